Source: an optimization exercise on an open RTL-to-GDS flow (aim: small area, a short achievable clock period and few clock cycles). Production flows keep margins and buffers that such runs may drop.
Where RTL was checked, it was by simulation tests only, not by an equivalence proof against the original.
Order is by start time. A run may have started before the one above it ended, and the first run may already hold edits.
Not every run is shown, and edits may drop behaviour that the tests do not exercise.
No functional check of the RTL was part of run 2.
Power figures rest on the tool's default switching activity, not on a simulated workload.

==> design/flow/design.v <==
module multi_64_33_9_10_16_3(clk, reset, s_data_in_x, s_valid_x, s_ready_x, m_data_out_y, m_valid_y, m_ready_y);
    parameter                      T = 16;
    input                          clk, reset, s_valid_x, m_ready_y;
    input signed [T-1:0]           s_data_in_x;
    output logic                   s_ready_x, m_valid_y;
    output logic signed [T-1:0]    m_data_out_y;
    logic                          m_ready_y1, m_ready_y2;
    logic                          m_valid_y1, m_valid_y2;
    logic signed [T-1:0]           m_data_out_y1, m_data_out_y2;
    layer1_64_33_16_1 l1(.clk(clk), .reset(reset), .s_data_in_x(s_data_in_x), .s_valid_x(s_valid_x), .s_ready_x(s_ready_x),
                       .m_data_out_y(m_data_out_y1), .m_valid_y(m_valid_y1), .m_ready_y(m_ready_y1));
    layer2_32_9_16_1 l2(.clk(clk), .reset(reset), .s_data_in_x(m_data_out_y1), .s_valid_x(m_valid_y1), .s_ready_x(m_ready_y1),
                       .m_data_out_y(m_data_out_y2), .m_valid_y(m_valid_y2), .m_ready_y(m_ready_y2));
    layer3_24_10_16_1 l3(.clk(clk), .reset(reset), .s_data_in_x(m_data_out_y2), .s_valid_x(m_valid_y2), .s_ready_x(m_ready_y2),
                      .m_data_out_y(m_data_out_y), .m_valid_y(m_valid_y), .m_ready_y(m_ready_y));
endmodule
module layer1_64_33_16_1(clk, reset, s_data_in_x, s_valid_x, s_ready_x, m_data_out_y, m_valid_y, m_ready_y);
    parameter                      T = 16, X_COUNT = 64, F_COUNT = 33, ADDR_X = $clog2(X_COUNT), ADDR_F = $clog2(F_COUNT);
    input                          clk, reset, s_valid_x, m_ready_y;
    input signed [T-1:0]           s_data_in_x;
    output logic                   s_ready_x, m_valid_y;
    output logic signed [T-1:0]    m_data_out_y;
    logic [ADDR_X-1:0]             addr_x1;
    logic [ADDR_F-1:0]             addr_f;
    logic                          wr_en_x, clear_acc, en_acc, op_done;
    datapath1 d(.clk(clk), .reset(reset), .s_data_in_x(s_data_in_x), .wr_en_x(wr_en_x), .clear_acc(clear_acc), .en_acc(en_acc),
               .m_data_out_y(m_data_out_y), .m_valid_y(m_valid_y), .m_ready_y(m_ready_y), .op_done(op_done), .addr_f(addr_f),
               .addr_x1(addr_x1));
    ctrlpath1 c(.clk(clk), .reset(reset), .s_valid_x(s_valid_x), .m_ready_y(m_ready_y), .wr_en_x(wr_en_x), .clear_acc(clear_acc),
               .en_acc(en_acc), .s_ready_x(s_ready_x), .m_valid_y(m_valid_y), .op_done(op_done), .addr_f(addr_f),
               .addr_x1(addr_x1));
endmodule
module datapath1 (clk, reset, s_data_in_x, wr_en_x, clear_acc, en_acc, m_data_out_y, m_valid_y, m_ready_y, op_done, addr_f,
                 addr_x1);
    parameter                      T = 16, P = 1, X_COUNT = 64, F_COUNT = 33, ADDR_X = $clog2(X_COUNT), ADDR_F = $clog2(F_COUNT);
    input                          clk, reset, wr_en_x, clear_acc, en_acc;
    input signed [T-1:0]           s_data_in_x;
    input [ADDR_X-1:0]             addr_x1;
    input [ADDR_F-1:0]             addr_f;
    logic signed [T-1:0]           m_data_out_y1;
    logic signed [T-1:0]           s_data_out_f, s_data_out_x1;
    output logic signed [T-1:0]    m_data_out_y;
    input logic                    m_valid_y, m_ready_y;
    logic [P:0]                    counter2;
    output logic                   op_done;
    layer1_64_33_16_1_f_rom rom(.clk(clk), .addr(addr_f), .z(s_data_out_f));
    memory1 #(T, X_COUNT, ADDR_X) x_mem1(.clk(clk), .data_in(s_data_in_x), .data_out(s_data_out_x1), .addr(addr_x1), .wr_en(wr_en_x));
    mac1 m1 (.clk(clk), .en_acc(en_acc), .reset(reset), .clear_acc(clear_acc), .inx(s_data_out_x1), .inf(s_data_out_f), .out(m_data_out_y1),
        	.m_valid_y(m_valid_y));
    always_comb begin
        if((m_valid_y == 1) & (m_ready_y == 1)) begin
            if(counter2 == 0) begin
                m_data_out_y = m_data_out_y1;
            end
            else begin
                m_data_out_y = 0;
            end
        end
        else begin
            m_data_out_y = 0;
        end
    end
    assign op_done = (m_valid_y == 1) & (m_ready_y == 1) & (counter2 == P-1); 
    always_ff @(posedge clk) begin
        if (reset == 1) begin
            counter2 <= 0;
        end
        else if((m_valid_y == 1) & (m_ready_y == 1)) begin
            counter2 <= counter2 + 1;
        end
        else if((m_valid_y == 0) & (m_ready_y == 1)) begin
            counter2 <= 0;
        end
        else if((m_valid_y == 0) & (m_ready_y == 0)) begin
            counter2 <= 0;
        end
    end
endmodule
module ctrlpath1 (clk, reset, s_valid_x, m_ready_y, wr_en_x, clear_acc, en_acc, s_ready_x, m_valid_y, op_done, addr_f,
                 addr_x1);
    parameter                      T = 16, P = 1, X_COUNT = 64, F_COUNT = 33, ADDR_X = $clog2(X_COUNT), ADDR_F = $clog2(F_COUNT),
	                               OP_COUNT = X_COUNT-F_COUNT+1, COUNTER_V = $clog2(OP_COUNT);
    input logic                    clk, reset, s_valid_x, m_ready_y;
    output logic                   s_ready_x, m_valid_y;
    output logic [ADDR_X-1:0]             addr_x1;
    output logic [ADDR_F-1:0]      addr_f;
    output logic                   wr_en_x, clear_acc, en_acc;
    logic                          wr_done_x, loaded_x; 
    logic [COUNTER_V + 1:0]        counter;
    logic [ADDR_F:0]               counter1;
    input logic                    op_done;
    always_ff @(posedge clk) begin
        if (reset == 1) begin
            s_ready_x <= 1;
            addr_x1<= 0;
            addr_f <= 0;
            counter1 <= 0;
            en_acc <= 0;
            counter <= P;
            wr_done_x <= 0;
            m_valid_y <= 0;
        end
        else begin
        if (wr_en_x == 1) begin
            addr_x1 <= addr_x1 + 1;
        end
        if (loaded_x == 1) begin
            addr_x1 <= 0;
            addr_f <= 0;
            counter1 <= 0;
            s_ready_x <= 0;
        end
        if ((s_ready_x == 0) & (m_valid_y == 0)) begin
            if (counter < OP_COUNT+1) begin
                if (counter1 == 1) begin
                    en_acc <= 1;
                end
                else if (counter1 == F_COUNT+1) begin
                    en_acc <= 0;
                end
                if (counter1 < F_COUNT+1) begin
                    addr_x1 <= addr_x1 + 1;
                    addr_f <=  addr_f + 1;
                    counter1 <= counter1 + 1;
                end
                else begin
                    m_valid_y <= 1;
                    counter <= counter + P;
                    addr_x1 <= counter + 0;
                    addr_f <= 0;
                    counter1 <= 0;
                end
            end
            else begin
                addr_x1<= 0;
                addr_f <= 0;
                counter1 <= 0;
                s_ready_x <= 1;
                counter <= P;
            end
        end
        if (clear_acc == 1) begin
            m_valid_y <= 0;
        end
        end
    end
    assign wr_en_x = (s_ready_x == 1) & (s_valid_x == 1);
    assign loaded_x = (addr_x1 == X_COUNT-1) & (wr_en_x == 1);
    assign clear_acc = (m_valid_y == 1) & (m_ready_y == 1) & (op_done == 1);
endmodule
module mac1(clk, en_acc, reset, clear_acc, inx, inf, out, m_valid_y);
    parameter                    T = 16, MAX_VAL = ((1<<(T-1))-1), MIN_VAL = (-1*(1<<(T-1)));
    input                        clk, clear_acc, reset;
    input signed [T-1:0]         inx, inf;
    output logic signed[T-1:0]   out;
    logic signed[T:0]            out_temp;
    logic signed[T-1:0]          mul;
    logic signed[2*T-1:0]        mul_temp;
    input                        en_acc;
    input logic                  m_valid_y;
    always_ff @(posedge clk)
    begin
        mul_temp <= inx * inf;
    end
    always_ff @(posedge clk) begin
        if (reset == 1) begin
           out_temp <= 0;
        end
        else if (clear_acc == 1) begin
           out_temp <= 0;
        end
         else if(en_acc == 1) begin
           out_temp <= mul + out;
        end
    end
    always_comb begin
        if(mul_temp>MAX_VAL) begin
            mul = MAX_VAL;
        end
        else if(mul_temp<MIN_VAL) begin
            mul = MIN_VAL;
        end
        else begin
            mul = mul_temp;
        end
        if(m_valid_y == 1) begin
            if(out_temp < 0) begin
                out = 0;
            end
            else if(out_temp>MAX_VAL) begin
                out = MAX_VAL;
            end
            else begin
                out = out_temp;
            end
        end
        else if(out_temp>MAX_VAL) begin
            out = MAX_VAL;
        end
        else if(out_temp<MIN_VAL)begin 
            out = MIN_VAL;
        end
        else begin
            out = out_temp;
        end
    end
endmodule
module memory1(clk, data_in, data_out, addr, wr_en);
    parameter                   WIDTH=16, SIZE=64, LOGSIZE=6;
    input [WIDTH-1:0]           data_in;
    output logic [WIDTH-1:0]    data_out;
    input [LOGSIZE-1:0]         addr;
    input                       clk, wr_en;
    logic [SIZE-1:0][WIDTH-1:0] mem;
    always_ff @(posedge clk) begin
        data_out <= mem[addr];
        if (wr_en)
            mem[addr] <= data_in;
    end
endmodule
module layer1_64_33_16_1_f_rom(clk, addr, z);
   input clk;
   input [5:0] addr;
   output logic signed [15:0] z;
   always_ff @(posedge clk) begin
      case(addr)
        0: z <= 16'd26;
        1: z <= 16'd236;
        2: z <= -16'd36;
        3: z <= -16'd27;
        4: z <= -16'd93;
        5: z <= 16'd111;
        6: z <= 16'd195;
        7: z <= 16'd114;
        8: z <= 16'd1;
        9: z <= 16'd234;
        10: z <= -16'd202;
        11: z <= -16'd14;
        12: z <= 16'd123;
        13: z <= 16'd236;
        14: z <= 16'd42;
        15: z <= -16'd3;
        16: z <= 16'd175;
        17: z <= -16'd152;
        18: z <= 16'd78;
        19: z <= -16'd210;
        20: z <= -16'd251;
        21: z <= -16'd206;
        22: z <= 16'd90;
        23: z <= 16'd54;
        24: z <= 16'd198;
        25: z <= -16'd30;
        26: z <= 16'd220;
        27: z <= -16'd48;
        28: z <= -16'd8;
        29: z <= 16'd169;
        30: z <= 16'd106;
        31: z <= -16'd238;
        32: z <= 16'd149;
      endcase
   end
endmodule
module layer2_32_9_16_1(clk, reset, s_data_in_x, s_valid_x, s_ready_x, m_data_out_y, m_valid_y, m_ready_y);
    parameter                      T = 16, X_COUNT = 32, F_COUNT = 9, ADDR_X = $clog2(X_COUNT), ADDR_F = $clog2(F_COUNT);
    input                          clk, reset, s_valid_x, m_ready_y;
    input signed [T-1:0]           s_data_in_x;
    output logic                   s_ready_x, m_valid_y;
    output logic signed [T-1:0]    m_data_out_y;
    logic [ADDR_X-1:0]             addr_x1;
    logic [ADDR_F-1:0]             addr_f;
    logic                          wr_en_x, clear_acc, en_acc, op_done;
    datapath2 d(.clk(clk), .reset(reset), .s_data_in_x(s_data_in_x), .wr_en_x(wr_en_x), .clear_acc(clear_acc), .en_acc(en_acc),
               .m_data_out_y(m_data_out_y), .m_valid_y(m_valid_y), .m_ready_y(m_ready_y), .op_done(op_done), .addr_f(addr_f),
               .addr_x1(addr_x1));
    ctrlpath2 c(.clk(clk), .reset(reset), .s_valid_x(s_valid_x), .m_ready_y(m_ready_y), .wr_en_x(wr_en_x), .clear_acc(clear_acc),
               .en_acc(en_acc), .s_ready_x(s_ready_x), .m_valid_y(m_valid_y), .op_done(op_done), .addr_f(addr_f),
               .addr_x1(addr_x1));
endmodule
module datapath2 (clk, reset, s_data_in_x, wr_en_x, clear_acc, en_acc, m_data_out_y, m_valid_y, m_ready_y, op_done, addr_f,
                 addr_x1);
    parameter                      T = 16, P = 1, X_COUNT = 32, F_COUNT = 9, ADDR_X = $clog2(X_COUNT), ADDR_F = $clog2(F_COUNT);
    input                          clk, reset, wr_en_x, clear_acc, en_acc;
    input signed [T-1:0]           s_data_in_x;
    input [ADDR_X-1:0]             addr_x1;
    input [ADDR_F-1:0]             addr_f;
    logic signed [T-1:0]           m_data_out_y1;
    logic signed [T-1:0]           s_data_out_f, s_data_out_x1;
    output logic signed [T-1:0]    m_data_out_y;
    input logic                    m_valid_y, m_ready_y;
    logic [P:0]                    counter2;
    output logic                   op_done;
    layer2_32_9_16_1_f_rom rom(.clk(clk), .addr(addr_f), .z(s_data_out_f));
    memory2 #(T, X_COUNT, ADDR_X) x_mem1(.clk(clk), .data_in(s_data_in_x), .data_out(s_data_out_x1), .addr(addr_x1), .wr_en(wr_en_x));
    mac2 m1 (.clk(clk), .en_acc(en_acc), .reset(reset), .clear_acc(clear_acc), .inx(s_data_out_x1), .inf(s_data_out_f), .out(m_data_out_y1),
        	.m_valid_y(m_valid_y));
    always_comb begin
        if((m_valid_y == 1) & (m_ready_y == 1)) begin
            if(counter2 == 0) begin
                m_data_out_y = m_data_out_y1;
            end
            else begin
                m_data_out_y = 0;
            end
        end
        else begin
            m_data_out_y = 0;
        end
    end
    assign op_done = (m_valid_y == 1) & (m_ready_y == 1) & (counter2 == P-1); 
    always_ff @(posedge clk) begin
        if (reset == 1) begin
            counter2 <= 0;
        end
        else if((m_valid_y == 1) & (m_ready_y == 1)) begin
            counter2 <= counter2 + 1;
        end
        else if((m_valid_y == 0) & (m_ready_y == 1)) begin
            counter2 <= 0;
        end
        else if((m_valid_y == 0) & (m_ready_y == 0)) begin
            counter2 <= 0;
        end
    end
endmodule
module ctrlpath2 (clk, reset, s_valid_x, m_ready_y, wr_en_x, clear_acc, en_acc, s_ready_x, m_valid_y, op_done, addr_f,
                 addr_x1);
    parameter                      T = 16, P = 1, X_COUNT = 32, F_COUNT = 9, ADDR_X = $clog2(X_COUNT), ADDR_F = $clog2(F_COUNT),
	                               OP_COUNT = X_COUNT-F_COUNT+1, COUNTER_V = $clog2(OP_COUNT);
    input logic                    clk, reset, s_valid_x, m_ready_y;
    output logic                   s_ready_x, m_valid_y;
    output logic [ADDR_X-1:0]             addr_x1;
    output logic [ADDR_F-1:0]      addr_f;
    output logic                   wr_en_x, clear_acc, en_acc;
    logic                          wr_done_x, loaded_x; 
    logic [COUNTER_V + 1:0]        counter;
    logic [ADDR_F:0]               counter1;
    input logic                    op_done;
    always_ff @(posedge clk) begin
        if (reset == 1) begin
            s_ready_x <= 1;
            addr_x1<= 0;
            addr_f <= 0;
            counter1 <= 0;
            en_acc <= 0;
            counter <= P;
            wr_done_x <= 0;
            m_valid_y <= 0;
        end
        else begin
        if (wr_en_x == 1) begin
            addr_x1 <= addr_x1 + 1;
        end
        if (loaded_x == 1) begin
            addr_x1 <= 0;
            addr_f <= 0;
            counter1 <= 0;
            s_ready_x <= 0;
        end
        if ((s_ready_x == 0) & (m_valid_y == 0)) begin
            if (counter < OP_COUNT+1) begin
                if (counter1 == 1) begin
                    en_acc <= 1;
                end
                else if (counter1 == F_COUNT+1) begin
                    en_acc <= 0;
                end
                if (counter1 < F_COUNT+1) begin
                    addr_x1 <= addr_x1 + 1;
                    addr_f <=  addr_f + 1;
                    counter1 <= counter1 + 1;
                end
                else begin
                    m_valid_y <= 1;
                    counter <= counter + P;
                    addr_x1 <= counter + 0;
                    addr_f <= 0;
                    counter1 <= 0;
                end
            end
            else begin
                addr_x1<= 0;
                addr_f <= 0;
                counter1 <= 0;
                s_ready_x <= 1;
                counter <= P;
            end
        end
        if (clear_acc == 1) begin
            m_valid_y <= 0;
        end
        end
    end
    assign wr_en_x = (s_ready_x == 1) & (s_valid_x == 1);
    assign loaded_x = (addr_x1 == X_COUNT-1) & (wr_en_x == 1);
    assign clear_acc = (m_valid_y == 1) & (m_ready_y == 1) & (op_done == 1);
endmodule
module mac2(clk, en_acc, reset, clear_acc, inx, inf, out, m_valid_y);
    parameter                    T = 16, MAX_VAL = ((1<<(T-1))-1), MIN_VAL = (-1*(1<<(T-1)));
    input                        clk, clear_acc, reset;
    input signed [T-1:0]         inx, inf;
    output logic signed[T-1:0]   out;
    logic signed[T:0]            out_temp;
    logic signed[T-1:0]          mul;
    logic signed[2*T-1:0]        mul_temp;
    input                        en_acc;
    input logic                  m_valid_y;
    always_ff @(posedge clk)
    begin
        mul_temp <= inx * inf;
    end
    always_ff @(posedge clk) begin
        if (reset == 1) begin
           out_temp <= 0;
        end
        else if (clear_acc == 1) begin
           out_temp <= 0;
        end
         else if(en_acc == 1) begin
           out_temp <= mul + out;
        end
    end
    always_comb begin
        if(mul_temp>MAX_VAL) begin
            mul = MAX_VAL;
        end
        else if(mul_temp<MIN_VAL) begin
            mul = MIN_VAL;
        end
        else begin
            mul = mul_temp;
        end
        if(m_valid_y == 1) begin
            if(out_temp < 0) begin
                out = 0;
            end
            else if(out_temp>MAX_VAL) begin
                out = MAX_VAL;
            end
            else begin
                out = out_temp;
            end
        end
        else if(out_temp>MAX_VAL) begin
            out = MAX_VAL;
        end
        else if(out_temp<MIN_VAL)begin 
            out = MIN_VAL;
        end
        else begin
            out = out_temp;
        end
    end
endmodule
module memory2(clk, data_in, data_out, addr, wr_en);
    parameter                   WIDTH=16, SIZE=64, LOGSIZE=6;
    input [WIDTH-1:0]           data_in;
    output logic [WIDTH-1:0]    data_out;
    input [LOGSIZE-1:0]         addr;
    input                       clk, wr_en;
    logic [SIZE-1:0][WIDTH-1:0] mem;
    always_ff @(posedge clk) begin
        data_out <= mem[addr];
        if (wr_en)
            mem[addr] <= data_in;
    end
endmodule
module layer2_32_9_16_1_f_rom(clk, addr, z);
   input clk;
   input [3:0] addr;
   output logic signed [15:0] z;
   always_ff @(posedge clk) begin
      case(addr)
        0: z <= -16'd186;
        1: z <= -16'd9;
        2: z <= -16'd200;
        3: z <= 16'd181;
        4: z <= -16'd70;
        5: z <= 16'd170;
        6: z <= -16'd74;
        7: z <= -16'd92;
        8: z <= 16'd224;
      endcase
   end
endmodule
module layer3_24_10_16_1(clk, reset, s_data_in_x, s_valid_x, s_ready_x, m_data_out_y, m_valid_y, m_ready_y);
    parameter                      T = 16, X_COUNT = 24, F_COUNT = 10, ADDR_X = $clog2(X_COUNT), ADDR_F = $clog2(F_COUNT);
    input                          clk, reset, s_valid_x, m_ready_y;
    input signed [T-1:0]           s_data_in_x;
    output logic                   s_ready_x, m_valid_y;
    output logic signed [T-1:0]    m_data_out_y;
    logic [ADDR_X-1:0]             addr_x1;
    logic [ADDR_F-1:0]             addr_f;
    logic                          wr_en_x, clear_acc, en_acc, op_done;
    datapath3 d(.clk(clk), .reset(reset), .s_data_in_x(s_data_in_x), .wr_en_x(wr_en_x), .clear_acc(clear_acc), .en_acc(en_acc),
               .m_data_out_y(m_data_out_y), .m_valid_y(m_valid_y), .m_ready_y(m_ready_y), .op_done(op_done), .addr_f(addr_f),
               .addr_x1(addr_x1));
    ctrlpath3 c(.clk(clk), .reset(reset), .s_valid_x(s_valid_x), .m_ready_y(m_ready_y), .wr_en_x(wr_en_x), .clear_acc(clear_acc),
               .en_acc(en_acc), .s_ready_x(s_ready_x), .m_valid_y(m_valid_y), .op_done(op_done), .addr_f(addr_f),
               .addr_x1(addr_x1));
endmodule
module datapath3 (clk, reset, s_data_in_x, wr_en_x, clear_acc, en_acc, m_data_out_y, m_valid_y, m_ready_y, op_done, addr_f,
                 addr_x1);
    parameter                      T = 16, P = 1, X_COUNT = 24, F_COUNT = 10, ADDR_X = $clog2(X_COUNT), ADDR_F = $clog2(F_COUNT);
    input                          clk, reset, wr_en_x, clear_acc, en_acc;
    input signed [T-1:0]           s_data_in_x;
    input [ADDR_X-1:0]             addr_x1;
    input [ADDR_F-1:0]             addr_f;
    logic signed [T-1:0]           m_data_out_y1;
    logic signed [T-1:0]           s_data_out_f, s_data_out_x1;
    output logic signed [T-1:0]    m_data_out_y;
    input logic                    m_valid_y, m_ready_y;
    logic [P:0]                    counter2;
    output logic                   op_done;
    layer3_24_10_16_1_f_rom rom(.clk(clk), .addr(addr_f), .z(s_data_out_f));
    memory3 #(T, X_COUNT, ADDR_X) x_mem1(.clk(clk), .data_in(s_data_in_x), .data_out(s_data_out_x1), .addr(addr_x1), .wr_en(wr_en_x));
    mac3 m1 (.clk(clk), .en_acc(en_acc), .reset(reset), .clear_acc(clear_acc), .inx(s_data_out_x1), .inf(s_data_out_f), .out(m_data_out_y1),
        	.m_valid_y(m_valid_y));
    always_comb begin
        if((m_valid_y == 1) & (m_ready_y == 1)) begin
            if(counter2 == 0) begin
                m_data_out_y = m_data_out_y1;
            end
            else begin
                m_data_out_y = 0;
            end
        end
        else begin
            m_data_out_y = 0;
        end
    end
    assign op_done = (m_valid_y == 1) & (m_ready_y == 1) & (counter2 == P-1); 
    always_ff @(posedge clk) begin
        if (reset == 1) begin
            counter2 <= 0;
        end
        else if((m_valid_y == 1) & (m_ready_y == 1)) begin
            counter2 <= counter2 + 1;
        end
        else if((m_valid_y == 0) & (m_ready_y == 1)) begin
            counter2 <= 0;
        end
        else if((m_valid_y == 0) & (m_ready_y == 0)) begin
            counter2 <= 0;
        end
    end
endmodule
module ctrlpath3 (clk, reset, s_valid_x, m_ready_y, wr_en_x, clear_acc, en_acc, s_ready_x, m_valid_y, op_done, addr_f,
                 addr_x1);
    parameter                      T = 16, P = 1, X_COUNT = 24, F_COUNT = 10, ADDR_X = $clog2(X_COUNT), ADDR_F = $clog2(F_COUNT),
	                               OP_COUNT = X_COUNT-F_COUNT+1, COUNTER_V = $clog2(OP_COUNT);
    input logic                    clk, reset, s_valid_x, m_ready_y;
    output logic                   s_ready_x, m_valid_y;
    output logic [ADDR_X-1:0]             addr_x1;
    output logic [ADDR_F-1:0]      addr_f;
    output logic                   wr_en_x, clear_acc, en_acc;
    logic                          wr_done_x, loaded_x; 
    logic [COUNTER_V + 1:0]        counter;
    logic [ADDR_F:0]               counter1;
    input logic                    op_done;
    always_ff @(posedge clk) begin
        if (reset == 1) begin
            s_ready_x <= 1;
            addr_x1<= 0;
            addr_f <= 0;
            counter1 <= 0;
            en_acc <= 0;
            counter <= P;
            wr_done_x <= 0;
            m_valid_y <= 0;
        end
        else begin
        if (wr_en_x == 1) begin
            addr_x1 <= addr_x1 + 1;
        end
        if (loaded_x == 1) begin
            addr_x1 <= 0;
            addr_f <= 0;
            counter1 <= 0;
            s_ready_x <= 0;
        end
        if ((s_ready_x == 0) & (m_valid_y == 0)) begin
            if (counter < OP_COUNT+1) begin
                if (counter1 == 1) begin
                    en_acc <= 1;
                end
                else if (counter1 == F_COUNT+1) begin
                    en_acc <= 0;
                end
                if (counter1 < F_COUNT+1) begin
                    addr_x1 <= addr_x1 + 1;
                    addr_f <=  addr_f + 1;
                    counter1 <= counter1 + 1;
                end
                else begin
                    m_valid_y <= 1;
                    counter <= counter + P;
                    addr_x1 <= counter + 0;
                    addr_f <= 0;
                    counter1 <= 0;
                end
            end
            else begin
                addr_x1<= 0;
                addr_f <= 0;
                counter1 <= 0;
                s_ready_x <= 1;
                counter <= P;
            end
        end
        if (clear_acc == 1) begin
            m_valid_y <= 0;
        end
        end
    end
    assign wr_en_x = (s_ready_x == 1) & (s_valid_x == 1);
    assign loaded_x = (addr_x1 == X_COUNT-1) & (wr_en_x == 1);
    assign clear_acc = (m_valid_y == 1) & (m_ready_y == 1) & (op_done == 1);
endmodule
module mac3(clk, en_acc, reset, clear_acc, inx, inf, out, m_valid_y);
    parameter                    T = 16, MAX_VAL = ((1<<(T-1))-1), MIN_VAL = (-1*(1<<(T-1)));
    input                        clk, clear_acc, reset;
    input signed [T-1:0]         inx, inf;
    output logic signed[T-1:0]   out;
    logic signed[T:0]            out_temp;
    logic signed[T-1:0]          mul;
    logic signed[2*T-1:0]        mul_temp;
    input                        en_acc;
    input logic                  m_valid_y;
    always_ff @(posedge clk)
    begin
        mul_temp <= inx * inf;
    end
    always_ff @(posedge clk) begin
        if (reset == 1) begin
           out_temp <= 0;
        end
        else if (clear_acc == 1) begin
           out_temp <= 0;
        end
         else if(en_acc == 1) begin
           out_temp <= mul + out;
        end
    end
    always_comb begin
        if(mul_temp>MAX_VAL) begin
            mul = MAX_VAL;
        end
        else if(mul_temp<MIN_VAL) begin
            mul = MIN_VAL;
        end
        else begin
            mul = mul_temp;
        end
        if(m_valid_y == 1) begin
            if(out_temp < 0) begin
                out = 0;
            end
            else if(out_temp>MAX_VAL) begin
                out = MAX_VAL;
            end
            else begin
                out = out_temp;
            end
        end
        else if(out_temp>MAX_VAL) begin
            out = MAX_VAL;
        end
        else if(out_temp<MIN_VAL)begin 
            out = MIN_VAL;
        end
        else begin
            out = out_temp;
        end
    end
endmodule
module memory3(clk, data_in, data_out, addr, wr_en);
    parameter                   WIDTH=16, SIZE=64, LOGSIZE=6;
    input [WIDTH-1:0]           data_in;
    output logic [WIDTH-1:0]    data_out;
    input [LOGSIZE-1:0]         addr;
    input                       clk, wr_en;
    logic [SIZE-1:0][WIDTH-1:0] mem;
    always_ff @(posedge clk) begin
        data_out <= mem[addr];
        if (wr_en)
            mem[addr] <= data_in;
    end
endmodule
module layer3_24_10_16_1_f_rom(clk, addr, z);
   input clk;
   input [3:0] addr;
   output logic signed [15:0] z;
   always_ff @(posedge clk) begin
      case(addr)
        0: z <= 16'd168;
        1: z <= -16'd224;
        2: z <= 16'd204;
        3: z <= -16'd46;
        4: z <= 16'd29;
        5: z <= 16'd123;
        6: z <= 16'd58;
        7: z <= -16'd149;
        8: z <= 16'd169;
        9: z <= 16'd64;
      endcase
   end
endmodule
==> design/flow/run.sh <==
#!/bin/bash
# synth_recipe.tcl (not shown) runs the flow's synth.tcl, then flattens the netlist and writes it again
# the make line also repeats each setting of config.mk as NAME=value (left out here)
make -C /OpenROAD-flow-scripts/flow DESIGN_CONFIG=/design/flow/config.mk WORK_HOME=/design/flow/orfs CLKGATE_MAP_FILE= SYNTH_SCRIPT=/design/flow/synth_recipe.tcl finish
==> design/flow/config.mk <==
export PLATFORM = sky130hd
export DESIGN_NAME = multi_64_33_9_10_16_3
export DESIGN_NICKNAME = multi_64_33_9_10_16_3
export VERILOG_FILES = /design/flow/design.v
export SDC_FILE = /design/flow/constraint.sdc
export NUM_CORES = 4
export LEC_CHECK = 0
export CAP_MARGIN = 20
export CORE_MARGIN = 2
export CORE_UTILIZATION = 40
export PLACE_DENSITY = 0.6
export SLEW_MARGIN = 20
==> design/flow/constraint.sdc <==
create_clock -name core_clock -period 8.0 [get_ports {clk}]
set_input_delay 1.6000 -clock core_clock [delete_from_list [all_inputs] [get_ports {clk}]]
set_output_delay 1.6000 -clock core_clock [all_outputs]
set_load 0.01 [all_outputs]
==> results.json, run 1 <==
{
  "status": "timing/DRC/antenna clean",
  "grt_max_degree": 184,
  "start_kind": "flip-flop",
  "fillerInstances": 30800,
  "power.internal_mw": 21.3,
  "core_um2": 336000,
  "cpLargestDelayFamily": "adder cells",
  "grt.total_usage": 0.215,
  "start_util": 0.401,
  "clock_latency_ps": 940,
  "drt_iter0_markers": 9492,
  "grt_pass1_vias": 92200,
  "synth.distinct_cells": 89,
  "dieArea_um2": 342000,
  "place_ws_ps": 1150,
  "worstPathRequired_ps": 8810,
  "gr-usage-met1": 0.283,
  "pin_count": 38,
  "drc": 0,
  "reg2reg_slack_ps": 1010,
  "setup-violations-final": 0,
  "crit_start": "l1.d.rom.z[14]",
  "dp.final_hpwl_um": 245000,
  "period_share": 0.874,
  "cp.arrival_ps": 7800,
  "rsz0062_at_grt": "false",
  "slew_violations": 0,
  "grt_most_used_layer": "met2",
  "cts_buffers": 244,
  "yosysTopAreaCell": "edfxtp_1",
  "fin_tns_setup_ps": 0,
  "yosys-top-cells-area": "edfxtp_1, fa_1, mux4_2",
  "wl_per_cell_um": 23.3,
  "setup_ws_ps": 1010,
  "fin_crit_ps": 6990,
  "crit_slowest_cell": "a211oi_1",
  "cp_cell_sequence": "and2_1, inv_1, fa_1, inv_1, fa_1, fa_1, fa_1, fa_1, inv_1, fa_1, inv_1, ha_1, a21o_1, a21o_1, a211oi_1, o21ai_0, a211oi_1, o31ai_1, o41ai_1, xnor2_1",
  "crit_cells": 20,
  "row_count": 213,
  "cp-end-kind": "flip-flop",
  "cts_max_level": 4,
  "post_cts_buffers": 0,
  "cts-root-buf": "clkbuf_16",
  "area_growth_pct": 9.12,
  "synth-edff-count": 1947,
  "synth.avg_cell_area_um2": 11.7,
  "grt_pass1_wl_um": 570000,
  "ant_nets": 0,
  "cts_tree": "done",
  "p_leak_nw": 55.8,
  "vdd_drop_max_v": 0.000211,
  "relSlewSlack": 0.248,
  "ys_warn_count": 15,
  "die_w_um": 585,
  "clkPwrFrac": 0.384,
  "fin_util": 0.438,
  "path_clk_slew_ps": 60,
  "gp_congestion": 0.875,
  "max_cap_viol_count": 0,
  "io_buffers": 36,
  "powerDensity_nw_per_um2": 198,
  "antenna_found_initial": 18,
  "p_sw_mw": 7.90,
  "met3_usage": 0.0343,
  "ys_seq_elements": 2224,
  "hold_path_class": "flip-flop to flip-flop",
  "async_reset_ff_frac": 0,
  "combPwrFrac": 0.162,
  "fin_nets": 12300,
  "cts_sinks": 2224,
  "cts_resized": 0,
  "final_cell_mix": "nand2_1, edfxtp_1, o21ai_0, inv_1, fa_1",
  "path_common_cell": "fa_1",
  "r2r_cells": 20,
  "cts_hold_buf": 0,
  "viasPerCell": 5.67,
  "synth_area_um2": 135000,
  "fmax_mhz": 143,
  "netlist.area_leader.share": 0.433,
  "seqPwrFrac": 0.454,
  "critPathMaxStageDelay_ps": 630,
  "synth_ff_type": "edfxtp_1",
  "syn_inst": 11500,
  "worstReg2RegEnd": "l1.d.m1.mul_temp[29]",
  "grtUsageMet2": 0.361,
  "cts.path.max_buffers": 4,
  "skew_ps": 83.9,
  "final_common_cell": "nand2_1",
  "yosysSeqAreaShare": 0.475,
  "drt-total-wl_um": 371000,
  "drt-pass1-iter-count": 6,
  "r2r_start": "l1.d.rom.z[14]",
  "overflow": 0,
  "die_h_um": 585,
  "critPathKind": "flip-flop to flip-flop",
  "layout-drive-gt1-share": 0.116,
  "crit_buf_inv": 4,
  "p_sw_frac": 0.270,
  "crit_path_end": "l1.d.m1.mul_temp[29]",
  "num_vias": 90400,
  "tightest_slew_ps": 1130,
  "critPathMaxFanout": 14,
  "hold_viol": 0
}
[through the flow]
| step | total power [mW] | std cells | hold WS, ps | area [um2] |
|---|---|---|---|---|
| after floorplan | 16.9 | 11500 | 445 | 135000 |
| after global placement | 18.1 | 15500 | 468 | 139000 |
| after detailed placement | 18.2 | 15500 | 467 | 139000 |
| after CTS | 29.4 | 15900 | 475 | 147000 |
| after global routing | 30.4 | 15900 | 498 | 147000 |
| final | 29.2 | 15900 | 477 | 147000 |
[worst reg2reg max path, cell delays in order, from the launching register on]
cell and delay (ps):
edfxtp_1 600, and2_1 390, inv_1 180, fa_1 520
inv_1 50, fa_1 440, fa_1 530, fa_1 430
fa_1 500, inv_1 50, fa_1 480, inv_1 40
ha_1 350, a21o_1 200, a21o_1 210, a211oi_1 300
o21ai_0 170, a211oi_1 630, o31ai_1 250, o41ai_1 380
xnor2_1 170
[metal layers]
layer / wire [um] / up-vias / share of wire
li1: - / 40200 / -
met1: 149000 / 45800 / 0.40
met2: 179000 / 3656 / 0.48
met3: 28400 / 650 / 0.077
met4: 13800 / 6 / 0.037
met5: 34 / - / 0.000092
[flip-flops by register name, indices dropped and copies added (netlist names), 6 cells and up]
register / flops
l2.c.counter: 7
l3.d.m1.out_temp: 17
l1.c.counter: 7
l1.d.x_mem1.mem: 1024
l3.d.x_mem1.data_out: 16
l3.d.rom.z: 9
l1.c.addr_x1: 6
l1.c.addr_f: 6
l1.d.rom.z: 9
l2.d.m1.out_temp: 17
l1.c.counter1: 7
l1.d.m1.out_temp: 17
l2.d.rom.z: 9
l1.d.m1.mul_temp: 32
l2.d.x_mem1.data_out: 16
l1.d.x_mem1.data_out: 16
l2.d.m1.mul_temp: 32
l3.d.m1.mul_temp: 32
l3.c.counter: 6
l2.d.x_mem1.mem: 512
l3.d.x_mem1.mem: 384
[Yosys cell counts, types with 11 or more instances]
library cell and count:
a211oi_1 27, mux4_2 599, nand2b_1 56, nor3b_1 15
buf_1 23, dfxtp_1 277, buf_2 145, inv_1 966
nand3_1 64, and3_1 23, xnor2_1 110, nand2_1 2019
a21oi_1 184, nand3b_1 24, a22o_1 345, fa_1 760
nor2_1 340, buf_4 25, clkbuf_1 612, or2_2 18
a22oi_1 13, o21bai_1 14, and2_1 318, a21o_1 45
nor2b_1 60, or3_1 12, nor3_1 78, xor2_1 39
o21ai_0 1549, o31ai_1 11, mux2i_1 96, o21a_1 66
a31oi_1 31, o211ai_1 14, mux2_2 99, nor4_1 18
edfxtp_1 1947, nand4_1 31, ha_1 327
[how the worst min path moves through the flow]
stage	from	to	slack, ps	depth (start not counted)
after floorplan	l3.c.counter[4]	l3.c.counter[4]	440	2
after global placement	l2.c.counter[5]	l2.c.counter[5]	470	1
after detailed placement	l2.c.counter[5]	l2.c.counter[5]	470	1
after CTS	l2.c.counter[5]	l2.c.counter[5]	470	1
after global routing	l2.c.counter[6]	l2.c.counter[6]	500	1
final	l2.c.counter[6]	l2.c.counter[6]	480	1
[cells by family after synthesis]
kind of cell             share of synthesized area
AO/OA/AOI/OAI                                0.105
XOR/XNOR                                   0.00980
adder cells (fa/ha/maj)                      0.143
flip-flops                                   0.475
AND/OR/NAND/NOR                              0.100
multiplexers                                 0.116
other                                    0.0000278
buffers and inverters                       0.0518
[final cells by class]
| type | count | area [um2] | area share |
|---|---|---|---|
| Clock inverter | 132 | 1100 | 0.00747 |
| Timing Repair Buffer | 216 | 1860 | 0.0127 |
| Antenna cell | 8 | 20.0 | 0.000136 |
| Multi-Input combinational cell | 7543 | 64100 | 0.435 |
| Inverter | 970 | 3660 | 0.0249 |
| Sequential cell | 2224 | 64000 | 0.435 |
| Tap cell | 4515 | 5650 | 0.0384 |
| Clock buffer | 324 | 6780 | 0.0461 |
[power by group through the flow]
stage	registers, mW	logic [mW]	clock network (mW)
4_1_cts	13.2	4.76	11.4
3_5_place_dp	13.5	4.74	0
5_1_grt	13.3	5.27	11.9
3_3_place_gp	13.5	4.63	0
2_1_floorplan	13.5	3.45	0
6_report	13.2	4.73	11.2
Testbench counts, summed over its fixed seeds: cycles 272,296.
==> run 2: changes to the inputs <==
==> design/flow/design.v (replaced) <==
module multi_64_33_9_10_16_3(clk, reset, s_data_in_x, s_valid_x, s_ready_x, m_data_out_y, m_valid_y, m_ready_y);
    parameter                      T = 16;
    input                          clk, reset, s_valid_x, m_ready_y;
    input signed [T-1:0]           s_data_in_x;
    output logic                   s_ready_x, m_valid_y;
    output logic signed [T-1:0]    m_data_out_y;
    logic [5:0] idx, idx_n;
    logic [3:0] credit, credit_n;
    logic accept, reserve, pop;
    assign accept   = s_valid_x & s_ready_x;
    assign reserve  = accept & (idx >= 6'd49);
    assign pop      = m_valid_y & m_ready_y;
    assign idx_n    = idx + {5'd0, accept};
    assign credit_n = credit - {3'd0, reserve} + {3'd0, pop};
    always_ff @(posedge clk) begin
        if (reset) begin
            idx       <= 6'd0;
            credit    <= 4'd15;
            s_ready_x <= 1'b1;
        end else begin
            idx       <= idx_n;
            credit    <= credit_n;
            s_ready_x <= (idx_n < 6'd49) | (credit_n != 0);
        end
    end
    logic signed [15:0] x0;
    logic v0;
    logic [2:0] t0;
    always_ff @(posedge clk) begin
        x0 <= s_data_in_x;
        t0 <= {idx >= 6'd49, idx >= 6'd40, idx >= 6'd32};
        if (reset) v0 <= 1'b0; else v0 <= accept;
    end
    logic [16:0] l1_m1;
    assign l1_m1 = {{1{x0[15]}}, x0};
    logic [16:0] l1_m3;
    assign l1_m3 = (l1_m1 << 1) + l1_m1;   
    logic [16:0] l1_m7;
    assign l1_m7 = (l1_m1 << 3) - l1_m1;   
    logic [16:0] l1_m9;
    assign l1_m9 = (l1_m1 << 3) + l1_m1;   
    logic [16:0] l1_m15;
    assign l1_m15 = (l1_m1 << 4) - l1_m1;   
    logic [16:0] l1_m13;
    assign l1_m13 = (l1_m3 << 2) + l1_m1;   
    logic [16:0] l1_m19;
    assign l1_m19 = (l1_m1 << 4) + l1_m3;   
    logic [16:0] l1_m21;
    assign l1_m21 = (l1_m3 << 3) - l1_m3;   
    logic [16:0] l1_m27;
    assign l1_m27 = (l1_m7 << 2) - l1_m1;   
    logic [16:0] l1_m39;
    assign l1_m39 = (l1_m1 << 5) + l1_m7;   
    logic [16:0] l1_m45;
    assign l1_m45 = (l1_m3 << 4) - l1_m3;   
    logic [16:0] l1_m53;
    assign l1_m53 = (l1_m7 << 3) - l1_m3;   
    logic [16:0] l1_m55;
    assign l1_m55 = (l1_m1 << 6) - l1_m9;   
    logic [16:0] l1_m57;
    assign l1_m57 = (l1_m7 << 3) + l1_m1;   
    logic [16:0] l1_m59;
    assign l1_m59 = (l1_m15 << 2) - l1_m1;   
    logic [16:0] l1_m93;
    assign l1_m93 = (l1_m3 << 5) - l1_m3;   
    logic [16:0] l1_m99;
    assign l1_m99 = (l1_m3 << 5) + l1_m3;   
    logic [16:0] l1_m103;
    assign l1_m103 = (l1_m3 << 5) + l1_m7;   
    logic [16:0] l1_m105;
    assign l1_m105 = (l1_m3 << 5) + l1_m9;   
    logic [16:0] l1_m111;
    assign l1_m111 = (l1_m7 << 4) - l1_m1;   
    logic [16:0] l1_m117;
    assign l1_m117 = (l1_m15 << 3) - l1_m3;   
    logic [16:0] l1_m119;
    assign l1_m119 = (l1_m1 << 7) - l1_m9;   
    logic [16:0] l1_m123;
    assign l1_m123 = (l1_m15 << 3) + l1_m3;   
    logic [16:0] l1_m195;
    assign l1_m195 = (l1_m3 << 6) + l1_m3;   
    logic [16:0] l1_m101;
    assign l1_m101 = (l1_m1 << 7) - l1_m27;   
    logic [16:0] l1_m149;
    assign l1_m149 = (l1_m1 << 7) + l1_m21;   
    logic [16:0] l1_m169;
    assign l1_m169 = (l1_m21 << 3) + l1_m1;   
    logic [16:0] l1_m175;
    assign l1_m175 = (l1_m1 << 6) + l1_m111;   
    logic [16:0] l1_m251;
    assign l1_m251 = (l1_m1 << 7) + l1_m123;   
    logic [32:0] l1_ovf;
    assign l1_ovf[0] = ($signed(x0) > 16'sd1260) | ($signed(x0) < -16'sd1260);
    assign l1_ovf[1] = ($signed(x0) > 16'sd138) | ($signed(x0) < -16'sd138);
    assign l1_ovf[2] = ($signed(x0) < -16'sd910) | ($signed(x0) > 16'sd910);
    assign l1_ovf[3] = ($signed(x0) < -16'sd1213) | ($signed(x0) > 16'sd1213);
    assign l1_ovf[4] = ($signed(x0) < -16'sd352) | ($signed(x0) > 16'sd352);
    assign l1_ovf[5] = ($signed(x0) > 16'sd295) | ($signed(x0) < -16'sd295);
    assign l1_ovf[6] = ($signed(x0) > 16'sd168) | ($signed(x0) < -16'sd168);
    assign l1_ovf[7] = ($signed(x0) > 16'sd287) | ($signed(x0) < -16'sd287);
    assign l1_ovf[8] = ($signed(x0) > 16'sd32767) | ($signed(x0) < -16'sd32768);
    assign l1_ovf[9] = ($signed(x0) > 16'sd140) | ($signed(x0) < -16'sd140);
    assign l1_ovf[10] = ($signed(x0) < -16'sd162) | ($signed(x0) > 16'sd162);
    assign l1_ovf[11] = ($signed(x0) < -16'sd2340) | ($signed(x0) > 16'sd2340);
    assign l1_ovf[12] = ($signed(x0) > 16'sd266) | ($signed(x0) < -16'sd266);
    assign l1_ovf[13] = ($signed(x0) > 16'sd138) | ($signed(x0) < -16'sd138);
    assign l1_ovf[14] = ($signed(x0) > 16'sd780) | ($signed(x0) < -16'sd780);
    assign l1_ovf[15] = ($signed(x0) < -16'sd10922) | ($signed(x0) > 16'sd10922);
    assign l1_ovf[16] = ($signed(x0) > 16'sd187) | ($signed(x0) < -16'sd187);
    assign l1_ovf[17] = ($signed(x0) < -16'sd215) | ($signed(x0) > 16'sd215);
    assign l1_ovf[18] = ($signed(x0) > 16'sd420) | ($signed(x0) < -16'sd420);
    assign l1_ovf[19] = ($signed(x0) < -16'sd156) | ($signed(x0) > 16'sd156);
    assign l1_ovf[20] = ($signed(x0) < -16'sd130) | ($signed(x0) > 16'sd130);
    assign l1_ovf[21] = ($signed(x0) < -16'sd159) | ($signed(x0) > 16'sd159);
    assign l1_ovf[22] = ($signed(x0) > 16'sd364) | ($signed(x0) < -16'sd364);
    assign l1_ovf[23] = ($signed(x0) > 16'sd606) | ($signed(x0) < -16'sd606);
    assign l1_ovf[24] = ($signed(x0) > 16'sd165) | ($signed(x0) < -16'sd165);
    assign l1_ovf[25] = ($signed(x0) < -16'sd1092) | ($signed(x0) > 16'sd1092);
    assign l1_ovf[26] = ($signed(x0) > 16'sd148) | ($signed(x0) < -16'sd148);
    assign l1_ovf[27] = ($signed(x0) < -16'sd682) | ($signed(x0) > 16'sd682);
    assign l1_ovf[28] = ($signed(x0) < -16'sd4095) | ($signed(x0) > 16'sd4096);
    assign l1_ovf[29] = ($signed(x0) > 16'sd193) | ($signed(x0) < -16'sd193);
    assign l1_ovf[30] = ($signed(x0) > 16'sd309) | ($signed(x0) < -16'sd309);
    assign l1_ovf[31] = ($signed(x0) < -16'sd137) | ($signed(x0) > 16'sd137);
    assign l1_ovf[32] = ($signed(x0) > 16'sd219) | ($signed(x0) < -16'sd219);
    logic [16:0] l1_q1, l1_q3, l1_q7, l1_q9, l1_q13, l1_q15, l1_q19, l1_q21, l1_q27, l1_q39, l1_q45, l1_q53, l1_q55, l1_q57, l1_q59, l1_q93, l1_q99, l1_q101, l1_q103, l1_q105, l1_q111, l1_q117, l1_q119, l1_q123, l1_q149, l1_q169, l1_q175, l1_q195, l1_q251;
    logic [32:0] l1_ovf_q;
    logic l1_neg_q, l1_v_q;
    logic [2:0] l1_t_q;
    always_ff @(posedge clk) begin
        l1_q1 <= l1_m1;
        l1_q3 <= l1_m3;
        l1_q7 <= l1_m7;
        l1_q9 <= l1_m9;
        l1_q13 <= l1_m13;
        l1_q15 <= l1_m15;
        l1_q19 <= l1_m19;
        l1_q21 <= l1_m21;
        l1_q27 <= l1_m27;
        l1_q39 <= l1_m39;
        l1_q45 <= l1_m45;
        l1_q53 <= l1_m53;
        l1_q55 <= l1_m55;
        l1_q57 <= l1_m57;
        l1_q59 <= l1_m59;
        l1_q93 <= l1_m93;
        l1_q99 <= l1_m99;
        l1_q101 <= l1_m101;
        l1_q103 <= l1_m103;
        l1_q105 <= l1_m105;
        l1_q111 <= l1_m111;
        l1_q117 <= l1_m117;
        l1_q119 <= l1_m119;
        l1_q123 <= l1_m123;
        l1_q149 <= l1_m149;
        l1_q169 <= l1_m169;
        l1_q175 <= l1_m175;
        l1_q195 <= l1_m195;
        l1_q251 <= l1_m251;
        l1_ovf_q <= l1_ovf;
        l1_neg_q <= x0[15];
        l1_t_q <= t0;
        if (reset) l1_v_q <= 1'b0; else l1_v_q <= v0;
    end
    logic signed [15:0] l1_s [0:31];
    logic [14:0] l1_y;
    wire [16:0] l1_sum0 = 17'd0 + (l1_ovf_q[0] ? (l1_neg_q ? 17'h18000 : 17'h07fff) : (l1_q13 << 1));
    wire [16:0] l1_sum1 = {l1_s[0][15], l1_s[0]} + (l1_ovf_q[1] ? (l1_neg_q ? 17'h18000 : 17'h07fff) : (l1_q59 << 2));
    wire [16:0] l1_sum2 = {l1_s[1][15], l1_s[1]} - (l1_ovf_q[2] ? (l1_neg_q ? 17'h18001 : 17'h08000) : (l1_q9 << 2));
    wire [16:0] l1_sum3 = {l1_s[2][15], l1_s[2]} - (l1_ovf_q[3] ? (l1_neg_q ? 17'h18001 : 17'h08000) : l1_q27);
    wire [16:0] l1_sum4 = {l1_s[3][15], l1_s[3]} - (l1_ovf_q[4] ? (l1_neg_q ? 17'h18001 : 17'h08000) : l1_q93);
    wire [16:0] l1_sum5 = {l1_s[4][15], l1_s[4]} + (l1_ovf_q[5] ? (l1_neg_q ? 17'h18000 : 17'h07fff) : l1_q111);
    wire [16:0] l1_sum6 = {l1_s[5][15], l1_s[5]} + (l1_ovf_q[6] ? (l1_neg_q ? 17'h18000 : 17'h07fff) : l1_q195);
    wire [16:0] l1_sum7 = {l1_s[6][15], l1_s[6]} + (l1_ovf_q[7] ? (l1_neg_q ? 17'h18000 : 17'h07fff) : (l1_q57 << 1));
    wire [16:0] l1_sum8 = {l1_s[7][15], l1_s[7]} + (l1_ovf_q[8] ? (l1_neg_q ? 17'h18000 : 17'h07fff) : l1_q1);
    wire [16:0] l1_sum9 = {l1_s[8][15], l1_s[8]} + (l1_ovf_q[9] ? (l1_neg_q ? 17'h18000 : 17'h07fff) : (l1_q117 << 1));
    wire [16:0] l1_sum10 = {l1_s[9][15], l1_s[9]} - (l1_ovf_q[10] ? (l1_neg_q ? 17'h18001 : 17'h08000) : (l1_q101 << 1));
    wire [16:0] l1_sum11 = {l1_s[10][15], l1_s[10]} - (l1_ovf_q[11] ? (l1_neg_q ? 17'h18001 : 17'h08000) : (l1_q7 << 1));
    wire [16:0] l1_sum12 = {l1_s[11][15], l1_s[11]} + (l1_ovf_q[12] ? (l1_neg_q ? 17'h18000 : 17'h07fff) : l1_q123);
    wire [16:0] l1_sum13 = {l1_s[12][15], l1_s[12]} + (l1_ovf_q[13] ? (l1_neg_q ? 17'h18000 : 17'h07fff) : (l1_q59 << 2));
    wire [16:0] l1_sum14 = {l1_s[13][15], l1_s[13]} + (l1_ovf_q[14] ? (l1_neg_q ? 17'h18000 : 17'h07fff) : (l1_q21 << 1));
    wire [16:0] l1_sum15 = {l1_s[14][15], l1_s[14]} - (l1_ovf_q[15] ? (l1_neg_q ? 17'h18001 : 17'h08000) : l1_q3);
    wire [16:0] l1_sum16 = {l1_s[15][15], l1_s[15]} + (l1_ovf_q[16] ? (l1_neg_q ? 17'h18000 : 17'h07fff) : l1_q175);
    wire [16:0] l1_sum17 = {l1_s[16][15], l1_s[16]} - (l1_ovf_q[17] ? (l1_neg_q ? 17'h18001 : 17'h08000) : (l1_q19 << 3));
    wire [16:0] l1_sum18 = {l1_s[17][15], l1_s[17]} + (l1_ovf_q[18] ? (l1_neg_q ? 17'h18000 : 17'h07fff) : (l1_q39 << 1));
    wire [16:0] l1_sum19 = {l1_s[18][15], l1_s[18]} - (l1_ovf_q[19] ? (l1_neg_q ? 17'h18001 : 17'h08000) : (l1_q105 << 1));
    wire [16:0] l1_sum20 = {l1_s[19][15], l1_s[19]} - (l1_ovf_q[20] ? (l1_neg_q ? 17'h18001 : 17'h08000) : l1_q251);
    wire [16:0] l1_sum21 = {l1_s[20][15], l1_s[20]} - (l1_ovf_q[21] ? (l1_neg_q ? 17'h18001 : 17'h08000) : (l1_q103 << 1));
    wire [16:0] l1_sum22 = {l1_s[21][15], l1_s[21]} + (l1_ovf_q[22] ? (l1_neg_q ? 17'h18000 : 17'h07fff) : (l1_q45 << 1));
    wire [16:0] l1_sum23 = {l1_s[22][15], l1_s[22]} + (l1_ovf_q[23] ? (l1_neg_q ? 17'h18000 : 17'h07fff) : (l1_q27 << 1));
    wire [16:0] l1_sum24 = {l1_s[23][15], l1_s[23]} + (l1_ovf_q[24] ? (l1_neg_q ? 17'h18000 : 17'h07fff) : (l1_q99 << 1));
    wire [16:0] l1_sum25 = {l1_s[24][15], l1_s[24]} - (l1_ovf_q[25] ? (l1_neg_q ? 17'h18001 : 17'h08000) : (l1_q15 << 1));
    wire [16:0] l1_sum26 = {l1_s[25][15], l1_s[25]} + (l1_ovf_q[26] ? (l1_neg_q ? 17'h18000 : 17'h07fff) : (l1_q55 << 2));
    wire [16:0] l1_sum27 = {l1_s[26][15], l1_s[26]} - (l1_ovf_q[27] ? (l1_neg_q ? 17'h18001 : 17'h08000) : (l1_q3 << 4));
    wire [16:0] l1_sum28 = {l1_s[27][15], l1_s[27]} - (l1_ovf_q[28] ? (l1_neg_q ? 17'h18001 : 17'h08000) : (l1_q1 << 3));
    wire [16:0] l1_sum29 = {l1_s[28][15], l1_s[28]} + (l1_ovf_q[29] ? (l1_neg_q ? 17'h18000 : 17'h07fff) : l1_q169);
    wire [16:0] l1_sum30 = {l1_s[29][15], l1_s[29]} + (l1_ovf_q[30] ? (l1_neg_q ? 17'h18000 : 17'h07fff) : (l1_q53 << 1));
    wire [16:0] l1_sum31 = {l1_s[30][15], l1_s[30]} - (l1_ovf_q[31] ? (l1_neg_q ? 17'h18001 : 17'h08000) : (l1_q119 << 1));
    wire [16:0] l1_sum32 = {l1_s[31][15], l1_s[31]} + (l1_ovf_q[32] ? (l1_neg_q ? 17'h18000 : 17'h07fff) : l1_q149);
    always_ff @(posedge clk) begin
        if (l1_v_q) begin
            l1_s[0] <= (l1_sum0[16] != l1_sum0[15]) ? {l1_sum0[16], {15{~l1_sum0[16]}}} : l1_sum0[15:0];
            l1_s[1] <= (l1_sum1[16] != l1_sum1[15]) ? {l1_sum1[16], {15{~l1_sum1[16]}}} : l1_sum1[15:0];
            l1_s[2] <= (l1_sum2[16] != l1_sum2[15]) ? {l1_sum2[16], {15{~l1_sum2[16]}}} : l1_sum2[15:0];
            l1_s[3] <= (l1_sum3[16] != l1_sum3[15]) ? {l1_sum3[16], {15{~l1_sum3[16]}}} : l1_sum3[15:0];
            l1_s[4] <= (l1_sum4[16] != l1_sum4[15]) ? {l1_sum4[16], {15{~l1_sum4[16]}}} : l1_sum4[15:0];
            l1_s[5] <= (l1_sum5[16] != l1_sum5[15]) ? {l1_sum5[16], {15{~l1_sum5[16]}}} : l1_sum5[15:0];
            l1_s[6] <= (l1_sum6[16] != l1_sum6[15]) ? {l1_sum6[16], {15{~l1_sum6[16]}}} : l1_sum6[15:0];
            l1_s[7] <= (l1_sum7[16] != l1_sum7[15]) ? {l1_sum7[16], {15{~l1_sum7[16]}}} : l1_sum7[15:0];
            l1_s[8] <= (l1_sum8[16] != l1_sum8[15]) ? {l1_sum8[16], {15{~l1_sum8[16]}}} : l1_sum8[15:0];
            l1_s[9] <= (l1_sum9[16] != l1_sum9[15]) ? {l1_sum9[16], {15{~l1_sum9[16]}}} : l1_sum9[15:0];
            l1_s[10] <= (l1_sum10[16] != l1_sum10[15]) ? {l1_sum10[16], {15{~l1_sum10[16]}}} : l1_sum10[15:0];
            l1_s[11] <= (l1_sum11[16] != l1_sum11[15]) ? {l1_sum11[16], {15{~l1_sum11[16]}}} : l1_sum11[15:0];
            l1_s[12] <= (l1_sum12[16] != l1_sum12[15]) ? {l1_sum12[16], {15{~l1_sum12[16]}}} : l1_sum12[15:0];
            l1_s[13] <= (l1_sum13[16] != l1_sum13[15]) ? {l1_sum13[16], {15{~l1_sum13[16]}}} : l1_sum13[15:0];
            l1_s[14] <= (l1_sum14[16] != l1_sum14[15]) ? {l1_sum14[16], {15{~l1_sum14[16]}}} : l1_sum14[15:0];
            l1_s[15] <= (l1_sum15[16] != l1_sum15[15]) ? {l1_sum15[16], {15{~l1_sum15[16]}}} : l1_sum15[15:0];
            l1_s[16] <= (l1_sum16[16] != l1_sum16[15]) ? {l1_sum16[16], {15{~l1_sum16[16]}}} : l1_sum16[15:0];
            l1_s[17] <= (l1_sum17[16] != l1_sum17[15]) ? {l1_sum17[16], {15{~l1_sum17[16]}}} : l1_sum17[15:0];
            l1_s[18] <= (l1_sum18[16] != l1_sum18[15]) ? {l1_sum18[16], {15{~l1_sum18[16]}}} : l1_sum18[15:0];
            l1_s[19] <= (l1_sum19[16] != l1_sum19[15]) ? {l1_sum19[16], {15{~l1_sum19[16]}}} : l1_sum19[15:0];
            l1_s[20] <= (l1_sum20[16] != l1_sum20[15]) ? {l1_sum20[16], {15{~l1_sum20[16]}}} : l1_sum20[15:0];
            l1_s[21] <= (l1_sum21[16] != l1_sum21[15]) ? {l1_sum21[16], {15{~l1_sum21[16]}}} : l1_sum21[15:0];
            l1_s[22] <= (l1_sum22[16] != l1_sum22[15]) ? {l1_sum22[16], {15{~l1_sum22[16]}}} : l1_sum22[15:0];
            l1_s[23] <= (l1_sum23[16] != l1_sum23[15]) ? {l1_sum23[16], {15{~l1_sum23[16]}}} : l1_sum23[15:0];
            l1_s[24] <= (l1_sum24[16] != l1_sum24[15]) ? {l1_sum24[16], {15{~l1_sum24[16]}}} : l1_sum24[15:0];
            l1_s[25] <= (l1_sum25[16] != l1_sum25[15]) ? {l1_sum25[16], {15{~l1_sum25[16]}}} : l1_sum25[15:0];
            l1_s[26] <= (l1_sum26[16] != l1_sum26[15]) ? {l1_sum26[16], {15{~l1_sum26[16]}}} : l1_sum26[15:0];
            l1_s[27] <= (l1_sum27[16] != l1_sum27[15]) ? {l1_sum27[16], {15{~l1_sum27[16]}}} : l1_sum27[15:0];
            l1_s[28] <= (l1_sum28[16] != l1_sum28[15]) ? {l1_sum28[16], {15{~l1_sum28[16]}}} : l1_sum28[15:0];
            l1_s[29] <= (l1_sum29[16] != l1_sum29[15]) ? {l1_sum29[16], {15{~l1_sum29[16]}}} : l1_sum29[15:0];
            l1_s[30] <= (l1_sum30[16] != l1_sum30[15]) ? {l1_sum30[16], {15{~l1_sum30[16]}}} : l1_sum30[15:0];
            l1_s[31] <= (l1_sum31[16] != l1_sum31[15]) ? {l1_sum31[16], {15{~l1_sum31[16]}}} : l1_sum31[15:0];
            l1_y <= (l1_sum32[16] ? 15'd0 : (l1_sum32[15] ? 15'h7fff : l1_sum32[14:0]));
        end
    end
    logic l1_vo;
    logic [2:0] l1_to;
    always_ff @(posedge clk) begin
        l1_to <= l1_t_q;
        if (reset) l1_vo <= 1'b0; else l1_vo <= l1_v_q & l1_t_q[0];
    end
    logic [16:0] l2_m1;
    assign l2_m1 = {2'd0, l1_y};
    logic [16:0] l2_m7;
    assign l2_m7 = (l2_m1 << 3) - l2_m1;   
    logic [16:0] l2_m9;
    assign l2_m9 = (l2_m1 << 3) + l2_m1;   
    logic [16:0] l2_m23;
    assign l2_m23 = (l2_m1 << 5) - l2_m9;   
    logic [16:0] l2_m25;
    assign l2_m25 = (l2_m1 << 4) + l2_m9;   
    logic [16:0] l2_m35;
    assign l2_m35 = (l2_m9 << 2) - l2_m1;   
    logic [16:0] l2_m37;
    assign l2_m37 = (l2_m9 << 2) + l2_m1;   
    logic [16:0] l2_m85;
    assign l2_m85 = (l2_m23 << 2) - l2_m7;   
    logic [16:0] l2_m93;
    assign l2_m93 = (l2_m1 << 7) - l2_m35;   
    logic [16:0] l2_m181;
    assign l2_m181 = (l2_m9 << 4) + l2_m37;   
    logic [8:0] l2_ovf;
    assign l2_ovf[0] = (l1_y > 15'd176);
    assign l2_ovf[1] = (l1_y > 15'd3640);
    assign l2_ovf[2] = (l1_y > 15'd163);
    assign l2_ovf[3] = (l1_y > 15'd181);
    assign l2_ovf[4] = (l1_y > 15'd468);
    assign l2_ovf[5] = (l1_y > 15'd192);
    assign l2_ovf[6] = (l1_y > 15'd442);
    assign l2_ovf[7] = (l1_y > 15'd356);
    assign l2_ovf[8] = (l1_y > 15'd146);
    logic [16:0] l2_q7, l2_q9, l2_q23, l2_q25, l2_q35, l2_q37, l2_q85, l2_q93, l2_q181;
    logic [8:0] l2_ovf_q;
    logic l2_neg_q, l2_v_q;
    logic [2:0] l2_t_q;
    always_ff @(posedge clk) begin
        l2_q7 <= l2_m7;
        l2_q9 <= l2_m9;
        l2_q23 <= l2_m23;
        l2_q25 <= l2_m25;
        l2_q35 <= l2_m35;
        l2_q37 <= l2_m37;
        l2_q85 <= l2_m85;
        l2_q93 <= l2_m93;
        l2_q181 <= l2_m181;
        l2_ovf_q <= l2_ovf;
        l2_neg_q <= 1'b0;
        l2_t_q <= l1_to;
        if (reset) l2_v_q <= 1'b0; else l2_v_q <= l1_vo;
    end
    logic signed [15:0] l2_s [0:7];
    logic [14:0] l2_y;
    wire [16:0] l2_sum0 = 17'd0 - (l2_ovf_q[0] ? (l2_neg_q ? 17'h18001 : 17'h08000) : (l2_q93 << 1));
    wire [16:0] l2_sum1 = {l2_s[0][15], l2_s[0]} - (l2_ovf_q[1] ? (l2_neg_q ? 17'h18001 : 17'h08000) : l2_q9);
    wire [16:0] l2_sum2 = {l2_s[1][15], l2_s[1]} - (l2_ovf_q[2] ? (l2_neg_q ? 17'h18001 : 17'h08000) : (l2_q25 << 3));
    wire [16:0] l2_sum3 = {l2_s[2][15], l2_s[2]} + (l2_ovf_q[3] ? (l2_neg_q ? 17'h18000 : 17'h07fff) : l2_q181);
    wire [16:0] l2_sum4 = {l2_s[3][15], l2_s[3]} - (l2_ovf_q[4] ? (l2_neg_q ? 17'h18001 : 17'h08000) : (l2_q35 << 1));
    wire [16:0] l2_sum5 = {l2_s[4][15], l2_s[4]} + (l2_ovf_q[5] ? (l2_neg_q ? 17'h18000 : 17'h07fff) : (l2_q85 << 1));
    wire [16:0] l2_sum6 = {l2_s[5][15], l2_s[5]} - (l2_ovf_q[6] ? (l2_neg_q ? 17'h18001 : 17'h08000) : (l2_q37 << 1));
    wire [16:0] l2_sum7 = {l2_s[6][15], l2_s[6]} - (l2_ovf_q[7] ? (l2_neg_q ? 17'h18001 : 17'h08000) : (l2_q23 << 2));
    wire [16:0] l2_sum8 = {l2_s[7][15], l2_s[7]} + (l2_ovf_q[8] ? (l2_neg_q ? 17'h18000 : 17'h07fff) : (l2_q7 << 5));
    always_ff @(posedge clk) begin
        if (l2_v_q) begin
            l2_s[0] <= (l2_sum0[16] != l2_sum0[15]) ? {l2_sum0[16], {15{~l2_sum0[16]}}} : l2_sum0[15:0];
            l2_s[1] <= (l2_sum1[16] != l2_sum1[15]) ? {l2_sum1[16], {15{~l2_sum1[16]}}} : l2_sum1[15:0];
            l2_s[2] <= (l2_sum2[16] != l2_sum2[15]) ? {l2_sum2[16], {15{~l2_sum2[16]}}} : l2_sum2[15:0];
            l2_s[3] <= (l2_sum3[16] != l2_sum3[15]) ? {l2_sum3[16], {15{~l2_sum3[16]}}} : l2_sum3[15:0];
            l2_s[4] <= (l2_sum4[16] != l2_sum4[15]) ? {l2_sum4[16], {15{~l2_sum4[16]}}} : l2_sum4[15:0];
            l2_s[5] <= (l2_sum5[16] != l2_sum5[15]) ? {l2_sum5[16], {15{~l2_sum5[16]}}} : l2_sum5[15:0];
            l2_s[6] <= (l2_sum6[16] != l2_sum6[15]) ? {l2_sum6[16], {15{~l2_sum6[16]}}} : l2_sum6[15:0];
            l2_s[7] <= (l2_sum7[16] != l2_sum7[15]) ? {l2_sum7[16], {15{~l2_sum7[16]}}} : l2_sum7[15:0];
            l2_y <= (l2_sum8[16] ? 15'd0 : (l2_sum8[15] ? 15'h7fff : l2_sum8[14:0]));
        end
    end
    logic l2_vo;
    logic [2:0] l2_to;
    always_ff @(posedge clk) begin
        l2_to <= l2_t_q;
        if (reset) l2_vo <= 1'b0; else l2_vo <= l2_v_q & l2_t_q[1];
    end
    logic [16:0] l3_m1;
    assign l3_m1 = {2'd0, l2_y};
    logic [16:0] l3_m7;
    assign l3_m7 = (l3_m1 << 3) - l3_m1;   
    logic [16:0] l3_m21;
    assign l3_m21 = (l3_m7 << 1) + l3_m7;   
    logic [16:0] l3_m23;
    assign l3_m23 = (l3_m1 << 4) + l3_m7;   
    logic [16:0] l3_m29;
    assign l3_m29 = (l3_m7 << 2) + l3_m1;   
    logic [16:0] l3_m51;
    assign l3_m51 = (l3_m29 << 1) - l3_m7;   
    logic [16:0] l3_m123;
    assign l3_m123 = (l3_m29 << 2) + l3_m7;   
    logic [16:0] l3_m149;
    assign l3_m149 = (l3_m1 << 7) + l3_m21;   
    logic [16:0] l3_m169;
    assign l3_m169 = (l3_m21 << 3) + l3_m1;   
    logic [9:0] l3_ovf;
    assign l3_ovf[0] = (l2_y > 15'd195);
    assign l3_ovf[1] = (l2_y > 15'd146);
    assign l3_ovf[2] = (l2_y > 15'd160);
    assign l3_ovf[3] = (l2_y > 15'd712);
    assign l3_ovf[4] = (l2_y > 15'd1129);
    assign l3_ovf[5] = (l2_y > 15'd266);
    assign l3_ovf[6] = (l2_y > 15'd564);
    assign l3_ovf[7] = (l2_y > 15'd219);
    assign l3_ovf[8] = (l2_y > 15'd193);
    assign l3_ovf[9] = (l2_y > 15'd511);
    logic [16:0] l3_q1, l3_q7, l3_q21, l3_q23, l3_q29, l3_q51, l3_q123, l3_q149, l3_q169;
    logic [9:0] l3_ovf_q;
    logic l3_neg_q, l3_v_q;
    logic [2:0] l3_t_q;
    always_ff @(posedge clk) begin
        l3_q1 <= l3_m1;
        l3_q7 <= l3_m7;
        l3_q21 <= l3_m21;
        l3_q23 <= l3_m23;
        l3_q29 <= l3_m29;
        l3_q51 <= l3_m51;
        l3_q123 <= l3_m123;
        l3_q149 <= l3_m149;
        l3_q169 <= l3_m169;
        l3_ovf_q <= l3_ovf;
        l3_neg_q <= 1'b0;
        l3_t_q <= l2_to;
        if (reset) l3_v_q <= 1'b0; else l3_v_q <= l2_vo;
    end
    logic signed [15:0] l3_s [0:8];
    logic [14:0] l3_y;
    wire [16:0] l3_sum0 = 17'd0 + (l3_ovf_q[0] ? (l3_neg_q ? 17'h18000 : 17'h07fff) : (l3_q21 << 3));
    wire [16:0] l3_sum1 = {l3_s[0][15], l3_s[0]} - (l3_ovf_q[1] ? (l3_neg_q ? 17'h18001 : 17'h08000) : (l3_q7 << 5));
    wire [16:0] l3_sum2 = {l3_s[1][15], l3_s[1]} + (l3_ovf_q[2] ? (l3_neg_q ? 17'h18000 : 17'h07fff) : (l3_q51 << 2));
    wire [16:0] l3_sum3 = {l3_s[2][15], l3_s[2]} - (l3_ovf_q[3] ? (l3_neg_q ? 17'h18001 : 17'h08000) : (l3_q23 << 1));
    wire [16:0] l3_sum4 = {l3_s[3][15], l3_s[3]} + (l3_ovf_q[4] ? (l3_neg_q ? 17'h18000 : 17'h07fff) : l3_q29);
    wire [16:0] l3_sum5 = {l3_s[4][15], l3_s[4]} + (l3_ovf_q[5] ? (l3_neg_q ? 17'h18000 : 17'h07fff) : l3_q123);
    wire [16:0] l3_sum6 = {l3_s[5][15], l3_s[5]} + (l3_ovf_q[6] ? (l3_neg_q ? 17'h18000 : 17'h07fff) : (l3_q29 << 1));
    wire [16:0] l3_sum7 = {l3_s[6][15], l3_s[6]} - (l3_ovf_q[7] ? (l3_neg_q ? 17'h18001 : 17'h08000) : l3_q149);
    wire [16:0] l3_sum8 = {l3_s[7][15], l3_s[7]} + (l3_ovf_q[8] ? (l3_neg_q ? 17'h18000 : 17'h07fff) : l3_q169);
    wire [16:0] l3_sum9 = {l3_s[8][15], l3_s[8]} + (l3_ovf_q[9] ? (l3_neg_q ? 17'h18000 : 17'h07fff) : (l3_q1 << 6));
    always_ff @(posedge clk) begin
        if (l3_v_q) begin
            l3_s[0] <= (l3_sum0[16] != l3_sum0[15]) ? {l3_sum0[16], {15{~l3_sum0[16]}}} : l3_sum0[15:0];
            l3_s[1] <= (l3_sum1[16] != l3_sum1[15]) ? {l3_sum1[16], {15{~l3_sum1[16]}}} : l3_sum1[15:0];
            l3_s[2] <= (l3_sum2[16] != l3_sum2[15]) ? {l3_sum2[16], {15{~l3_sum2[16]}}} : l3_sum2[15:0];
            l3_s[3] <= (l3_sum3[16] != l3_sum3[15]) ? {l3_sum3[16], {15{~l3_sum3[16]}}} : l3_sum3[15:0];
            l3_s[4] <= (l3_sum4[16] != l3_sum4[15]) ? {l3_sum4[16], {15{~l3_sum4[16]}}} : l3_sum4[15:0];
            l3_s[5] <= (l3_sum5[16] != l3_sum5[15]) ? {l3_sum5[16], {15{~l3_sum5[16]}}} : l3_sum5[15:0];
            l3_s[6] <= (l3_sum6[16] != l3_sum6[15]) ? {l3_sum6[16], {15{~l3_sum6[16]}}} : l3_sum6[15:0];
            l3_s[7] <= (l3_sum7[16] != l3_sum7[15]) ? {l3_sum7[16], {15{~l3_sum7[16]}}} : l3_sum7[15:0];
            l3_s[8] <= (l3_sum8[16] != l3_sum8[15]) ? {l3_sum8[16], {15{~l3_sum8[16]}}} : l3_sum8[15:0];
        end
    end
    wire [14:0] res = (l3_sum9[16] ? 15'd0 : (l3_sum9[15] ? 15'h7fff : l3_sum9[14:0]));
    wire res_wr = l3_v_q & l3_t_q[2];
    logic [14:0] q [0:14];
    logic [14:0] qv;
    logic [14:0] qv_s;
    assign qv_s = pop ? {1'b0, qv[14:1]} : qv;
    always_ff @(posedge clk) begin
        if (res_wr & ~qv_s[0]) q[0] <= res;
        else if (pop) q[0] <= q[1];
        if (res_wr & qv_s[0] & ~qv_s[1]) q[1] <= res;
        else if (pop) q[1] <= q[2];
        if (res_wr & qv_s[1] & ~qv_s[2]) q[2] <= res;
        else if (pop) q[2] <= q[3];
        if (res_wr & qv_s[2] & ~qv_s[3]) q[3] <= res;
        else if (pop) q[3] <= q[4];
        if (res_wr & qv_s[3] & ~qv_s[4]) q[4] <= res;
        else if (pop) q[4] <= q[5];
        if (res_wr & qv_s[4] & ~qv_s[5]) q[5] <= res;
        else if (pop) q[5] <= q[6];
        if (res_wr & qv_s[5] & ~qv_s[6]) q[6] <= res;
        else if (pop) q[6] <= q[7];
        if (res_wr & qv_s[6] & ~qv_s[7]) q[7] <= res;
        else if (pop) q[7] <= q[8];
        if (res_wr & qv_s[7] & ~qv_s[8]) q[8] <= res;
        else if (pop) q[8] <= q[9];
        if (res_wr & qv_s[8] & ~qv_s[9]) q[9] <= res;
        else if (pop) q[9] <= q[10];
        if (res_wr & qv_s[9] & ~qv_s[10]) q[10] <= res;
        else if (pop) q[10] <= q[11];
        if (res_wr & qv_s[10] & ~qv_s[11]) q[11] <= res;
        else if (pop) q[11] <= q[12];
        if (res_wr & qv_s[11] & ~qv_s[12]) q[12] <= res;
        else if (pop) q[12] <= q[13];
        if (res_wr & qv_s[12] & ~qv_s[13]) q[13] <= res;
        else if (pop) q[13] <= q[14];
        if (res_wr & qv_s[13] & ~qv_s[14]) q[14] <= res;
        else if (pop) q[14] <= q[14];
        if (reset) qv <= '0;
        else qv <= res_wr ? {qv_s[13:0], 1'b1} : qv_s;
    end
    logic [3:0] rel;
    always_ff @(posedge clk) begin
        if (reset) rel <= '0;
        else rel <= rel + ((accept && idx == 6'd63) ? 4'd15 : 4'd0) - {3'd0, pop};
    end
    assign m_valid_y = qv[0] & (rel != '0);
    assign m_data_out_y = {1'b0, q[0]};
endmodule
==> results.json, run 2 <==
{
  "area_growth_pct": 10.0,
  "grt_max_degree": 168,
  "largestRegisters": "l1_s x512, q x225, l3_s x140",
  "dp.cells": 15800,
  "post_layout_nonfiller_instances": 16200,
  "num_vias": 88000,
  "yosysTopAreaCell": "edfxtp_1",
  "crit_path_end": "l1_q251[16]",
  "reg2reg_slack_ps": 1570,
  "power.internal_mw": 20.7,
  "core_um2": 288000,
  "path_clk_slew_ps": 70,
  "critPathKind": "flip-flop to flip-flop",
  "drc": 0,
  "vdd_drop_max_v": 0.000188,
  "slew_violations": 0,
  "period_share": 0.804,
  "cts_hold_buf": 0,
  "skew_ps": 76.7,
  "cts.path.max_buffers": 4,
  "antenna_found_initial": 30,
  "fin_area_um2": 127000,
  "async_reset_ff_frac": 0,
  "powerDensity_nw_per_um2": 256,
  "cts_tree": "done",
  "r2r_cells": 26,
  "fin_tns_setup_ps": 0,
  "ant_nets": 0,
  "synth-edff-count": 1035,
  "syn_inst": 12200,
  "fin_util": 0.442,
  "synth.avg_cell_area_um2": 9.46,
  "synth_ff_type": "edfxtp_1",
  "p_leak_nw": 51.8,
  "crit_start": "x0[1]",
  "row_count": 197,
  "start_util": 0.402,
  "grt_pass1_vias": 83700,
  "max_cap_viol_count": 0,
  "pin_count": 38,
  "worstReg2RegEnd": "l1_q251[16]",
  "drt-total-wl_um": 360000,
  "tightest_slew_ps": 1260,
  "whs_ps": 325,
  "final_common_cell": "ha_1",
  "synth.distinct_cells": 113,
  "ys_warn_count": 5,
  "gp_congestion": 0.989,
  "viasPerCell": 5.43,
  "worstPathRequired_ps": 8820,
  "post_cts_buffers": 0,
  "largest_register": "l1_s",
  "dp.final_hpwl_um": 280000,
  "io_buffers": 36,
  "cts_max_level": 4,
  "cts_sinks": 1735,
  "place_ws_ps": 1720,
  "synth_area_um2": 116000,
  "cp.arrival_ps": 7250,
  "cts_buffers": 202,
  "die_h_um": 542,
  "cts-root-buf": "clkbuf_16",
  "status": "timing/DRC/antenna clean",
  "hold_viol": 0,
  "place_area_um2": 121000,
  "die_w_um": 542,
  "critPathMaxFanout": 16,
  "relSlewSlack": 0.154,
  "drt_iter0_markers": 6805,
  "grt_pass1_wl_um": 529000,
  "p_sw_frac": 0.364,
  "yosysSeqAreaShare": 0.389,
  "fmax_mhz": 155,
  "synth.top_cells.by_count": "ha_1, o21ai_0, a21oi_1, edfxtp_1, inv_1",
  "netlist.area_leader.share": 0.268,
  "layout-drive-gt1-share": 0.0600,
  "setup_ws_ps": 1570,
  "yosys-top-cells-area": "edfxtp_1, ha_1, dfxtp_1",
  "drt-pass1-iter-count": 9,
  "fin_crit_ps": 6430,
  "overflow": 0,
  "hold_path_class": "flip-flop to flip-flop",
  "rsz0062_at_grt": "false",
  "largest_reg_flops": 512,
  "wl_per_cell_um": 22.2,
  "ys_seq_elements": 1735,
  "p_sw_mw": 11.8,
  "cts_resized": 0,
  "r2r_start": "x0[1]",
  "power_mw": 32.6,
  "final_cell_mix": "ha_1, o21ai_0, a21oi_1, edfxtp_1, inv_1",
  "clkPwrFrac": 0.291,
  "fin_nets": 13600,
  "dieArea_um2": 294000,
  "cp-end-kind": "flip-flop",
  "seqPwrFrac": 0.371,
  "synth_most_common_cell": "ha_1",
  "combPwrFrac": 0.338,
  "grt.total_usage": 0.238,
  "setup-violations-final": 0,
  "start_kind": "flip-flop",
  "clock_latency_ps": 910
}
run 2: cell count changes after synthesis, sizes merged, moves of 311 or more:
cell	delta
nand2	-1164
a21oi	+968
ha	+965
edfxtp	-912
xnor2	+756
fa	-689
mux4	-599
dfxtp	+423
xor2	+378
o21ai	-358
a22o	-342
clkbuf	-333
nor2	+311
run 2: kinds of logic after synthesis:
logic type	synth area share
AO/OA/AOI/OAI	0.191
AND/OR/NAND/NOR	0.118
flip-flops	0.389
adder cells (fa/ha/maj)	0.158
XOR/XNOR	0.0987
buffers and inverters	0.0412
multiplexers	0.00399
other	0.0000324
run 2: power by group through the flow:
stage | logic (mW) | registers [mW] | clock network (mW)
global route | 11.9 | 12.1 | 9.99
CTS | 10.9 | 12.1 | 9.67
detailed placement | 10.8 | 12.2 | 0
finish | 11.0 | 12.1 | 9.49
global placement | 10.8 | 12.3 | 0
floorplan | 7.51 | 11.6 | 0
run 2: final cells by class:
cell class | count | area (um2)
antenna | 25 | 62.6
clock buffer | 273 | 5770
clock inverter | 98 | 982
fill | 27800 | 161000
inverter | 883 | 3310
multi-input combinational | 9265 | 66000
sequential | 1735 | 45100
tap | 3781 | 4730
timing repair buffer | 160 | 1330
run 2: worst min path at each step:
stage	from	endpoint	depth (start not counted)
2_1_floorplan	t0[0]	l1_t_q[0]	0
3_3_place_gp	t0[0]	l1_t_q[0]	0
3_5_place_dp	t0[1]	l1_t_q[1]	0
4_1_cts	t0[1]	l1_t_q[1]	0
5_1_grt	t0[1]	l1_t_q[1]	0
6_report	t0[1]	l1_t_q[1]	0
run 2: critical path, stage by stage, from the launching register on:
cell and delay, ps:
dfxtp_2 560, ha_1 490, inv_1 130, fa_1 440, nand2b_1 220, a2111oi_1 510
a211oi_2 90, buf_4 260, inv_1 410, ha_1 410, nand2_1 100, nor2_1 50
a21oi_1 270, nor2b_1 200, xnor2_1 260, ha_1 320, a21o_1 160, a21oi_1 240
o21bai_1 90, a21oi_1 250, nor2b_1 80, o21a_1 190, o21ai_0 140, nand2b_1 70
a21oi_1 170, xnor2_1 150, xnor2_1 140
run 2: routing by layer:
metal,share of wire,global-route usage
met1,0.43,0.298
met2,0.46,0.390
met3,0.055,0.0383
met4,0.063,0.135
met5,0.00034,0
==> run 3: changes to the inputs <==
==> design/flow/design.v (replaced) <==
module multi_64_33_9_10_16_3(clk, reset, s_data_in_x, s_valid_x, s_ready_x, m_data_out_y, m_valid_y, m_ready_y);
    parameter                      T = 16;
    input                          clk, reset, s_valid_x, m_ready_y;
    input signed [T-1:0]           s_data_in_x;
    output logic                   s_ready_x, m_valid_y;
    output logic signed [T-1:0]    m_data_out_y;
    logic [5:0] idx, idx_n;
    logic [3:0] credit, credit_n;
    logic accept, reserve, pop;
    assign accept   = s_valid_x & s_ready_x;
    assign reserve  = accept & (idx >= 6'd49);
    assign pop      = m_valid_y & m_ready_y;
    assign idx_n    = idx + {5'd0, accept};
    assign credit_n = credit - {3'd0, reserve} + {3'd0, pop};
    always_ff @(posedge clk) begin
        if (reset) begin
            idx       <= 6'd0;
            credit    <= 4'd15;
            s_ready_x <= 1'b1;
        end else begin
            idx       <= idx_n;
            credit    <= credit_n;
            s_ready_x <= (idx_n < 6'd49) | (credit_n != 0);
        end
    end
    logic signed [15:0] x0;
    logic v0;
    logic [2:0] t0;
    always_ff @(posedge clk) begin
        x0 <= s_data_in_x;
        t0 <= {idx >= 6'd49, idx >= 6'd40, idx >= 6'd32};
        if (reset) v0 <= 1'b0; else v0 <= accept;
    end
    logic [16:0] l1_x1;
    assign l1_x1 = {{1{x0[15]}}, x0};
    logic [16:0] l1_x3;
    assign l1_x3 = (l1_x1 << 1) + l1_x1;
    logic [16:0] l1_x5;
    assign l1_x5 = (l1_x1 << 2) + l1_x1;
    logic [16:0] l1_x7;
    assign l1_x7 = (l1_x1 << 3) - l1_x1;
    logic [16:0] l1_x9;
    assign l1_x9 = (l1_x1 << 3) + l1_x1;
    logic [16:0] l1_x15;
    assign l1_x15 = (l1_x1 << 4) - l1_x1;
    logic [32:0] l1_ovf;
    assign l1_ovf[0] = (x0 > 16'sd1260) | (x0 < -16'sd1260);
    assign l1_ovf[1] = (x0 > 16'sd138) | (x0 < -16'sd138);
    assign l1_ovf[2] = (x0 < -16'sd910) | (x0 > 16'sd910);
    assign l1_ovf[3] = (x0 < -16'sd1213) | (x0 > 16'sd1213);
    assign l1_ovf[4] = (x0 < -16'sd352) | (x0 > 16'sd352);
    assign l1_ovf[5] = (x0 > 16'sd295) | (x0 < -16'sd295);
    assign l1_ovf[6] = (x0 > 16'sd168) | (x0 < -16'sd168);
    assign l1_ovf[7] = (x0 > 16'sd287) | (x0 < -16'sd287);
    assign l1_ovf[8] = 1'b0;
    assign l1_ovf[9] = (x0 > 16'sd140) | (x0 < -16'sd140);
    assign l1_ovf[10] = (x0 < -16'sd162) | (x0 > 16'sd162);
    assign l1_ovf[11] = (x0 < -16'sd2340) | (x0 > 16'sd2340);
    assign l1_ovf[12] = (x0 > 16'sd266) | (x0 < -16'sd266);
    assign l1_ovf[13] = (x0 > 16'sd138) | (x0 < -16'sd138);
    assign l1_ovf[14] = (x0 > 16'sd780) | (x0 < -16'sd780);
    assign l1_ovf[15] = (x0 < -16'sd10922) | (x0 > 16'sd10922);
    assign l1_ovf[16] = (x0 > 16'sd187) | (x0 < -16'sd187);
    assign l1_ovf[17] = (x0 < -16'sd215) | (x0 > 16'sd215);
    assign l1_ovf[18] = (x0 > 16'sd420) | (x0 < -16'sd420);
    assign l1_ovf[19] = (x0 < -16'sd156) | (x0 > 16'sd156);
    assign l1_ovf[20] = (x0 < -16'sd130) | (x0 > 16'sd130);
    assign l1_ovf[21] = (x0 < -16'sd159) | (x0 > 16'sd159);
    assign l1_ovf[22] = (x0 > 16'sd364) | (x0 < -16'sd364);
    assign l1_ovf[23] = (x0 > 16'sd606) | (x0 < -16'sd606);
    assign l1_ovf[24] = (x0 > 16'sd165) | (x0 < -16'sd165);
    assign l1_ovf[25] = (x0 < -16'sd1092) | (x0 > 16'sd1092);
    assign l1_ovf[26] = (x0 > 16'sd148) | (x0 < -16'sd148);
    assign l1_ovf[27] = (x0 < -16'sd682) | (x0 > 16'sd682);
    assign l1_ovf[28] = (x0 < -16'sd4095) | (x0 > 16'sd4096);
    assign l1_ovf[29] = (x0 > 16'sd193) | (x0 < -16'sd193);
    assign l1_ovf[30] = (x0 > 16'sd309) | (x0 < -16'sd309);
    assign l1_ovf[31] = (x0 < -16'sd137) | (x0 > 16'sd137);
    assign l1_ovf[32] = (x0 > 16'sd219) | (x0 < -16'sd219);
    logic l1_neg;
    assign l1_neg = x0[15];
    logic [16:0] l1_b1, l1_b3, l1_b5, l1_b7, l1_b9, l1_b15;
    logic [32:0] l1_ovf_b;
    logic l1_neg_b, l1_v_b;
    logic [2:0] l1_t_b;
    always_ff @(posedge clk) begin
        l1_b1 <= l1_x1;
        l1_b3 <= l1_x3;
        l1_b5 <= l1_x5;
        l1_b7 <= l1_x7;
        l1_b9 <= l1_x9;
        l1_b15 <= l1_x15;
        l1_ovf_b <= l1_ovf;
        l1_neg_b <= l1_neg;
        l1_t_b <= t0;
        if (reset) l1_v_b <= 1'b0; else l1_v_b <= v0;
    end
    wire [16:0] l1_m1 = l1_b1;
    wire [16:0] l1_m3 = l1_b3;
    wire [16:0] l1_m7 = l1_b7;
    wire [16:0] l1_m9 = l1_b9;
    wire [16:0] l1_m13 = l1_b3 + (l1_b5 << 1);   
    wire [16:0] l1_m15 = l1_b15;
    wire [16:0] l1_m19 = l1_b1 + (l1_b9 << 1);   
    wire [16:0] l1_m21 = l1_b3 + (l1_b9 << 1);   
    wire [16:0] l1_m27 = l1_b9 + (l1_b9 << 1);   
    wire [16:0] l1_m39 = l1_b9 + (l1_b15 << 1);   
    wire [16:0] l1_m45 = l1_b15 + (l1_b15 << 1);   
    wire [16:0] l1_m53 = (l1_b15 << 2) - l1_b7;   
    wire [16:0] l1_m55 = (l1_b15 << 2) - l1_b5;   
    wire [16:0] l1_m57 = (l1_b15 << 2) - l1_b3;   
    wire [16:0] l1_m59 = (l1_b15 << 2) - l1_b1;   
    wire [16:0] l1_m93 = (l1_b3 << 5) - l1_b3;   
    wire [16:0] l1_m99 = l1_b3 + (l1_b3 << 5);   
    wire [16:0] l1_m101 = (l1_b3 << 5) + l1_b5;   
    wire [16:0] l1_m103 = (l1_b7 << 4) - l1_b9;   
    wire [16:0] l1_m105 = (l1_b15 << 3) - l1_b15;   
    wire [16:0] l1_m111 = (l1_b15 << 3) - l1_b9;   
    wire [16:0] l1_m117 = (l1_b15 << 3) - l1_b3;   
    wire [16:0] l1_m119 = (l1_b15 << 3) - l1_b1;   
    wire [16:0] l1_m123 = l1_b3 + (l1_b15 << 3);   
    wire [16:0] l1_m149 = l1_b5 + (l1_b9 << 4);   
    wire [16:0] l1_m169 = (l1_b5 << 5) + l1_b9;   
    wire [16:0] l1_m175 = (l1_b5 << 5) + l1_b15;   
    wire [16:0] l1_m195 = l1_b3 + (l1_b3 << 6);   
    wire [16:0] l1_m251 = (l1_b1 << 8) - l1_b5;   
    logic [15:0] l1_op0;
    logic [15:0] l1_op1;
    logic [16:0] l1_op2;
    logic [16:0] l1_op3;
    logic [16:0] l1_op4;
    logic [15:0] l1_op5;
    logic [15:0] l1_op6;
    logic [15:0] l1_op7;
    logic [15:0] l1_op8;
    logic [15:0] l1_op9;
    logic [16:0] l1_op10;
    logic [16:0] l1_op11;
    logic [15:0] l1_op12;
    logic [15:0] l1_op13;
    logic [15:0] l1_op14;
    logic [16:0] l1_op15;
    logic [15:0] l1_op16;
    logic [16:0] l1_op17;
    logic [15:0] l1_op18;
    logic [16:0] l1_op19;
    logic [16:0] l1_op20;
    logic [16:0] l1_op21;
    logic [15:0] l1_op22;
    logic [15:0] l1_op23;
    logic [15:0] l1_op24;
    logic [16:0] l1_op25;
    logic [15:0] l1_op26;
    logic [16:0] l1_op27;
    logic [16:0] l1_op28;
    logic [15:0] l1_op29;
    logic [15:0] l1_op30;
    logic [16:0] l1_op31;
    logic [15:0] l1_op32;
    logic l1_v_o;
    logic [2:0] l1_t_o;
    always_ff @(posedge clk) begin
        l1_op0 <= l1_ovf_b[0] ? (l1_neg_b ? 16'h8000 : 16'h7fff) : {l1_m13[14:0], 1'd0};
        l1_op1 <= l1_ovf_b[1] ? (l1_neg_b ? 16'h8000 : 16'h7fff) : {l1_m59[13:0], 2'd0};
        l1_op2 <= l1_ovf_b[2] ? (l1_neg_b ? 17'h18001 : 17'h08000) : {l1_m9[14:0], 2'd0};
        l1_op3 <= l1_ovf_b[3] ? (l1_neg_b ? 17'h18001 : 17'h08000) : l1_m27;
        l1_op4 <= l1_ovf_b[4] ? (l1_neg_b ? 17'h18001 : 17'h08000) : l1_m93;
        l1_op5 <= l1_ovf_b[5] ? (l1_neg_b ? 16'h8000 : 16'h7fff) : l1_m111[15:0];
        l1_op6 <= l1_ovf_b[6] ? (l1_neg_b ? 16'h8000 : 16'h7fff) : l1_m195[15:0];
        l1_op7 <= l1_ovf_b[7] ? (l1_neg_b ? 16'h8000 : 16'h7fff) : {l1_m57[14:0], 1'd0};
        l1_op8 <= l1_ovf_b[8] ? (l1_neg_b ? 16'h8000 : 16'h7fff) : l1_m1[15:0];
        l1_op9 <= l1_ovf_b[9] ? (l1_neg_b ? 16'h8000 : 16'h7fff) : {l1_m117[14:0], 1'd0};
        l1_op10 <= l1_ovf_b[10] ? (l1_neg_b ? 17'h18001 : 17'h08000) : {l1_m101[15:0], 1'd0};
        l1_op11 <= l1_ovf_b[11] ? (l1_neg_b ? 17'h18001 : 17'h08000) : {l1_m7[15:0], 1'd0};
        l1_op12 <= l1_ovf_b[12] ? (l1_neg_b ? 16'h8000 : 16'h7fff) : l1_m123[15:0];
        l1_op13 <= l1_ovf_b[13] ? (l1_neg_b ? 16'h8000 : 16'h7fff) : {l1_m59[13:0], 2'd0};
        l1_op14 <= l1_ovf_b[14] ? (l1_neg_b ? 16'h8000 : 16'h7fff) : {l1_m21[14:0], 1'd0};
        l1_op15 <= l1_ovf_b[15] ? (l1_neg_b ? 17'h18001 : 17'h08000) : l1_m3;
        l1_op16 <= l1_ovf_b[16] ? (l1_neg_b ? 16'h8000 : 16'h7fff) : l1_m175[15:0];
        l1_op17 <= l1_ovf_b[17] ? (l1_neg_b ? 17'h18001 : 17'h08000) : {l1_m19[13:0], 3'd0};
        l1_op18 <= l1_ovf_b[18] ? (l1_neg_b ? 16'h8000 : 16'h7fff) : {l1_m39[14:0], 1'd0};
        l1_op19 <= l1_ovf_b[19] ? (l1_neg_b ? 17'h18001 : 17'h08000) : {l1_m105[15:0], 1'd0};
        l1_op20 <= l1_ovf_b[20] ? (l1_neg_b ? 17'h18001 : 17'h08000) : l1_m251;
        l1_op21 <= l1_ovf_b[21] ? (l1_neg_b ? 17'h18001 : 17'h08000) : {l1_m103[15:0], 1'd0};
        l1_op22 <= l1_ovf_b[22] ? (l1_neg_b ? 16'h8000 : 16'h7fff) : {l1_m45[14:0], 1'd0};
        l1_op23 <= l1_ovf_b[23] ? (l1_neg_b ? 16'h8000 : 16'h7fff) : {l1_m27[14:0], 1'd0};
        l1_op24 <= l1_ovf_b[24] ? (l1_neg_b ? 16'h8000 : 16'h7fff) : {l1_m99[14:0], 1'd0};
        l1_op25 <= l1_ovf_b[25] ? (l1_neg_b ? 17'h18001 : 17'h08000) : {l1_m15[15:0], 1'd0};
        l1_op26 <= l1_ovf_b[26] ? (l1_neg_b ? 16'h8000 : 16'h7fff) : {l1_m55[13:0], 2'd0};
        l1_op27 <= l1_ovf_b[27] ? (l1_neg_b ? 17'h18001 : 17'h08000) : {l1_m3[12:0], 4'd0};
        l1_op28 <= l1_ovf_b[28] ? (l1_neg_b ? 17'h18001 : 17'h08000) : {l1_m1[13:0], 3'd0};
        l1_op29 <= l1_ovf_b[29] ? (l1_neg_b ? 16'h8000 : 16'h7fff) : l1_m169[15:0];
        l1_op30 <= l1_ovf_b[30] ? (l1_neg_b ? 16'h8000 : 16'h7fff) : {l1_m53[14:0], 1'd0};
        l1_op31 <= l1_ovf_b[31] ? (l1_neg_b ? 17'h18001 : 17'h08000) : {l1_m119[15:0], 1'd0};
        l1_op32 <= l1_ovf_b[32] ? (l1_neg_b ? 16'h8000 : 16'h7fff) : l1_m149[15:0];
        l1_t_o <= l1_t_b;
        if (reset) l1_v_o <= 1'b0; else l1_v_o <= l1_v_b;
    end
    logic signed [15:0] l1_s [0:31];
    logic [14:0] l1_y;
    wire [16:0] l1_sum0 = {l1_op0[15], l1_op0};
    wire [16:0] l1_sum1 = {l1_s[0][15], l1_s[0]} + {l1_op1[15], l1_op1};
    wire [16:0] l1_sum2 = {l1_s[1][15], l1_s[1]} - l1_op2;
    wire [16:0] l1_sum3 = {l1_s[2][15], l1_s[2]} - l1_op3;
    wire [16:0] l1_sum4 = {l1_s[3][15], l1_s[3]} - l1_op4;
    wire [16:0] l1_sum5 = {l1_s[4][15], l1_s[4]} + {l1_op5[15], l1_op5};
    wire [16:0] l1_sum6 = {l1_s[5][15], l1_s[5]} + {l1_op6[15], l1_op6};
    wire [16:0] l1_sum7 = {l1_s[6][15], l1_s[6]} + {l1_op7[15], l1_op7};
    wire [16:0] l1_sum8 = {l1_s[7][15], l1_s[7]} + {l1_op8[15], l1_op8};
    wire [16:0] l1_sum9 = {l1_s[8][15], l1_s[8]} + {l1_op9[15], l1_op9};
    wire [16:0] l1_sum10 = {l1_s[9][15], l1_s[9]} - l1_op10;
    wire [16:0] l1_sum11 = {l1_s[10][15], l1_s[10]} - l1_op11;
    wire [16:0] l1_sum12 = {l1_s[11][15], l1_s[11]} + {l1_op12[15], l1_op12};
    wire [16:0] l1_sum13 = {l1_s[12][15], l1_s[12]} + {l1_op13[15], l1_op13};
    wire [16:0] l1_sum14 = {l1_s[13][15], l1_s[13]} + {l1_op14[15], l1_op14};
    wire [16:0] l1_sum15 = {l1_s[14][15], l1_s[14]} - l1_op15;
    wire [16:0] l1_sum16 = {l1_s[15][15], l1_s[15]} + {l1_op16[15], l1_op16};
    wire [16:0] l1_sum17 = {l1_s[16][15], l1_s[16]} - l1_op17;
    wire [16:0] l1_sum18 = {l1_s[17][15], l1_s[17]} + {l1_op18[15], l1_op18};
    wire [16:0] l1_sum19 = {l1_s[18][15], l1_s[18]} - l1_op19;
    wire [16:0] l1_sum20 = {l1_s[19][15], l1_s[19]} - l1_op20;
    wire [16:0] l1_sum21 = {l1_s[20][15], l1_s[20]} - l1_op21;
    wire [16:0] l1_sum22 = {l1_s[21][15], l1_s[21]} + {l1_op22[15], l1_op22};
    wire [16:0] l1_sum23 = {l1_s[22][15], l1_s[22]} + {l1_op23[15], l1_op23};
    wire [16:0] l1_sum24 = {l1_s[23][15], l1_s[23]} + {l1_op24[15], l1_op24};
    wire [16:0] l1_sum25 = {l1_s[24][15], l1_s[24]} - l1_op25;
    wire [16:0] l1_sum26 = {l1_s[25][15], l1_s[25]} + {l1_op26[15], l1_op26};
    wire [16:0] l1_sum27 = {l1_s[26][15], l1_s[26]} - l1_op27;
    wire [16:0] l1_sum28 = {l1_s[27][15], l1_s[27]} - l1_op28;
    wire [16:0] l1_sum29 = {l1_s[28][15], l1_s[28]} + {l1_op29[15], l1_op29};
    wire [16:0] l1_sum30 = {l1_s[29][15], l1_s[29]} + {l1_op30[15], l1_op30};
    wire [16:0] l1_sum31 = {l1_s[30][15], l1_s[30]} - l1_op31;
    wire [16:0] l1_sum32 = {l1_s[31][15], l1_s[31]} + {l1_op32[15], l1_op32};
    always_ff @(posedge clk) begin
        if (l1_v_o) begin
            l1_s[0] <= (l1_sum0[16] != l1_sum0[15]) ? {l1_sum0[16], {15{~l1_sum0[16]}}} : l1_sum0[15:0];
            l1_s[1] <= (l1_sum1[16] != l1_sum1[15]) ? {l1_sum1[16], {15{~l1_sum1[16]}}} : l1_sum1[15:0];
            l1_s[2] <= (l1_sum2[16] != l1_sum2[15]) ? {l1_sum2[16], {15{~l1_sum2[16]}}} : l1_sum2[15:0];
            l1_s[3] <= (l1_sum3[16] != l1_sum3[15]) ? {l1_sum3[16], {15{~l1_sum3[16]}}} : l1_sum3[15:0];
            l1_s[4] <= (l1_sum4[16] != l1_sum4[15]) ? {l1_sum4[16], {15{~l1_sum4[16]}}} : l1_sum4[15:0];
            l1_s[5] <= (l1_sum5[16] != l1_sum5[15]) ? {l1_sum5[16], {15{~l1_sum5[16]}}} : l1_sum5[15:0];
            l1_s[6] <= (l1_sum6[16] != l1_sum6[15]) ? {l1_sum6[16], {15{~l1_sum6[16]}}} : l1_sum6[15:0];
            l1_s[7] <= (l1_sum7[16] != l1_sum7[15]) ? {l1_sum7[16], {15{~l1_sum7[16]}}} : l1_sum7[15:0];
            l1_s[8] <= (l1_sum8[16] != l1_sum8[15]) ? {l1_sum8[16], {15{~l1_sum8[16]}}} : l1_sum8[15:0];
            l1_s[9] <= (l1_sum9[16] != l1_sum9[15]) ? {l1_sum9[16], {15{~l1_sum9[16]}}} : l1_sum9[15:0];
            l1_s[10] <= (l1_sum10[16] != l1_sum10[15]) ? {l1_sum10[16], {15{~l1_sum10[16]}}} : l1_sum10[15:0];
            l1_s[11] <= (l1_sum11[16] != l1_sum11[15]) ? {l1_sum11[16], {15{~l1_sum11[16]}}} : l1_sum11[15:0];
            l1_s[12] <= (l1_sum12[16] != l1_sum12[15]) ? {l1_sum12[16], {15{~l1_sum12[16]}}} : l1_sum12[15:0];
            l1_s[13] <= (l1_sum13[16] != l1_sum13[15]) ? {l1_sum13[16], {15{~l1_sum13[16]}}} : l1_sum13[15:0];
            l1_s[14] <= (l1_sum14[16] != l1_sum14[15]) ? {l1_sum14[16], {15{~l1_sum14[16]}}} : l1_sum14[15:0];
            l1_s[15] <= (l1_sum15[16] != l1_sum15[15]) ? {l1_sum15[16], {15{~l1_sum15[16]}}} : l1_sum15[15:0];
            l1_s[16] <= (l1_sum16[16] != l1_sum16[15]) ? {l1_sum16[16], {15{~l1_sum16[16]}}} : l1_sum16[15:0];
            l1_s[17] <= (l1_sum17[16] != l1_sum17[15]) ? {l1_sum17[16], {15{~l1_sum17[16]}}} : l1_sum17[15:0];
            l1_s[18] <= (l1_sum18[16] != l1_sum18[15]) ? {l1_sum18[16], {15{~l1_sum18[16]}}} : l1_sum18[15:0];
            l1_s[19] <= (l1_sum19[16] != l1_sum19[15]) ? {l1_sum19[16], {15{~l1_sum19[16]}}} : l1_sum19[15:0];
            l1_s[20] <= (l1_sum20[16] != l1_sum20[15]) ? {l1_sum20[16], {15{~l1_sum20[16]}}} : l1_sum20[15:0];
            l1_s[21] <= (l1_sum21[16] != l1_sum21[15]) ? {l1_sum21[16], {15{~l1_sum21[16]}}} : l1_sum21[15:0];
            l1_s[22] <= (l1_sum22[16] != l1_sum22[15]) ? {l1_sum22[16], {15{~l1_sum22[16]}}} : l1_sum22[15:0];
            l1_s[23] <= (l1_sum23[16] != l1_sum23[15]) ? {l1_sum23[16], {15{~l1_sum23[16]}}} : l1_sum23[15:0];
            l1_s[24] <= (l1_sum24[16] != l1_sum24[15]) ? {l1_sum24[16], {15{~l1_sum24[16]}}} : l1_sum24[15:0];
            l1_s[25] <= (l1_sum25[16] != l1_sum25[15]) ? {l1_sum25[16], {15{~l1_sum25[16]}}} : l1_sum25[15:0];
            l1_s[26] <= (l1_sum26[16] != l1_sum26[15]) ? {l1_sum26[16], {15{~l1_sum26[16]}}} : l1_sum26[15:0];
            l1_s[27] <= (l1_sum27[16] != l1_sum27[15]) ? {l1_sum27[16], {15{~l1_sum27[16]}}} : l1_sum27[15:0];
            l1_s[28] <= (l1_sum28[16] != l1_sum28[15]) ? {l1_sum28[16], {15{~l1_sum28[16]}}} : l1_sum28[15:0];
            l1_s[29] <= (l1_sum29[16] != l1_sum29[15]) ? {l1_sum29[16], {15{~l1_sum29[16]}}} : l1_sum29[15:0];
            l1_s[30] <= (l1_sum30[16] != l1_sum30[15]) ? {l1_sum30[16], {15{~l1_sum30[16]}}} : l1_sum30[15:0];
            l1_s[31] <= (l1_sum31[16] != l1_sum31[15]) ? {l1_sum31[16], {15{~l1_sum31[16]}}} : l1_sum31[15:0];
            l1_y <= (l1_sum32[16] ? 15'd0 : (l1_sum32[15] ? 15'h7fff : l1_sum32[14:0]));
        end
    end
    logic l1_vo;
    logic [2:0] l1_to;
    always_ff @(posedge clk) begin
        l1_to <= l1_t_o;
        if (reset) l1_vo <= 1'b0; else l1_vo <= l1_v_o & l1_t_o[0];
    end
    logic [16:0] l2_x1;
    assign l2_x1 = {2'd0, l1_y};
    logic [16:0] l2_x3;
    assign l2_x3 = (l2_x1 << 1) + l2_x1;
    logic [16:0] l2_x5;
    assign l2_x5 = (l2_x1 << 2) + l2_x1;
    logic [8:0] l2_ovf;
    assign l2_ovf[0] = (l1_y > 15'd176);
    assign l2_ovf[1] = (l1_y > 15'd3640);
    assign l2_ovf[2] = (l1_y > 15'd163);
    assign l2_ovf[3] = (l1_y > 15'd181);
    assign l2_ovf[4] = (l1_y > 15'd468);
    assign l2_ovf[5] = (l1_y > 15'd192);
    assign l2_ovf[6] = (l1_y > 15'd442);
    assign l2_ovf[7] = (l1_y > 15'd356);
    assign l2_ovf[8] = (l1_y > 15'd146);
    logic l2_neg;
    assign l2_neg = 1'b0;
    logic [16:0] l2_b1, l2_b3, l2_b5;
    logic [8:0] l2_ovf_b;
    logic l2_neg_b, l2_v_b;
    logic [2:0] l2_t_b;
    always_ff @(posedge clk) begin
        l2_b1 <= l2_x1;
        l2_b3 <= l2_x3;
        l2_b5 <= l2_x5;
        l2_ovf_b <= l2_ovf;
        l2_neg_b <= l2_neg;
        l2_t_b <= l1_to;
        if (reset) l2_v_b <= 1'b0; else l2_v_b <= l1_vo;
    end
    wire [16:0] l2_m7 = l2_b1 + (l2_b3 << 1);   
    wire [16:0] l2_m9 = l2_b3 + (l2_b3 << 1);   
    wire [16:0] l2_m23 = l2_b3 + (l2_b5 << 2);   
    wire [16:0] l2_m25 = l2_b5 + (l2_b5 << 2);   
    wire [16:0] l2_m35 = (l2_b5 << 3) - l2_b5;   
    wire [16:0] l2_m37 = (l2_b5 << 3) - l2_b3;   
    wire [16:0] l2_m85 = l2_b5 + (l2_b5 << 4);   
    wire [16:0] l2_m93 = (l2_b3 << 5) - l2_b3;   
    wire [16:0] l2_m181 = l2_b1 - (l2_b3 << 2) + (l2_b3 << 6);   
    logic [16:0] l2_op0;
    logic [16:0] l2_op1;
    logic [16:0] l2_op2;
    logic [15:0] l2_op3;
    logic [16:0] l2_op4;
    logic [15:0] l2_op5;
    logic [16:0] l2_op6;
    logic [16:0] l2_op7;
    logic [15:0] l2_op8;
    logic l2_v_o;
    logic [2:0] l2_t_o;
    always_ff @(posedge clk) begin
        l2_op0 <= l2_ovf_b[0] ? (l2_neg_b ? 17'h18001 : 17'h08000) : {l2_m93[15:0], 1'd0};
        l2_op1 <= l2_ovf_b[1] ? (l2_neg_b ? 17'h18001 : 17'h08000) : l2_m9;
        l2_op2 <= l2_ovf_b[2] ? (l2_neg_b ? 17'h18001 : 17'h08000) : {l2_m25[13:0], 3'd0};
        l2_op3 <= l2_ovf_b[3] ? (l2_neg_b ? 16'h8000 : 16'h7fff) : l2_m181[15:0];
        l2_op4 <= l2_ovf_b[4] ? (l2_neg_b ? 17'h18001 : 17'h08000) : {l2_m35[15:0], 1'd0};
        l2_op5 <= l2_ovf_b[5] ? (l2_neg_b ? 16'h8000 : 16'h7fff) : {l2_m85[14:0], 1'd0};
        l2_op6 <= l2_ovf_b[6] ? (l2_neg_b ? 17'h18001 : 17'h08000) : {l2_m37[15:0], 1'd0};
        l2_op7 <= l2_ovf_b[7] ? (l2_neg_b ? 17'h18001 : 17'h08000) : {l2_m23[14:0], 2'd0};
        l2_op8 <= l2_ovf_b[8] ? (l2_neg_b ? 16'h8000 : 16'h7fff) : {l2_m7[10:0], 5'd0};
        l2_t_o <= l2_t_b;
        if (reset) l2_v_o <= 1'b0; else l2_v_o <= l2_v_b;
    end
    logic signed [15:0] l2_s [0:7];
    logic [14:0] l2_y;
    wire [16:0] l2_sum0 = 17'd0 - l2_op0;
    wire [16:0] l2_sum1 = {l2_s[0][15], l2_s[0]} - l2_op1;
    wire [16:0] l2_sum2 = {l2_s[1][15], l2_s[1]} - l2_op2;
    wire [16:0] l2_sum3 = {l2_s[2][15], l2_s[2]} + {l2_op3[15], l2_op3};
    wire [16:0] l2_sum4 = {l2_s[3][15], l2_s[3]} - l2_op4;
    wire [16:0] l2_sum5 = {l2_s[4][15], l2_s[4]} + {l2_op5[15], l2_op5};
    wire [16:0] l2_sum6 = {l2_s[5][15], l2_s[5]} - l2_op6;
    wire [16:0] l2_sum7 = {l2_s[6][15], l2_s[6]} - l2_op7;
    wire [16:0] l2_sum8 = {l2_s[7][15], l2_s[7]} + {l2_op8[15], l2_op8};
    always_ff @(posedge clk) begin
        if (l2_v_o) begin
            l2_s[0] <= (l2_sum0[16] != l2_sum0[15]) ? {l2_sum0[16], {15{~l2_sum0[16]}}} : l2_sum0[15:0];
            l2_s[1] <= (l2_sum1[16] != l2_sum1[15]) ? {l2_sum1[16], {15{~l2_sum1[16]}}} : l2_sum1[15:0];
            l2_s[2] <= (l2_sum2[16] != l2_sum2[15]) ? {l2_sum2[16], {15{~l2_sum2[16]}}} : l2_sum2[15:0];
            l2_s[3] <= (l2_sum3[16] != l2_sum3[15]) ? {l2_sum3[16], {15{~l2_sum3[16]}}} : l2_sum3[15:0];
            l2_s[4] <= (l2_sum4[16] != l2_sum4[15]) ? {l2_sum4[16], {15{~l2_sum4[16]}}} : l2_sum4[15:0];
            l2_s[5] <= (l2_sum5[16] != l2_sum5[15]) ? {l2_sum5[16], {15{~l2_sum5[16]}}} : l2_sum5[15:0];
            l2_s[6] <= (l2_sum6[16] != l2_sum6[15]) ? {l2_sum6[16], {15{~l2_sum6[16]}}} : l2_sum6[15:0];
            l2_s[7] <= (l2_sum7[16] != l2_sum7[15]) ? {l2_sum7[16], {15{~l2_sum7[16]}}} : l2_sum7[15:0];
            l2_y <= (l2_sum8[16] ? 15'd0 : (l2_sum8[15] ? 15'h7fff : l2_sum8[14:0]));
        end
    end
    logic l2_vo;
    logic [2:0] l2_to;
    always_ff @(posedge clk) begin
        l2_to <= l2_t_o;
        if (reset) l2_vo <= 1'b0; else l2_vo <= l2_v_o & l2_t_o[1];
    end
    logic [16:0] l3_x1;
    assign l3_x1 = {2'd0, l2_y};
    logic [16:0] l3_x5;
    assign l3_x5 = (l3_x1 << 2) + l3_x1;
    logic [16:0] l3_x7;
    assign l3_x7 = (l3_x1 << 3) - l3_x1;
    logic [16:0] l3_x9;
    assign l3_x9 = (l3_x1 << 3) + l3_x1;
    logic [9:0] l3_ovf;
    assign l3_ovf[0] = (l2_y > 15'd195);
    assign l3_ovf[1] = (l2_y > 15'd146);
    assign l3_ovf[2] = (l2_y > 15'd160);
    assign l3_ovf[3] = (l2_y > 15'd712);
    assign l3_ovf[4] = (l2_y > 15'd1129);
    assign l3_ovf[5] = (l2_y > 15'd266);
    assign l3_ovf[6] = (l2_y > 15'd564);
    assign l3_ovf[7] = (l2_y > 15'd219);
    assign l3_ovf[8] = (l2_y > 15'd193);
    assign l3_ovf[9] = (l2_y > 15'd511);
    logic l3_neg;
    assign l3_neg = 1'b0;
    logic [16:0] l3_b1, l3_b5, l3_b7, l3_b9;
    logic [9:0] l3_ovf_b;
    logic l3_neg_b, l3_v_b;
    logic [2:0] l3_t_b;
    always_ff @(posedge clk) begin
        l3_b1 <= l3_x1;
        l3_b5 <= l3_x5;
        l3_b7 <= l3_x7;
        l3_b9 <= l3_x9;
        l3_ovf_b <= l3_ovf;
        l3_neg_b <= l3_neg;
        l3_t_b <= l2_to;
        if (reset) l3_v_b <= 1'b0; else l3_v_b <= l2_vo;
    end
    wire [16:0] l3_m1 = l3_b1;
    wire [16:0] l3_m7 = l3_b7;
    wire [16:0] l3_m21 = l3_b7 + (l3_b7 << 1);   
    wire [16:0] l3_m23 = l3_b5 + (l3_b9 << 1);   
    wire [16:0] l3_m29 = l3_b1 + (l3_b7 << 2);   
    wire [16:0] l3_m51 = (l3_b7 << 3) - l3_b5;   
    wire [16:0] l3_m123 = (l3_b1 << 7) - l3_b5;   
    wire [16:0] l3_m149 = l3_b5 + (l3_b9 << 4);   
    wire [16:0] l3_m169 = (l3_b5 << 5) + l3_b9;   
    logic [15:0] l3_op0;
    logic [16:0] l3_op1;
    logic [15:0] l3_op2;
    logic [16:0] l3_op3;
    logic [15:0] l3_op4;
    logic [15:0] l3_op5;
    logic [15:0] l3_op6;
    logic [16:0] l3_op7;
    logic [15:0] l3_op8;
    logic [15:0] l3_op9;
    logic l3_v_o;
    logic [2:0] l3_t_o;
    always_ff @(posedge clk) begin
        l3_op0 <= l3_ovf_b[0] ? (l3_neg_b ? 16'h8000 : 16'h7fff) : {l3_m21[12:0], 3'd0};
        l3_op1 <= l3_ovf_b[1] ? (l3_neg_b ? 17'h18001 : 17'h08000) : {l3_m7[11:0], 5'd0};
        l3_op2 <= l3_ovf_b[2] ? (l3_neg_b ? 16'h8000 : 16'h7fff) : {l3_m51[13:0], 2'd0};
        l3_op3 <= l3_ovf_b[3] ? (l3_neg_b ? 17'h18001 : 17'h08000) : {l3_m23[15:0], 1'd0};
        l3_op4 <= l3_ovf_b[4] ? (l3_neg_b ? 16'h8000 : 16'h7fff) : l3_m29[15:0];
        l3_op5 <= l3_ovf_b[5] ? (l3_neg_b ? 16'h8000 : 16'h7fff) : l3_m123[15:0];
        l3_op6 <= l3_ovf_b[6] ? (l3_neg_b ? 16'h8000 : 16'h7fff) : {l3_m29[14:0], 1'd0};
        l3_op7 <= l3_ovf_b[7] ? (l3_neg_b ? 17'h18001 : 17'h08000) : l3_m149;
        l3_op8 <= l3_ovf_b[8] ? (l3_neg_b ? 16'h8000 : 16'h7fff) : l3_m169[15:0];
        l3_op9 <= l3_ovf_b[9] ? (l3_neg_b ? 16'h8000 : 16'h7fff) : {l3_m1[9:0], 6'd0};
        l3_t_o <= l3_t_b;
        if (reset) l3_v_o <= 1'b0; else l3_v_o <= l3_v_b;
    end
    logic signed [15:0] l3_s [0:8];
    logic [14:0] l3_y;
    wire [16:0] l3_sum0 = {l3_op0[15], l3_op0};
    wire [16:0] l3_sum1 = {l3_s[0][15], l3_s[0]} - l3_op1;
    wire [16:0] l3_sum2 = {l3_s[1][15], l3_s[1]} + {l3_op2[15], l3_op2};
    wire [16:0] l3_sum3 = {l3_s[2][15], l3_s[2]} - l3_op3;
    wire [16:0] l3_sum4 = {l3_s[3][15], l3_s[3]} + {l3_op4[15], l3_op4};
    wire [16:0] l3_sum5 = {l3_s[4][15], l3_s[4]} + {l3_op5[15], l3_op5};
    wire [16:0] l3_sum6 = {l3_s[5][15], l3_s[5]} + {l3_op6[15], l3_op6};
    wire [16:0] l3_sum7 = {l3_s[6][15], l3_s[6]} - l3_op7;
    wire [16:0] l3_sum8 = {l3_s[7][15], l3_s[7]} + {l3_op8[15], l3_op8};
    wire [16:0] l3_sum9 = {l3_s[8][15], l3_s[8]} + {l3_op9[15], l3_op9};
    always_ff @(posedge clk) begin
        if (l3_v_o) begin
            l3_s[0] <= (l3_sum0[16] != l3_sum0[15]) ? {l3_sum0[16], {15{~l3_sum0[16]}}} : l3_sum0[15:0];
            l3_s[1] <= (l3_sum1[16] != l3_sum1[15]) ? {l3_sum1[16], {15{~l3_sum1[16]}}} : l3_sum1[15:0];
            l3_s[2] <= (l3_sum2[16] != l3_sum2[15]) ? {l3_sum2[16], {15{~l3_sum2[16]}}} : l3_sum2[15:0];
            l3_s[3] <= (l3_sum3[16] != l3_sum3[15]) ? {l3_sum3[16], {15{~l3_sum3[16]}}} : l3_sum3[15:0];
            l3_s[4] <= (l3_sum4[16] != l3_sum4[15]) ? {l3_sum4[16], {15{~l3_sum4[16]}}} : l3_sum4[15:0];
            l3_s[5] <= (l3_sum5[16] != l3_sum5[15]) ? {l3_sum5[16], {15{~l3_sum5[16]}}} : l3_sum5[15:0];
            l3_s[6] <= (l3_sum6[16] != l3_sum6[15]) ? {l3_sum6[16], {15{~l3_sum6[16]}}} : l3_sum6[15:0];
            l3_s[7] <= (l3_sum7[16] != l3_sum7[15]) ? {l3_sum7[16], {15{~l3_sum7[16]}}} : l3_sum7[15:0];
            l3_s[8] <= (l3_sum8[16] != l3_sum8[15]) ? {l3_sum8[16], {15{~l3_sum8[16]}}} : l3_sum8[15:0];
        end
    end
    wire [14:0] res = (l3_sum9[16] ? 15'd0 : (l3_sum9[15] ? 15'h7fff : l3_sum9[14:0]));
    wire res_wr = l3_v_o & l3_t_o[2];
    logic [14:0] mem [0:13];
    logic [3:0] wp, rp;
    logic [3:0] cnt;
    logic [3:0] rel, rel_n;
    logic hv, take, direct;
    assign take = ~hv | pop;
    assign direct = (cnt == '0);
    assign rel_n = rel + ((accept && idx == 6'd63) ? 4'd15 : 4'd0) - {3'd0, pop};
    always_ff @(posedge clk) begin
        if (res_wr & ~(direct & take)) mem[wp] <= res;
        if (take) m_data_out_y <= {1'b0, direct ? res : mem[rp]};
        if (reset) begin
            wp <= '0;
            rp <= '0;
            cnt <= '0;
            hv <= 1'b0;
            rel <= '0;
            m_valid_y <= 1'b0;
        end else begin
            if (res_wr & ~(direct & take)) wp <= (wp == 4'd13) ? '0 : wp + 1'b1;
            if (take & ~direct) rp <= (rp == 4'd13) ? '0 : rp + 1'b1;
            cnt <= cnt + {3'd0, res_wr & ~(direct & take)} - {3'd0, take & ~direct};
            hv <= take ? (~direct | res_wr) : hv;
            rel <= rel_n;
            m_valid_y <= (take ? (~direct | res_wr) : hv) & (rel_n != '0);
        end
    end
endmodule
==> results.json, run 3 <==
{
  "grt_max_degree": 166,
  "critPathKind": "flip-flop to flip-flop",
  "synth-xor-area-share": 0.0756,
  "rsz0062_at_grt": "false",
  "die_w_um": 578,
  "reg2reg_slack_ps": 3850,
  "drt-pass1-iter-count": 6,
  "hold_path_class": "flip-flop to flip-flop",
  "r2r_cells": 12,
  "drt_iter0_markers": 8639,
  "power.internal_mw": 23.3,
  "synth.distinct_cells": 110,
  "r2r_start": "l1_s[5][0]",
  "core_um2": 328000,
  "period_share": 0.519,
  "final_common_cell": "ha_1",
  "area_growth_pct": 10.6,
  "worstPathRequired_ps": 8620,
  "viasPerCell": 5.47,
  "critPathMaxFanout": 16,
  "io_buffers": 36,
  "relSlewSlack": 0.190,
  "synth_ff_type": "dfxtp_1",
  "p_leak_nw": 58.5,
  "synthAdderAreaFrac": 0.160,
  "largest_reg_flops": 512,
  "ys_seq_elements": 2153,
  "synth_area_um2": 132000,
  "cts_tree": "done",
  "drt-total-wl_um": 387000,
  "synth_top_family_by_area": "compound AO/OA/AOI/OAI gates",
  "cpLargestDelayFamily": "compound AO/OA/AOI/OAI gates",
  "yosysTopAreaCell": "edfxtp_1",
  "dp.final_hpwl_um": 288000,
  "die_h_um": 578,
  "fin_nets": 15300,
  "gp_congestion": 0.981,
  "yosysSeqAreaShare": 0.405,
  "fin_util": 0.445,
  "cts_resized": 0,
  "num_vias": 100000,
  "fillerInstances": 31400,
  "wl_per_cell_um": 21.1,
  "combPwrFrac": 0.292,
  "dieArea_um2": 334000,
  "overflow": 0,
  "ant_nets": 0,
  "start_util": 0.403,
  "crit_start": "l1_s[5][0]",
  "fin_crit_ps": 4150,
  "netlist.area_leader.share": 0.236,
  "p_sw_mw": 11.5,
  "final_cell_mix": "ha_1, a21oi_1, inv_1, dfxtp_1, o21ai_0",
  "pin_count": 38,
  "vdd_drop_max_v": 0.000211,
  "cp.arrival_ps": 4770,
  "cts_hold_buf": 0,
  "worstReg2RegEnd": "l1_s[6][8]",
  "fmax_mhz": 241,
  "path_clk_slew_ps": 60,
  "row_count": 210,
  "cp-end-kind": "flip-flop",
  "crit_path_end": "l1_s[6][8]",
  "cp_cell_sequence": "ha_1, inv_1, fa_1, nor2b_1, o21ai_0, a21boi_0, o211ai_1, o211ai_1, a21boi_1, inv_1, o21ai_0, o32ai_1",
  "skew_ps": 103,
  "powerDensity_nw_per_um2": 239,
  "grt.total_usage": 0.226,
  "cts_max_level": 4,
  "seqPwrFrac": 0.373,
  "synth_most_common_cell": "ha_1",
  "antenna_found_initial": 31,
  "clock_latency_ps": 970,
  "crit_slowest_cell": "a21boi_1",
  "slew_violations": 0,
  "syn_inst": 13700,
  "ys_warn_count": 4,
  "grt_pass1_vias": 95300,
  "async_reset_ff_frac": 0,
  "largest_register": "l1_s",
  "largestRegisters": "l1_s x512, mem x210, l3_s x140",
  "hold_viol": 0,
  "fin_tns_setup_ps": 0,
  "max_cap_viol_count": 0,
  "synth-edff-count": 1035,
  "synth.avg_cell_area_um2": 9.66,
  "layout-drive-gt1-share": 0.0599,
  "setup-violations-final": 0,
  "yosys-top-cells-area": "edfxtp_1, dfxtp_1, ha_1",
  "clkPwrFrac": 0.335,
  "cts_sinks": 2153,
  "synth.top_cells.by_count": "ha_1, a21oi_1, inv_1, dfxtp_1, o21ai_0",
  "drc": 0,
  "synth-simple-area-share": 0.116,
  "cts-root-buf": "clkbuf_16",
  "critPathMaxStageDelay_ps": 870,
  "start_kind": "flip-flop",
  "tightest_slew_ps": 1210,
  "crit_buf_inv": 2,
  "synthMuxAreaShare": 0.0151,
  "post_cts_buffers": 0,
  "p_sw_frac": 0.329,
  "crit_cells": 12,
  "cts.path.max_buffers": 4,
  "grt_pass1_wl_um": 580000,
  "cts_buffers": 243,
  "synth-compound-area-share": 0.185,
  "status": "timing/DRC/antenna clean"
}
[run 3: changes by cell type after synthesis, moves of 84 or more]
cell,previous run,this run
dfxtp_1,700,1118
nor2_1,656,1053
inv_1,874,1138
nand2_1,865,603
ha_1,1292,1463
xnor2_1,858,695
o21ai_0,1176,1061
o21a_1,156,258
a31oi_1,91,175
[run 3: metrics by stage]
step | cell area (um2) | setup slack, ps | hold WS [ps] | cells | power, mW
floorplan | 132000 | 916 | 310 | 13700 | 20.2
global placement | 137000 | 3180 | 312 | 17800 | 23.1
detailed placement | 138000 | 3130 | 312 | 17800 | 23.2
CTS | 146000 | 3810 | 327 | 18300 | 34.9
global route | 146000 | 3510 | 332 | 18300 | 36.5
finish | 146000 | 3850 | 326 | 18300 | 34.8
[run 3: kinds of logic after synthesis]
logic type | Yosys count
xor gates and xnor gates | 1136
muxes | 120
and+or+nand+nor | 3151
buffers and inverters | 1464
DFF | 2153
other | 1
adders and majority gates | 1664
AOI/OAI and AO/OA | 3962
[run 3: power by group through the flow]
stage	clock network, mW	logic (mW)	registers, mW
final	11.7	10.2	13.0
after global routing	12.3	11.2	13.0
after CTS	11.9	10.0	13.0
after detailed placement	0	9.96	13.2
after global placement	0	9.94	13.2
after floorplan	0	7.24	13.0
[run 3: how the worst min path moves through the flow]
| stage | startpoint | endpoint | slack (ps) | cells after the start |
|---|---|---|---|---|
| 5_1_grt | t0[2] | l1_t_b[2] | 330 | 0 |
| 3_5_place_dp | t0[0] | l1_t_b[0] | 310 | 0 |
| 4_1_cts | t0[2] | l1_t_b[2] | 330 | 0 |
| 2_1_floorplan | t0[0] | l1_t_b[0] | 310 | 0 |
| 3_3_place_gp | l1_t_o[1] | l1_to[1] | 310 | 0 |
| 6_report | t0[2] | l1_t_b[2] | 330 | 0 |
[run 3: cell type report]
class,instances,area (um2),share of cell area
antenna,16,40.0,0.000274
clock inverter,129,1480,0.0101
tap,4346,5440,0.0373
inverter,1141,4280,0.0294
sequential,2153,53500,0.367
multi-input combinational,10000,73000,0.500
timing repair buffer,163,1370,0.00937
clock buffer,329,6830,0.0468
[run 3: metal layers]
metal	up-vias	GRT usage	routed length, um
met1	47300	0.300	169000
met2	2932	0.365	174000
met3	731	0.0351	25600
met5	-	0	69
met4	8	0.0966	18100
li1	49100	-	-
Testbench counts for the RTL of run 3, summed over its fixed seeds: cycles 12,408.
==> run 4: changes to the inputs <==
--- a/design/flow/config.mk
+++ b/design/flow/config.mk
@@ -9,4 +9,5 @@
 export CORE_MARGIN = 2
 export CORE_UTILIZATION = 40
 export PLACE_DENSITY = 0.6
+export SETUP_SLACK_MARGIN = 4
 export SLEW_MARGIN = 20
==> results.json, run 4 <==
{
  "status": "timing/DRC/antenna clean",
  "die_w_um": 578,
  "power.internal_mw": 23.2,
  "synthMuxAreaShare": 0.0151,
  "row_count": 210,
  "dieArea_um2": 334000,
  "grt_pass1_vias": 94900,
  "drc": 0,
  "synth_ff_type": "dfxtp_1",
  "cp_cell_sequence": "ha_1, inv_1, fa_1, nor2b_1, o31a_1, o211ai_1, a21boi_1, or2_2, a31oi_1, nand2b_1, o21ai_0, o22ai_1",
  "start_util": 0.403,
  "critPathMaxStageDelay_ps": 730,
  "synth_top_family_by_area": "compound AO/OA/AOI/OAI gates",
  "yosysTopAreaCell": "edfxtp_1",
  "rsz0062_at_grt": "false",
  "fin_crit_ps": 3840,
  "relSlewSlack": 0.176,
  "fin_tns_setup_ps": 0,
  "drt-total-wl_um": 385000,
  "drt-pass1-iter-count": 6,
  "clkPwrFrac": 0.333,
  "syn_inst": 13700,
  "largest_reg_flops": 512,
  "synth-simple-area-share": 0.116,
  "cpLargestDelayFamily": "compound AO/OA/AOI/OAI gates",
  "path_clk_slew_ps": 60,
  "power_mw": 34.8,
  "hold_path_class": "flip-flop to flip-flop",
  "start_kind": "flip-flop",
  "drt_iter0_markers": 8051,
  "ant_nets": 0,
  "viasPerCell": 5.48,
  "clock_latency_ps": 990,
  "max_cap_viol_count": 0,
  "area_growth_pct": 10.7,
  "grt.total_usage": 0.224,
  "worstPathRequired_ps": 8600,
  "overflow": 0,
  "final_cell_mix": "ha_1, a21oi_1, inv_1, dfxtp_1, o21ai_0",
  "yosysSeqAreaShare": 0.405,
  "crit_slowest_cell": "a31oi_1",
  "cp-end-kind": "flip-flop",
  "cts_tree": "done",
  "synth-edff-count": 1035,
  "synthAdderAreaFrac": 0.160,
  "synth.top_cells.by_count": "ha_1, a21oi_1, inv_1, dfxtp_1, o21ai_0",
  "period_share": 0.479,
  "p_sw_mw": 11.5,
  "wl_per_cell_um": 21.1,
  "cts.path.max_buffers": 4,
  "hold_viol": 0,
  "synth.distinct_cells": 110,
  "cts_sinks": 2153,
  "final_common_cell": "ha_1",
  "die_h_um": 578,
  "powerDensity_nw_per_um2": 238,
  "synth_area_um2": 132000,
  "skew_ps": 127,
  "p_leak_nw": 58.5,
  "layout-drive-gt1-share": 0.0625,
  "tightest_slew_ps": 1220,
  "fin_util": 0.446,
  "cts_hold_buf": 0,
  "critPathMaxFanout": 11,
  "cts_buffers": 241,
  "grt_max_degree": 159,
  "ys_warn_count": 4,
  "p_sw_frac": 0.331,
  "io_buffers": 36,
  "synth-xor-area-share": 0.0756,
  "gp_congestion": 0.957,
  "netlist.area_leader.share": 0.236,
  "critPathKind": "flip-flop to flip-flop",
  "fin_nets": 15300,
  "ys_seq_elements": 2153,
  "yosys-top-cells-area": "edfxtp_1, dfxtp_1, ha_1",
  "num_vias": 100000,
  "synth_most_common_cell": "ha_1",
  "largestRegisters": "l1_s x512, mem x210, l3_s x140",
  "cts-root-buf": "clkbuf_16",
  "largest_register": "l1_s",
  "setup-violations-final": 0,
  "synth-compound-area-share": 0.185,
  "seqPwrFrac": 0.374,
  "antenna_found_initial": 29,
  "synth.avg_cell_area_um2": 9.66,
  "fmax_mhz": 261,
  "grt_pass1_wl_um": 576000,
  "vdd_drop_max_v": 0.000237,
  "pin_count": 38,
  "slew_violations": 0,
  "cts_max_level": 4,
  "core_um2": 328000,
  "combPwrFrac": 0.292,
  "cp.arrival_ps": 4440,
  "async_reset_ff_frac": 0,
  "dp.final_hpwl_um": 287000,
  "crit_buf_inv": 1
}
==> run 4: cell types whose count changed in the layout (fill, tap and decap cells not counted), moves of 6 or more <==
cell | previous run | this run
clkinv_1 | 29 | 14
nor2_1 | 1048 | 1034
bufinv_16 | 28 | 17
clkbuf_16 | 252 | 263
nor2_2 | 5 | 13
diode_2 | 16 | 9
clkbuf_1 | 53 | 47
nor2_4 | 1 | 7
==> run 4: layer usage <==
layer	wire [um]	vias to the layer above	track usage
met2	172000	2979	0.362
met4	17900	14	0.0923
li1	-	49100	-
met3	25100	770	0.0324
met5	86	-	0
met1	170000	47400	0.300
==> run 4: timing repair <==
item | CTS | global route
endpoints found under the setup margin | 164 | 237
gates resized for setup | 12 | 28
setup buffers | 0 | 6
==> run 4: logic make-up after synthesis <==
| family | after synthesis |
|---|---|
| muxes | 120 |
| xor gates and xnor gates | 1136 |
| and+or+nand+nor | 3151 |
| AOI/OAI and AO/OA | 3962 |
| adders and majority gates | 1664 |
| other | 1 |
| DFF | 2153 |
| buffers and inverters | 1464 |
==> run 4: worst reg2reg max path, delay by kind of cell (launching register included) <==
kind,cells,cell delay (ps)
adder cells (fa/ha/maj),2,420
AND/OR/NAND/NOR,3,740
AO/OA/AOI/OAI,6,1920
buffers and inverters,1,70
flip-flops,1,390
==> run 4: area by class of cell <==
class                           instances  area (um2)
Inverter                             1141        4290
Sequential cell                      2153       53500
Timing Repair Buffer                  159        1340
Clock buffer                          337        7120
Antenna cell                            9        22.5
Multi-Input combinational cell      10000       73100
Tap cell                             4346        5440
Fill cell                           31200      182000
Clock inverter                        115        1190
==> run 4: final timing paths <==
kind | startpoint | end | slack (ps) | depth (start not counted)
max | l1_s[13][0] | l1_s[14][0] | 4160 | 12
min | l3_op0[12] | l3_s[0][12] | 300 | 0
max reg2reg | l1_s[13][0] | l1_s[14][0] | 4160 | 12
min reg2reg | l3_op0[12] | l3_s[0][12] | 300 | 0
==> run 4: power by group through the flow <==
stage / logic (mW) / clock network (mW) / registers (mW)
floorplan: 7.24 / 0 / 13.0
finish: 10.2 / 11.6 / 13.0
global placement: 9.92 / 0 / 13.2
CTS: 10.0 / 11.8 / 13.0
global route: 11.2 / 12.2 / 13.0
detailed placement: 9.95 / 0 / 13.2
==> run 4: metrics by stage <==
stage / setup WS (ps) / cell area, um2 / std cells / hold WS, ps
finish: 4160 / 146000 / 18300 / 304
global route: 4000 / 146000 / 18300 / 307
CTS: 3860 / 146000 / 18300 / 291
detailed placement: 3120 / 137000 / 17800 / 312
global placement: 3170 / 137000 / 17800 / 310
floorplan: 3690 / 132000 / 13700 / 310
==> run 5: changes to the inputs <==
--- a/design/flow/config.mk
+++ b/design/flow/config.mk
@@ -9,5 +9,5 @@
 export CORE_MARGIN = 2
 export CORE_UTILIZATION = 40
 export PLACE_DENSITY = 0.6
-export SETUP_SLACK_MARGIN = 4
+export SETUP_SLACK_MARGIN = 5
 export SLEW_MARGIN = 20
==> results.json, run 5 <==
{
  "async_reset_ff_frac": 0,
  "pin_count": 38,
  "largestRegisters": "l1_s x512, mem x210, l3_s x140",
  "yosys-top-cells-area": "edfxtp_1, dfxtp_1, ha_1",
  "viasPerCell": 5.51,
  "drt-met1-wl_um": 170000,
  "relSlewSlack": 0.145,
  "start_util": 0.403,
  "cts.path.max_buffers": 4,
  "drc": 0,
  "gp_congestion": 0.961,
  "ys_warn_count": 4,
  "area_growth_pct": 19.7,
  "cts_max_level": 4,
  "skew_ps": 115,
  "setup-violations-final": 0,
  "ys_seq_elements": 2153,
  "critPathKind": "flip-flop to flip-flop",
  "grt_max_degree": 152,
  "path_clk_slew_ps": 70,
  "period_share": 0.405,
  "power_mw": 36.4,
  "cp.arrival_ps": 3900,
  "drt-total-wl_um": 404000,
  "start_kind": "flip-flop",
  "fin_nets": 15900,
  "synth_most_common_cell": "ha_1",
  "yosysTopAreaCell": "edfxtp_1",
  "yosysSeqAreaShare": 0.405,
  "largest_reg_flops": 512,
  "hold_path_class": "flip-flop to flip-flop",
  "core_um2": 328000,
  "dr_wl_met2_um": 185000,
  "die_w_um": 578,
  "synth_area_um2": 132000,
  "row_count": 210,
  "fin_util": 0.482,
  "overflow": 0,
  "clock_latency_ps": 960,
  "p_leak_nw": 62.8,
  "wl_met3_um": 26900,
  "synth.top_cells.by_count": "ha_1, a21oi_1, inv_1, dfxtp_1, o21ai_0",
  "grt_pass1_vias": 98400,
  "synth_ff_type": "dfxtp_1",
  "status": "timing/DRC/antenna clean",
  "fin_crit_ps": 3240,
  "final_common_cell": "ha_1",
  "antenna_found_initial": 29,
  "num_vias": 104000,
  "vdd_drop_max_v": 0.000222,
  "powerDensity_nw_per_um2": 231,
  "dp.final_hpwl_um": 286000,
  "slew_violations": 0,
  "synth-edff-count": 1035,
  "synth.avg_cell_area_um2": 9.66,
  "drt-pass1-iter-count": 6,
  "hold_viol": 0,
  "io_buffers": 36,
  "final_cell_mix": "ha_1, inv_1, dfxtp_1, edfxtp_1, a21oi_1",
  "fmax_mhz": 309,
  "critPathMaxFanout": 5,
  "worstPathRequired_ps": 8660,
  "routed.top_layer": "met5",
  "synth.distinct_cells": 110,
  "whs_ps": 298,
  "dieArea_um2": 334000,
  "cp-end-kind": "flip-flop",
  "tightest_slew_ps": 1280,
  "layout-drive-gt1-share": 0.175,
  "largest_register": "l1_s",
  "cts_hold_buf": 0,
  "max_cap_viol_count": 0,
  "grt.total_usage": 0.230,
  "drt_iter0_markers": 8218,
  "ant_nets": 0,
  "cts_buffers": 238,
  "fin_tns_setup_ps": 0,
  "grt_pass1_wl_um": 593000,
  "cts_tree": "done",
  "die_h_um": 578,
  "rsz0062_at_grt": "true",
  "cts-root-buf": "clkbuf_16",
  "wl_per_cell_um": 21.4,
  "cts_sinks": 2153,
  "netlist.area_leader.share": 0.236,
  "syn_inst": 13700
}
## run 5: cell counts after synthesis
No cell type changed its count.
## run 5: power by group
part,internal (mW),leakage (nW),switching [mW]
logic,4.97,40.2,6.80
registers,12.4,18.6,0.626
clock network,6.77,4.06,4.84
total,24.1,62.8,12.3
## run 5: final cells by class
type	instances	area, um2
clock buffer	321	6840
antenna	12	30.0
timing repair inverter	1	16.3
tap	4346	5440
multi-input combinational	10100	79400
timing repair buffer	716	6640
clock inverter	130	1470
fill	30200	170000
sequential	2153	53600
inverter	1141	4400
## run 5: worst paths after layout
check | start | endpoint | slack (ps) | cells past startpoint
max reg2reg | l1_s[1][5] | l1_s[2][3] | 4760 | 12
min reg2reg | t0[1] | l1_t_b[1] | 300 | 0
min | t0[1] | l1_t_b[1] | 300 | 0
max | l1_s[1][5] | l1_s[2][3] | 4760 | 12
## run 5: critical path, stage by stage (launching register included)
cell and delay, ps:
edfxtp_1 420, ha_4 240, or4_4 530, o21ai_4 80, a211oi_2 70, o31a_1 270, or4_4 440, a31oi_4 240
xnor2_4 140, nor2_4 220, buf_6 140, buf_12 120, a21oi_2 40
## run 5: cell families after synthesis
logic type | after synthesis | share of synthesized area
adders and majority gates | 1664 | 0.160
AOI/OAI and AO/OA | 3962 | 0.185
xor gates and xnor gates | 1136 | 0.0756
other | 1 | 0.0000284
buffers and inverters | 1464 | 0.0422
muxes | 120 | 0.0151
and+or+nand+nor | 3151 | 0.116
DFF | 2153 | 0.405
## run 5: layer usage
layer	track usage	vias up
met5	0	-
met4	0.112	10
li1	-	50400
met2	0.376	3205
met3	0.0390	896
met1	0.293	49700
## run 5: timing repair
action                                   CTS  global route
cloned                                    39            18
endpoints found under the setup margin  1322          1162
buffers inserted                         308           253
pin swaps                                241           479
resized for setup                        852          1015
## run 5: through the flow
| step | instances | cell area (um2) | worst slack, ps |
|---|---|---|---|
| 5_1_grt | 18900 | 158000 | 4640 |
| 3_3_place_gp | 17800 | 138000 | 3660 |
| 3_5_place_dp | 17800 | 138000 | 3640 |
| 4_1_cts | 18600 | 152000 | 4740 |
| 2_1_floorplan | 13700 | 132000 | 3690 |
| 6_report | 18900 | 158000 | 4760 |
==> run 6: changes to the inputs <==
--- a/design/flow/config.mk
+++ b/design/flow/config.mk
@@ -7,7 +7,10 @@
 export LEC_CHECK = 0
 export CAP_MARGIN = 20
 export CORE_MARGIN = 2
-export CORE_UTILIZATION = 40
-export PLACE_DENSITY = 0.6
+export CORE_UTILIZATION = 55
+export CTS_BUF_LIST = sky130_fd_sc_hd__clkbuf_16
+export CTS_CLUSTER_DIAMETER = 80
+export CTS_CLUSTER_SIZE = 30
+export PLACE_DENSITY = 0.7
 export SETUP_SLACK_MARGIN = 5
 export SLEW_MARGIN = 20
==> results.json, run 6 <==
{
  "status": "timing/DRC/antenna clean",
  "netlist.area_leader.share": 0.236,
  "cts_max_level": 4,
  "hold_viol": 0,
  "skew_ps": 40.8,
  "ys_seq_elements": 2153,
  "yosysSeqAreaShare": 0.405,
  "viasPerCell": 6.10,
  "grt_pass1_vias": 102000,
  "r2r_start": "l3_op9[4]",
  "largestRegisters": "l1_s x512, mem x210, l3_s x140",
  "drt-total-wl_um": 412000,
  "hold_path.startpoint": "l1_t_b[0]",
  "final_common_cell": "ha_1",
  "p_leak_nw": 61.1,
  "syn_inst": 13700,
  "ant_nets": 0,
  "setup-violations-final": 0,
  "synth-edff-count": 1035,
  "cp-end-kind": "flip-flop",
  "cp.arrival_ps": 3940,
  "area_growth_pct": 16.1,
  "crit_slowest_cell": "or4_4",
  "critPathMaxFanout": 7,
  "combPwrFrac": 0.364,
  "min_path_cells": 0,
  "r2r_cells": 13,
  "ys_warn_count": 4,
  "synth_ff_type": "dfxtp_1",
  "final_cell_mix": "ha_1, inv_1, dfxtp_1, edfxtp_1, a21oi_1",
  "num_vias": 107000,
  "reg2reg_slack_ps": 4730,
  "start_util": 0.554,
  "p_sw_frac": 0.366,
  "path_clk_slew_ps": 110,
  "grt.total_usage": 0.321,
  "dp.final_hpwl_um": 294000,
  "slew_violations": 0,
  "largest_reg_flops": 512,
  "powerDensity_nw_per_um2": 217,
  "dieArea_um2": 244000,
  "cts_tree": "done",
  "start_kind": "flip-flop",
  "overflow": 0,
  "rsz0062_at_grt": "true",
  "path_common_cell": "buf_12",
  "worstReg2RegEnd": "mem[4][3]",
  "fin_tns_setup_ps": 0,
  "die_w_um": 494,
  "relSlewSlack": 0.0836,
  "pin_count": 38,
  "yosysTopAreaCell": "edfxtp_1",
  "clock_latency_ps": 850,
  "fin_area_um2": 153000,
  "vdd_drop_max_v": 0.000172,
  "worstPathRequired_ps": 8670,
  "place_area_um2": 136000,
  "synth_area_um2": 132000,
  "max_cap_viol_count": 0,
  "hold_path_class": "flip-flop to flip-flop",
  "min_to": "l1_t_o[0]",
  "drt-pass1-iter-count": 6,
  "drt_iter0_markers": 9937,
  "power.internal_mw": 21.1,
  "largest_register": "l1_s",
  "layout-drive-gt1-share": 0.167,
  "cts_sinks": 2153,
  "cts_buffers": 132,
  "critPathKind": "flip-flop to flip-flop",
  "cts.path.max_buffers": 3,
  "fin_nets": 15800,
  "synth.distinct_cells": 110,
  "clkPwrFrac": 0.244,
  "fin_crit_ps": 3270,
  "io_buffers": 36,
  "yosys-top-cells-area": "edfxtp_1, dfxtp_1, ha_1",
  "antenna_found_initial": 13,
  "cts-root-buf": "clkbuf_16",
  "fmax_mhz": 306,
  "gp_congestion": 0.990,
  "wl_per_cell_um": 23.6,
  "period_share": 0.409,
  "async_reset_ff_frac": 0,
  "cts_hold_buf": 0,
  "seqPwrFrac": 0.392,
  "row_count": 179,
  "synth_most_common_cell": "ha_1",
  "grt_pass1_wl_um": 605000,
  "die_h_um": 494,
  "synth.avg_cell_area_um2": 9.66,
  "drc": 0,
  "critPathMaxStageDelay_ps": 580,
  "tightest_slew_ps": 1370,
  "cp_cell_sequence": "buf_12, ha_4, a211oi_2, o21bai_1, a211oi_2, o21ai_2, o311a_1, or4_4, buf_12, nand3_4, buf_12, nor2_4, nor2_4",
  "grt_max_degree": 150,
  "synth.top_cells.by_count": "ha_1, a21oi_1, inv_1, dfxtp_1, o21ai_0",
  "core_um2": 238000,
  "p_sw_mw": 12.2
}
## run 6: cell counts after synthesis
No cell type changed its count.
## run 6: cell families after synthesis
kind of cell | after synthesis | share of synthesized area
other cells | 1 | 0.0000284
xor+xnor | 1136 | 0.0756
simple gates | 3151 | 0.116
fa+ha+maj | 1664 | 0.160
flops | 2153 | 0.405
mux | 120 | 0.0151
compound gates | 3962 | 0.185
buf+inv | 1464 | 0.0422
## run 6: worst max-delay path by stage
stage / startpoint / endpoint / slack, ps
6_report: l3_op9[4] / mem[4][3] / 4730
5_1_grt: l2_s[5][2] / l2_s[6][1] / 4650
4_1_cts: l2_s[5][2] / l2_s[6][1] / 4720
3_5_place_dp: s_valid_x / s_ready_x / 3540
3_3_place_gp: s_valid_x / s_ready_x / 3470
2_1_floorplan: l1_v_o / l1_s[0][0] / 3690
## run 6: per-layer routing
layer,global-route usage,vias up,wire length [um]
met1,0.401,51600,165000
met4,0.197,10,29200
met2,0.523,3911,191000
met5,0,-,64
met3,0.0494,1141,27500
li1,-,50000,-
## run 6: power by group through the flow
stage / logic (mW) / registers (mW) / clock network [mW]
finish: 12.1 / 13.1 / 8.11
global route: 13.1 / 13.1 / 8.59
CTS: 10.9 / 13.0 / 8.22
detailed placement: 10.1 / 13.3 / 0
global placement: 9.85 / 13.3 / 0
floorplan: 7.28 / 13.0 / 0
## run 6: layout make-up
cell class	instances	area, um2
flip-flops and latches	2153	53600
well taps	3167	3960
repair buffers	692	6540
multi-input cells	10100	79600
inverters	1141	4410
clock inverters	101	1340
fillers	18900	85200
repair inverters	1	11.3
diodes	12	30.0
clock buffers	145	3630
## run 6: worst max-delay path, delay by kind of cell (launching register included)
family	cells	cell delay, ps
AO/OA/AOI/OAI	5	1050
adder cells (fa/ha/maj)	1	210
buffers and inverters	3	430
flip-flops	1	390
AND/OR/NAND/NOR	4	1020
## run 6: stage by stage
step                      power [mW]  hold slack [ps]  cells  utilization  setup slack (ps)
after detailed placement        23.3              315  16600        0.571              3540
after floorplan                 20.2              310  13700            -              3690
final                           33.3              310  17500        0.643              4730
after global routing            34.7              319  17500        0.642              4650
after CTS                       32.2              312  17200        0.617              4720
after global placement          23.1              312  16600        0.570              3470
## run 6: repair_timing
action	CTS	global route
pin swaps	250	500
setup buffers	288	270
gates cloned	32	27
gates resized for setup	926	950
endpoints found under the setup margin	1317	1115
==> run 7: changes to the inputs <==
--- a/design/flow/config.mk
+++ b/design/flow/config.mk
@@ -8,9 +8,9 @@
 export CAP_MARGIN = 20
 export CORE_MARGIN = 2
 export CORE_UTILIZATION = 55
-export CTS_BUF_LIST = sky130_fd_sc_hd__clkbuf_16
-export CTS_CLUSTER_DIAMETER = 80
-export CTS_CLUSTER_SIZE = 30
+export CTS_BUF_LIST = sky130_fd_sc_hd__clkbuf_8
+export CTS_CLUSTER_DIAMETER = 40
+export CTS_CLUSTER_SIZE = 16
 export PLACE_DENSITY = 0.7
 export SETUP_SLACK_MARGIN = 5
 export SLEW_MARGIN = 20
==> results.json, run 7 <==
{
  "synthAdderAreaFrac": 0.160,
  "drt-total-wl_um": 419000,
  "fin_crit_ps": 3390,
  "crit_start": "m_data_out_y[14]",
  "power.internal_mw": 23.4,
  "place_area_um2": 136000,
  "start_kind": "flip-flop",
  "grt_pass1_wl_um": 611000,
  "largest_register": "l1_s",
  "p_sw_mw": 13.3,
  "min_to": "l1_t_o[0]",
  "hold_path_class": "flip-flop to flip-flop",
  "pin_count": 38,
  "period_share": 0.423,
  "die_w_um": 494,
  "cp-end-kind": "output port",
  "synth-compound-area-share": 0.185,
  "yosysSeqAreaShare": 0.405,
  "fin_area_um2": 157000,
  "cts.path.max_buffers": 4,
  "cts_buffers": 364,
  "fmax_mhz": 295,
  "antenna_found_initial": 15,
  "p_leak_nw": 63.0,
  "row_count": 179,
  "ant_nets": 0,
  "viasPerCell": 6.04,
  "critPathKind": "flip-flop to output port",
  "seqPwrFrac": 0.357,
  "fin_util": 0.659,
  "crit_slowest_cell": "edfxtp_1",
  "drt-pass1-iter-count": 8,
  "rsz0062_at_grt": "true",
  "seqCellArea_um2": 53600,
  "dp.final_hpwl_um": 294000,
  "ys_warn_count": 4,
  "dp.cells": 16600,
  "yosysTopAreaCell": "edfxtp_1",
  "fin_nets": 16000,
  "cts_sinks": 2153,
  "fin_tns_setup_ps": 0,
  "setup-violations-final": 0,
  "num_vias": 108000,
  "synth.distinct_cells": 110,
  "largestRegisters": "l1_s x512, mem x210, l3_s x140",
  "synth_area_um2": 132000,
  "power_mw": 36.6,
  "yosys-top-cells-area": "edfxtp_1, dfxtp_1, ha_1",
  "clkPwrFrac": 0.309,
  "grt.total_usage": 0.324,
  "final_common_cell": "ha_1",
  "synth-xor-area-share": 0.0756,
  "whs_ps": 309,
  "crit_buf_inv": 1,
  "slew_violations": 0,
  "grt_max_degree": 150,
  "critPathMaxStageDelay_ps": 490,
  "core_um2": 238000,
  "grt_pass1_vias": 104000,
  "max_cap_viol_count": 0,
  "cts-root-buf": "clkbuf_8",
  "cp.arrival_ps": 1790,
  "crit_cells": 1,
  "async_reset_ff_frac": 0,
  "synth_most_common_cell": "ha_1",
  "vdd_drop_max_v": 0.000163,
  "synth-simple-area-share": 0.116,
  "hold_viol": 0,
  "gp_congestion": 0.990,
  "largest_reg_flops": 512,
  "status": "timing/DRC/antenna clean",
  "wl_per_cell_um": 23.3,
  "synthMuxAreaShare": 0.0151,
  "overflow": 0,
  "io_buffers": 36,
  "worstPathRequired_ps": 6400,
  "drt_iter0_markers": 9619,
  "syn_inst": 13700,
  "multi_input_area_um2": 79700,
  "cts_max_level": 5,
  "cts_hold_buf": 0,
  "relSlewSlack": 0.162,
  "p_sw_frac": 0.362,
  "combPwrFrac": 0.334,
  "powerDensity_nw_per_um2": 233,
  "path_clk_slew_ps": 80,
  "r2r_cells": 14,
  "layout-drive-gt1-share": 0.192,
  "area_growth_pct": 19.0,
  "cts_tree": "done",
  "r2r_start": "l3_op9[4]",
  "synth.avg_cell_area_um2": 9.66,
  "final_cell_mix": "ha_1, inv_1, dfxtp_1, edfxtp_1, a21oi_1",
  "clock_latency_ps": 1110,
  "worstReg2RegEnd": "mem[9][2]",
  "min_path_cells": 0,
  "synth_top_family_by_area": "compound AO/OA/AOI/OAI gates",
  "hold_path.startpoint": "l1_t_b[0]",
  "fillerInstances": 18500,
  "synth_ff_type": "dfxtp_1",
  "ys_seq_elements": 2153,
  "reg2reg_slack_ps": 4720,
  "synth.top_cells.by_count": "ha_1, a21oi_1, inv_1, dfxtp_1, o21ai_0",
  "cp_cell_sequence": "buf_2",
  "netlist.area_leader.share": 0.236,
  "cpLargestDelayFamily": "flip-flops",
  "setup_ws_ps": 4610,
  "skew_ps": 93.1,
  "start_util": 0.554,
  "drc": 0,
  "tightest_slew_ps": 1250,
  "dieArea_um2": 244000,
  "post_layout_nonfiller_instances": 17900,
  "critPathMaxFanout": 1,
  "synth-edff-count": 1035,
  "place_ws_ps": 3540,
  "die_h_um": 494
}
-- run 7: cell counts after synthesis --
No cell type changed its count.
-- run 7: power by group through the flow --
| stage | registers [mW] | clock network, mW | logic [mW] |
|---|---|---|---|
| 2_1_floorplan | 13.0 | 0 | 7.28 |
| 3_5_place_dp | 13.3 | 0 | 10.1 |
| 5_1_grt | 13.1 | 11.9 | 13.2 |
| 6_report | 13.1 | 11.3 | 12.2 |
| 3_3_place_gp | 13.3 | 0 | 9.85 |
| 4_1_cts | 13.0 | 11.5 | 11.0 |
-- run 7: worst max-delay path by stage --
| stage | end | slack (ps) |
|---|---|---|
| after floorplan | l1_s[0][0] | 3690 |
| after global placement | s_ready_x | 3470 |
| after detailed placement | s_ready_x | 3540 |
| after CTS | m_data_out_y[14] | 4550 |
| after global routing | m_data_out_y[14] | 4560 |
| final | m_data_out_y[14] | 4610 |
-- run 7: repair_timing --
action	in CTS	in global routing
setup buffers	303	289
gates resized for setup	900	997
pin swaps	244	506
gates cloned	30	29
endpoints found under the setup margin	1282	1124
-- run 7: kinds of logic after synthesis --
group / count (synthesis)
xor+xnor: 1136
fa+ha+maj: 1664
flops: 2153
simple gates: 3151
other cells: 1
compound gates: 3962
mux: 120
buf+inv: 1464
-- run 7: final cells by class --
type                    instances  share of cell area
diodes                         15            0.000239
clock buffers                 382              0.0335
clock inverters               280              0.0196
inverters                    1141              0.0282
multi-input cells           10100               0.508
flip-flops and latches       2153               0.342
well taps                    3167              0.0252
repair buffers                727              0.0439
repair inverters                1           0.0000717
-- run 7: routing by layer --
layer  vias to the layer above  share of wire  GRT usage
li1                      50700              -          -
met1                     52100           0.39      0.399
met2                      4232           0.46      0.527
met3                      1367          0.071     0.0569
met4                         8          0.074      0.206
met5                         -        0.00011          0
==> run 8: changes to the inputs <==
--- a/design/flow/config.mk
+++ b/design/flow/config.mk
@@ -8,9 +8,9 @@
 export CAP_MARGIN = 20
 export CORE_MARGIN = 2
 export CORE_UTILIZATION = 55
-export CTS_BUF_LIST = sky130_fd_sc_hd__clkbuf_8
-export CTS_CLUSTER_DIAMETER = 40
-export CTS_CLUSTER_SIZE = 16
+export CTS_BUF_LIST = sky130_fd_sc_hd__clkbuf_16
+export CTS_CLUSTER_DIAMETER = 80
+export CTS_CLUSTER_SIZE = 30
 export PLACE_DENSITY = 0.7
-export SETUP_SLACK_MARGIN = 5
+export SETUP_SLACK_MARGIN = 4.7
 export SLEW_MARGIN = 20
==> results.json, run 8 <==
{
  "viasPerCell": 6.03,
  "largest_reg_flops": 512,
  "clock_latency_ps": 850,
  "start_kind": "flip-flop",
  "gp_congestion": 1.00,
  "crit_slowest_cell": "dfxtp_1",
  "synth-xor-area-share": 0.0756,
  "cts_hold_buf": 0,
  "cp.arrival_ps": 3980,
  "start_util": 0.554,
  "cts_buffers": 121,
  "dp.final_hpwl_um": 298000,
  "seqCellArea_um2": 53500,
  "cts.path.max_buffers": 3,
  "wl_per_cell_um": 23.5,
  "synth-edff-count": 1035,
  "critPathMaxStageDelay_ps": 490,
  "status": "timing/DRC/antenna clean",
  "die_w_um": 494,
  "grt_pass1_wl_um": 592000,
  "final_cell_mix": "ha_1, a21oi_1, inv_1, dfxtp_1, edfxtp_1",
  "path_clk_slew_ps": 110,
  "cts-root-buf": "clkbuf_16",
  "drc": 0,
  "area_growth_pct": 9.77,
  "yosys-top-cells-area": "edfxtp_1, dfxtp_1, ha_1",
  "num_vias": 103000,
  "cts_tree": "done",
  "hold_viol": 0,
  "row_count": 179,
  "largest_register": "l1_s",
  "skew_ps": 32.0,
  "rsz0062_at_grt": "true",
  "dieArea_um2": 244000,
  "core_um2": 238000,
  "io_buffers": 36,
  "worstPathRequired_ps": 8700,
  "synth.avg_cell_area_um2": 9.66,
  "async_reset_ff_frac": 0,
  "synthAdderAreaFrac": 0.160,
  "hold_path_class": "flip-flop to flip-flop",
  "largestRegisters": "l1_s x512, mem x210, l3_s x140",
  "powerDensity_nw_per_um2": 217,
  "synth_area_um2": 132000,
  "cts_sinks": 2153,
  "slew_violations": 0,
  "grt.total_usage": 0.317,
  "synth.top_cells.by_count": "ha_1, a21oi_1, inv_1, dfxtp_1, o21ai_0",
  "fin_util": 0.608,
  "synth.distinct_cells": 110,
  "synth_most_common_cell": "ha_1",
  "tightest_slew_ps": 1220,
  "layout-drive-gt1-share": 0.0907,
  "setup-violations-final": 0,
  "pin_count": 38,
  "synth_top_family_by_area": "compound AO/OA/AOI/OAI gates",
  "fin_nets": 15400,
  "ant_nets": 0,
  "relSlewSlack": 0.186,
  "critPathKind": "flip-flop to flip-flop",
  "syn_inst": 13700,
  "synth_ff_type": "dfxtp_1",
  "cp_cell_sequence": "inv_1, ha_1, and3_2, and2_1, nand2_1, o21ai_0, a211oi_1, a31oi_1",
  "ys_seq_elements": 2153,
  "overflow": 0,
  "max_cap_viol_count": 0,
  "yosysTopAreaCell": "edfxtp_1",
  "grt_max_degree": 157,
  "fin_crit_ps": 3290,
  "die_h_um": 494,
  "drt_iter0_markers": 8428,
  "grt_pass1_vias": 99100,
  "ys_warn_count": 4,
  "netlist.area_leader.share": 0.236,
  "fillerInstances": 19800,
  "yosysSeqAreaShare": 0.405,
  "period_share": 0.411,
  "synth-compound-area-share": 0.185,
  "drt-total-wl_um": 402000,
  "p_leak_nw": 58.1,
  "cp-end-kind": "flip-flop",
  "vdd_drop_max_v": 0.000189,
  "synth-simple-area-share": 0.116,
  "fmax_mhz": 304,
  "antenna_found_initial": 25,
  "synthMuxAreaShare": 0.0151,
  "drt-pass1-iter-count": 6,
  "critPathMaxFanout": 10,
  "final_common_cell": "ha_1",
  "fin_tns_setup_ps": 0,
  "multi_input_area_um2": 75300,
  "cts_max_level": 3
}
-- run 8: cell counts after synthesis --
Identical to the previous run, type by type.
-- run 8: through the flow --
step	hold slack (ps)	worst slack [ps]	std cells	power, mW	cell area (um2)
finish	338	4710	17100	31.4	145000
global route	346	4590	17100	32.9	145000
CTS	339	4620	16900	31.0	142000
global placement	314	3380	16600	23.1	136000
detailed placement	313	3500	16600	23.3	136000
floorplan	310	3690	13700	20.2	132000
-- run 8: report_power, final --
part           total (mW)  leakage [nW]  internal (mW)  switching, mW
registers            12.9          18.6           12.4          0.552
logic                10.9          37.4           4.38           6.55
clock network        7.57          2.21           3.24           4.33
-- run 8: repair_timing --
action,in CTS,in global routing
setup buffers,68,140
gates resized for setup,253,382
pin swaps,26,142
cloned,3,21
endpoints found under the setup margin,927,970
hold endpoints to repair,0,0
-- run 8: layout make-up --
type,instances,area share
diodes,14,0.000242
clock buffers,123,0.0213
clock inverters,106,0.00985
inverters,1141,0.0301
multi-input cells,10100,0.520
flip-flops and latches,2153,0.370
well taps,3167,0.0274
repair buffers,353,0.0215
-- run 8: layer usage --
metal / up-vias / part of all wire / GRT usage
met3: 940 / 0.057 / 0.0423
met5: - / 0.00025 / 0
met4: 14 / 0.074 / 0.198
li1: 49200 / - / -
met2: 3372 / 0.47 / 0.528
met1: 49600 / 0.40 / 0.389
-- run 8: cell families (layout without fill, tap and decap cells) --
group,Yosys count,in the layout
buffers and inverters,1464,1723
multiplexers,120,120
AO/OA/AOI/OAI,3962,3963
adder cells (fa/ha/maj),1664,1664
other,1,15
flip-flops,2153,2153
XOR/XNOR,1136,1137
AND/OR/NAND/NOR,3151,3171
-- run 8: critical path: cells and delay by family (launching register included) --
| family | cells | cell delay, ps |
|---|---|---|
| buffers and inverters | 1 | 330 |
| adder cells (fa/ha/maj) | 1 | 470 |
| flip-flops | 1 | 490 |
| AND/OR/NAND/NOR | 3 | 980 |
| AO/OA/AOI/OAI | 3 | 860 |
-- run 8: worst paths after layout --
kind | slack (ps) | cells past startpoint | to | startpoint
setup reg to reg | 4710 | 8 | l1_ovf_b[17] | x0[13]
hold / removal | 340 | 0 | l2_t_b[2] | l1_to[2]
hold reg to reg | 340 | 0 | l2_t_b[2] | l1_to[2]
setup / recovery | 4710 | 8 | l1_ovf_b[17] | x0[13]
==> run 9: changes to the inputs <==
--- a/design/flow/config.mk
+++ b/design/flow/config.mk
@@ -9,8 +9,8 @@
 export CORE_MARGIN = 2
 export CORE_UTILIZATION = 55
 export CTS_BUF_LIST = sky130_fd_sc_hd__clkbuf_16
-export CTS_CLUSTER_DIAMETER = 80
-export CTS_CLUSTER_SIZE = 30
+export CTS_CLUSTER_DIAMETER = 70
+export CTS_CLUSTER_SIZE = 24
 export PLACE_DENSITY = 0.7
 export SETUP_SLACK_MARGIN = 4.7
 export SLEW_MARGIN = 20
==> results.json, run 9 <==
{
  "skew_ps": 34.4,
  "seqPwrFrac": 0.397,
  "die_h_um": 494,
  "synth-edff-count": 1035,
  "critPathKind": "flip-flop to flip-flop",
  "syn_inst": 13700,
  "clkPwrFrac": 0.265,
  "overflow": 0,
  "clock_latency_ps": 890,
  "row_count": 179,
  "synth.top_cells.by_count": "ha_1, a21oi_1, inv_1, dfxtp_1, o21ai_0",
  "dieArea_um2": 244000,
  "yosysTopAreaCell": "edfxtp_1",
  "grt_pass1_wl_um": 596000,
  "core_um2": 238000,
  "combPwrFrac": 0.337,
  "p_leak_nw": 58.6,
  "fillerInstances": 19800,
  "yosysSeqAreaShare": 0.405,
  "wl_per_cell_um": 23.6,
  "fin_tns_setup_ps": 0,
  "hold_viol": 0,
  "pin_count": 38,
  "async_reset_ff_frac": 0,
  "tightest_slew_ps": 1190,
  "max_cap_viol_count": 0,
  "grt_max_degree": 157,
  "cts_max_level": 4,
  "path_clk_slew_ps": 90,
  "power.internal_mw": 20.9,
  "relSlewSlack": 0.204,
  "fin_crit_ps": 3330,
  "period_share": 0.417,
  "grtUsageMet2": 0.532,
  "cts_tree": "done",
  "drc": 0,
  "met3_usage": 0.0450,
  "drt-total-wl_um": 405000,
  "area_growth_pct": 10.6,
  "largest_register": "l1_s",
  "p_sw_frac": 0.359,
  "cts_buffers": 153,
  "ys_warn_count": 4,
  "antenna_found_initial": 23,
  "status": "timing/DRC/antenna clean",
  "power_mw": 32.5,
  "drt_iter0_markers": 8897,
  "ys_seq_elements": 2153,
  "worstPathRequired_ps": 8700,
  "gp_congestion": 1.00,
  "slew_violations": 0,
  "powerDensity_nw_per_um2": 223,
  "viasPerCell": 6.03,
  "r2r_cells": 15,
  "grt.total_usage": 0.319,
  "io_buffers": 36,
  "drt-pass1-iter-count": 6,
  "gr-usage-met1": 0.391,
  "fin_nets": 15400,
  "ant_nets": 0,
  "synth.distinct_cells": 110,
  "largest_reg_flops": 512,
  "whs_ps": 325,
  "critPathMaxFanout": 7,
  "grt_pass1_vias": 99500,
  "min_path_cells": 0,
  "die_w_um": 494,
  "final_cell_mix": "ha_1, a21oi_1, inv_1, dfxtp_1, edfxtp_1",
  "setup-violations-final": 0,
  "start_util": 0.554,
  "hold_path_class": "flip-flop to flip-flop",
  "final_common_cell": "ha_1",
  "vdd_drop_max_v": 0.000168,
  "fmax_mhz": 300,
  "synth.avg_cell_area_um2": 9.66,
  "synth_ff_type": "dfxtp_1",
  "reg2reg_slack_ps": 4670,
  "layout-drive-gt1-share": 0.0953,
  "cp.arrival_ps": 4030,
  "synth_area_um2": 132000,
  "cts-root-buf": "clkbuf_16",
  "cts_sinks": 2153,
  "synth_most_common_cell": "ha_1",
  "grt_most_used_layer": "met2",
  "p_sw_mw": 11.7,
  "num_vias": 104000,
  "rsz0062_at_grt": "true",
  "largestRegisters": "l1_s x512, mem x210, l3_s x140",
  "start_kind": "flip-flop",
  "cts.path.max_buffers": 3,
  "netlist.area_leader.share": 0.236,
  "yosys-top-cells-area": "edfxtp_1, dfxtp_1, ha_1",
  "dp.final_hpwl_um": 298000,
  "cp-end-kind": "flip-flop"
}
run 9: repair_timing:
action / CTS / global route
pin swaps: 24 / 134
buffers inserted: 66 / 141
endpoints found under the hold margin: 0 / 0
hold buffers: 0 / 0
resized for setup: 263 / 382
setup endpoints to repair: 924 / 924
cloned: 4 / 22
run 9: worst max-delay path, cell delays in order, from the launching register on:
cell and delay (ps):
edfxtp_1 390, inv_1 70, ha_1 160, inv_1 60
fa_2 370, a211o_1 290, a21oi_2 180, o21ai_1 140
a21oi_2 230, nand3_2 120, a31oi_2 240, xor2_2 310
buf_6 170, nor2_4 40, buf_12 150, o31ai_2 220
run 9: final cells by class:
cell class | count | area, um2 | area share
Multi-Input combinational cell | 10100 | 75300 | 0.516
Antenna cell | 16 | 40.0 | 0.000275
Clock buffer | 163 | 4080 | 0.0280
Tap cell | 3167 | 3960 | 0.0272
Clock inverter | 121 | 1430 | 0.00981
Inverter | 1141 | 4360 | 0.0299
Sequential cell | 2153 | 53500 | 0.367
Timing Repair Buffer | 353 | 3150 | 0.0216
run 9: per-stage QoR:
step                      cell area [um2]  setup WS (ps)  instances   util
after detailed placement           136000           3500      16600  0.570
final                              146000           4670      17200  0.612
after global routing               146000           4520      17200  0.612
after floorplan                    132000           3690      13700      -
after global placement             136000           3380      16600  0.570
after CTS                          143000           4660      17000  0.600
run 9: per-layer routing:
layer / part of all wire / vias to the layer above
met5: 0.00023 / -
met4: 0.072 / 14
met3: 0.058 / 1000
met2: 0.47 / 3514
met1: 0.40 / 49800
li1: - / 49300
run 9: worst paths after layout:
path,startpoint,end
min reg2reg,l1_to[2],l2_t_b[2]
min,l1_to[2],l2_t_b[2]
max,l1_s[2][0],l1_s[3][11]
max reg2reg,l1_s[2][0],l1_s[3][11]
run 9: cell families after synthesis:
group,after synthesis,share of synthesized area
xor gates and xnor gates,1136,0.0756
DFF,2153,0.405
adders and majority gates,1664,0.160
AOI/OAI and AO/OA,3962,0.185
buffers and inverters,1464,0.0422
other,1,0.0000284
and+or+nand+nor,3151,0.116
muxes,120,0.0151
run 9: power groups by stage:
stage | clock [mW] | combinational (mW) | sequential, mW
detailed placement | 0 | 10.1 | 13.2
global placement | 0 | 9.94 | 13.2
global route | 9.16 | 11.9 | 13.0
CTS | 8.78 | 10.4 | 12.9
floorplan | 0 | 7.25 | 13.0
finish | 8.64 | 11.0 | 12.9
==> run 10: changes to the inputs <==
--- a/design/flow/config.mk
+++ b/design/flow/config.mk
@@ -7,10 +7,10 @@
 export LEC_CHECK = 0
 export CAP_MARGIN = 20
 export CORE_MARGIN = 2
-export CORE_UTILIZATION = 55
+export CORE_UTILIZATION = 65
 export CTS_BUF_LIST = sky130_fd_sc_hd__clkbuf_16
 export CTS_CLUSTER_DIAMETER = 70
 export CTS_CLUSTER_SIZE = 24
-export PLACE_DENSITY = 0.7
+export PLACE_DENSITY = 0.75
 export SETUP_SLACK_MARGIN = 4.7
 export SLEW_MARGIN = 20
==> results.json, run 10 <==
{
  "yosysTopAreaCell": "edfxtp_1",
  "antenna_found_initial": 17,
  "grt_pass1_vias": 101000,
  "wl_per_cell_um": 23.9,
  "cts_max_level": 4,
  "cts_sinks": 2153,
  "rsz0062_at_grt": "true",
  "p_leak_nw": 58.3,
  "largest_register": "l1_s",
  "netlist.area_leader.share": 0.236,
  "ant_nets": 0,
  "setup-violations-final": 0,
  "synth.distinct_cells": 110,
  "cp.arrival_ps": 4000,
  "ys_seq_elements": 2153,
  "synth_area_um2": 132000,
  "max_cap_viol_count": 0,
  "start_kind": "flip-flop",
  "synth_most_common_cell": "ha_1",
  "worstReg2RegEnd": "l1_s[11][13]",
  "min_to": "l2_t_b[2]",
  "gp_congestion": 1.01,
  "drt-total-wl_um": 396000,
  "syn_inst": 13700,
  "power.internal_mw": 20.6,
  "worstPathRequired_ps": 8610,
  "period_share": 0.424,
  "power_mw": 31.9,
  "clkPwrFrac": 0.255,
  "r2r_cells": 12,
  "cts_hold_buf": 0,
  "reg2reg_slack_ps": 4610,
  "hold_path_class": "flip-flop to flip-flop",
  "fin_crit_ps": 3390,
  "path_clk_slew_ps": 90,
  "row_count": 165,
  "cts_tree": "done",
  "hold_path.startpoint": "l1_to[2]",
  "fin_tns_setup_ps": 0,
  "min_path_cells": 0,
  "critPathMaxFanout": 7,
  "drt-pass1-iter-count": 6,
  "hold_viol": 0,
  "dieArea_um2": 207000,
  "area_growth_pct": 9.38,
  "drt_iter0_markers": 9821,
  "synth_ff_type": "dfxtp_1",
  "cts_buffers": 144,
  "viasPerCell": 6.34,
  "powerDensity_nw_per_um2": 221,
  "p_sw_mw": 11.4,
  "clock_latency_ps": 860,
  "r2r_start": "l1_s[10][0]",
  "grt_pass1_wl_um": 586000,
  "fin_nets": 15400,
  "final_cell_mix": "ha_1, a21oi_1, inv_1, dfxtp_1, edfxtp_1",
  "fmax_mhz": 295,
  "overflow": 0,
  "seqPwrFrac": 0.408,
  "synth.top_cells.by_count": "ha_1, a21oi_1, inv_1, dfxtp_1, o21ai_0",
  "die_h_um": 455,
  "cp-end-kind": "flip-flop",
  "die_w_um": 455,
  "start_util": 0.653,
  "combPwrFrac": 0.336,
  "io_buffers": 36,
  "tightest_slew_ps": 1180,
  "slew_violations": 0,
  "vdd_drop_max_v": 0.000252,
  "cts.path.max_buffers": 3,
  "skew_ps": 46.8,
  "dp.final_hpwl_um": 293000,
  "grt_max_degree": 132,
  "final_common_cell": "ha_1",
  "ys_warn_count": 4,
  "critPathKind": "flip-flop to flip-flop",
  "p_sw_frac": 0.357,
  "yosys-top-cells-area": "edfxtp_1, dfxtp_1, ha_1",
  "largest_reg_flops": 512,
  "core_um2": 202000,
  "synth-edff-count": 1035,
  "yosysSeqAreaShare": 0.405,
  "synth.avg_cell_area_um2": 9.66,
  "largestRegisters": "l1_s x512, mem x210, l3_s x140",
  "drc": 0,
  "layout-drive-gt1-share": 0.0871,
  "async_reset_ff_frac": 0,
  "status": "timing/DRC/antenna clean",
  "relSlewSlack": 0.212,
  "num_vias": 105000,
  "pin_count": 38,
  "cts-root-buf": "clkbuf_16",
  "grt.total_usage": 0.370
}
## run 10: critical path, cell delays in order (launching register included)
cell,delay (ps)
edfxtp_1,390
inv_1,70
ha_2,170
inv_2,40
fa_2,370
a21oi_4,160
o21bai_4,80
a211oi_2,260
nor3_2,100
or4b_1,530
a2111o_1,420
o311a_4,200
maj3_1,370
## run 10: kinds of logic after synthesis
kind of cell,after synthesis,synth area share
flip-flops,2153,0.405
multiplexers,120,0.0151
AO/OA/AOI/OAI,3962,0.185
adder cells (fa/ha/maj),1664,0.160
other,1,0.0000284
AND/OR/NAND/NOR,3151,0.116
XOR/XNOR,1136,0.0756
buffers and inverters,1464,0.0422
## run 10: power by group through the flow
stage	sequential (mW)	combinational (mW)	clock, mW
6_report	13.0	10.7	8.16
5_1_grt	13.1	11.7	8.61
4_1_cts	13.1	10.1	8.21
3_5_place_dp	13.3	9.87	0
3_3_place_gp	13.3	9.60	0
2_1_floorplan	13.0	7.25	0
## run 10: through the flow
step           hold WS [ps]  worst slack (ps)  cell area (um2)  instances  utilization
6_report                335              4610           144000      16600        0.715
4_1_cts                 336              4650           142000      16500        0.702
5_1_grt                 341              4450           144000      16600        0.714
3_3_place_gp            313              3500           135000      16100        0.670
2_1_floorplan           310              3690           132000      13700            -
3_5_place_dp            314              3610           135000      16100        0.670
## run 10: how the worst max path moves through the flow
stage | endpoint | depth (start not counted) | slack [ps] | start
6_report | l1_s[11][13] | 12 | 4610 | l1_s[10][0]
2_1_floorplan | l1_s[0][0] | 0 | 3690 | l1_v_o
4_1_cts | l1_ovf_b[22] | 9 | 4650 | x0[15]
3_3_place_gp | s_ready_x | 13 | 3500 | s_valid_x
5_1_grt | l2_b5[12] | 11 | 4450 | l1_y[3]
3_5_place_dp | s_ready_x | 13 | 3610 | s_valid_x
## run 10: what timing repair did
action                                  4_1_cts  5_1_grt
endpoints found under the setup margin      870      960
cloned                                        2       16
resized for setup                           242      373
buffers inserted                             50      115
pin swaps                                    31      110
## run 10: layout make-up
type	instances	area, um2
multi-input combinational	10100	75200
antenna	26	65.1
timing repair buffer	301	2750
fill	14700	57600
clock buffer	159	3980
clock inverter	110	1080
sequential	2153	53500
tap	2672	3340
inverter	1141	4330
## run 10: metal layers
layer / wire length, um / vias to the layer above / track usage / part of all wire
li1: - / 49200 / - / -
met1: 154000 / 50300 / 0.459 / 0.39
met2: 180000 / 4623 / 0.592 / 0.45
met3: 31500 / 1195 / 0.0609 / 0.079
met4: 31200 / 6 / 0.252 / 0.079
met5: 38 / - / 0 / 0.000096
==> run 11: changes to the inputs <==
--- a/design/flow/config.mk
+++ b/design/flow/config.mk
@@ -7,10 +7,10 @@
 export LEC_CHECK = 0
 export CAP_MARGIN = 20
 export CORE_MARGIN = 2
-export CORE_UTILIZATION = 65
+export CORE_UTILIZATION = 55
 export CTS_BUF_LIST = sky130_fd_sc_hd__clkbuf_16
 export CTS_CLUSTER_DIAMETER = 70
 export CTS_CLUSTER_SIZE = 24
-export PLACE_DENSITY = 0.75
-export SETUP_SLACK_MARGIN = 4.7
+export PLACE_DENSITY = 0.7
+export SETUP_SLACK_MARGIN = 4.85
 export SLEW_MARGIN = 20
==> results.json, run 11 <==
{
  "whs_ps": 327,
  "powerDensity_nw_per_um2": 222,
  "final_cell_mix": "ha_1, inv_1, a21oi_1, dfxtp_1, edfxtp_1",
  "skew_ps": 38.2,
  "num_vias": 105000,
  "ys_warn_count": 4,
  "async_reset_ff_frac": 0,
  "yosysTopAreaCell": "edfxtp_1",
  "place_area_um2": 136000,
  "vdd_drop_max_v": 0.000176,
  "yosys-top-cells-area": "edfxtp_1, dfxtp_1, ha_1",
  "fmax_mhz": 302,
  "cts-root-buf": "clkbuf_16",
  "netlist.area_leader.share": 0.236,
  "synth-xor-area-share": 0.0756,
  "fin_nets": 15600,
  "hold_viol": 0,
  "grt_pass1_wl_um": 602000,
  "cts_hold_buf": 0,
  "drc": 0,
  "io_buffers": 36,
  "r2r_start": "l1_s[10][0]",
  "worstReg2RegEnd": "l1_s[11][0]",
  "layout-drive-gt1-share": 0.126,
  "tightest_slew_ps": 1150,
  "die_w_um": 494,
  "start_util": 0.554,
  "synth.avg_cell_area_um2": 9.66,
  "setup-violations-final": 0,
  "pin_count": 38,
  "critPathMaxFanout": 7,
  "syn_inst": 13700,
  "rsz0062_at_grt": "true",
  "synth_area_um2": 132000,
  "synth_ff_type": "dfxtp_1",
  "cts.path.max_buffers": 3,
  "reg2reg_slack_ps": 4690,
  "synth.top_cells.by_count": "ha_1, a21oi_1, inv_1, dfxtp_1, o21ai_0",
  "grt_max_degree": 140,
  "grt_pass1_vias": 101000,
  "largestRegisters": "l1_s x512, mem x210, l3_s x140",
  "ant_nets": 0,
  "largest_register": "l1_s",
  "die_h_um": 494,
  "synth_top_family_by_area": "compound AO/OA/AOI/OAI gates",
  "fillerInstances": 19200,
  "hold_path_class": "flip-flop to flip-flop",
  "critPathMaxStageDelay_ps": 500,
  "synthAdderAreaFrac": 0.160,
  "max_cap_viol_count": 0,
  "crit_path_end": "l1_s[11][0]",
  "core_um2": 238000,
  "path_clk_slew_ps": 100,
  "critPathKind": "flip-flop to flip-flop",
  "ys_seq_elements": 2153,
  "fin_crit_ps": 3310,
  "worstPathRequired_ps": 8580,
  "overflow": 0,
  "cts_max_level": 4,
  "crit_start": "l1_s[10][0]",
  "viasPerCell": 6.06,
  "area_growth_pct": 13.2,
  "crit_slowest_cell": "or4b_4",
  "final_common_cell": "ha_1",
  "gp_congestion": 0.998,
  "grt.total_usage": 0.323,
  "largest_reg_flops": 512,
  "cts_sinks": 2153,
  "fin_tns_setup_ps": 0,
  "relSlewSlack": 0.233,
  "row_count": 179,
  "dieArea_um2": 244000,
  "cp_cell_sequence": "inv_1, ha_2, inv_2, fa_2, a21oi_2, o21bai_2, a211oi_2, nor3_2, or4b_4, a2111o_1, o311a_4, nor2_4, o21ai_1",
  "clock_latency_ps": 860,
  "cts_buffers": 154,
  "status": "timing/DRC/antenna clean",
  "period_share": 0.413,
  "start_kind": "flip-flop",
  "cp-end-kind": "flip-flop",
  "cts_tree": "done",
  "drt-total-wl_um": 412000,
  "synth-compound-area-share": 0.185,
  "cp.arrival_ps": 3890,
  "r2r_cells": 13,
  "slew_violations": 0,
  "synth-simple-area-share": 0.116,
  "synth-edff-count": 1035,
  "synth_most_common_cell": "ha_1",
  "p_leak_nw": 59.9,
  "dp.final_hpwl_um": 302000,
  "fin_area_um2": 149000,
  "wl_per_cell_um": 23.8,
  "synth.distinct_cells": 110,
  "antenna_found_initial": 23,
  "yosysSeqAreaShare": 0.405,
  "drt-pass1-iter-count": 6,
  "drt_iter0_markers": 9082,
  "synthMuxAreaShare": 0.0151
}
-- run 11: final cells by class --
class | instances | area [um2] | area share
tap | 3167 | 3960 | 0.0265
clock inverter | 126 | 1490 | 0.00999
clock buffer | 162 | 4050 | 0.0271
inverter | 1141 | 4370 | 0.0293
antenna | 14 | 35.0 | 0.000235
sequential | 2153 | 53600 | 0.359
multi-input combinational | 10100 | 77200 | 0.517
timing repair buffer | 489 | 4680 | 0.0313
-- run 11: worst min-delay path by stage --
| stage | cells past startpoint | to | from |
|---|---|---|---|
| 5_1_grt | 0 | l3_t_o[2] | l3_t_b[2] |
| 2_1_floorplan | 0 | l1_t_b[0] | t0[0] |
| 3_3_place_gp | 0 | l3_t_b[2] | l2_to[2] |
| 4_1_cts | 0 | l3_t_o[2] | l3_t_b[2] |
| 3_5_place_dp | 0 | l2_to[2] | l2_t_o[2] |
| 6_report | 0 | l3_t_o[2] | l3_t_b[2] |
-- run 11: per-stage QoR --
stage | total power [mW] | utilization | std cells | setup slack (ps)
2_1_floorplan | 20.2 | - | 13700 | 3690
3_3_place_gp | 23.1 | 0.571 | 16600 | 3510
3_5_place_dp | 23.3 | 0.571 | 16600 | 3550
4_1_cts | 32.3 | 0.607 | 17100 | 4620
5_1_grt | 34.6 | 0.627 | 17300 | 4540
6_report | 33.1 | 0.627 | 17300 | 4690
-- run 11: what timing repair did --
| action | in CTS | in global routing |
|---|---|---|
| gates cloned | 15 | 24 |
| gates resized for setup | 471 | 659 |
| endpoints found under the setup margin | 1263 | 1121 |
| pin swaps | 101 | 233 |
| buffers inserted | 133 | 210 |
-- run 11: power by group --
part	total, mW	leakage, nW	switching (mW)	internal, mW
Combinational	11.4	38.6	6.74	4.68
Clock	8.72	2.74	4.61	4.11
Sequential	13.0	18.6	0.611	12.4
-- run 11: worst max-delay path, delay by kind of cell (launching register included) --
| kind | cells | cell delay, ps |
|---|---|---|
| compound gates | 6 | 1200 |
| simple gates | 3 | 820 |
| buf+inv | 2 | 110 |
| fa+ha+maj | 2 | 520 |
| flops | 1 | 400 |
-- run 11: per-layer routing --
| metal | vias to the layer above | wire length (um) | share of wire | track usage |
|---|---|---|---|---|
| met5 | - | 97 | 0.00024 | 0 |
| met2 | 3814 | 195000 | 0.47 | 0.543 |
| met3 | 1118 | 26000 | 0.063 | 0.0493 |
| met1 | 50400 | 160000 | 0.39 | 0.385 |
| li1 | 49600 | - | - | - |
| met4 | 14 | 31700 | 0.077 | 0.207 |
-- run 11: kinds of logic after synthesis --
| kind of cell | count (synthesis) |
|---|---|
| compound gates | 3962 |
| simple gates | 3151 |
| mux | 120 |
| xor+xnor | 1136 |
| fa+ha+maj | 1664 |
| other cells | 1 |
| flops | 2153 |
| buf+inv | 1464 |
==> run 12: changes to the inputs <==
--- a/design/flow/config.mk
+++ b/design/flow/config.mk
@@ -12,5 +12,5 @@
 export CTS_CLUSTER_DIAMETER = 70
 export CTS_CLUSTER_SIZE = 24
 export PLACE_DENSITY = 0.7
-export SETUP_SLACK_MARGIN = 4.85
+export SETUP_SLACK_MARGIN = 4.5
 export SLEW_MARGIN = 20
==> results.json, run 12 <==
{
  "status": "timing/DRC/antenna clean",
  "synth.distinct_cells": 110,
  "fin_area_um2": 143000,
  "rsz0062_at_grt": "true",
  "largest_register": "l1_s",
  "setup-violations-final": 0,
  "tightest_slew_ps": 1170,
  "die_w_um": 494,
  "period_share": 0.455,
  "fillerInstances": 20100,
  "start_kind": "flip-flop",
  "cp-end-kind": "flip-flop",
  "grt.total_usage": 0.314,
  "synth_ff_type": "dfxtp_1",
  "powerDensity_nw_per_um2": 223,
  "cts_tree": "done",
  "overflow": 0,
  "worstPathRequired_ps": 8680,
  "row_count": 179,
  "num_vias": 103000,
  "fin_nets": 15200,
  "grt_max_degree": 158,
  "place_area_um2": 136000,
  "viasPerCell": 6.05,
  "drc": 0,
  "antenna_found_initial": 13,
  "core_um2": 238000,
  "pin_count": 38,
  "relSlewSlack": 0.220,
  "synth_most_common_cell": "ha_1",
  "fin_tns_setup_ps": 0,
  "ys_warn_count": 4,
  "post_layout_nonfiller_instances": 17000,
  "cts.path.max_buffers": 3,
  "async_reset_ff_frac": 0,
  "syn_inst": 13700,
  "critPathKind": "flip-flop to flip-flop",
  "drt_iter0_markers": 8509,
  "drt-pass1-iter-count": 6,
  "layout-drive-gt1-share": 0.0705,
  "yosysTopAreaCell": "edfxtp_1",
  "gp_congestion": 1.01,
  "dieArea_um2": 244000,
  "ant_nets": 0,
  "path_clk_slew_ps": 100,
  "largestRegisters": "l1_s x512, mem x210, l3_s x140",
  "cts_max_level": 4,
  "fin_crit_ps": 3640,
  "grt_pass1_vias": 99800,
  "ys_seq_elements": 2153,
  "yosys-top-cells-area": "edfxtp_1, dfxtp_1, ha_1",
  "final_cell_mix": "ha_1, a21oi_1, inv_1, dfxtp_1, o21ai_0",
  "synth.avg_cell_area_um2": 9.66,
  "yosysSeqAreaShare": 0.405,
  "final_common_cell": "ha_1",
  "cts-root-buf": "clkbuf_16",
  "hold_viol": 0,
  "wl_per_cell_um": 23.2,
  "start_util": 0.554,
  "power_mw": 32.0,
  "slew_violations": 0,
  "drt-total-wl_um": 394000,
  "largest_reg_flops": 512,
  "synth-edff-count": 1035,
  "cts_buffers": 149,
  "p_leak_nw": 57.5,
  "synth_area_um2": 132000,
  "grt_pass1_wl_um": 590000,
  "fmax_mhz": 275,
  "max_cap_viol_count": 0,
  "vdd_drop_max_v": 0.000181,
  "critPathMaxFanout": 7,
  "area_growth_pct": 8.60,
  "dp.cells": 16600,
  "die_h_um": 494,
  "hold_path_class": "flip-flop to flip-flop",
  "clock_latency_ps": 850,
  "synth.top_cells.by_count": "ha_1, a21oi_1, inv_1, dfxtp_1, o21ai_0",
  "io_buffers": 36,
  "cp.arrival_ps": 4320,
  "skew_ps": 35.0,
  "netlist.area_leader.share": 0.236,
  "cts_sinks": 2153,
  "dp.final_hpwl_um": 299000
}
## run 12: cell types whose count changed in the layout (fill, tap and decap cells not counted), sizes merged, moves of 6 or more
cell,previous run,this run
clkdlybuf4s15,12,0
inv,1197,1211
nand2,613,605
clkbuf,169,157
clkinvlp,26,13
buf,446,160
clkdlybuf4s50,17,36
nor2,1070,1058
dlygate4sd2,6,0
## run 12: worst paths after layout
path	from	cells past startpoint	slack, ps	end
worst max register to register	l1_b3[12]	9	4360	l1_op4[16]
worst max-delay path	l1_b3[12]	9	4360	l1_op4[16]
worst min register to register	t0[0]	0	330	l1_t_b[0]
worst min-delay path	t0[0]	0	330	l1_t_b[0]
## run 12: cells by family (layout without fill, tap and decap cells)
| family | count (synthesis) | in the layout | share of synthesized area |
|---|---|---|---|
| DFF | 2153 | 2153 | 0.405 |
| muxes | 120 | 120 | 0.0151 |
| adders and majority gates | 1664 | 1664 | 0.160 |
| AOI/OAI and AO/OA | 3962 | 3962 | 0.185 |
| buffers and inverters | 1464 | 1616 | 0.0422 |
| and+or+nand+nor | 3151 | 3158 | 0.116 |
| other | 1 | 14 | 0.0000284 |
| xor gates and xnor gates | 1136 | 1136 | 0.0756 |
## run 12: cell type report
class,count,area (um2),area share
multi-input cells,10000,74300,0.519
flip-flops and latches,2153,53500,0.374
inverters,1141,4320,0.0302
well taps,3167,3960,0.0277
clock buffers,157,3930,0.0274
repair buffers,196,1830,0.0128
clock inverters,122,1380,0.00962
diodes,13,32.5,0.000227
## run 12: routing by layer
layer	wire, um	track usage	vias to the layer above	part of all wire
met5	25	0	-	0.000063
met4	30200	0.204	4	0.077
met3	24800	0.0515	1080	0.063
met2	181000	0.516	3576	0.46
met1	158000	0.383	49200	0.40
li1	-	-	48900	-
## run 12: timing repair
| action | CTS | global route |
|---|---|---|
| endpoints found under the hold margin | 0 | 0 |
| buffers inserted | 20 | 46 |
| gates resized for setup | 112 | 220 |
| hold buffers | 0 | 0 |
| pin swaps | 8 | 44 |
| cloned | 1 | 6 |
| endpoints found under the setup margin | 675 | 833 |
## run 12: through the flow
step | hold WS, ps | setup WS, ps | utilization
after floorplan | 310 | 3690 | -
after global placement | 315 | 3500 | 0.570
after detailed placement | 314 | 3430 | 0.570
after CTS | 336 | 4460 | 0.595
after global routing | 346 | 4420 | 0.601
final | 331 | 4360 | 0.601
## run 12: power by group
group	internal, mW	switching [mW]	total, mW
combinational	4.20	6.33	10.5
sequential	12.4	0.611	13.0
clock	3.94	4.50	8.44
total	20.5	11.4	32.0
## run 12: worst max-delay path, cell delays in order (launching register included)
cell     delay, ps
dfxtp_1        950
inv_1          740
ha_1           640
nand3_1        140
nand2_1         90
a211o_1        310
or2_1          210
a31oi_1        190
xnor2_1        130
o21ai_0         80
==> run 13: changes to the inputs <==
--- a/design/flow/config.mk
+++ b/design/flow/config.mk
@@ -12,5 +12,5 @@
 export CTS_CLUSTER_DIAMETER = 70
 export CTS_CLUSTER_SIZE = 24
 export PLACE_DENSITY = 0.7
-export SETUP_SLACK_MARGIN = 4.5
+export SETUP_SLACK_MARGIN = 4.3
 export SLEW_MARGIN = 20
==> results.json, run 13 <==
{
  "cts.path.max_buffers": 3,
  "async_reset_ff_frac": 0,
  "grt.total_usage": 0.317,
  "synth-edff-count": 1035,
  "die_h_um": 494,
  "path_clk_slew_ps": 90,
  "p_sw_mw": 11.4,
  "worstPathRequired_ps": 8690,
  "rsz0062_at_grt": "true",
  "yosysTopAreaCell": "edfxtp_1",
  "synth_area_um2": 132000,
  "row_count": 179,
  "cts_tree": "done",
  "synth_most_common_cell": "ha_1",
  "slew_violations": 0,
  "status": "timing/DRC/antenna clean",
  "clkPwrFrac": 0.267,
  "start_kind": "flip-flop",
  "core_um2": 238000,
  "largest_register": "l1_s",
  "final_cell_mix": "ha_1, a21oi_1, inv_1, dfxtp_1, o21ai_0",
  "fin_nets": 15200,
  "dieArea_um2": 244000,
  "syn_inst": 13700,
  "clock_latency_ps": 870,
  "whs_ps": 333,
  "fmax_mhz": 274,
  "viasPerCell": 6.02,
  "ys_seq_elements": 2153,
  "p_sw_frac": 0.358,
  "grt_pass1_vias": 99500,
  "area_growth_pct": 7.97,
  "largest_reg_flops": 512,
  "yosysSeqAreaShare": 0.405,
  "period_share": 0.455,
  "hold_path_class": "flip-flop to flip-flop",
  "dp.final_hpwl_um": 303000,
  "p_leak_nw": 57.3,
  "cp-end-kind": "flip-flop",
  "power_mw": 31.9,
  "routed.top_layer": "met5",
  "final_common_cell": "ha_1",
  "synth.top_cells.by_count": "ha_1, a21oi_1, inv_1, dfxtp_1, o21ai_0",
  "antenna_found_initial": 16,
  "synth.avg_cell_area_um2": 9.66,
  "drc": 0,
  "power.internal_mw": 20.5,
  "setup-violations-final": 0,
  "synth.distinct_cells": 110,
  "cts_max_level": 4,
  "powerDensity_nw_per_um2": 224,
  "multi_input_area_um2": 73600,
  "grt_max_degree": 178,
  "critPathMaxFanout": 10,
  "fillerInstances": 20200,
  "tightest_slew_ps": 1140,
  "largestRegisters": "l1_s x512, mem x210, l3_s x140",
  "cp.arrival_ps": 4330,
  "skew_ps": 46.0,
  "relSlewSlack": 0.239,
  "start_util": 0.554,
  "drt_iter0_markers": 8233,
  "vdd_drop_max_v": 0.000193,
  "netlist.area_leader.share": 0.236,
  "io_buffers": 36,
  "critPathKind": "flip-flop to flip-flop",
  "drt-met1-wl_um": 159000,
  "fin_tns_setup_ps": 0,
  "num_vias": 102000,
  "cts_hold_buf": 0,
  "wl_per_cell_um": 23.3,
  "synth_ff_type": "dfxtp_1",
  "cts_buffers": 152,
  "max_cap_viol_count": 0,
  "drt-pass1-iter-count": 8,
  "cts_sinks": 2153,
  "seqCellArea_um2": 53500,
  "ant_nets": 0,
  "gp_congestion": 0.998,
  "wl_met3_um": 23200,
  "drt-total-wl_um": 396000,
  "yosys-top-cells-area": "edfxtp_1, dfxtp_1, ha_1",
  "hold_viol": 0,
  "cts-root-buf": "clkbuf_16",
  "grt_pass1_wl_um": 593000,
  "dr_wl_met2_um": 185000,
  "fin_crit_ps": 3640,
  "die_w_um": 494,
  "overflow": 0,
  "pin_count": 38,
  "place_ws_ps": 2840,
  "layout-drive-gt1-share": 0.0625,
  "seqPwrFrac": 0.408,
  "setup_ws_ps": 4360,
  "ys_warn_count": 4,
  "combPwrFrac": 0.325
}
run 13: cell families (layout without fill, tap and decap cells):
| logic type | Yosys count | count (layout) | synth area share |
|---|---|---|---|
| flops | 2153 | 2153 | 0.405 |
| buf+inv | 1464 | 1605 | 0.0422 |
| simple gates | 3151 | 3152 | 0.116 |
| mux | 120 | 120 | 0.0151 |
| fa+ha+maj | 1664 | 1664 | 0.160 |
| compound gates | 3962 | 3962 | 0.185 |
| other cells | 1 | 15 | 0.0000284 |
| xor+xnor | 1136 | 1136 | 0.0756 |
run 13: repair_timing:
item                                    4_1_cts  5_1_grt
cloned                                        0        1
endpoints found under the setup margin      460      739
gates resized for setup                      44      133
pin swaps                                     3        9
buffers inserted                             17       20
run 13: worst paths after layout:
check | startpoint | endpoint | cells past startpoint | slack [ps]
hold / removal | l2_t_b[1] | l2_t_o[1] | 0 | 330
hold reg to reg | l2_t_b[1] | l2_t_o[1] | 0 | 330
setup reg to reg | l1_b3[8] | l1_op24[15] | 11 | 4360
setup / recovery | l1_b3[8] | l1_op24[15] | 11 | 4360
run 13: layout make-up:
class | instances | area share
Antenna cell | 14 | 0.000246
Multi-Input combinational cell | 10000 | 0.517
Sequential cell | 2153 | 0.376
Inverter | 1141 | 0.0303
Clock buffer | 157 | 0.0276
Clock inverter | 126 | 0.0103
Tap cell | 3167 | 0.0278
Timing Repair Buffer | 181 | 0.0113
run 13: critical path: stages (launching register included):
cell and delay [ps]:
dfxtp_1 300, buf_4 230, inv_1 730, ha_1 410, inv_1 150, o21ai_0 100
a21oi_1 190, o21ai_0 100, a21o_1 210, a221o_1 310, nor4bb_1 150, nor4_1 610
run 13: power by group through the flow:
stage | Sequential [mW] | Combinational [mW] | Clock (mW)
final | 13.0 | 10.4 | 8.54
after global routing | 13.0 | 11.3 | 9.08
after CTS | 13.0 | 10.1 | 8.69
after detailed placement | 13.3 | 10.0 | 0
after global placement | 13.3 | 9.85 | 0
after floorplan | 13.0 | 7.24 | 0
run 13: stage by stage:
stage,std cells,instance area (um2),util
after detailed placement,16600,136000,0.570
final,17000,142000,0.598
after floorplan,13700,132000,-
after CTS,16900,142000,0.594
after global routing,17000,142000,0.598
after global placement,16600,136000,0.570
run 13: routing by layer:
| layer | vias to the layer above | global-route usage |
|---|---|---|
| met5 | - | 0 |
| met4 | 4 | 0.201 |
| met3 | 939 | 0.0479 |
| met2 | 3387 | 0.527 |
| met1 | 49000 | 0.385 |
| li1 | 48900 | - |

[re-timing with driven ports]
Ports are ideal in the flow. The routed layouts listed here were re-timed in OpenROAD.
Step 1, drivers: a clkbuf_16 drives clk and a buf_2 each remaining input, both assumed.
Step 2, shift: input delay + t, output delay - t, t = (earliest + latest rising clock arrival at the registers) / 2. This alone moves slack from input paths to output paths.
a / b / c = ideal ports / drivers / drivers and shift; a / b = the first two.
run	shift t [ns]	slack for setup (ns)	clock arrival spread, ns
run 1	1.009	1.012 / 1.012 / 1.012	0.107 / 0.108
run 2	0.976	1.568 / 1.568 / 1.568	0.088 / 0.088
run 3	1.028	3.851 / 3.851 / 3.188	0.107 / 0.108
run 4	1.031	4.165 / 4.165 / 3.328	0.132 / 0.132
run 5	1.018	4.761 / 4.714 / 4.165	0.120 / 0.120
run 6	0.924	4.729 / 4.729 / 4.205	0.044 / 0.044
run 7	1.163	4.612 / 4.516 / 4.030	0.097 / 0.097
run 8	0.940	4.712 / 4.712 / 3.992	0.042 / 0.042
run 9	0.954	4.666 / 4.666 / 3.994	0.041 / 0.041
run 10	0.940	4.608 / 4.608 / 3.928	0.056 / 0.055
run 11	0.936	4.694 / 4.694 / 4.047	0.047 / 0.047
run 12	0.934	4.358 / 4.358 / 3.748	0.047 / 0.047
run 13	0.944	4.356 / 4.356 / 3.529	0.063 / 0.063
After both steps setup and hold are still met in every run listed. The setup slack of run 4, which loses most, moves by 0.000 ns with the drivers and by -0.837 ns with both steps.
